This is an optimization exercise on Yosys and OpenROAD, whose aim is small area and a short achievable clock period, not a production implementation. RTL that was checked went through simulation tests only; none was proved equivalent to the original. Runs are listed by start time; runs that overlapped did not see each other's results, and the first one shown may already differ from the original design. Not every run is shown, and edits may drop behaviour that the tests do not exercise. Function not checked in runs 5 and 6: the RTL went through the layout flow alone. The flow treats the clock pin as an ideal source, which a real chip does not have.

File: config.mk
export PLATFORM = sky130hd
export DESIGN_NAME = keyed_permutation
export DESIGN_NICKNAME = keyed_permutation
export VERILOG_FILES = /design/flow/design.v
export SDC_FILE = /design/flow/constraint.sdc
export NUM_CORES = 4
export LEC_CHECK = 0
export CAP_MARGIN = 20
export CORE_MARGIN = 2
export CORE_UTILIZATION = 40
export SLEW_MARGIN = 20
File: constraint.sdc
create_clock -name core_clock -period 300.0 [get_ports {i_clk}]
set_input_delay 60.0000 -clock core_clock [delete_from_list [all_inputs] [get_ports {i_clk}]]
set_output_delay 60.0000 -clock core_clock [all_outputs]
set_load 0.01 [all_outputs]
File: design.v
module keyed_permutation #(
    parameter UNIT_WIDTH = 1
    )(
    input wire i_clk,
    input wire [16*UNIT_WIDTH-1:0] i_dat,
    input wire [16*INDEX_WIDTH-1:0] i_key,
    input wire i_inverse,
    output reg [16*UNIT_WIDTH-1:0] o_dat
    );
localparam NUNITS = 16;
localparam INDEX_WIDTH = 4;
localparam KEY_WIDTH = 49;
function [INDEX_WIDTH-1:0] get_nth_zero_index;
    input [NUNITS-1:0] in;
    input [INDEX_WIDTH-1:0] index;
    integer i;
    reg [INDEX_WIDTH-1:0] zero_index;
    reg [INDEX_WIDTH-1:0] out;
    begin
        out = {INDEX_WIDTH{1'bx}};
        zero_index = 0;
        for(i=0;i<NUNITS;i=i+1) begin
           if(~in[i]) begin
            if(index==zero_index) begin
                out = i;
            end
            zero_index = zero_index + 1;
           end 
        end
        get_nth_zero_index = out;
    end
endfunction
function [NUNITS*INDEX_WIDTH-1:0] compute_map;
	input [KEY_WIDTH-1:0] key;
	reg [NUNITS*INDEX_WIDTH-1:0] map;
    reg [NUNITS-1:0] done;
    reg [INDEX_WIDTH-1:0] outPos;
    reg [NUNITS-1:0] outDone;
	reg [8:0] pos;
    reg [INDEX_WIDTH-1:0] index;
    begin
        outDone = {NUNITS{1'b0}};
        pos = 0;
        outPos = 0;
		index = {INDEX_WIDTH{1'b0}};
		index = key[pos+:4] % 16;
		pos = pos + 4;
		outPos = get_nth_zero_index(outDone,index);
		outDone[outPos]=1'b1;
		map[0*INDEX_WIDTH+:INDEX_WIDTH]=outPos; 
		index = {INDEX_WIDTH{1'b0}};
		index = key[pos+:4] % 15;
		pos = pos + 4;
		outPos = get_nth_zero_index(outDone,index);
		outDone[outPos]=1'b1;
		map[1*INDEX_WIDTH+:INDEX_WIDTH]=outPos; 
		index = {INDEX_WIDTH{1'b0}};
		index = key[pos+:4] % 14;
		pos = pos + 4;
		outPos = get_nth_zero_index(outDone,index);
		outDone[outPos]=1'b1;
		map[2*INDEX_WIDTH+:INDEX_WIDTH]=outPos; 
		index = {INDEX_WIDTH{1'b0}};
		index = key[pos+:4] % 13;
		pos = pos + 4;
		outPos = get_nth_zero_index(outDone,index);
		outDone[outPos]=1'b1;
		map[3*INDEX_WIDTH+:INDEX_WIDTH]=outPos; 
		index = {INDEX_WIDTH{1'b0}};
		index = key[pos+:4] % 12;
		pos = pos + 4;
		outPos = get_nth_zero_index(outDone,index);
		outDone[outPos]=1'b1;
		map[4*INDEX_WIDTH+:INDEX_WIDTH]=outPos; 
		index = {INDEX_WIDTH{1'b0}};
		index = key[pos+:4] % 11;
		pos = pos + 4;
		outPos = get_nth_zero_index(outDone,index);
		outDone[outPos]=1'b1;
		map[5*INDEX_WIDTH+:INDEX_WIDTH]=outPos; 
		index = {INDEX_WIDTH{1'b0}};
		index = key[pos+:4] % 10;
		pos = pos + 4;
		outPos = get_nth_zero_index(outDone,index);
		outDone[outPos]=1'b1;
		map[6*INDEX_WIDTH+:INDEX_WIDTH]=outPos; 
		index = {INDEX_WIDTH{1'b0}};
		index = key[pos+:4] % 9;
		pos = pos + 4;
		outPos = get_nth_zero_index(outDone,index);
		outDone[outPos]=1'b1;
		map[7*INDEX_WIDTH+:INDEX_WIDTH]=outPos; 
		index = {INDEX_WIDTH{1'b0}};
		index = key[pos+:3] % 8;
		pos = pos + 3;
		outPos = get_nth_zero_index(outDone,index);
		outDone[outPos]=1'b1;
		map[8*INDEX_WIDTH+:INDEX_WIDTH]=outPos; 
		index = {INDEX_WIDTH{1'b0}};
		index = key[pos+:3] % 7;
		pos = pos + 3;
		outPos = get_nth_zero_index(outDone,index);
		outDone[outPos]=1'b1;
		map[9*INDEX_WIDTH+:INDEX_WIDTH]=outPos; 
		index = {INDEX_WIDTH{1'b0}};
		index = key[pos+:3] % 6;
		pos = pos + 3;
		outPos = get_nth_zero_index(outDone,index);
		outDone[outPos]=1'b1;
		map[10*INDEX_WIDTH+:INDEX_WIDTH]=outPos; 
		index = {INDEX_WIDTH{1'b0}};
		index = key[pos+:3] % 5;
		pos = pos + 3;
		outPos = get_nth_zero_index(outDone,index);
		outDone[outPos]=1'b1;
		map[11*INDEX_WIDTH+:INDEX_WIDTH]=outPos; 
		index = {INDEX_WIDTH{1'b0}};
		index = key[pos+:2] % 4;
		pos = pos + 2;
		outPos = get_nth_zero_index(outDone,index);
		outDone[outPos]=1'b1;
		map[12*INDEX_WIDTH+:INDEX_WIDTH]=outPos; 
		index = {INDEX_WIDTH{1'b0}};
		index = key[pos+:2] % 3;
		pos = pos + 2;
		outPos = get_nth_zero_index(outDone,index);
		outDone[outPos]=1'b1;
		map[13*INDEX_WIDTH+:INDEX_WIDTH]=outPos; 
		index = {INDEX_WIDTH{1'b0}};
		index = key[pos+:1] % 2;
		pos = pos + 1;
		outPos = get_nth_zero_index(outDone,index);
		outDone[outPos]=1'b1;
		map[14*INDEX_WIDTH+:INDEX_WIDTH]=outPos; 
		index = {INDEX_WIDTH{1'b0}};
		outPos = get_nth_zero_index(outDone,index);
		outDone[outPos]=1'b1;
		map[15*INDEX_WIDTH+:INDEX_WIDTH]=outPos; 
        compute_map = map;
    end 
endfunction 
function [NUNITS*UNIT_WIDTH-1:0] permute;
    input [NUNITS*UNIT_WIDTH-1:0] in;
    input [NUNITS*INDEX_WIDTH-1:0] map;
    reg [NUNITS*UNIT_WIDTH-1:0] out;
    integer i;    
    reg [INDEX_WIDTH-1:0] index;    
    begin
        for(i=0;i<NUNITS;i=i+1) begin
            index = map[i*INDEX_WIDTH+:INDEX_WIDTH];
            out[i*UNIT_WIDTH+:UNIT_WIDTH] = in[index*UNIT_WIDTH+:UNIT_WIDTH];
        end
        permute = out;
    end
endfunction
function [NUNITS*UNIT_WIDTH-1:0] unpermute;
    input [NUNITS*UNIT_WIDTH-1:0] in;
    input [NUNITS*INDEX_WIDTH-1:0] map;
    reg [NUNITS*UNIT_WIDTH-1:0] out;
    integer i;    
    reg [INDEX_WIDTH-1:0] index;    
    begin
        for(i=0;i<NUNITS;i=i+1) begin
            index = map[i*INDEX_WIDTH+:INDEX_WIDTH];
            out[index*UNIT_WIDTH+:UNIT_WIDTH] = in[i*UNIT_WIDTH+:UNIT_WIDTH];
        end
        unpermute = out;
    end
endfunction
reg [NUNITS*INDEX_WIDTH-1:0] map;
always @(posedge i_clk) begin
    map <= compute_map(i_key);
    o_dat <= i_inverse ? unpermute(i_dat,map) : permute(i_dat,map);
end
endmodule
File: run.sh
#!/bin/bash
# synth_recipe.tcl (not shown) runs the flow's synth.tcl, then flattens the netlist and writes it again
# the make line also repeats each setting of config.mk as NAME=value (left out here)
make -C /OpenROAD-flow-scripts/flow DESIGN_CONFIG=/design/flow/config.mk WORK_HOME=/design/flow/orfs CLKGATE_MAP_FILE= SYNTH_SCRIPT=/design/flow/synth_recipe.tcl finish
==> summary.txt, run 1 <==
Setup crit end=map[61]; root buffer cell=clkbuf_16; clock-pin slew on the worst setup and hold paths=about 70 ps; hold crit path type=reg -> reg; Worst EP required=300300 ps; Routed WL=a little under 200 mm; placed inst area=0.0609 mm²; ys async rst share=0%; Critical Path Stages=1138; Post-Place Worst Slack=56310 ps; core area=0.146 mm²; post-CTS setup repair buffer count=0; synthesized area per cell=7.50 µm²; Initial Util=40.3%; H-tree depth=3; r2r startpoint=map[4]; worst path bufs/invs=142; fill count=15053; max_cap viols=0; Data arrival, critical path=246500 ps; worst hold start=map[7]; drc violations=0; Worst Skew=about 10 ps; status=timing/DRC/antenna clean; final setup vio count=0; Slew @ Worst Pin=1220 ps; post-DR vias/cell=6.40; Syn Nets=8239; nets@finish=8083; sequential area share after synthesis=under 10%; CP Launch Type=input pin; delay-heaviest family, CP=adder cells; die width=387 µm; vias in the first global route=around 56000; Worst Setup End Kind=register; Post-Synthesis Cells=7835; #FFs+latches synth=80; Worst Path Class, Setup=in -> reg; Min Clock Period, post-route=246200 ps; # IOs=98; maximum number of pins on one net before global-route repair=33; FMAX=a little over 0.004 GHz; Reg2Reg Depth=32; post-DR wirelength/cell=20.5 µm; most common cell after layout, fill and taps aside=nand2_1; share of cells above drive strength 1=under 10%; R2R setup slack=294830 ps; Final TNS setup=0 ps; IO buf count=82; slew margin rel.=about a fifth; HPWL after DPL=159 mm; row count=140; synthesized area=between 0.05 and 0.06 mm²; final worst slack=53800 ps; peak fanout along the critical path=22; Die ar.=0.150 mm²; Num Clock Sinks=80; Crit path top cell by count=ha_1; Global Route Usage Sum=between 20% and 30%; Vert. Die Dim=a little under 400 µm; fin area=0.0612 mm²; Layout area overhead=4.18%; cts repair resizes=0; top_reg_cell synth=dfxtp_1; leading cell types in the layout, fill and taps excluded=nand2_1, xnor2_1, nor2_1; Post-synth EDFFs=0; Min-Delay Endpoint=o_dat[1]; first-pass GRT wire length=310 mm; CTS Buf Count=9; # hold bufs at CTS=0; Slew Limit Fails=0; Yosys warnings=17; Tcrit/Tclk final=82.1%; Worst-Skew Late Latency=370 ps; Fin. Hold Viols=0; reg2reg end=o_dat[15]; Hold Crit Depth=3; initial antenna violation count=15; drt first pass iters=5; total grt overflow=0; gpl congestion=approximately 0.94; post-route ant nets=0; vias=a little over 60000; library cells used by synthesis=between 150 and 200; worst stage delay on the critical path=980 ps; RSZ-0062 raised after global routing=false; Bufs on Longest Clock Path=2; CTS tree=done; slowest CP cell=clkdlybuf4s50_1; DR iter-0 viols=5766; Crit. Startpoint=i_key[0]
==> per-stage QoR <==
| step | instances | hold slack (ps) | util [%] |
|---|---|---|---|
| floorplan | 7835 | 667 | - |
| global placement | 9584 | 725 | 41.8 |
| detailed placement | 9584 | 737 | 41.8 |
| CTS | 9600 | 762 | 42.0 |
| global route | 9602 | 799 | 42.0 |
| finish | 9604 | 759 | 42.0 |
==> flip-flops by register name, summed over array words and instances (netlist names) <==
register,flops
map,64
o_dat,16
==> logic make-up (layout without fill, tap and decap cells) <==
family                     after synthesis  count (layout)  synth area share [%]
xor gates and xnor gates              1113            1113                  21.8
muxes                                  246             246                  6.13
AOI/OAI and AO/OA                     2395            2395                  30.5
and+or+nand+nor                       2976            2976                  26.6
buffers and inverters                  703             552                  5.35
other                                    0               3                     0
DFF                                     80              80                  2.73
adders and majority gates              322             322                  6.87
==> cell usage after synthesis, drive strengths merged, types with 41 or more instances <==
master   count  area share [%]
a31oi      153             1.7
buf        144             1.6
o22ai       57            0.63
mux2        58             1.2
o21a        68            0.88
o211a       42            0.73
nor3       285             2.5
or2         71            0.76
or3         88            0.98
a21boi      41            0.58
o21ai      348             3.0
nor2       596             4.0
clkbuf     182             1.3
and3       107             1.2
nor2b       66            0.70
xnor2      725              12
nor4       108             1.3
o2111ai     45            0.71
a31o        52            0.78
and2       150             1.6
a22oi       53            0.72
nand2b      89            0.96
inv        364             2.3
o31ai       87             1.3
nand3      299             2.6
mux4        80             3.1
a2111oi     62             1.3
a21oi      513             4.5
mux2i      108             1.9
xor2       225             3.6
nand2      742             4.8
o211ai     110             1.4
and4        42            0.64
dfxtp       80             2.7
a211o       51            0.77
ha         321             6.8
a211oi     127             1.8
nand4      111             1.2
a21o        99             1.3
xnor3      138             5.3
==> layer usage <==
layer	vias up	global-route usage, %	part of all wire [%]
met4	22	5.11	1.9
met5	-	0	0.063
met3	250	2.75	7.0
li1	29447	-	-
met2	2254	40.4	45
met1	29485	34.6	46
==> cell type report <==
type / instances / area, µm² / share of cell area [%]
clock inverters: 7 / 104 / 0.170
clock buffers: 9 / 225 / 0.368
diodes: 3 / 7.51 / 0.0123
flip-flops and latches: 80 / 1600 / 2.62
multi-input cells: 7052 / 54000 / 88.3
repair buffers: 163 / 1420 / 2.32
inverters: 373 / 1410 / 2.30
well taps: 1917 / 2400 / 3.92
Power of run 1 is not shown: the default activity estimate is doubtful for this run.
==> run 2: changes to the inputs <==
==> design.v (replaced) <==
module keyed_permutation #(
    parameter UNIT_WIDTH = 1
    )(
    input wire i_clk,
    input wire [16*UNIT_WIDTH-1:0] i_dat,
    input wire [16*INDEX_WIDTH-1:0] i_key,
    input wire i_inverse,
    output reg [16*UNIT_WIDTH-1:0] o_dat
    );
localparam INDEX_WIDTH = 4;
reg [48:0] key_r;
always @(posedge i_clk) key_r <= i_key[48:0];
wire [3:0] x [0:14];
wire [15:0] t [0:14];
genvar g, h;
generate
    for (g = 0; g < 15; g = g + 1) begin : dig
        localparam integer W = (g < 8) ? 4 : (g < 12) ? 3 : (g < 14) ? 2 : 1;
        localparam integer P = (g < 8) ? 4*g : (g < 12) ? 32 + 3*(g-8) : (g < 14) ? 44 + 2*(g-12) : 48;
        wire [3:0] d = key_r[P +: W];
        reg [3:0] xr;
        reg [15:0] tr;
        integer v;
        always @* begin
            xr = 4'd0;
            tr = 16'd0;
            for (v = 0; v < (1 << W); v = v + 1)
                if (d == v) begin
                    xr = v % (16 - g);
                    tr = ~(16'hffff << (v % (16 - g)));
                end
        end
        assign x[g] = xr;
        assign t[g] = tr;
    end
endgenerate
reg [15:0] D;
reg c, a;
integer s, i, k, kr;
always @* begin
    D = i_dat;
    for (s = 0; s < 29; s = s + 1) begin
        for (i = 0; i < 15; i = i + 1) begin
            if (((14 - i) % 2) == (s % 2) && i >= 14 - s && i >= s - 14) begin
                k  = (s - 14 + i) / 2;
                kr = (14 - s + i) / 2;
                c = i_inverse ? t[kr][i-kr] : t[k][i-k];
                if (c) begin
                    a = D[i];
                    D[i] = D[i+1];
                    D[i+1] = a;
                end
            end
        end
    end
end
always @(posedge i_clk)
    o_dat <= D;
endmodule
--- a/config.mk
+++ b/config.mk
@@ -5,6 +5,7 @@
 export SDC_FILE = /design/flow/constraint.sdc
 export NUM_CORES = 4
 export LEC_CHECK = 0
+export ABC_AREA = 1
 export CAP_MARGIN = 20
 export CORE_MARGIN = 2
 export CORE_UTILIZATION = 40
==> run 2 against run 1 <==
Net effect: routed wire length down 89%; synthesized cell count down 84%; clock skew about the same; cell area down 87%; critical endpoint is now o_dat[13]; utilization up 6.8 points.
==> summary.txt, run 2 <==
top_reg_cell synth=dfxtp_1; core area=0.0167 mm² (-89%); hold crit path type=reg -> reg; R2R setup slack=295330 ps (+500 ps); drt first pass iters=5 (unchanged); row count=47 (-66%); Layout area overhead=18.7%; top cells by area, synth=nand3_1, dfxtp_1, nand2_1; vias in the first global route=7194 (-87%); Worst-Skew Late Latency=350 ps (-20 ps); peak fanout along the critical path=103 (+370%); Worst EP required=300240 ps (-60 ps); max reg flops=49 (-23%); drc violations=0 (unchanged); cts repair resizes=0 (unchanged); Yosys warnings=1 (-16); Die ar.=0.0182 mm² (-88%); CTS tree=done; synthesized area=0.00687 mm² (-88%); total grt overflow=0 (unchanged); clock-pin slew on the worst setup and hold paths=60 ps (about the same); # IOs=98 (unchanged); most flop-heavy register=key_r; nets@finish=1411 (-83%); Critical Path Stages=33 (-97%); post-route ant nets=0 (unchanged); Fin. Hold Viols=0 (unchanged); Crit. Startpoint=i_inverse; Slew @ Worst Pin=968 ps (-247 ps); gpl congestion=0.911 (-3.6%); most common cell after layout, fill and taps aside=nand3_1; Worst Setup End Kind=register; Data arrival, critical path=64810 ps (-181690 ps); Reg2Reg Depth=32 (unchanged); HPWL after DPL=18.0 mm (-89%); dominant cell type by area after synthesis=nand3_1; commonest cells in the netlist=nand3_1, nand2_1, inv_1; count leader, synth=nand3_1; Bufs on Longest Clock Path=2 (unchanged); DR iter-0 viols=596 (-90%); Initial Util=41.1% (+0.83 points); H-tree depth=3 (unchanged); Vert. Die Dim=135 µm (-65%); CP Launch Type=input pin; die width=135 µm (-65%); RSZ-0062 raised after global routing=false; biggest regs=key_r x49, o_dat x16; Worst Skew=10.8 ps (+0.324 ps); first-pass GRT wire length=34.4 mm (-89%); ys async rst share=0% (unchanged); fill count=1885 (-87%); Global Route Usage Sum=24.0% (-0.63 points); Setup crit end=o_dat[13]; slew margin rel.=35.4% (+17 points); library cells used by synthesis=33 (-83%); worst path bufs/invs=3 (-98%); post-DR wirelength/cell=13.9 µm (-32%); post-CTS setup repair buffer count=0 (unchanged); IO buf count=82 (unchanged); root buffer cell=clkbuf_16; fin cells=1553 (-84%); Min Clock Period, post-route=64570 ps (-181630 ps); Routed WL=21.6 mm (-89%); slowest CP cell=buf_4; CTS Buf Count=9 (unchanged); post-DR vias/cell=5.31 (-17%); initial antenna violation count=0 (-15); Worst Path Class, Setup=in -> reg; FMAX=0.0155 GHz (+280%); leading cell types in the layout, fill and taps excluded=nand3_1, nand2_1, inv_1; Num Clock Sinks=65 (-19%); synthesized area per cell=5.46 µm² (-27%); Antenna diodes=0 (-3); Min Hold Slack=596 ps (-163 ps); Tcrit/Tclk final=21.5% (-61 points); Post-synth EDFFs=0 (unchanged); Crit path top cell by count=nand3_1; Post-Synthesis Cells=1259 (-84%); Slew Limit Fails=0 (unchanged); worst stage delay on the critical path=690 ps (-290 ps); Syn Nets=1342 (-84%); share of cells above drive strength 1=4.95% (-4.9 points); sequential area share after synthesis=18.9% (+16 points); Placed Cells=1537 (-84%); #FFs+latches synth=65 (-19%); max_cap viols=0 (unchanged); final setup vio count=0 (unchanged); top cell type's share of synthesized area=31.4% (+22 points); maximum number of pins on one net before global-route repair=104 (+220%); status=timing/DRC/antenna clean; reg2reg end=o_dat[13]; Final TNS setup=0 ps (unchanged); # hold bufs at CTS=0 (unchanged); r2r startpoint=key_r[3]; vias=8246 (-87%); delay-heaviest family, CP=simple AND/OR/NAND/NOR gates
-- run 2: how the worst min path moves through the flow --
stage	slack, ps	end	from	cells past startpoint
global route	670	o_dat[0]	key_r[0]	3
floorplan	530	o_dat[0]	key_r[0]	3
detailed placement	600	o_dat[0]	key_r[0]	3
finish	600	o_dat[0]	key_r[0]	3
CTS	600	o_dat[0]	key_r[0]	3
global placement	580	o_dat[0]	key_r[0]	3
-- run 2: cell type report --
type                            instances  area, µm²  share of cell area, %
Tap cell                              220        275                   3.38
Timing Repair Buffer                   84        833                   10.2
Multi-Input combinational cell        949       4620                   56.6
Sequential cell                        65       1300                   16.0
Inverter                              219        823                   10.1
Clock buffer                            9        225                   2.76
Clock inverter                          7       78.8                  0.967
-- run 2: metrics by stage --
step	setup WS [ps]	util [%]	cell area (µm²)
after floorplan	236730	-	6870
after global placement	235130	47.0	7850
after detailed placement	235110	47.0	7850
after CTS	235450	48.8	8160
after global routing	234720	48.8	8160
final	235430	48.8	8160
-- run 2: cell families (layout without fill, tap and decap cells) --
kind of cell,Yosys count,in the layout,synth area share (%)
buffers and inverters,245,319,13.9
AOI/OAI and AO/OA,175,175,13.8
adders and majority gates,1,1,0.182
xor gates and xnor gates,1,1,0.127
and+or+nand+nor,772,772,53.1
DFF,65,65,18.9
-- run 2: metal layers --
layer	GRT usage, %	vias to the layer above	wire (µm)
met1	32.9	3674	10300
li1	-	4357	-
met2	39.5	192	9820
met5	0	-	0
met4	6.31	0	392
met3	3.49	23	1080
-- run 2: worst min-delay path, stage by stage (launching register included) --
cell	delay [ps]
dfxtp_1	370
nor2_1	90
nand2_1	50
nand2_1	40
Power of run 2 is not shown: the default activity estimate is doubtful for this run.
==> run 3: changes to the inputs <==
==> flow/run.sh (new file) <==
#!/bin/bash
# Layout flow: the standard ORFS flow, with two changes:
#  - synthesis maps with an area-oriented ABC script (flow/abc_map.script)
#  - ports are buffered with the smallest buffer (sky130_fd_sc_hd__buf_1)
# Each tool's output goes to a log file of its own in this folder.
set -euo pipefail
W=$PWD
F=$W/flow
# synthesis script: the standard flow's, with every abc call using our ABC script
{
  echo 'proc abc {args} {'
  echo '  set i [lsearch -exact $args -script]'
  echo "  if {\$i >= 0} { lset args [expr {\$i + 1}] $F/abc_map.script }"
  echo '  yosys abc {*}$args'
  echo '}'
  cat $W/synth_recipe.tcl
} > $W/flow_synth.tcl
# the make command of standard.sh, with our synthesis script
MK=$(grep -m1 '^make ' $W/standard.sh | sed "s|SYNTH_SCRIPT=[^ ]*|SYNTH_SCRIPT=$W/flow_synth.tcl|; s|\"\${@:-finish}\"||")
export BUFFER_PORTS_ARGS="-buffer_cell sky130_fd_sc_hd__buf_1"
eval "$MK finish" > $W/flow_make.log 2>&1
R=$(echo "$MK" | sed -E 's|.*WORK_HOME=([^ ]*).*|\1|')/results/$FLOW_PLATFORM/keyed_permutation/base
: # left out here: write the final layout as DEF
==> flow/abc_map.script (new file) <==
strash
dch
amap -m
topo
==> standard.sh (new file) <==
#!/bin/bash
# synth_recipe.tcl (not shown) runs the flow's synth.tcl, then flattens the netlist and writes it again
# the make line also repeats each setting of config.mk as NAME=value (left out here)
make -C /OpenROAD-flow-scripts/flow DESIGN_CONFIG=/design/flow/config.mk WORK_HOME=/design/flow/orfs CLKGATE_MAP_FILE= SYNTH_SCRIPT=/design/flow/synth_recipe.tcl "${@:-finish}"
removed: run.sh
==> run 3 against run 2 <==
Net effect: still clean on timing, DRC and antenna; final cell count decreased by 33%; non-clock buffer count increased by 1; clock skew decreased by 5.9 ps; synthesized cell count decreased by 39%; cell area decreased by 22%; fmax decreased by 4.0%; critical endpoint is now o_dat[15]; highest routed layer unchanged.
==> summary.txt, run 3 <==
status=timing/DRC/antenna clean; row count=42 (-11%); max_cap viols=0 (unchanged); Antenna diodes=0 (unchanged); Worst Setup End Kind=register; Post-Synth Simple-Gate Area=8.22% (-45 points); synthesized area=0.00548 mm² (-20%); Fin. Hold Viols=0 (unchanged); Final TNS setup=0 ps (unchanged); #FFs+latches synth=65 (unchanged); Data arrival, critical path=67560 ps (+2750 ps); register area=0.00130 mm² (unchanged); die width=121 µm (-10%); HPWL after DPL=12.4 mm (-31%); peak fanout along the critical path=66 (-36%); Yosys warnings=1 (unchanged); FMAX=0.0149 GHz (-4.0%); RSZ-0062 raised after global routing=false; count leader, synth=o22a_1; Worst EP required=300260 ps (+20 ps); Post-synth EDFFs=0 (unchanged); most flop-heavy register=key_r; fill count=1373 (-27%); slew margin rel.=53.2% (+18 points); slowest CP cell=clkbuf_4; Global Route Usage Sum=22.2% (-1.8 points); CTS Buf Count=9 (unchanged); drt first pass iters=5 (unchanged); post-DR vias/cell=5.82 (+9.7%); Synth Area in XOR/XNOR=0% (-0.13 points); Syn Nets=846 (-37%); clock-pin slew on the worst setup and hold paths=50 ps (about the same); gpl congestion=0.824 (-9.5%); # hold bufs at CTS=0 (unchanged); # IOs=98 (unchanged); share of cells above drive strength 1=2.20% (-2.7 points); ys async rst share=0% (unchanged); maximum number of pins on one net before global-route repair=67 (-36%); leading cell types in the layout, fill and taps excluded=o22a_1, clkinv_1, o22ai_1; Slew @ Worst Pin=702 ps (-266 ps); Vert. Die Dim=121 µm (-10%); H-tree depth=3 (unchanged); library cells used by synthesis=25 (-24%); vias in the first global route=5485 (-24%); Min Clock Period, post-route=67300 ps (+2720 ps); Worst Path Class, Setup=in -> reg; CTS tree=done; Layout area overhead=15.5%; worst stage delay on the critical path=560 ps (-130 ps); post-synthesis adder-cell area fraction=0.228% (+0.046 points); Synth Area in Compound Gates=56.2% (+42 points); max reg flops=49 (unchanged); Hold Crit Depth=3 (unchanged); post-route ant nets=0 (unchanged); largest family of logic cells by synthesized area=compound AO/OA/AOI/OAI gates; top_reg_cell synth=dfxtp_1; cts repair resizes=0 (unchanged); Routed WL=15.6 mm (-28%); dominant cell type by area after synthesis=o22a_1; top cells by area, synth=o22a_1, dfxtp_1, o22ai_1; Die ar.=0.0146 mm² (-20%); biggest regs=key_r x49, o_dat x16; IO buf count=82 (unchanged); post-CTS setup repair buffer count=0 (unchanged); top cell type's share of synthesized area=32.8% (+1.4 points); core area=0.0133 mm² (-20%); Reg2Reg Depth=36 (+13%); Multi-input gate area=0.00354 mm² (-23%); Tcrit/Tclk final=22.4% (+0.91 points); Bufs on Longest Clock Path=2 (unchanged); multiplexer share of the synthesized area=0% (unchanged); nets@finish=942 (-33%); Worst-Skew Late Latency=340 ps (about the same); synthesized area per cell=7.18 µm² (+32%); CP Launch Type=input pin; post-DR wirelength/cell=15.0 µm (+7.8%); Slew Limit Fails=0 (unchanged); Min Hold Slack=616 ps (+20.0 ps); fin cells=1039 (-33%); first-pass GRT wire length=25.5 mm (-26%); initial antenna violation count=0 (unchanged); hold crit path type=reg -> reg; R2R setup slack=292590 ps (-2740 ps); Initial Util=41.2% (+0.066 points); Placed Cells=1024 (-33%); DR iter-0 viols=377 (-37%); most common cell after layout, fill and taps aside=o22a_1; total grt overflow=0 (unchanged); Worst Skew=4.90 ps (-5.87 ps); final setup vio count=0 (unchanged); Crit path top cell by count=o22a_1; commonest cells in the netlist=o22a_1, clkinv_1, o22ai_1; Post-Synthesis Cells=763 (-39%); drc violations=0 (unchanged); Num Clock Sinks=65 (unchanged); sequential area share after synthesis=23.7% (+4.8 points); vias=6050 (-27%); root buffer cell=clkbuf_16
[run 3: cell families (layout without fill, tap and decap cells)]
group / Yosys count / count (layout)
buffers and inverters: 170 / 270
adder cells (fa/ha/maj): 1 / 1
AO/OA/AOI/OAI: 416 / 416
AND/OR/NAND/NOR: 111 / 111
flip-flops: 65 / 65
[run 3: worst max-delay path: cells and delay by family]
| kind | cells | cell delay [ps] |
|---|---|---|
| AND/OR/NAND/NOR | 3 | 290 |
| buffers and inverters | 3 | 1200 |
| AO/OA/AOI/OAI | 30 | 6010 |
[run 3: routing by layer]
metal,part of all wire (%),track usage (%),up-vias
met5,0,0,-
met4,2.5,7.56,0
met3,4.0,3.57,18
met2,47,37.6,127
met1,47,28.5,2714
li1,-,-,3191
[run 3: layout make-up]
type,instances,share of cell area (%)
tap,176,3.48
timing repair buffer,85,5.28
inverter,170,10.1
clock inverter,3,0.633
multi-input combinational,528,55.9
clock buffer,12,4.05
sequential,65,20.6
[run 3: final timing paths]
path,from,endpoint
worst max-delay path,i_inverse,o_dat[15]
worst min-delay path,key_r[0],o_dat[0]
worst max register to register,key_r[1],o_dat[15]
worst min register to register,key_r[0],o_dat[0]
[run 3: per-stage QoR]
| step | setup slack [ps] | area, µm² | util (%) |
|---|---|---|---|
| after global placement | 232460 | 6030 | 45.4 |
| after global routing | 232120 | 6330 | 47.6 |
| final | 232700 | 6330 | 47.6 |
| after floorplan | 232010 | 5480 | - |
| after CTS | 232770 | 6330 | 47.6 |
| after detailed placement | 232460 | 6030 | 45.4 |
Power of run 3 is not shown: the default activity estimate is doubtful for this run.
==> run 4: changes to the inputs <==
==> design.v (replaced) <==
module kp_digit #(
    parameter K = 0,
    parameter W = 4
    )(
    input wire [W-1:0] d,
    output reg [14-K:0] t
    );
integer v;
always @* begin
    t = 0;
    for (v = 0; v < (1 << W); v = v + 1)
        if (d == v)
            t = ~({(15-K){1'b1}} << (v % (16 - K)));
end
endmodule
module kp_swap (
    input wire a,
    input wire b,
    input wire c,
    input wire cn,
    output wire ya,
    output wire yb
    );
assign ya = ~((c | a) & (cn | b));
assign yb = ~((c | b) & (cn | a));
endmodule
module kp_ctl (
    input wire inv,
    input wire invn,
    input wire tf,
    input wire ti,
    output wire c,
    output wire cn
    );
assign cn = ~((inv | tf) & (invn | ti));
assign c = ~cn;
endmodule
module keyed_permutation #(
    parameter UNIT_WIDTH = 1
    )(
    input wire i_clk,
    input wire [16*UNIT_WIDTH-1:0] i_dat,
    input wire [16*INDEX_WIDTH-1:0] i_key,
    input wire i_inverse,
    output reg [16*UNIT_WIDTH-1:0] o_dat
    );
localparam INDEX_WIDTH = 4;
reg [48:0] key_r;
always @(posedge i_clk) key_r <= i_key[48:0];
wire [14:0] t0;
kp_digit #(.K(0), .W(4)) u_dig0 (.d(key_r[3:0]), .t(t0));
wire [13:0] t1;
kp_digit #(.K(1), .W(4)) u_dig1 (.d(key_r[7:4]), .t(t1));
wire [12:0] t2;
kp_digit #(.K(2), .W(4)) u_dig2 (.d(key_r[11:8]), .t(t2));
wire [11:0] t3;
kp_digit #(.K(3), .W(4)) u_dig3 (.d(key_r[15:12]), .t(t3));
wire [10:0] t4;
kp_digit #(.K(4), .W(4)) u_dig4 (.d(key_r[19:16]), .t(t4));
wire [9:0] t5;
kp_digit #(.K(5), .W(4)) u_dig5 (.d(key_r[23:20]), .t(t5));
wire [8:0] t6;
kp_digit #(.K(6), .W(4)) u_dig6 (.d(key_r[27:24]), .t(t6));
wire [7:0] t7;
kp_digit #(.K(7), .W(4)) u_dig7 (.d(key_r[31:28]), .t(t7));
wire [6:0] t8;
kp_digit #(.K(8), .W(3)) u_dig8 (.d(key_r[34:32]), .t(t8));
wire [5:0] t9;
kp_digit #(.K(9), .W(3)) u_dig9 (.d(key_r[37:35]), .t(t9));
wire [4:0] t10;
kp_digit #(.K(10), .W(3)) u_dig10 (.d(key_r[40:38]), .t(t10));
wire [3:0] t11;
kp_digit #(.K(11), .W(3)) u_dig11 (.d(key_r[43:41]), .t(t11));
wire [2:0] t12;
kp_digit #(.K(12), .W(2)) u_dig12 (.d(key_r[45:44]), .t(t12));
wire [1:0] t13;
kp_digit #(.K(13), .W(2)) u_dig13 (.d(key_r[47:46]), .t(t13));
wire [0:0] t14;
kp_digit #(.K(14), .W(1)) u_dig14 (.d(key_r[48:48]), .t(t14));
wire invn = ~i_inverse;
wire d0_14, d0_15;
wire c0_14, cn0_14;
kp_ctl u_c0_14 (.inv(i_inverse), .invn(invn), .tf(t0[14]), .ti(t14[0]), .c(c0_14), .cn(cn0_14));
kp_swap u_s0_14 (.a(i_dat[14]), .b((~(~i_dat[15]))), .c(c0_14), .cn(cn0_14), .ya(d0_14), .yb(d0_15));
wire d1_13, d1_14;
wire c1_13, cn1_13;
kp_ctl u_c1_13 (.inv(i_inverse), .invn(invn), .tf(t0[13]), .ti(t13[0]), .c(c1_13), .cn(cn1_13));
kp_swap u_s1_13 (.a((~i_dat[13])), .b(d0_14), .c(c1_13), .cn(cn1_13), .ya(d1_13), .yb(d1_14));
wire d2_12, d2_13;
wire c2_12, cn2_12;
kp_ctl u_c2_12 (.inv(i_inverse), .invn(invn), .tf(t0[12]), .ti(t12[0]), .c(c2_12), .cn(cn2_12));
kp_swap u_s2_12 (.a(i_dat[12]), .b(d1_13), .c(c2_12), .cn(cn2_12), .ya(d2_12), .yb(d2_13));
wire d2_14, d2_15;
wire c2_14, cn2_14;
kp_ctl u_c2_14 (.inv(i_inverse), .invn(invn), .tf(t1[13]), .ti(t13[1]), .c(c2_14), .cn(cn2_14));
kp_swap u_s2_14 (.a(d1_14), .b((~d0_15)), .c(c2_14), .cn(cn2_14), .ya(d2_14), .yb(d2_15));
wire d3_11, d3_12;
wire c3_11, cn3_11;
kp_ctl u_c3_11 (.inv(i_inverse), .invn(invn), .tf(t0[11]), .ti(t11[0]), .c(c3_11), .cn(cn3_11));
kp_swap u_s3_11 (.a((~i_dat[11])), .b(d2_12), .c(c3_11), .cn(cn3_11), .ya(d3_11), .yb(d3_12));
wire d3_13, d3_14;
wire c3_13, cn3_13;
kp_ctl u_c3_13 (.inv(i_inverse), .invn(invn), .tf(t1[12]), .ti(t12[1]), .c(c3_13), .cn(cn3_13));
kp_swap u_s3_13 (.a(d2_13), .b(d2_14), .c(c3_13), .cn(cn3_13), .ya(d3_13), .yb(d3_14));
wire d4_10, d4_11;
wire c4_10, cn4_10;
kp_ctl u_c4_10 (.inv(i_inverse), .invn(invn), .tf(t0[10]), .ti(t10[0]), .c(c4_10), .cn(cn4_10));
kp_swap u_s4_10 (.a(i_dat[10]), .b(d3_11), .c(c4_10), .cn(cn4_10), .ya(d4_10), .yb(d4_11));
wire d4_12, d4_13;
wire c4_12, cn4_12;
kp_ctl u_c4_12 (.inv(i_inverse), .invn(invn), .tf(t1[11]), .ti(t11[1]), .c(c4_12), .cn(cn4_12));
kp_swap u_s4_12 (.a(d3_12), .b(d3_13), .c(c4_12), .cn(cn4_12), .ya(d4_12), .yb(d4_13));
wire d4_14, d4_15;
wire c4_14, cn4_14;
kp_ctl u_c4_14 (.inv(i_inverse), .invn(invn), .tf(t2[12]), .ti(t12[2]), .c(c4_14), .cn(cn4_14));
kp_swap u_s4_14 (.a(d3_14), .b((~d2_15)), .c(c4_14), .cn(cn4_14), .ya(d4_14), .yb(d4_15));
wire d5_9, d5_10;
wire c5_9, cn5_9;
kp_ctl u_c5_9 (.inv(i_inverse), .invn(invn), .tf(t0[9]), .ti(t9[0]), .c(c5_9), .cn(cn5_9));
kp_swap u_s5_9 (.a((~i_dat[9])), .b(d4_10), .c(c5_9), .cn(cn5_9), .ya(d5_9), .yb(d5_10));
wire d5_11, d5_12;
wire c5_11, cn5_11;
kp_ctl u_c5_11 (.inv(i_inverse), .invn(invn), .tf(t1[10]), .ti(t10[1]), .c(c5_11), .cn(cn5_11));
kp_swap u_s5_11 (.a(d4_11), .b(d4_12), .c(c5_11), .cn(cn5_11), .ya(d5_11), .yb(d5_12));
wire d5_13, d5_14;
wire c5_13, cn5_13;
kp_ctl u_c5_13 (.inv(i_inverse), .invn(invn), .tf(t2[11]), .ti(t11[2]), .c(c5_13), .cn(cn5_13));
kp_swap u_s5_13 (.a(d4_13), .b(d4_14), .c(c5_13), .cn(cn5_13), .ya(d5_13), .yb(d5_14));
wire d6_8, d6_9;
wire c6_8, cn6_8;
kp_ctl u_c6_8 (.inv(i_inverse), .invn(invn), .tf(t0[8]), .ti(t8[0]), .c(c6_8), .cn(cn6_8));
kp_swap u_s6_8 (.a(i_dat[8]), .b(d5_9), .c(c6_8), .cn(cn6_8), .ya(d6_8), .yb(d6_9));
wire d6_10, d6_11;
wire c6_10, cn6_10;
kp_ctl u_c6_10 (.inv(i_inverse), .invn(invn), .tf(t1[9]), .ti(t9[1]), .c(c6_10), .cn(cn6_10));
kp_swap u_s6_10 (.a(d5_10), .b(d5_11), .c(c6_10), .cn(cn6_10), .ya(d6_10), .yb(d6_11));
wire d6_12, d6_13;
wire c6_12, cn6_12;
kp_ctl u_c6_12 (.inv(i_inverse), .invn(invn), .tf(t2[10]), .ti(t10[2]), .c(c6_12), .cn(cn6_12));
kp_swap u_s6_12 (.a(d5_12), .b(d5_13), .c(c6_12), .cn(cn6_12), .ya(d6_12), .yb(d6_13));
wire d6_14, d6_15;
wire c6_14, cn6_14;
kp_ctl u_c6_14 (.inv(i_inverse), .invn(invn), .tf(t3[11]), .ti(t11[3]), .c(c6_14), .cn(cn6_14));
kp_swap u_s6_14 (.a(d5_14), .b((~d4_15)), .c(c6_14), .cn(cn6_14), .ya(d6_14), .yb(d6_15));
wire d7_7, d7_8;
wire c7_7, cn7_7;
kp_ctl u_c7_7 (.inv(i_inverse), .invn(invn), .tf(t0[7]), .ti(t7[0]), .c(c7_7), .cn(cn7_7));
kp_swap u_s7_7 (.a((~i_dat[7])), .b(d6_8), .c(c7_7), .cn(cn7_7), .ya(d7_7), .yb(d7_8));
wire d7_9, d7_10;
wire c7_9, cn7_9;
kp_ctl u_c7_9 (.inv(i_inverse), .invn(invn), .tf(t1[8]), .ti(t8[1]), .c(c7_9), .cn(cn7_9));
kp_swap u_s7_9 (.a(d6_9), .b(d6_10), .c(c7_9), .cn(cn7_9), .ya(d7_9), .yb(d7_10));
wire d7_11, d7_12;
wire c7_11, cn7_11;
kp_ctl u_c7_11 (.inv(i_inverse), .invn(invn), .tf(t2[9]), .ti(t9[2]), .c(c7_11), .cn(cn7_11));
kp_swap u_s7_11 (.a(d6_11), .b(d6_12), .c(c7_11), .cn(cn7_11), .ya(d7_11), .yb(d7_12));
wire d7_13, d7_14;
wire c7_13, cn7_13;
kp_ctl u_c7_13 (.inv(i_inverse), .invn(invn), .tf(t3[10]), .ti(t10[3]), .c(c7_13), .cn(cn7_13));
kp_swap u_s7_13 (.a(d6_13), .b(d6_14), .c(c7_13), .cn(cn7_13), .ya(d7_13), .yb(d7_14));
wire d8_6, d8_7;
wire c8_6, cn8_6;
kp_ctl u_c8_6 (.inv(i_inverse), .invn(invn), .tf(t0[6]), .ti(t6[0]), .c(c8_6), .cn(cn8_6));
kp_swap u_s8_6 (.a(i_dat[6]), .b(d7_7), .c(c8_6), .cn(cn8_6), .ya(d8_6), .yb(d8_7));
wire d8_8, d8_9;
wire c8_8, cn8_8;
kp_ctl u_c8_8 (.inv(i_inverse), .invn(invn), .tf(t1[7]), .ti(t7[1]), .c(c8_8), .cn(cn8_8));
kp_swap u_s8_8 (.a(d7_8), .b(d7_9), .c(c8_8), .cn(cn8_8), .ya(d8_8), .yb(d8_9));
wire d8_10, d8_11;
wire c8_10, cn8_10;
kp_ctl u_c8_10 (.inv(i_inverse), .invn(invn), .tf(t2[8]), .ti(t8[2]), .c(c8_10), .cn(cn8_10));
kp_swap u_s8_10 (.a(d7_10), .b(d7_11), .c(c8_10), .cn(cn8_10), .ya(d8_10), .yb(d8_11));
wire d8_12, d8_13;
wire c8_12, cn8_12;
kp_ctl u_c8_12 (.inv(i_inverse), .invn(invn), .tf(t3[9]), .ti(t9[3]), .c(c8_12), .cn(cn8_12));
kp_swap u_s8_12 (.a(d7_12), .b(d7_13), .c(c8_12), .cn(cn8_12), .ya(d8_12), .yb(d8_13));
wire d8_14, d8_15;
wire c8_14, cn8_14;
kp_ctl u_c8_14 (.inv(i_inverse), .invn(invn), .tf(t4[10]), .ti(t10[4]), .c(c8_14), .cn(cn8_14));
kp_swap u_s8_14 (.a(d7_14), .b((~d6_15)), .c(c8_14), .cn(cn8_14), .ya(d8_14), .yb(d8_15));
wire d9_5, d9_6;
wire c9_5, cn9_5;
kp_ctl u_c9_5 (.inv(i_inverse), .invn(invn), .tf(t0[5]), .ti(t5[0]), .c(c9_5), .cn(cn9_5));
kp_swap u_s9_5 (.a((~i_dat[5])), .b(d8_6), .c(c9_5), .cn(cn9_5), .ya(d9_5), .yb(d9_6));
wire d9_7, d9_8;
wire c9_7, cn9_7;
kp_ctl u_c9_7 (.inv(i_inverse), .invn(invn), .tf(t1[6]), .ti(t6[1]), .c(c9_7), .cn(cn9_7));
kp_swap u_s9_7 (.a(d8_7), .b(d8_8), .c(c9_7), .cn(cn9_7), .ya(d9_7), .yb(d9_8));
wire d9_9, d9_10;
wire c9_9, cn9_9;
kp_ctl u_c9_9 (.inv(i_inverse), .invn(invn), .tf(t2[7]), .ti(t7[2]), .c(c9_9), .cn(cn9_9));
kp_swap u_s9_9 (.a(d8_9), .b(d8_10), .c(c9_9), .cn(cn9_9), .ya(d9_9), .yb(d9_10));
wire d9_11, d9_12;
wire c9_11, cn9_11;
kp_ctl u_c9_11 (.inv(i_inverse), .invn(invn), .tf(t3[8]), .ti(t8[3]), .c(c9_11), .cn(cn9_11));
kp_swap u_s9_11 (.a(d8_11), .b(d8_12), .c(c9_11), .cn(cn9_11), .ya(d9_11), .yb(d9_12));
wire d9_13, d9_14;
wire c9_13, cn9_13;
kp_ctl u_c9_13 (.inv(i_inverse), .invn(invn), .tf(t4[9]), .ti(t9[4]), .c(c9_13), .cn(cn9_13));
kp_swap u_s9_13 (.a(d8_13), .b(d8_14), .c(c9_13), .cn(cn9_13), .ya(d9_13), .yb(d9_14));
wire d10_4, d10_5;
wire c10_4, cn10_4;
kp_ctl u_c10_4 (.inv(i_inverse), .invn(invn), .tf(t0[4]), .ti(t4[0]), .c(c10_4), .cn(cn10_4));
kp_swap u_s10_4 (.a(i_dat[4]), .b(d9_5), .c(c10_4), .cn(cn10_4), .ya(d10_4), .yb(d10_5));
wire d10_6, d10_7;
wire c10_6, cn10_6;
kp_ctl u_c10_6 (.inv(i_inverse), .invn(invn), .tf(t1[5]), .ti(t5[1]), .c(c10_6), .cn(cn10_6));
kp_swap u_s10_6 (.a(d9_6), .b(d9_7), .c(c10_6), .cn(cn10_6), .ya(d10_6), .yb(d10_7));
wire d10_8, d10_9;
wire c10_8, cn10_8;
kp_ctl u_c10_8 (.inv(i_inverse), .invn(invn), .tf(t2[6]), .ti(t6[2]), .c(c10_8), .cn(cn10_8));
kp_swap u_s10_8 (.a(d9_8), .b(d9_9), .c(c10_8), .cn(cn10_8), .ya(d10_8), .yb(d10_9));
wire d10_10, d10_11;
wire c10_10, cn10_10;
kp_ctl u_c10_10 (.inv(i_inverse), .invn(invn), .tf(t3[7]), .ti(t7[3]), .c(c10_10), .cn(cn10_10));
kp_swap u_s10_10 (.a(d9_10), .b(d9_11), .c(c10_10), .cn(cn10_10), .ya(d10_10), .yb(d10_11));
wire d10_12, d10_13;
wire c10_12, cn10_12;
kp_ctl u_c10_12 (.inv(i_inverse), .invn(invn), .tf(t4[8]), .ti(t8[4]), .c(c10_12), .cn(cn10_12));
kp_swap u_s10_12 (.a(d9_12), .b(d9_13), .c(c10_12), .cn(cn10_12), .ya(d10_12), .yb(d10_13));
wire d10_14, d10_15;
wire c10_14, cn10_14;
kp_ctl u_c10_14 (.inv(i_inverse), .invn(invn), .tf(t5[9]), .ti(t9[5]), .c(c10_14), .cn(cn10_14));
kp_swap u_s10_14 (.a(d9_14), .b((~d8_15)), .c(c10_14), .cn(cn10_14), .ya(d10_14), .yb(d10_15));
wire d11_3, d11_4;
wire c11_3, cn11_3;
kp_ctl u_c11_3 (.inv(i_inverse), .invn(invn), .tf(t0[3]), .ti(t3[0]), .c(c11_3), .cn(cn11_3));
kp_swap u_s11_3 (.a((~i_dat[3])), .b(d10_4), .c(c11_3), .cn(cn11_3), .ya(d11_3), .yb(d11_4));
wire d11_5, d11_6;
wire c11_5, cn11_5;
kp_ctl u_c11_5 (.inv(i_inverse), .invn(invn), .tf(t1[4]), .ti(t4[1]), .c(c11_5), .cn(cn11_5));
kp_swap u_s11_5 (.a(d10_5), .b(d10_6), .c(c11_5), .cn(cn11_5), .ya(d11_5), .yb(d11_6));
wire d11_7, d11_8;
wire c11_7, cn11_7;
kp_ctl u_c11_7 (.inv(i_inverse), .invn(invn), .tf(t2[5]), .ti(t5[2]), .c(c11_7), .cn(cn11_7));
kp_swap u_s11_7 (.a(d10_7), .b(d10_8), .c(c11_7), .cn(cn11_7), .ya(d11_7), .yb(d11_8));
wire d11_9, d11_10;
wire c11_9, cn11_9;
kp_ctl u_c11_9 (.inv(i_inverse), .invn(invn), .tf(t3[6]), .ti(t6[3]), .c(c11_9), .cn(cn11_9));
kp_swap u_s11_9 (.a(d10_9), .b(d10_10), .c(c11_9), .cn(cn11_9), .ya(d11_9), .yb(d11_10));
wire d11_11, d11_12;
wire c11_11, cn11_11;
kp_ctl u_c11_11 (.inv(i_inverse), .invn(invn), .tf(t4[7]), .ti(t7[4]), .c(c11_11), .cn(cn11_11));
kp_swap u_s11_11 (.a(d10_11), .b(d10_12), .c(c11_11), .cn(cn11_11), .ya(d11_11), .yb(d11_12));
wire d11_13, d11_14;
wire c11_13, cn11_13;
kp_ctl u_c11_13 (.inv(i_inverse), .invn(invn), .tf(t5[8]), .ti(t8[5]), .c(c11_13), .cn(cn11_13));
kp_swap u_s11_13 (.a(d10_13), .b(d10_14), .c(c11_13), .cn(cn11_13), .ya(d11_13), .yb(d11_14));
wire d12_2, d12_3;
wire c12_2, cn12_2;
kp_ctl u_c12_2 (.inv(i_inverse), .invn(invn), .tf(t0[2]), .ti(t2[0]), .c(c12_2), .cn(cn12_2));
kp_swap u_s12_2 (.a(i_dat[2]), .b(d11_3), .c(c12_2), .cn(cn12_2), .ya(d12_2), .yb(d12_3));
wire d12_4, d12_5;
wire c12_4, cn12_4;
kp_ctl u_c12_4 (.inv(i_inverse), .invn(invn), .tf(t1[3]), .ti(t3[1]), .c(c12_4), .cn(cn12_4));
kp_swap u_s12_4 (.a(d11_4), .b(d11_5), .c(c12_4), .cn(cn12_4), .ya(d12_4), .yb(d12_5));
wire d12_6, d12_7;
wire c12_6, cn12_6;
kp_ctl u_c12_6 (.inv(i_inverse), .invn(invn), .tf(t2[4]), .ti(t4[2]), .c(c12_6), .cn(cn12_6));
kp_swap u_s12_6 (.a(d11_6), .b(d11_7), .c(c12_6), .cn(cn12_6), .ya(d12_6), .yb(d12_7));
wire d12_8, d12_9;
wire c12_8, cn12_8;
kp_ctl u_c12_8 (.inv(i_inverse), .invn(invn), .tf(t3[5]), .ti(t5[3]), .c(c12_8), .cn(cn12_8));
kp_swap u_s12_8 (.a(d11_8), .b(d11_9), .c(c12_8), .cn(cn12_8), .ya(d12_8), .yb(d12_9));
wire d12_10, d12_11;
wire c12_10, cn12_10;
kp_ctl u_c12_10 (.inv(i_inverse), .invn(invn), .tf(t4[6]), .ti(t6[4]), .c(c12_10), .cn(cn12_10));
kp_swap u_s12_10 (.a(d11_10), .b(d11_11), .c(c12_10), .cn(cn12_10), .ya(d12_10), .yb(d12_11));
wire d12_12, d12_13;
wire c12_12, cn12_12;
kp_ctl u_c12_12 (.inv(i_inverse), .invn(invn), .tf(t5[7]), .ti(t7[5]), .c(c12_12), .cn(cn12_12));
kp_swap u_s12_12 (.a(d11_12), .b(d11_13), .c(c12_12), .cn(cn12_12), .ya(d12_12), .yb(d12_13));
wire d12_14, d12_15;
wire c12_14, cn12_14;
kp_ctl u_c12_14 (.inv(i_inverse), .invn(invn), .tf(t6[8]), .ti(t8[6]), .c(c12_14), .cn(cn12_14));
kp_swap u_s12_14 (.a(d11_14), .b((~d10_15)), .c(c12_14), .cn(cn12_14), .ya(d12_14), .yb(d12_15));
wire d13_1, d13_2;
wire c13_1, cn13_1;
kp_ctl u_c13_1 (.inv(i_inverse), .invn(invn), .tf(t0[1]), .ti(t1[0]), .c(c13_1), .cn(cn13_1));
kp_swap u_s13_1 (.a((~i_dat[1])), .b(d12_2), .c(c13_1), .cn(cn13_1), .ya(d13_1), .yb(d13_2));
wire d13_3, d13_4;
wire c13_3, cn13_3;
kp_ctl u_c13_3 (.inv(i_inverse), .invn(invn), .tf(t1[2]), .ti(t2[1]), .c(c13_3), .cn(cn13_3));
kp_swap u_s13_3 (.a(d12_3), .b(d12_4), .c(c13_3), .cn(cn13_3), .ya(d13_3), .yb(d13_4));
wire d13_5, d13_6;
wire c13_5, cn13_5;
kp_ctl u_c13_5 (.inv(i_inverse), .invn(invn), .tf(t2[3]), .ti(t3[2]), .c(c13_5), .cn(cn13_5));
kp_swap u_s13_5 (.a(d12_5), .b(d12_6), .c(c13_5), .cn(cn13_5), .ya(d13_5), .yb(d13_6));
wire d13_7, d13_8;
wire c13_7, cn13_7;
kp_ctl u_c13_7 (.inv(i_inverse), .invn(invn), .tf(t3[4]), .ti(t4[3]), .c(c13_7), .cn(cn13_7));
kp_swap u_s13_7 (.a(d12_7), .b(d12_8), .c(c13_7), .cn(cn13_7), .ya(d13_7), .yb(d13_8));
wire d13_9, d13_10;
wire c13_9, cn13_9;
kp_ctl u_c13_9 (.inv(i_inverse), .invn(invn), .tf(t4[5]), .ti(t5[4]), .c(c13_9), .cn(cn13_9));
kp_swap u_s13_9 (.a(d12_9), .b(d12_10), .c(c13_9), .cn(cn13_9), .ya(d13_9), .yb(d13_10));
wire d13_11, d13_12;
wire c13_11, cn13_11;
kp_ctl u_c13_11 (.inv(i_inverse), .invn(invn), .tf(t5[6]), .ti(t6[5]), .c(c13_11), .cn(cn13_11));
kp_swap u_s13_11 (.a(d12_11), .b(d12_12), .c(c13_11), .cn(cn13_11), .ya(d13_11), .yb(d13_12));
wire d13_13, d13_14;
wire c13_13, cn13_13;
kp_ctl u_c13_13 (.inv(i_inverse), .invn(invn), .tf(t6[7]), .ti(t7[6]), .c(c13_13), .cn(cn13_13));
kp_swap u_s13_13 (.a(d12_13), .b(d12_14), .c(c13_13), .cn(cn13_13), .ya(d13_13), .yb(d13_14));
wire d14_0, d14_1;
kp_swap u_s14_0 (.a(i_dat[0]), .b(d13_1), .c(t0[0]), .cn((~t0[0])), .ya(d14_0), .yb(d14_1));
wire d14_2, d14_3;
kp_swap u_s14_2 (.a(d13_2), .b(d13_3), .c(t1[1]), .cn((~t1[1])), .ya(d14_2), .yb(d14_3));
wire d14_4, d14_5;
kp_swap u_s14_4 (.a(d13_4), .b(d13_5), .c(t2[2]), .cn((~t2[2])), .ya(d14_4), .yb(d14_5));
wire d14_6, d14_7;
kp_swap u_s14_6 (.a(d13_6), .b(d13_7), .c(t3[3]), .cn((~t3[3])), .ya(d14_6), .yb(d14_7));
wire d14_8, d14_9;
kp_swap u_s14_8 (.a(d13_8), .b(d13_9), .c(t4[4]), .cn((~t4[4])), .ya(d14_8), .yb(d14_9));
wire d14_10, d14_11;
kp_swap u_s14_10 (.a(d13_10), .b(d13_11), .c(t5[5]), .cn((~t5[5])), .ya(d14_10), .yb(d14_11));
wire d14_12, d14_13;
kp_swap u_s14_12 (.a(d13_12), .b(d13_13), .c(t6[6]), .cn((~t6[6])), .ya(d14_12), .yb(d14_13));
wire d14_14, d14_15;
kp_swap u_s14_14 (.a(d13_14), .b((~d12_15)), .c(t7[7]), .cn((~t7[7])), .ya(d14_14), .yb(d14_15));
wire d15_1, d15_2;
wire c15_1, cn15_1;
kp_ctl u_c15_1 (.inv(i_inverse), .invn(invn), .tf(t1[0]), .ti(t0[1]), .c(c15_1), .cn(cn15_1));
kp_swap u_s15_1 (.a(d14_1), .b(d14_2), .c(c15_1), .cn(cn15_1), .ya(d15_1), .yb(d15_2));
wire d15_3, d15_4;
wire c15_3, cn15_3;
kp_ctl u_c15_3 (.inv(i_inverse), .invn(invn), .tf(t2[1]), .ti(t1[2]), .c(c15_3), .cn(cn15_3));
kp_swap u_s15_3 (.a(d14_3), .b(d14_4), .c(c15_3), .cn(cn15_3), .ya(d15_3), .yb(d15_4));
wire d15_5, d15_6;
wire c15_5, cn15_5;
kp_ctl u_c15_5 (.inv(i_inverse), .invn(invn), .tf(t3[2]), .ti(t2[3]), .c(c15_5), .cn(cn15_5));
kp_swap u_s15_5 (.a(d14_5), .b(d14_6), .c(c15_5), .cn(cn15_5), .ya(d15_5), .yb(d15_6));
wire d15_7, d15_8;
wire c15_7, cn15_7;
kp_ctl u_c15_7 (.inv(i_inverse), .invn(invn), .tf(t4[3]), .ti(t3[4]), .c(c15_7), .cn(cn15_7));
kp_swap u_s15_7 (.a(d14_7), .b(d14_8), .c(c15_7), .cn(cn15_7), .ya(d15_7), .yb(d15_8));
wire d15_9, d15_10;
wire c15_9, cn15_9;
kp_ctl u_c15_9 (.inv(i_inverse), .invn(invn), .tf(t5[4]), .ti(t4[5]), .c(c15_9), .cn(cn15_9));
kp_swap u_s15_9 (.a(d14_9), .b(d14_10), .c(c15_9), .cn(cn15_9), .ya(d15_9), .yb(d15_10));
wire d15_11, d15_12;
wire c15_11, cn15_11;
kp_ctl u_c15_11 (.inv(i_inverse), .invn(invn), .tf(t6[5]), .ti(t5[6]), .c(c15_11), .cn(cn15_11));
kp_swap u_s15_11 (.a(d14_11), .b(d14_12), .c(c15_11), .cn(cn15_11), .ya(d15_11), .yb(d15_12));
wire d15_13, d15_14;
wire c15_13, cn15_13;
kp_ctl u_c15_13 (.inv(i_inverse), .invn(invn), .tf(t7[6]), .ti(t6[7]), .c(c15_13), .cn(cn15_13));
kp_swap u_s15_13 (.a(d14_13), .b(d14_14), .c(c15_13), .cn(cn15_13), .ya(d15_13), .yb(d15_14));
wire d16_2, d16_3;
wire c16_2, cn16_2;
kp_ctl u_c16_2 (.inv(i_inverse), .invn(invn), .tf(t2[0]), .ti(t0[2]), .c(c16_2), .cn(cn16_2));
kp_swap u_s16_2 (.a(d15_2), .b(d15_3), .c(c16_2), .cn(cn16_2), .ya(d16_2), .yb(d16_3));
wire d16_4, d16_5;
wire c16_4, cn16_4;
kp_ctl u_c16_4 (.inv(i_inverse), .invn(invn), .tf(t3[1]), .ti(t1[3]), .c(c16_4), .cn(cn16_4));
kp_swap u_s16_4 (.a(d15_4), .b(d15_5), .c(c16_4), .cn(cn16_4), .ya(d16_4), .yb(d16_5));
wire d16_6, d16_7;
wire c16_6, cn16_6;
kp_ctl u_c16_6 (.inv(i_inverse), .invn(invn), .tf(t4[2]), .ti(t2[4]), .c(c16_6), .cn(cn16_6));
kp_swap u_s16_6 (.a(d15_6), .b(d15_7), .c(c16_6), .cn(cn16_6), .ya(d16_6), .yb(d16_7));
wire d16_8, d16_9;
wire c16_8, cn16_8;
kp_ctl u_c16_8 (.inv(i_inverse), .invn(invn), .tf(t5[3]), .ti(t3[5]), .c(c16_8), .cn(cn16_8));
kp_swap u_s16_8 (.a(d15_8), .b(d15_9), .c(c16_8), .cn(cn16_8), .ya(d16_8), .yb(d16_9));
wire d16_10, d16_11;
wire c16_10, cn16_10;
kp_ctl u_c16_10 (.inv(i_inverse), .invn(invn), .tf(t6[4]), .ti(t4[6]), .c(c16_10), .cn(cn16_10));
kp_swap u_s16_10 (.a(d15_10), .b(d15_11), .c(c16_10), .cn(cn16_10), .ya(d16_10), .yb(d16_11));
wire d16_12, d16_13;
wire c16_12, cn16_12;
kp_ctl u_c16_12 (.inv(i_inverse), .invn(invn), .tf(t7[5]), .ti(t5[7]), .c(c16_12), .cn(cn16_12));
kp_swap u_s16_12 (.a(d15_12), .b(d15_13), .c(c16_12), .cn(cn16_12), .ya(d16_12), .yb(d16_13));
wire d16_14, d16_15;
wire c16_14, cn16_14;
kp_ctl u_c16_14 (.inv(i_inverse), .invn(invn), .tf(t8[6]), .ti(t6[8]), .c(c16_14), .cn(cn16_14));
kp_swap u_s16_14 (.a(d15_14), .b((~d14_15)), .c(c16_14), .cn(cn16_14), .ya(d16_14), .yb(d16_15));
wire d17_3, d17_4;
wire c17_3, cn17_3;
kp_ctl u_c17_3 (.inv(i_inverse), .invn(invn), .tf(t3[0]), .ti(t0[3]), .c(c17_3), .cn(cn17_3));
kp_swap u_s17_3 (.a(d16_3), .b(d16_4), .c(c17_3), .cn(cn17_3), .ya(d17_3), .yb(d17_4));
wire d17_5, d17_6;
wire c17_5, cn17_5;
kp_ctl u_c17_5 (.inv(i_inverse), .invn(invn), .tf(t4[1]), .ti(t1[4]), .c(c17_5), .cn(cn17_5));
kp_swap u_s17_5 (.a(d16_5), .b(d16_6), .c(c17_5), .cn(cn17_5), .ya(d17_5), .yb(d17_6));
wire d17_7, d17_8;
wire c17_7, cn17_7;
kp_ctl u_c17_7 (.inv(i_inverse), .invn(invn), .tf(t5[2]), .ti(t2[5]), .c(c17_7), .cn(cn17_7));
kp_swap u_s17_7 (.a(d16_7), .b(d16_8), .c(c17_7), .cn(cn17_7), .ya(d17_7), .yb(d17_8));
wire d17_9, d17_10;
wire c17_9, cn17_9;
kp_ctl u_c17_9 (.inv(i_inverse), .invn(invn), .tf(t6[3]), .ti(t3[6]), .c(c17_9), .cn(cn17_9));
kp_swap u_s17_9 (.a(d16_9), .b(d16_10), .c(c17_9), .cn(cn17_9), .ya(d17_9), .yb(d17_10));
wire d17_11, d17_12;
wire c17_11, cn17_11;
kp_ctl u_c17_11 (.inv(i_inverse), .invn(invn), .tf(t7[4]), .ti(t4[7]), .c(c17_11), .cn(cn17_11));
kp_swap u_s17_11 (.a(d16_11), .b(d16_12), .c(c17_11), .cn(cn17_11), .ya(d17_11), .yb(d17_12));
wire d17_13, d17_14;
wire c17_13, cn17_13;
kp_ctl u_c17_13 (.inv(i_inverse), .invn(invn), .tf(t8[5]), .ti(t5[8]), .c(c17_13), .cn(cn17_13));
kp_swap u_s17_13 (.a(d16_13), .b(d16_14), .c(c17_13), .cn(cn17_13), .ya(d17_13), .yb(d17_14));
wire d18_4, d18_5;
wire c18_4, cn18_4;
kp_ctl u_c18_4 (.inv(i_inverse), .invn(invn), .tf(t4[0]), .ti(t0[4]), .c(c18_4), .cn(cn18_4));
kp_swap u_s18_4 (.a(d17_4), .b(d17_5), .c(c18_4), .cn(cn18_4), .ya(d18_4), .yb(d18_5));
wire d18_6, d18_7;
wire c18_6, cn18_6;
kp_ctl u_c18_6 (.inv(i_inverse), .invn(invn), .tf(t5[1]), .ti(t1[5]), .c(c18_6), .cn(cn18_6));
kp_swap u_s18_6 (.a(d17_6), .b(d17_7), .c(c18_6), .cn(cn18_6), .ya(d18_6), .yb(d18_7));
wire d18_8, d18_9;
wire c18_8, cn18_8;
kp_ctl u_c18_8 (.inv(i_inverse), .invn(invn), .tf(t6[2]), .ti(t2[6]), .c(c18_8), .cn(cn18_8));
kp_swap u_s18_8 (.a(d17_8), .b(d17_9), .c(c18_8), .cn(cn18_8), .ya(d18_8), .yb(d18_9));
wire d18_10, d18_11;
wire c18_10, cn18_10;
kp_ctl u_c18_10 (.inv(i_inverse), .invn(invn), .tf(t7[3]), .ti(t3[7]), .c(c18_10), .cn(cn18_10));
kp_swap u_s18_10 (.a(d17_10), .b(d17_11), .c(c18_10), .cn(cn18_10), .ya(d18_10), .yb(d18_11));
wire d18_12, d18_13;
wire c18_12, cn18_12;
kp_ctl u_c18_12 (.inv(i_inverse), .invn(invn), .tf(t8[4]), .ti(t4[8]), .c(c18_12), .cn(cn18_12));
kp_swap u_s18_12 (.a(d17_12), .b(d17_13), .c(c18_12), .cn(cn18_12), .ya(d18_12), .yb(d18_13));
wire d18_14, d18_15;
wire c18_14, cn18_14;
kp_ctl u_c18_14 (.inv(i_inverse), .invn(invn), .tf(t9[5]), .ti(t5[9]), .c(c18_14), .cn(cn18_14));
kp_swap u_s18_14 (.a(d17_14), .b((~d16_15)), .c(c18_14), .cn(cn18_14), .ya(d18_14), .yb(d18_15));
wire d19_5, d19_6;
wire c19_5, cn19_5;
kp_ctl u_c19_5 (.inv(i_inverse), .invn(invn), .tf(t5[0]), .ti(t0[5]), .c(c19_5), .cn(cn19_5));
kp_swap u_s19_5 (.a(d18_5), .b(d18_6), .c(c19_5), .cn(cn19_5), .ya(d19_5), .yb(d19_6));
wire d19_7, d19_8;
wire c19_7, cn19_7;
kp_ctl u_c19_7 (.inv(i_inverse), .invn(invn), .tf(t6[1]), .ti(t1[6]), .c(c19_7), .cn(cn19_7));
kp_swap u_s19_7 (.a(d18_7), .b(d18_8), .c(c19_7), .cn(cn19_7), .ya(d19_7), .yb(d19_8));
wire d19_9, d19_10;
wire c19_9, cn19_9;
kp_ctl u_c19_9 (.inv(i_inverse), .invn(invn), .tf(t7[2]), .ti(t2[7]), .c(c19_9), .cn(cn19_9));
kp_swap u_s19_9 (.a(d18_9), .b(d18_10), .c(c19_9), .cn(cn19_9), .ya(d19_9), .yb(d19_10));
wire d19_11, d19_12;
wire c19_11, cn19_11;
kp_ctl u_c19_11 (.inv(i_inverse), .invn(invn), .tf(t8[3]), .ti(t3[8]), .c(c19_11), .cn(cn19_11));
kp_swap u_s19_11 (.a(d18_11), .b(d18_12), .c(c19_11), .cn(cn19_11), .ya(d19_11), .yb(d19_12));
wire d19_13, d19_14;
wire c19_13, cn19_13;
kp_ctl u_c19_13 (.inv(i_inverse), .invn(invn), .tf(t9[4]), .ti(t4[9]), .c(c19_13), .cn(cn19_13));
kp_swap u_s19_13 (.a(d18_13), .b(d18_14), .c(c19_13), .cn(cn19_13), .ya(d19_13), .yb(d19_14));
wire d20_6, d20_7;
wire c20_6, cn20_6;
kp_ctl u_c20_6 (.inv(i_inverse), .invn(invn), .tf(t6[0]), .ti(t0[6]), .c(c20_6), .cn(cn20_6));
kp_swap u_s20_6 (.a(d19_6), .b(d19_7), .c(c20_6), .cn(cn20_6), .ya(d20_6), .yb(d20_7));
wire d20_8, d20_9;
wire c20_8, cn20_8;
kp_ctl u_c20_8 (.inv(i_inverse), .invn(invn), .tf(t7[1]), .ti(t1[7]), .c(c20_8), .cn(cn20_8));
kp_swap u_s20_8 (.a(d19_8), .b(d19_9), .c(c20_8), .cn(cn20_8), .ya(d20_8), .yb(d20_9));
wire d20_10, d20_11;
wire c20_10, cn20_10;
kp_ctl u_c20_10 (.inv(i_inverse), .invn(invn), .tf(t8[2]), .ti(t2[8]), .c(c20_10), .cn(cn20_10));
kp_swap u_s20_10 (.a(d19_10), .b(d19_11), .c(c20_10), .cn(cn20_10), .ya(d20_10), .yb(d20_11));
wire d20_12, d20_13;
wire c20_12, cn20_12;
kp_ctl u_c20_12 (.inv(i_inverse), .invn(invn), .tf(t9[3]), .ti(t3[9]), .c(c20_12), .cn(cn20_12));
kp_swap u_s20_12 (.a(d19_12), .b(d19_13), .c(c20_12), .cn(cn20_12), .ya(d20_12), .yb(d20_13));
wire d20_14, d20_15;
wire c20_14, cn20_14;
kp_ctl u_c20_14 (.inv(i_inverse), .invn(invn), .tf(t10[4]), .ti(t4[10]), .c(c20_14), .cn(cn20_14));
kp_swap u_s20_14 (.a(d19_14), .b((~d18_15)), .c(c20_14), .cn(cn20_14), .ya(d20_14), .yb(d20_15));
wire d21_7, d21_8;
wire c21_7, cn21_7;
kp_ctl u_c21_7 (.inv(i_inverse), .invn(invn), .tf(t7[0]), .ti(t0[7]), .c(c21_7), .cn(cn21_7));
kp_swap u_s21_7 (.a(d20_7), .b(d20_8), .c(c21_7), .cn(cn21_7), .ya(d21_7), .yb(d21_8));
wire d21_9, d21_10;
wire c21_9, cn21_9;
kp_ctl u_c21_9 (.inv(i_inverse), .invn(invn), .tf(t8[1]), .ti(t1[8]), .c(c21_9), .cn(cn21_9));
kp_swap u_s21_9 (.a(d20_9), .b(d20_10), .c(c21_9), .cn(cn21_9), .ya(d21_9), .yb(d21_10));
wire d21_11, d21_12;
wire c21_11, cn21_11;
kp_ctl u_c21_11 (.inv(i_inverse), .invn(invn), .tf(t9[2]), .ti(t2[9]), .c(c21_11), .cn(cn21_11));
kp_swap u_s21_11 (.a(d20_11), .b(d20_12), .c(c21_11), .cn(cn21_11), .ya(d21_11), .yb(d21_12));
wire d21_13, d21_14;
wire c21_13, cn21_13;
kp_ctl u_c21_13 (.inv(i_inverse), .invn(invn), .tf(t10[3]), .ti(t3[10]), .c(c21_13), .cn(cn21_13));
kp_swap u_s21_13 (.a(d20_13), .b(d20_14), .c(c21_13), .cn(cn21_13), .ya(d21_13), .yb(d21_14));
wire d22_8, d22_9;
wire c22_8, cn22_8;
kp_ctl u_c22_8 (.inv(i_inverse), .invn(invn), .tf(t8[0]), .ti(t0[8]), .c(c22_8), .cn(cn22_8));
kp_swap u_s22_8 (.a(d21_8), .b(d21_9), .c(c22_8), .cn(cn22_8), .ya(d22_8), .yb(d22_9));
wire d22_10, d22_11;
wire c22_10, cn22_10;
kp_ctl u_c22_10 (.inv(i_inverse), .invn(invn), .tf(t9[1]), .ti(t1[9]), .c(c22_10), .cn(cn22_10));
kp_swap u_s22_10 (.a(d21_10), .b(d21_11), .c(c22_10), .cn(cn22_10), .ya(d22_10), .yb(d22_11));
wire d22_12, d22_13;
wire c22_12, cn22_12;
kp_ctl u_c22_12 (.inv(i_inverse), .invn(invn), .tf(t10[2]), .ti(t2[10]), .c(c22_12), .cn(cn22_12));
kp_swap u_s22_12 (.a(d21_12), .b(d21_13), .c(c22_12), .cn(cn22_12), .ya(d22_12), .yb(d22_13));
wire d22_14, d22_15;
wire c22_14, cn22_14;
kp_ctl u_c22_14 (.inv(i_inverse), .invn(invn), .tf(t11[3]), .ti(t3[11]), .c(c22_14), .cn(cn22_14));
kp_swap u_s22_14 (.a(d21_14), .b((~d20_15)), .c(c22_14), .cn(cn22_14), .ya(d22_14), .yb(d22_15));
wire d23_9, d23_10;
wire c23_9, cn23_9;
kp_ctl u_c23_9 (.inv(i_inverse), .invn(invn), .tf(t9[0]), .ti(t0[9]), .c(c23_9), .cn(cn23_9));
kp_swap u_s23_9 (.a(d22_9), .b(d22_10), .c(c23_9), .cn(cn23_9), .ya(d23_9), .yb(d23_10));
wire d23_11, d23_12;
wire c23_11, cn23_11;
kp_ctl u_c23_11 (.inv(i_inverse), .invn(invn), .tf(t10[1]), .ti(t1[10]), .c(c23_11), .cn(cn23_11));
kp_swap u_s23_11 (.a(d22_11), .b(d22_12), .c(c23_11), .cn(cn23_11), .ya(d23_11), .yb(d23_12));
wire d23_13, d23_14;
wire c23_13, cn23_13;
kp_ctl u_c23_13 (.inv(i_inverse), .invn(invn), .tf(t11[2]), .ti(t2[11]), .c(c23_13), .cn(cn23_13));
kp_swap u_s23_13 (.a(d22_13), .b(d22_14), .c(c23_13), .cn(cn23_13), .ya(d23_13), .yb(d23_14));
wire d24_10, d24_11;
wire c24_10, cn24_10;
kp_ctl u_c24_10 (.inv(i_inverse), .invn(invn), .tf(t10[0]), .ti(t0[10]), .c(c24_10), .cn(cn24_10));
kp_swap u_s24_10 (.a(d23_10), .b(d23_11), .c(c24_10), .cn(cn24_10), .ya(d24_10), .yb(d24_11));
wire d24_12, d24_13;
wire c24_12, cn24_12;
kp_ctl u_c24_12 (.inv(i_inverse), .invn(invn), .tf(t11[1]), .ti(t1[11]), .c(c24_12), .cn(cn24_12));
kp_swap u_s24_12 (.a(d23_12), .b(d23_13), .c(c24_12), .cn(cn24_12), .ya(d24_12), .yb(d24_13));
wire d24_14, d24_15;
wire c24_14, cn24_14;
kp_ctl u_c24_14 (.inv(i_inverse), .invn(invn), .tf(t12[2]), .ti(t2[12]), .c(c24_14), .cn(cn24_14));
kp_swap u_s24_14 (.a(d23_14), .b((~d22_15)), .c(c24_14), .cn(cn24_14), .ya(d24_14), .yb(d24_15));
wire d25_11, d25_12;
wire c25_11, cn25_11;
kp_ctl u_c25_11 (.inv(i_inverse), .invn(invn), .tf(t11[0]), .ti(t0[11]), .c(c25_11), .cn(cn25_11));
kp_swap u_s25_11 (.a(d24_11), .b(d24_12), .c(c25_11), .cn(cn25_11), .ya(d25_11), .yb(d25_12));
wire d25_13, d25_14;
wire c25_13, cn25_13;
kp_ctl u_c25_13 (.inv(i_inverse), .invn(invn), .tf(t12[1]), .ti(t1[12]), .c(c25_13), .cn(cn25_13));
kp_swap u_s25_13 (.a(d24_13), .b(d24_14), .c(c25_13), .cn(cn25_13), .ya(d25_13), .yb(d25_14));
wire d26_12, d26_13;
wire c26_12, cn26_12;
kp_ctl u_c26_12 (.inv(i_inverse), .invn(invn), .tf(t12[0]), .ti(t0[12]), .c(c26_12), .cn(cn26_12));
kp_swap u_s26_12 (.a(d25_12), .b(d25_13), .c(c26_12), .cn(cn26_12), .ya(d26_12), .yb(d26_13));
wire d26_14, d26_15;
wire c26_14, cn26_14;
kp_ctl u_c26_14 (.inv(i_inverse), .invn(invn), .tf(t13[1]), .ti(t1[13]), .c(c26_14), .cn(cn26_14));
kp_swap u_s26_14 (.a(d25_14), .b((~d24_15)), .c(c26_14), .cn(cn26_14), .ya(d26_14), .yb(d26_15));
wire d27_13, d27_14;
wire c27_13, cn27_13;
kp_ctl u_c27_13 (.inv(i_inverse), .invn(invn), .tf(t13[0]), .ti(t0[13]), .c(c27_13), .cn(cn27_13));
kp_swap u_s27_13 (.a(d26_13), .b(d26_14), .c(c27_13), .cn(cn27_13), .ya(d27_13), .yb(d27_14));
wire d28_14, d28_15;
wire c28_14, cn28_14;
kp_ctl u_c28_14 (.inv(i_inverse), .invn(invn), .tf(t14[0]), .ti(t0[14]), .c(c28_14), .cn(cn28_14));
kp_swap u_s28_14 (.a(d27_14), .b((~d26_15)), .c(c28_14), .cn(cn28_14), .ya(d28_14), .yb(d28_15));
wire [15:0] res = {~d28_15, ~d28_14, d27_13, ~d26_12, d25_11, ~d24_10, d23_9, ~d22_8, d21_7, ~d20_6, d19_5, ~d18_4, d17_3, ~d16_2, d15_1, ~d14_0};
always @(posedge i_clk)
    o_dat <= res;
endmodule
--- a/flow/run.sh
+++ b/flow/run.sh
@@ -1,7 +1,8 @@
 #!/bin/bash
-# Layout flow: the standard ORFS flow, with two changes:
+# Layout flow: the standard ORFS flow, with these changes:
 #  - synthesis maps with an area-oriented ABC script (flow/abc_map.script)
 #  - ports are buffered with the smallest buffer (sky130_fd_sc_hd__buf_1)
+#  - the clock tree is built from clkbuf_8 cells, without dummy loads
 # Each tool's output goes to a log file of its own in this folder.
 set -euo pipefail
 W=$PWD
@@ -18,6 +19,7 @@
 # the make command of standard.sh, with our synthesis script
 MK=$(grep -m1 '^make ' $W/standard.sh | sed "s|SYNTH_SCRIPT=[^ ]*|SYNTH_SCRIPT=$W/flow_synth.tcl|; s|\"\${@:-finish}\"||")
 export BUFFER_PORTS_ARGS="-buffer_cell sky130_fd_sc_hd__buf_1"
+export CTS_ARGS="-sink_clustering_enable -repair_clock_nets -dont_use_dummy_load -buf_list sky130_fd_sc_hd__clkbuf_8 -sink_clustering_size 12 -sink_clustering_max_diameter 50"
 eval "$MK finish" > $W/flow_make.log 2>&1
 R=$(echo "$MK" | sed -E 's|.*WORK_HOME=([^ ]*).*|\1|')/results/$FLOW_PLATFORM/keyed_permutation/base
 : # left out here: write the final layout as DEF
--- a/config.mk
+++ b/config.mk
@@ -8,5 +8,7 @@
 export ABC_AREA = 1
 export CAP_MARGIN = 20
 export CORE_MARGIN = 2
-export CORE_UTILIZATION = 40
+export CORE_UTILIZATION = 65
 export SLEW_MARGIN = 20
+export SYNTH_HIERARCHICAL = 1
+export SYNTH_MINIMUM_KEEP_SIZE = 0
==> run 4 against run 3 <==
Net effect: still clean on timing, DRC and antenna; setup slack got worse by 200 ps; first-iteration DRC count increased by 49%; cell area decreased by 11%; routed wire length decreased by 0.24%; sequential share of layout area increased by 2.5 points; non-clock buffer count decreased by 1; die area decreased by 42%; final cell count decreased by 6.4%; largest cell class unchanged.
==> summary.txt, run 4 <==
commonest cells in the netlist=o22ai_1, clkinv_1, dfxtp_1; Post-synth EDFFs=0 (unchanged); status=timing/DRC/antenna clean; Worst Skew=29.6 ps (+24.7 ps); IO buf count=82 (unchanged); Slew Limit Fails=0 (unchanged); top cell type's share of synthesized area=43.3% (+11 points); post-DR wirelength/cell=16.0 µm (+6.6%); gpl congestion=0.979 (+19%); maximum number of pins on one net before global-route repair=77 (+15%); count leader, synth=o22ai_1; FMAX=0.0148 GHz (-0.30%); Worst Setup End Kind=register; max_cap viols=0 (unchanged); most common cell after layout, fill and taps aside=o22ai_1; Vert. Die Dim=92.5 µm (-24%); drc violations=0 (unchanged); Routed WL=15.6 mm (-0.24%); cts repair resizes=0 (unchanged); RSZ-0062 raised after global routing=false; Layout area overhead=11.0%; drt first pass iters=6 (+1); peak fanout along the critical path=72 (+9.1%); Syn Nets=864 (+2.1%); row count=32 (-24%); Data arrival, critical path=67720 ps (+160 ps); root buffer cell=clkbuf_8; total grt overflow=0 (unchanged); H-tree depth=3 (unchanged); Tcrit/Tclk final=22.5% (+0.067 points); Min Clock Period, post-route=67500 ps (+200 ps); first-pass GRT wire length=24.3 mm (-4.9%); Finished Core Util=73.8% (+26 points); Global Route Usage Sum=35.9% (+14 points); post-CTS setup repair buffer count=0 (unchanged); Worst Path Class, Setup=in -> reg; worst stage delay on the critical path=690 ps (+130 ps); Crit path top cell by count=o22ai_1; CP Launch Type=input pin; HPWL after DPL=12.2 mm (-2.0%); library cells used by synthesis=31 (+24%); DR iter-0 viols=563 (+49%); post-route ant nets=0 (unchanged); biggest regs=key_r x49, o_dat x16; # IOs=98 (unchanged); Synth Area in Compound Gates=51.1% (-5.1 points); Min Hold Slack=674 ps (+58.1 ps); largest family of logic cells by synthesized area=compound AO/OA/AOI/OAI gates; Worst EP required=300230 ps (-30 ps); vias in the first global route=5437 (-0.88%); Initial Util=66.5% (+25 points); sequential area share after synthesis=25.6% (+1.8 points); fill count=654 (-52%); most flop-heavy register=key_r; Yosys warnings=22 (+21); final setup vio count=0 (unchanged); Slew @ Worst Pin=730 ps (+27.2 ps); post-synthesis adder-cell area fraction=0.246% (+0.018 points); Synth Area in XOR/XNOR=0% (unchanged); initial antenna violation count=0 (unchanged); top cells by area, synth=o22ai_1, dfxtp_1, clkinv_1; CTS tree=done; slew margin rel.=51.4% (-1.8 points); dominant cell type by area after synthesis=o22ai_1; register area=0.00130 mm² (unchanged); Worst-Skew Late Latency=360 ps (+20 ps); share of cells above drive strength 1=1.49% (-0.71 points); #FFs+latches synth=65 (unchanged); Multi-input gate area=0.00304 mm² (-14%); Final TNS setup=0 ps (unchanged); synthesized area=0.00509 mm² (-7.2%); nets@finish=955 (+1.4%); post-DR vias/cell=6.73 (+16%); Bufs on Longest Clock Path=2 (unchanged); leading cell types in the layout, fill and taps excluded=o22ai_1, clkinv_1, buf_1; R2R setup slack=292400 ps (-190 ps); ys async rst share=0% (unchanged); Antenna diodes=0 (unchanged); Post-Synth Simple-Gate Area=8.41% (+0.19 points); hold crit path type=reg -> reg; slowest CP cell=buf_4; CTS Buf Count=9 (unchanged); clock-pin slew on the worst setup and hold paths=60 ps (about the same); Post-Synthesis Cells=781 (+2.4%); die width=92.5 µm (-24%); # hold bufs at CTS=0 (unchanged); Num Clock Sinks=65 (unchanged); Fin. Hold Viols=0 (unchanged); multiplexer share of the synthesized area=0% (unchanged); synthesized area per cell=6.51 µm² (-9.3%); vias=6538 (+8.1%); Die ar.=0.00855 mm² (-42%); top_reg_cell synth=dfxtp_1; max reg flops=49 (unchanged); core area=0.00765 mm² (-42%)
## run 4: cell families (layout without fill, tap and decap cells)
group	Yosys count	count (layout)
compound gates	415	415
fa+ha+maj	1	1
buf+inv	198	287
flops	65	65
simple gates	102	102
## run 4: layout make-up
class                      instances  area share [%]
inverter                         194            12.9
multi-input combinational        518            53.8
tap                              102            2.26
clock buffer                       9            2.19
timing repair buffer              84            5.78
sequential                        65            23.0
## run 4: through the flow
| step | cell area [µm²] | cells | setup WS [ps] |
|---|---|---|---|
| after global routing | 5650 | 972 | 232010 |
| after global placement | 5520 | 963 | 232720 |
| final | 5650 | 972 | 232500 |
| after floorplan | 5090 | 781 | 232700 |
| after detailed placement | 5520 | 963 | 232530 |
| after CTS | 5650 | 972 | 232840 |
## run 4: per-module statistics from Yosys (local to each module, per instance), a selection
module             flops+latches  cells
keyed_permutation             65    104
kp_ctl                         0      2
kp_swap                        0      2
## run 4: worst paths after layout
path	depth (start not counted)	start	end
max	34	i_inverse	o_dat[15]
min	4	key_r[48]	o_dat[14]
max reg2reg	35	key_r[3]	o_dat[15]
min reg2reg	4	key_r[48]	o_dat[14]
## run 4: critical path: cells and delay by family
family | cells | cell delay (ps)
AOI/OAI and AO/OA | 29 | 5960
buffers and inverters | 5 | 1710
## run 4: per-layer routing
layer  GRT usage, %  vias up  wire length [µm]
met5              0        -                 0
met4           16.8        0               632
met3           6.02       60              1550
met2           60.7      374              7200
met1           44.4     2901              6180
li1               -     3203                 -
Power of run 4 is not shown: the default activity estimate is doubtful for this run.
==> run 5: changes to the inputs <==
==> design.v (replaced) <==
module kp_swap (
    input wire a,
    input wire b,
    input wire c,
    input wire cn,
    output wire ya,
    output wire yb
    );
assign ya = ~((c | a) & (cn | b));
assign yb = ~((c | b) & (cn | a));
endmodule
module keyed_permutation #(
    parameter UNIT_WIDTH = 1
    )(
    input wire i_clk,
    input wire [16*UNIT_WIDTH-1:0] i_dat,
    input wire [16*INDEX_WIDTH-1:0] i_key,
    input wire i_inverse,
    output reg [16*UNIT_WIDTH-1:0] o_dat
    );
localparam INDEX_WIDTH = 4;
reg [48:0] key_r;
always @(posedge i_clk) key_r <= i_key[48:0];
reg [14:0] t0;
integer v0;
always @* begin
    t0 = 0;
    for (v0 = 0; v0 < 16; v0 = v0 + 1)
        if (key_r[3:0] == v0)
            t0 = ~({15{1'b1}} << (v0 % 16));
end
reg [13:0] t1;
integer v1;
always @* begin
    t1 = 0;
    for (v1 = 0; v1 < 16; v1 = v1 + 1)
        if (key_r[7:4] == v1)
            t1 = ~({14{1'b1}} << (v1 % 15));
end
reg [12:0] t2;
integer v2;
always @* begin
    t2 = 0;
    for (v2 = 0; v2 < 16; v2 = v2 + 1)
        if (key_r[11:8] == v2)
            t2 = ~({13{1'b1}} << (v2 % 14));
end
reg [11:0] t3;
integer v3;
always @* begin
    t3 = 0;
    for (v3 = 0; v3 < 16; v3 = v3 + 1)
        if (key_r[15:12] == v3)
            t3 = ~({12{1'b1}} << (v3 % 13));
end
reg [10:0] t4;
integer v4;
always @* begin
    t4 = 0;
    for (v4 = 0; v4 < 16; v4 = v4 + 1)
        if (key_r[19:16] == v4)
            t4 = ~({11{1'b1}} << (v4 % 12));
end
reg [9:0] t5;
integer v5;
always @* begin
    t5 = 0;
    for (v5 = 0; v5 < 16; v5 = v5 + 1)
        if (key_r[23:20] == v5)
            t5 = ~({10{1'b1}} << (v5 % 11));
end
reg [8:0] t6;
integer v6;
always @* begin
    t6 = 0;
    for (v6 = 0; v6 < 16; v6 = v6 + 1)
        if (key_r[27:24] == v6)
            t6 = ~({9{1'b1}} << (v6 % 10));
end
reg [7:0] t7;
integer v7;
always @* begin
    t7 = 0;
    for (v7 = 0; v7 < 16; v7 = v7 + 1)
        if (key_r[31:28] == v7)
            t7 = ~({8{1'b1}} << (v7 % 9));
end
reg [6:0] t8;
integer v8;
always @* begin
    t8 = 0;
    for (v8 = 0; v8 < 8; v8 = v8 + 1)
        if (key_r[34:32] == v8)
            t8 = ~({7{1'b1}} << (v8 % 8));
end
reg [5:0] t9;
integer v9;
always @* begin
    t9 = 0;
    for (v9 = 0; v9 < 8; v9 = v9 + 1)
        if (key_r[37:35] == v9)
            t9 = ~({6{1'b1}} << (v9 % 7));
end
reg [4:0] t10;
integer v10;
always @* begin
    t10 = 0;
    for (v10 = 0; v10 < 8; v10 = v10 + 1)
        if (key_r[40:38] == v10)
            t10 = ~({5{1'b1}} << (v10 % 6));
end
reg [3:0] t11;
integer v11;
always @* begin
    t11 = 0;
    for (v11 = 0; v11 < 8; v11 = v11 + 1)
        if (key_r[43:41] == v11)
            t11 = ~({4{1'b1}} << (v11 % 5));
end
reg [2:0] t12;
integer v12;
always @* begin
    t12 = 0;
    for (v12 = 0; v12 < 4; v12 = v12 + 1)
        if (key_r[45:44] == v12)
            t12 = ~({3{1'b1}} << (v12 % 4));
end
reg [1:0] t13;
integer v13;
always @* begin
    t13 = 0;
    for (v13 = 0; v13 < 4; v13 = v13 + 1)
        if (key_r[47:46] == v13)
            t13 = ~({2{1'b1}} << (v13 % 3));
end
reg [0:0] t14;
integer v14;
always @* begin
    t14 = 0;
    for (v14 = 0; v14 < 2; v14 = v14 + 1)
        if (key_r[48:48] == v14)
            t14 = ~({1{1'b1}} << (v14 % 2));
end
wire invn = ~i_inverse;
wire d0_14, d0_15;
wire c0_14, cn0_14;
assign cn0_14 = ~((i_inverse | t0[14]) & (invn | t14[0]));
assign c0_14 = ~cn0_14;
kp_swap u_s0_14 (.a(i_dat[14]), .b(i_dat[15]), .c(c0_14), .cn(cn0_14), .ya(d0_14), .yb(d0_15));
wire d1_13, d1_14;
wire c1_13, cn1_13;
assign cn1_13 = ~((i_inverse | t0[13]) & (invn | t13[0]));
assign c1_13 = ~cn1_13;
kp_swap u_s1_13 (.a(i_dat[13]), .b((~d0_14)), .c(c1_13), .cn(cn1_13), .ya(d1_13), .yb(d1_14));
wire d2_12, d2_13;
wire c2_12, cn2_12;
assign cn2_12 = ~((i_inverse | t0[12]) & (invn | t12[0]));
assign c2_12 = ~cn2_12;
kp_swap u_s2_12 (.a((~i_dat[12])), .b(d1_13), .c(c2_12), .cn(cn2_12), .ya(d2_12), .yb(d2_13));
wire d2_14, d2_15;
wire c2_14, cn2_14;
assign cn2_14 = ~((i_inverse | t1[13]) & (invn | t13[1]));
assign c2_14 = ~cn2_14;
kp_swap u_s2_14 (.a(d1_14), .b(d0_15), .c(c2_14), .cn(cn2_14), .ya(d2_14), .yb(d2_15));
wire d3_11, d3_12;
wire c3_11, cn3_11;
assign cn3_11 = ~((i_inverse | t0[11]) & (invn | t11[0]));
assign c3_11 = ~cn3_11;
kp_swap u_s3_11 (.a(i_dat[11]), .b(d2_12), .c(c3_11), .cn(cn3_11), .ya(d3_11), .yb(d3_12));
wire d3_13, d3_14;
wire c3_13, cn3_13;
assign cn3_13 = ~((i_inverse | t1[12]) & (invn | t12[1]));
assign c3_13 = ~cn3_13;
kp_swap u_s3_13 (.a(d2_13), .b(d2_14), .c(c3_13), .cn(cn3_13), .ya(d3_13), .yb(d3_14));
wire d4_10, d4_11;
wire c4_10, cn4_10;
assign cn4_10 = ~((i_inverse | t0[10]) & (invn | t10[0]));
assign c4_10 = ~cn4_10;
kp_swap u_s4_10 (.a((~i_dat[10])), .b(d3_11), .c(c4_10), .cn(cn4_10), .ya(d4_10), .yb(d4_11));
wire d4_12, d4_13;
wire c4_12, cn4_12;
assign cn4_12 = ~((i_inverse | t1[11]) & (invn | t11[1]));
assign c4_12 = ~cn4_12;
kp_swap u_s4_12 (.a(d3_12), .b(d3_13), .c(c4_12), .cn(cn4_12), .ya(d4_12), .yb(d4_13));
wire d4_14, d4_15;
wire c4_14, cn4_14;
assign cn4_14 = ~((i_inverse | t2[12]) & (invn | t12[2]));
assign c4_14 = ~cn4_14;
kp_swap u_s4_14 (.a(d3_14), .b((~d2_15)), .c(c4_14), .cn(cn4_14), .ya(d4_14), .yb(d4_15));
wire d5_9, d5_10;
wire c5_9, cn5_9;
assign cn5_9 = ~((i_inverse | t0[9]) & (invn | t9[0]));
assign c5_9 = ~cn5_9;
kp_swap u_s5_9 (.a(i_dat[9]), .b(d4_10), .c(c5_9), .cn(cn5_9), .ya(d5_9), .yb(d5_10));
wire d5_11, d5_12;
wire c5_11, cn5_11;
assign cn5_11 = ~((i_inverse | t1[10]) & (invn | t10[1]));
assign c5_11 = ~cn5_11;
kp_swap u_s5_11 (.a(d4_11), .b(d4_12), .c(c5_11), .cn(cn5_11), .ya(d5_11), .yb(d5_12));
wire d5_13, d5_14;
wire c5_13, cn5_13;
assign cn5_13 = ~((i_inverse | t2[11]) & (invn | t11[2]));
assign c5_13 = ~cn5_13;
kp_swap u_s5_13 (.a(d4_13), .b(d4_14), .c(c5_13), .cn(cn5_13), .ya(d5_13), .yb(d5_14));
wire d6_8, d6_9;
wire c6_8, cn6_8;
assign cn6_8 = ~((i_inverse | t0[8]) & (invn | t8[0]));
assign c6_8 = ~cn6_8;
kp_swap u_s6_8 (.a((~i_dat[8])), .b(d5_9), .c(c6_8), .cn(cn6_8), .ya(d6_8), .yb(d6_9));
wire d6_10, d6_11;
wire c6_10, cn6_10;
assign cn6_10 = ~((i_inverse | t1[9]) & (invn | t9[1]));
assign c6_10 = ~cn6_10;
kp_swap u_s6_10 (.a(d5_10), .b(d5_11), .c(c6_10), .cn(cn6_10), .ya(d6_10), .yb(d6_11));
wire d6_12, d6_13;
wire c6_12, cn6_12;
assign cn6_12 = ~((i_inverse | t2[10]) & (invn | t10[2]));
assign c6_12 = ~cn6_12;
kp_swap u_s6_12 (.a(d5_12), .b(d5_13), .c(c6_12), .cn(cn6_12), .ya(d6_12), .yb(d6_13));
wire d6_14, d6_15;
wire c6_14, cn6_14;
assign cn6_14 = ~((i_inverse | t3[11]) & (invn | t11[3]));
assign c6_14 = ~cn6_14;
kp_swap u_s6_14 (.a(d5_14), .b((~d4_15)), .c(c6_14), .cn(cn6_14), .ya(d6_14), .yb(d6_15));
wire d7_7, d7_8;
wire c7_7, cn7_7;
assign cn7_7 = ~((i_inverse | t0[7]) & (invn | t7[0]));
assign c7_7 = ~cn7_7;
kp_swap u_s7_7 (.a(i_dat[7]), .b(d6_8), .c(c7_7), .cn(cn7_7), .ya(d7_7), .yb(d7_8));
wire d7_9, d7_10;
wire c7_9, cn7_9;
assign cn7_9 = ~((i_inverse | t1[8]) & (invn | t8[1]));
assign c7_9 = ~cn7_9;
kp_swap u_s7_9 (.a(d6_9), .b(d6_10), .c(c7_9), .cn(cn7_9), .ya(d7_9), .yb(d7_10));
wire d7_11, d7_12;
wire c7_11, cn7_11;
assign cn7_11 = ~((i_inverse | t2[9]) & (invn | t9[2]));
assign c7_11 = ~cn7_11;
kp_swap u_s7_11 (.a(d6_11), .b(d6_12), .c(c7_11), .cn(cn7_11), .ya(d7_11), .yb(d7_12));
wire d7_13, d7_14;
wire c7_13, cn7_13;
assign cn7_13 = ~((i_inverse | t3[10]) & (invn | t10[3]));
assign c7_13 = ~cn7_13;
kp_swap u_s7_13 (.a(d6_13), .b(d6_14), .c(c7_13), .cn(cn7_13), .ya(d7_13), .yb(d7_14));
wire d8_6, d8_7;
wire c8_6, cn8_6;
assign cn8_6 = ~((i_inverse | t0[6]) & (invn | t6[0]));
assign c8_6 = ~cn8_6;
kp_swap u_s8_6 (.a((~i_dat[6])), .b(d7_7), .c(c8_6), .cn(cn8_6), .ya(d8_6), .yb(d8_7));
wire d8_8, d8_9;
wire c8_8, cn8_8;
assign cn8_8 = ~((i_inverse | t1[7]) & (invn | t7[1]));
assign c8_8 = ~cn8_8;
kp_swap u_s8_8 (.a(d7_8), .b(d7_9), .c(c8_8), .cn(cn8_8), .ya(d8_8), .yb(d8_9));
wire d8_10, d8_11;
wire c8_10, cn8_10;
assign cn8_10 = ~((i_inverse | t2[8]) & (invn | t8[2]));
assign c8_10 = ~cn8_10;
kp_swap u_s8_10 (.a(d7_10), .b(d7_11), .c(c8_10), .cn(cn8_10), .ya(d8_10), .yb(d8_11));
wire d8_12, d8_13;
wire c8_12, cn8_12;
assign cn8_12 = ~((i_inverse | t3[9]) & (invn | t9[3]));
assign c8_12 = ~cn8_12;
kp_swap u_s8_12 (.a(d7_12), .b(d7_13), .c(c8_12), .cn(cn8_12), .ya(d8_12), .yb(d8_13));
wire d8_14, d8_15;
wire c8_14, cn8_14;
assign cn8_14 = ~((i_inverse | t4[10]) & (invn | t10[4]));
assign c8_14 = ~cn8_14;
kp_swap u_s8_14 (.a(d7_14), .b((~d6_15)), .c(c8_14), .cn(cn8_14), .ya(d8_14), .yb(d8_15));
wire d9_5, d9_6;
wire c9_5, cn9_5;
assign cn9_5 = ~((i_inverse | t0[5]) & (invn | t5[0]));
assign c9_5 = ~cn9_5;
kp_swap u_s9_5 (.a(i_dat[5]), .b(d8_6), .c(c9_5), .cn(cn9_5), .ya(d9_5), .yb(d9_6));
wire d9_7, d9_8;
wire c9_7, cn9_7;
assign cn9_7 = ~((i_inverse | t1[6]) & (invn | t6[1]));
assign c9_7 = ~cn9_7;
kp_swap u_s9_7 (.a(d8_7), .b(d8_8), .c(c9_7), .cn(cn9_7), .ya(d9_7), .yb(d9_8));
wire d9_9, d9_10;
wire c9_9, cn9_9;
assign cn9_9 = ~((i_inverse | t2[7]) & (invn | t7[2]));
assign c9_9 = ~cn9_9;
kp_swap u_s9_9 (.a(d8_9), .b(d8_10), .c(c9_9), .cn(cn9_9), .ya(d9_9), .yb(d9_10));
wire d9_11, d9_12;
wire c9_11, cn9_11;
assign cn9_11 = ~((i_inverse | t3[8]) & (invn | t8[3]));
assign c9_11 = ~cn9_11;
kp_swap u_s9_11 (.a(d8_11), .b(d8_12), .c(c9_11), .cn(cn9_11), .ya(d9_11), .yb(d9_12));
wire d9_13, d9_14;
wire c9_13, cn9_13;
assign cn9_13 = ~((i_inverse | t4[9]) & (invn | t9[4]));
assign c9_13 = ~cn9_13;
kp_swap u_s9_13 (.a(d8_13), .b(d8_14), .c(c9_13), .cn(cn9_13), .ya(d9_13), .yb(d9_14));
wire d10_4, d10_5;
wire c10_4, cn10_4;
assign cn10_4 = ~((i_inverse | t0[4]) & (invn | t4[0]));
assign c10_4 = ~cn10_4;
kp_swap u_s10_4 (.a((~i_dat[4])), .b(d9_5), .c(c10_4), .cn(cn10_4), .ya(d10_4), .yb(d10_5));
wire d10_6, d10_7;
wire c10_6, cn10_6;
assign cn10_6 = ~((i_inverse | t1[5]) & (invn | t5[1]));
assign c10_6 = ~cn10_6;
kp_swap u_s10_6 (.a(d9_6), .b(d9_7), .c(c10_6), .cn(cn10_6), .ya(d10_6), .yb(d10_7));
wire d10_8, d10_9;
wire c10_8, cn10_8;
assign cn10_8 = ~((i_inverse | t2[6]) & (invn | t6[2]));
assign c10_8 = ~cn10_8;
kp_swap u_s10_8 (.a(d9_8), .b(d9_9), .c(c10_8), .cn(cn10_8), .ya(d10_8), .yb(d10_9));
wire d10_10, d10_11;
wire c10_10, cn10_10;
assign cn10_10 = ~((i_inverse | t3[7]) & (invn | t7[3]));
assign c10_10 = ~cn10_10;
kp_swap u_s10_10 (.a(d9_10), .b(d9_11), .c(c10_10), .cn(cn10_10), .ya(d10_10), .yb(d10_11));
wire d10_12, d10_13;
wire c10_12, cn10_12;
assign cn10_12 = ~((i_inverse | t4[8]) & (invn | t8[4]));
assign c10_12 = ~cn10_12;
kp_swap u_s10_12 (.a(d9_12), .b(d9_13), .c(c10_12), .cn(cn10_12), .ya(d10_12), .yb(d10_13));
wire d10_14, d10_15;
wire c10_14, cn10_14;
assign cn10_14 = ~((i_inverse | t5[9]) & (invn | t9[5]));
assign c10_14 = ~cn10_14;
kp_swap u_s10_14 (.a(d9_14), .b((~d8_15)), .c(c10_14), .cn(cn10_14), .ya(d10_14), .yb(d10_15));
wire d11_3, d11_4;
wire c11_3, cn11_3;
assign cn11_3 = ~((i_inverse | t0[3]) & (invn | t3[0]));
assign c11_3 = ~cn11_3;
kp_swap u_s11_3 (.a(i_dat[3]), .b(d10_4), .c(c11_3), .cn(cn11_3), .ya(d11_3), .yb(d11_4));
wire d11_5, d11_6;
wire c11_5, cn11_5;
assign cn11_5 = ~((i_inverse | t1[4]) & (invn | t4[1]));
assign c11_5 = ~cn11_5;
kp_swap u_s11_5 (.a(d10_5), .b(d10_6), .c(c11_5), .cn(cn11_5), .ya(d11_5), .yb(d11_6));
wire d11_7, d11_8;
wire c11_7, cn11_7;
assign cn11_7 = ~((i_inverse | t2[5]) & (invn | t5[2]));
assign c11_7 = ~cn11_7;
kp_swap u_s11_7 (.a(d10_7), .b(d10_8), .c(c11_7), .cn(cn11_7), .ya(d11_7), .yb(d11_8));
wire d11_9, d11_10;
wire c11_9, cn11_9;
assign cn11_9 = ~((i_inverse | t3[6]) & (invn | t6[3]));
assign c11_9 = ~cn11_9;
kp_swap u_s11_9 (.a(d10_9), .b(d10_10), .c(c11_9), .cn(cn11_9), .ya(d11_9), .yb(d11_10));
wire d11_11, d11_12;
wire c11_11, cn11_11;
assign cn11_11 = ~((i_inverse | t4[7]) & (invn | t7[4]));
assign c11_11 = ~cn11_11;
kp_swap u_s11_11 (.a(d10_11), .b(d10_12), .c(c11_11), .cn(cn11_11), .ya(d11_11), .yb(d11_12));
wire d11_13, d11_14;
wire c11_13, cn11_13;
assign cn11_13 = ~((i_inverse | t5[8]) & (invn | t8[5]));
assign c11_13 = ~cn11_13;
kp_swap u_s11_13 (.a(d10_13), .b(d10_14), .c(c11_13), .cn(cn11_13), .ya(d11_13), .yb(d11_14));
wire d12_2, d12_3;
wire c12_2, cn12_2;
assign cn12_2 = ~((i_inverse | t0[2]) & (invn | t2[0]));
assign c12_2 = ~cn12_2;
kp_swap u_s12_2 (.a((~i_dat[2])), .b(d11_3), .c(c12_2), .cn(cn12_2), .ya(d12_2), .yb(d12_3));
wire d12_4, d12_5;
wire c12_4, cn12_4;
assign cn12_4 = ~((i_inverse | t1[3]) & (invn | t3[1]));
assign c12_4 = ~cn12_4;
kp_swap u_s12_4 (.a(d11_4), .b(d11_5), .c(c12_4), .cn(cn12_4), .ya(d12_4), .yb(d12_5));
wire d12_6, d12_7;
wire c12_6, cn12_6;
assign cn12_6 = ~((i_inverse | t2[4]) & (invn | t4[2]));
assign c12_6 = ~cn12_6;
kp_swap u_s12_6 (.a(d11_6), .b(d11_7), .c(c12_6), .cn(cn12_6), .ya(d12_6), .yb(d12_7));
wire d12_8, d12_9;
wire c12_8, cn12_8;
assign cn12_8 = ~((i_inverse | t3[5]) & (invn | t5[3]));
assign c12_8 = ~cn12_8;
kp_swap u_s12_8 (.a(d11_8), .b(d11_9), .c(c12_8), .cn(cn12_8), .ya(d12_8), .yb(d12_9));
wire d12_10, d12_11;
wire c12_10, cn12_10;
assign cn12_10 = ~((i_inverse | t4[6]) & (invn | t6[4]));
assign c12_10 = ~cn12_10;
kp_swap u_s12_10 (.a(d11_10), .b(d11_11), .c(c12_10), .cn(cn12_10), .ya(d12_10), .yb(d12_11));
wire d12_12, d12_13;
wire c12_12, cn12_12;
assign cn12_12 = ~((i_inverse | t5[7]) & (invn | t7[5]));
assign c12_12 = ~cn12_12;
kp_swap u_s12_12 (.a(d11_12), .b(d11_13), .c(c12_12), .cn(cn12_12), .ya(d12_12), .yb(d12_13));
wire d12_14, d12_15;
wire c12_14, cn12_14;
assign cn12_14 = ~((i_inverse | t6[8]) & (invn | t8[6]));
assign c12_14 = ~cn12_14;
kp_swap u_s12_14 (.a(d11_14), .b((~d10_15)), .c(c12_14), .cn(cn12_14), .ya(d12_14), .yb(d12_15));
wire d13_1, d13_2;
wire c13_1, cn13_1;
assign cn13_1 = ~((i_inverse | t0[1]) & (invn | t1[0]));
assign c13_1 = ~cn13_1;
kp_swap u_s13_1 (.a(i_dat[1]), .b(d12_2), .c(c13_1), .cn(cn13_1), .ya(d13_1), .yb(d13_2));
wire d13_3, d13_4;
wire c13_3, cn13_3;
assign cn13_3 = ~((i_inverse | t1[2]) & (invn | t2[1]));
assign c13_3 = ~cn13_3;
kp_swap u_s13_3 (.a(d12_3), .b(d12_4), .c(c13_3), .cn(cn13_3), .ya(d13_3), .yb(d13_4));
wire d13_5, d13_6;
wire c13_5, cn13_5;
assign cn13_5 = ~((i_inverse | t2[3]) & (invn | t3[2]));
assign c13_5 = ~cn13_5;
kp_swap u_s13_5 (.a(d12_5), .b(d12_6), .c(c13_5), .cn(cn13_5), .ya(d13_5), .yb(d13_6));
wire d13_7, d13_8;
wire c13_7, cn13_7;
assign cn13_7 = ~((i_inverse | t3[4]) & (invn | t4[3]));
assign c13_7 = ~cn13_7;
kp_swap u_s13_7 (.a(d12_7), .b(d12_8), .c(c13_7), .cn(cn13_7), .ya(d13_7), .yb(d13_8));
wire d13_9, d13_10;
wire c13_9, cn13_9;
assign cn13_9 = ~((i_inverse | t4[5]) & (invn | t5[4]));
assign c13_9 = ~cn13_9;
kp_swap u_s13_9 (.a(d12_9), .b(d12_10), .c(c13_9), .cn(cn13_9), .ya(d13_9), .yb(d13_10));
wire d13_11, d13_12;
wire c13_11, cn13_11;
assign cn13_11 = ~((i_inverse | t5[6]) & (invn | t6[5]));
assign c13_11 = ~cn13_11;
kp_swap u_s13_11 (.a(d12_11), .b(d12_12), .c(c13_11), .cn(cn13_11), .ya(d13_11), .yb(d13_12));
wire d13_13, d13_14;
wire c13_13, cn13_13;
assign cn13_13 = ~((i_inverse | t6[7]) & (invn | t7[6]));
assign c13_13 = ~cn13_13;
kp_swap u_s13_13 (.a(d12_13), .b(d12_14), .c(c13_13), .cn(cn13_13), .ya(d13_13), .yb(d13_14));
wire d14_0, d14_1;
kp_swap u_s14_0 (.a((~i_dat[0])), .b(d13_1), .c(t0[0]), .cn((~t0[0])), .ya(d14_0), .yb(d14_1));
wire d14_2, d14_3;
kp_swap u_s14_2 (.a(d13_2), .b(d13_3), .c(t1[1]), .cn((~t1[1])), .ya(d14_2), .yb(d14_3));
wire d14_4, d14_5;
kp_swap u_s14_4 (.a(d13_4), .b(d13_5), .c(t2[2]), .cn((~t2[2])), .ya(d14_4), .yb(d14_5));
wire d14_6, d14_7;
kp_swap u_s14_6 (.a(d13_6), .b(d13_7), .c(t3[3]), .cn((~t3[3])), .ya(d14_6), .yb(d14_7));
wire d14_8, d14_9;
kp_swap u_s14_8 (.a(d13_8), .b(d13_9), .c(t4[4]), .cn((~t4[4])), .ya(d14_8), .yb(d14_9));
wire d14_10, d14_11;
kp_swap u_s14_10 (.a(d13_10), .b(d13_11), .c(t5[5]), .cn((~t5[5])), .ya(d14_10), .yb(d14_11));
wire d14_12, d14_13;
kp_swap u_s14_12 (.a(d13_12), .b(d13_13), .c(t6[6]), .cn((~t6[6])), .ya(d14_12), .yb(d14_13));
wire d14_14, d14_15;
kp_swap u_s14_14 (.a(d13_14), .b((~d12_15)), .c(t7[7]), .cn((~t7[7])), .ya(d14_14), .yb(d14_15));
wire d15_1, d15_2;
wire c15_1, cn15_1;
assign cn15_1 = ~((i_inverse | t1[0]) & (invn | t0[1]));
assign c15_1 = ~cn15_1;
kp_swap u_s15_1 (.a(d14_1), .b(d14_2), .c(c15_1), .cn(cn15_1), .ya(d15_1), .yb(d15_2));
wire d15_3, d15_4;
wire c15_3, cn15_3;
assign cn15_3 = ~((i_inverse | t2[1]) & (invn | t1[2]));
assign c15_3 = ~cn15_3;
kp_swap u_s15_3 (.a(d14_3), .b(d14_4), .c(c15_3), .cn(cn15_3), .ya(d15_3), .yb(d15_4));
wire d15_5, d15_6;
wire c15_5, cn15_5;
assign cn15_5 = ~((i_inverse | t3[2]) & (invn | t2[3]));
assign c15_5 = ~cn15_5;
kp_swap u_s15_5 (.a(d14_5), .b(d14_6), .c(c15_5), .cn(cn15_5), .ya(d15_5), .yb(d15_6));
wire d15_7, d15_8;
wire c15_7, cn15_7;
assign cn15_7 = ~((i_inverse | t4[3]) & (invn | t3[4]));
assign c15_7 = ~cn15_7;
kp_swap u_s15_7 (.a(d14_7), .b(d14_8), .c(c15_7), .cn(cn15_7), .ya(d15_7), .yb(d15_8));
wire d15_9, d15_10;
wire c15_9, cn15_9;
assign cn15_9 = ~((i_inverse | t5[4]) & (invn | t4[5]));
assign c15_9 = ~cn15_9;
kp_swap u_s15_9 (.a(d14_9), .b(d14_10), .c(c15_9), .cn(cn15_9), .ya(d15_9), .yb(d15_10));
wire d15_11, d15_12;
wire c15_11, cn15_11;
assign cn15_11 = ~((i_inverse | t6[5]) & (invn | t5[6]));
assign c15_11 = ~cn15_11;
kp_swap u_s15_11 (.a(d14_11), .b(d14_12), .c(c15_11), .cn(cn15_11), .ya(d15_11), .yb(d15_12));
wire d15_13, d15_14;
wire c15_13, cn15_13;
assign cn15_13 = ~((i_inverse | t7[6]) & (invn | t6[7]));
assign c15_13 = ~cn15_13;
kp_swap u_s15_13 (.a(d14_13), .b(d14_14), .c(c15_13), .cn(cn15_13), .ya(d15_13), .yb(d15_14));
wire d16_2, d16_3;
wire c16_2, cn16_2;
assign cn16_2 = ~((i_inverse | t2[0]) & (invn | t0[2]));
assign c16_2 = ~cn16_2;
kp_swap u_s16_2 (.a(d15_2), .b(d15_3), .c(c16_2), .cn(cn16_2), .ya(d16_2), .yb(d16_3));
wire d16_4, d16_5;
wire c16_4, cn16_4;
assign cn16_4 = ~((i_inverse | t3[1]) & (invn | t1[3]));
assign c16_4 = ~cn16_4;
kp_swap u_s16_4 (.a(d15_4), .b(d15_5), .c(c16_4), .cn(cn16_4), .ya(d16_4), .yb(d16_5));
wire d16_6, d16_7;
wire c16_6, cn16_6;
assign cn16_6 = ~((i_inverse | t4[2]) & (invn | t2[4]));
assign c16_6 = ~cn16_6;
kp_swap u_s16_6 (.a(d15_6), .b(d15_7), .c(c16_6), .cn(cn16_6), .ya(d16_6), .yb(d16_7));
wire d16_8, d16_9;
wire c16_8, cn16_8;
assign cn16_8 = ~((i_inverse | t5[3]) & (invn | t3[5]));
assign c16_8 = ~cn16_8;
kp_swap u_s16_8 (.a(d15_8), .b(d15_9), .c(c16_8), .cn(cn16_8), .ya(d16_8), .yb(d16_9));
wire d16_10, d16_11;
wire c16_10, cn16_10;
assign cn16_10 = ~((i_inverse | t6[4]) & (invn | t4[6]));
assign c16_10 = ~cn16_10;
kp_swap u_s16_10 (.a(d15_10), .b(d15_11), .c(c16_10), .cn(cn16_10), .ya(d16_10), .yb(d16_11));
wire d16_12, d16_13;
wire c16_12, cn16_12;
assign cn16_12 = ~((i_inverse | t7[5]) & (invn | t5[7]));
assign c16_12 = ~cn16_12;
kp_swap u_s16_12 (.a(d15_12), .b(d15_13), .c(c16_12), .cn(cn16_12), .ya(d16_12), .yb(d16_13));
wire d16_14, d16_15;
wire c16_14, cn16_14;
assign cn16_14 = ~((i_inverse | t8[6]) & (invn | t6[8]));
assign c16_14 = ~cn16_14;
kp_swap u_s16_14 (.a(d15_14), .b((~d14_15)), .c(c16_14), .cn(cn16_14), .ya(d16_14), .yb(d16_15));
wire d17_3, d17_4;
wire c17_3, cn17_3;
assign cn17_3 = ~((i_inverse | t3[0]) & (invn | t0[3]));
assign c17_3 = ~cn17_3;
kp_swap u_s17_3 (.a(d16_3), .b(d16_4), .c(c17_3), .cn(cn17_3), .ya(d17_3), .yb(d17_4));
wire d17_5, d17_6;
wire c17_5, cn17_5;
assign cn17_5 = ~((i_inverse | t4[1]) & (invn | t1[4]));
assign c17_5 = ~cn17_5;
kp_swap u_s17_5 (.a(d16_5), .b(d16_6), .c(c17_5), .cn(cn17_5), .ya(d17_5), .yb(d17_6));
wire d17_7, d17_8;
wire c17_7, cn17_7;
assign cn17_7 = ~((i_inverse | t5[2]) & (invn | t2[5]));
assign c17_7 = ~cn17_7;
kp_swap u_s17_7 (.a(d16_7), .b(d16_8), .c(c17_7), .cn(cn17_7), .ya(d17_7), .yb(d17_8));
wire d17_9, d17_10;
wire c17_9, cn17_9;
assign cn17_9 = ~((i_inverse | t6[3]) & (invn | t3[6]));
assign c17_9 = ~cn17_9;
kp_swap u_s17_9 (.a(d16_9), .b(d16_10), .c(c17_9), .cn(cn17_9), .ya(d17_9), .yb(d17_10));
wire d17_11, d17_12;
wire c17_11, cn17_11;
assign cn17_11 = ~((i_inverse | t7[4]) & (invn | t4[7]));
assign c17_11 = ~cn17_11;
kp_swap u_s17_11 (.a(d16_11), .b(d16_12), .c(c17_11), .cn(cn17_11), .ya(d17_11), .yb(d17_12));
wire d17_13, d17_14;
wire c17_13, cn17_13;
assign cn17_13 = ~((i_inverse | t8[5]) & (invn | t5[8]));
assign c17_13 = ~cn17_13;
kp_swap u_s17_13 (.a(d16_13), .b(d16_14), .c(c17_13), .cn(cn17_13), .ya(d17_13), .yb(d17_14));
wire d18_4, d18_5;
wire c18_4, cn18_4;
assign cn18_4 = ~((i_inverse | t4[0]) & (invn | t0[4]));
assign c18_4 = ~cn18_4;
kp_swap u_s18_4 (.a(d17_4), .b(d17_5), .c(c18_4), .cn(cn18_4), .ya(d18_4), .yb(d18_5));
wire d18_6, d18_7;
wire c18_6, cn18_6;
assign cn18_6 = ~((i_inverse | t5[1]) & (invn | t1[5]));
assign c18_6 = ~cn18_6;
kp_swap u_s18_6 (.a(d17_6), .b(d17_7), .c(c18_6), .cn(cn18_6), .ya(d18_6), .yb(d18_7));
wire d18_8, d18_9;
wire c18_8, cn18_8;
assign cn18_8 = ~((i_inverse | t6[2]) & (invn | t2[6]));
assign c18_8 = ~cn18_8;
kp_swap u_s18_8 (.a(d17_8), .b(d17_9), .c(c18_8), .cn(cn18_8), .ya(d18_8), .yb(d18_9));
wire d18_10, d18_11;
wire c18_10, cn18_10;
assign cn18_10 = ~((i_inverse | t7[3]) & (invn | t3[7]));
assign c18_10 = ~cn18_10;
kp_swap u_s18_10 (.a(d17_10), .b(d17_11), .c(c18_10), .cn(cn18_10), .ya(d18_10), .yb(d18_11));
wire d18_12, d18_13;
wire c18_12, cn18_12;
assign cn18_12 = ~((i_inverse | t8[4]) & (invn | t4[8]));
assign c18_12 = ~cn18_12;
kp_swap u_s18_12 (.a(d17_12), .b(d17_13), .c(c18_12), .cn(cn18_12), .ya(d18_12), .yb(d18_13));
wire d18_14, d18_15;
wire c18_14, cn18_14;
assign cn18_14 = ~((i_inverse | t9[5]) & (invn | t5[9]));
assign c18_14 = ~cn18_14;
kp_swap u_s18_14 (.a(d17_14), .b((~d16_15)), .c(c18_14), .cn(cn18_14), .ya(d18_14), .yb(d18_15));
wire d19_5, d19_6;
wire c19_5, cn19_5;
assign cn19_5 = ~((i_inverse | t5[0]) & (invn | t0[5]));
assign c19_5 = ~cn19_5;
kp_swap u_s19_5 (.a(d18_5), .b(d18_6), .c(c19_5), .cn(cn19_5), .ya(d19_5), .yb(d19_6));
wire d19_7, d19_8;
wire c19_7, cn19_7;
assign cn19_7 = ~((i_inverse | t6[1]) & (invn | t1[6]));
assign c19_7 = ~cn19_7;
kp_swap u_s19_7 (.a(d18_7), .b(d18_8), .c(c19_7), .cn(cn19_7), .ya(d19_7), .yb(d19_8));
wire d19_9, d19_10;
wire c19_9, cn19_9;
assign cn19_9 = ~((i_inverse | t7[2]) & (invn | t2[7]));
assign c19_9 = ~cn19_9;
kp_swap u_s19_9 (.a(d18_9), .b(d18_10), .c(c19_9), .cn(cn19_9), .ya(d19_9), .yb(d19_10));
wire d19_11, d19_12;
wire c19_11, cn19_11;
assign cn19_11 = ~((i_inverse | t8[3]) & (invn | t3[8]));
assign c19_11 = ~cn19_11;
kp_swap u_s19_11 (.a(d18_11), .b(d18_12), .c(c19_11), .cn(cn19_11), .ya(d19_11), .yb(d19_12));
wire d19_13, d19_14;
wire c19_13, cn19_13;
assign cn19_13 = ~((i_inverse | t9[4]) & (invn | t4[9]));
assign c19_13 = ~cn19_13;
kp_swap u_s19_13 (.a(d18_13), .b(d18_14), .c(c19_13), .cn(cn19_13), .ya(d19_13), .yb(d19_14));
wire d20_6, d20_7;
wire c20_6, cn20_6;
assign cn20_6 = ~((i_inverse | t6[0]) & (invn | t0[6]));
assign c20_6 = ~cn20_6;
kp_swap u_s20_6 (.a(d19_6), .b(d19_7), .c(c20_6), .cn(cn20_6), .ya(d20_6), .yb(d20_7));
wire d20_8, d20_9;
wire c20_8, cn20_8;
assign cn20_8 = ~((i_inverse | t7[1]) & (invn | t1[7]));
assign c20_8 = ~cn20_8;
kp_swap u_s20_8 (.a(d19_8), .b(d19_9), .c(c20_8), .cn(cn20_8), .ya(d20_8), .yb(d20_9));
wire d20_10, d20_11;
wire c20_10, cn20_10;
assign cn20_10 = ~((i_inverse | t8[2]) & (invn | t2[8]));
assign c20_10 = ~cn20_10;
kp_swap u_s20_10 (.a(d19_10), .b(d19_11), .c(c20_10), .cn(cn20_10), .ya(d20_10), .yb(d20_11));
wire d20_12, d20_13;
wire c20_12, cn20_12;
assign cn20_12 = ~((i_inverse | t9[3]) & (invn | t3[9]));
assign c20_12 = ~cn20_12;
kp_swap u_s20_12 (.a(d19_12), .b(d19_13), .c(c20_12), .cn(cn20_12), .ya(d20_12), .yb(d20_13));
wire d20_14, d20_15;
wire c20_14, cn20_14;
assign cn20_14 = ~((i_inverse | t10[4]) & (invn | t4[10]));
assign c20_14 = ~cn20_14;
kp_swap u_s20_14 (.a(d19_14), .b((~d18_15)), .c(c20_14), .cn(cn20_14), .ya(d20_14), .yb(d20_15));
wire d21_7, d21_8;
wire c21_7, cn21_7;
assign cn21_7 = ~((i_inverse | t7[0]) & (invn | t0[7]));
assign c21_7 = ~cn21_7;
kp_swap u_s21_7 (.a(d20_7), .b(d20_8), .c(c21_7), .cn(cn21_7), .ya(d21_7), .yb(d21_8));
wire d21_9, d21_10;
wire c21_9, cn21_9;
assign cn21_9 = ~((i_inverse | t8[1]) & (invn | t1[8]));
assign c21_9 = ~cn21_9;
kp_swap u_s21_9 (.a(d20_9), .b(d20_10), .c(c21_9), .cn(cn21_9), .ya(d21_9), .yb(d21_10));
wire d21_11, d21_12;
wire c21_11, cn21_11;
assign cn21_11 = ~((i_inverse | t9[2]) & (invn | t2[9]));
assign c21_11 = ~cn21_11;
kp_swap u_s21_11 (.a(d20_11), .b(d20_12), .c(c21_11), .cn(cn21_11), .ya(d21_11), .yb(d21_12));
wire d21_13, d21_14;
wire c21_13, cn21_13;
assign cn21_13 = ~((i_inverse | t10[3]) & (invn | t3[10]));
assign c21_13 = ~cn21_13;
kp_swap u_s21_13 (.a(d20_13), .b(d20_14), .c(c21_13), .cn(cn21_13), .ya(d21_13), .yb(d21_14));
wire d22_8, d22_9;
wire c22_8, cn22_8;
assign cn22_8 = ~((i_inverse | t8[0]) & (invn | t0[8]));
assign c22_8 = ~cn22_8;
kp_swap u_s22_8 (.a(d21_8), .b(d21_9), .c(c22_8), .cn(cn22_8), .ya(d22_8), .yb(d22_9));
wire d22_10, d22_11;
wire c22_10, cn22_10;
assign cn22_10 = ~((i_inverse | t9[1]) & (invn | t1[9]));
assign c22_10 = ~cn22_10;
kp_swap u_s22_10 (.a(d21_10), .b(d21_11), .c(c22_10), .cn(cn22_10), .ya(d22_10), .yb(d22_11));
wire d22_12, d22_13;
wire c22_12, cn22_12;
assign cn22_12 = ~((i_inverse | t10[2]) & (invn | t2[10]));
assign c22_12 = ~cn22_12;
kp_swap u_s22_12 (.a(d21_12), .b(d21_13), .c(c22_12), .cn(cn22_12), .ya(d22_12), .yb(d22_13));
wire d22_14, d22_15;
wire c22_14, cn22_14;
assign cn22_14 = ~((i_inverse | t11[3]) & (invn | t3[11]));
assign c22_14 = ~cn22_14;
kp_swap u_s22_14 (.a(d21_14), .b((~d20_15)), .c(c22_14), .cn(cn22_14), .ya(d22_14), .yb(d22_15));
wire d23_9, d23_10;
wire c23_9, cn23_9;
assign cn23_9 = ~((i_inverse | t9[0]) & (invn | t0[9]));
assign c23_9 = ~cn23_9;
kp_swap u_s23_9 (.a(d22_9), .b(d22_10), .c(c23_9), .cn(cn23_9), .ya(d23_9), .yb(d23_10));
wire d23_11, d23_12;
wire c23_11, cn23_11;
assign cn23_11 = ~((i_inverse | t10[1]) & (invn | t1[10]));
assign c23_11 = ~cn23_11;
kp_swap u_s23_11 (.a(d22_11), .b(d22_12), .c(c23_11), .cn(cn23_11), .ya(d23_11), .yb(d23_12));
wire d23_13, d23_14;
wire c23_13, cn23_13;
assign cn23_13 = ~((i_inverse | t11[2]) & (invn | t2[11]));
assign c23_13 = ~cn23_13;
kp_swap u_s23_13 (.a(d22_13), .b(d22_14), .c(c23_13), .cn(cn23_13), .ya(d23_13), .yb(d23_14));
wire d24_10, d24_11;
wire c24_10, cn24_10;
assign cn24_10 = ~((i_inverse | t10[0]) & (invn | t0[10]));
assign c24_10 = ~cn24_10;
kp_swap u_s24_10 (.a(d23_10), .b(d23_11), .c(c24_10), .cn(cn24_10), .ya(d24_10), .yb(d24_11));
wire d24_12, d24_13;
wire c24_12, cn24_12;
assign cn24_12 = ~((i_inverse | t11[1]) & (invn | t1[11]));
assign c24_12 = ~cn24_12;
kp_swap u_s24_12 (.a(d23_12), .b(d23_13), .c(c24_12), .cn(cn24_12), .ya(d24_12), .yb(d24_13));
wire d24_14, d24_15;
wire c24_14, cn24_14;
assign cn24_14 = ~((i_inverse | t12[2]) & (invn | t2[12]));
assign c24_14 = ~cn24_14;
kp_swap u_s24_14 (.a(d23_14), .b((~d22_15)), .c(c24_14), .cn(cn24_14), .ya(d24_14), .yb(d24_15));
wire d25_11, d25_12;
wire c25_11, cn25_11;
assign cn25_11 = ~((i_inverse | t11[0]) & (invn | t0[11]));
assign c25_11 = ~cn25_11;
kp_swap u_s25_11 (.a(d24_11), .b(d24_12), .c(c25_11), .cn(cn25_11), .ya(d25_11), .yb(d25_12));
wire d25_13, d25_14;
wire c25_13, cn25_13;
assign cn25_13 = ~((i_inverse | t12[1]) & (invn | t1[12]));
assign c25_13 = ~cn25_13;
kp_swap u_s25_13 (.a(d24_13), .b(d24_14), .c(c25_13), .cn(cn25_13), .ya(d25_13), .yb(d25_14));
wire d26_12, d26_13;
wire c26_12, cn26_12;
assign cn26_12 = ~((i_inverse | t12[0]) & (invn | t0[12]));
assign c26_12 = ~cn26_12;
kp_swap u_s26_12 (.a(d25_12), .b(d25_13), .c(c26_12), .cn(cn26_12), .ya(d26_12), .yb(d26_13));
wire d26_14, d26_15;
wire c26_14, cn26_14;
assign cn26_14 = ~((i_inverse | t13[1]) & (invn | t1[13]));
assign c26_14 = ~cn26_14;
kp_swap u_s26_14 (.a(d25_14), .b((~d24_15)), .c(c26_14), .cn(cn26_14), .ya(d26_14), .yb(d26_15));
wire d27_13, d27_14;
wire c27_13, cn27_13;
assign cn27_13 = ~((i_inverse | t13[0]) & (invn | t0[13]));
assign c27_13 = ~cn27_13;
kp_swap u_s27_13 (.a(d26_13), .b(d26_14), .c(c27_13), .cn(cn27_13), .ya(d27_13), .yb(d27_14));
wire d28_14, d28_15;
wire c28_14, cn28_14;
assign cn28_14 = ~((i_inverse | t14[0]) & (invn | t0[14]));
assign c28_14 = ~cn28_14;
kp_swap u_s28_14 (.a(d27_14), .b((~d26_15)), .c(c28_14), .cn(cn28_14), .ya(d28_14), .yb(d28_15));
wire [15:0] res = {d28_15, d28_14, ~d27_13, d26_12, ~d25_11, d24_10, ~d23_9, d22_8, ~d21_7, d20_6, ~d19_5, d18_4, ~d17_3, d16_2, ~d15_1, d14_0};
always @(posedge i_clk)
    o_dat <= res;
endmodule
--- a/flow/run.sh
+++ b/flow/run.sh
@@ -19,7 +19,7 @@
 # the make command of standard.sh, with our synthesis script
 MK=$(grep -m1 '^make ' $W/standard.sh | sed "s|SYNTH_SCRIPT=[^ ]*|SYNTH_SCRIPT=$W/flow_synth.tcl|; s|\"\${@:-finish}\"||")
 export BUFFER_PORTS_ARGS="-buffer_cell sky130_fd_sc_hd__buf_1"
-export CTS_ARGS="-sink_clustering_enable -repair_clock_nets -dont_use_dummy_load -buf_list sky130_fd_sc_hd__clkbuf_8 -sink_clustering_size 12 -sink_clustering_max_diameter 50"
+export CTS_ARGS="-sink_clustering_enable -repair_clock_nets -dont_use_dummy_load -buf_list sky130_fd_sc_hd__clkbuf_8 -sink_clustering_size 20 -sink_clustering_max_diameter 80"
 eval "$MK finish" > $W/flow_make.log 2>&1
 R=$(echo "$MK" | sed -E 's|.*WORK_HOME=([^ ]*).*|\1|')/results/$FLOW_PLATFORM/keyed_permutation/base
 : # left out here: write the final layout as DEF
==> flow/abc_map.script (replaced) <==
strash
&get -n
&deepsyn -T 5
&put
dch
amap -m
topo
--- a/config.mk
+++ b/config.mk
@@ -8,7 +8,7 @@
 export ABC_AREA = 1
 export CAP_MARGIN = 20
 export CORE_MARGIN = 2
-export CORE_UTILIZATION = 65
+export CORE_UTILIZATION = 75
 export SLEW_MARGIN = 20
 export SYNTH_HIERARCHICAL = 1
 export SYNTH_MINIMUM_KEEP_SIZE = 0
==> run 5 against run 4 <==
Net effect: still clean; synthesized cell count rose by 0.77%; clock skew fell by 20 ps; final cell count fell by 1.5%; via count rose by 3.3%; routed wire length rose by 6.6%; critical endpoint unchanged; largest cell class unchanged; highest routed layer unchanged.
==> summary.txt, run 5 <==
delay-heaviest family, CP=compound AO/OA/AOI/OAI gates; share of cells above drive strength 1=1.36% (-0.13 points); final setup vio count=0 (unchanged); most common cell after layout, fill and taps aside=o22ai_1; gpl congestion=1.06 (+8.3%); die width=85.6 µm (-7.4%); sequential area share after synthesis=26.0% (+0.46 points); # hold bufs at CTS=0 (unchanged); Min Hold Slack=710 ps (+35.7 ps); drt first pass iters=9 (+3); DR iter-0 viols=1075 (+91%); biggest regs=key_r x49, o_dat x16; maximum number of pins on one net before global-route repair=78 (+1.3%); peak fanout along the critical path=68 (-5.6%); Worst-Skew Late Latency=360 ps (about the same); Crit. Startpoint=i_inverse; RSZ-0062 raised after global routing=false; Routed WL=16.6 mm (+6.6%); total grt overflow=0 (unchanged); Post-Synthesis Cells=787 (+0.77%); status=timing/DRC/antenna clean; slew margin rel.=47.6% (-3.7 points); cts repair resizes=0 (unchanged); # IOs=98 (unchanged); FMAX=0.0148 GHz (-0.36%); Hold Crit Depth=2 (-2); CTS tree=done; drc violations=0 (unchanged); Fin. Hold Viols=0 (unchanged); Placed Cells=948 (-1.6%); root buffer cell=clkbuf_8; Global Route Usage Sum=44.7% (+8.9 points); post-route ant nets=0 (unchanged); slowest CP cell=buf_4; dominant cell type by area after synthesis=o22ai_1; Slew Limit Fails=0 (unchanged); R2R setup slack=292030 ps (-370 ps); r2r startpoint=key_r[2]; post-DR vias/cell=7.06 (+4.9%); CTS Buf Count=9 (unchanged); top cells by area, synth=o22ai_1, dfxtp_1, clkinv_1; Initial Util=78.2% (+12 points); row count=29 (-9.4%); IO buf count=82 (unchanged); Min-Delay Endpoint=o_dat[0]; max_cap viols=0 (unchanged); library cells used by synthesis=20 (-35%); core area=0.00639 mm² (-16%); nets@finish=965 (+1.0%); Post-synth EDFFs=0 (unchanged); Worst Setup End Kind=register; synthesized area=0.00500 mm² (-1.8%); clock-pin slew on the worst setup and hold paths=60 ps (about the same); initial antenna violation count=0 (unchanged); most flop-heavy register=key_r; top_reg_cell synth=dfxtp_1; Min Clock Period, post-route=67740 ps (+241 ps); leading cell types in the layout, fill and taps excluded=o22ai_1, clkinv_1, buf_1; #FFs+latches synth=65 (unchanged); Tcrit/Tclk final=22.6% (+0.080 points); fill count=389 (-41%); HPWL after DPL=12.3 mm (+1.1%); worst hold start=key_r[0]; worst path bufs/invs=5 (unchanged); H-tree depth=3 (unchanged); hold crit path type=reg -> reg; vias=6755 (+3.3%); Final TNS setup=0 ps (unchanged); Worst EP required=300220 ps (about the same); worst stage delay on the critical path=570 ps (-120 ps); vias in the first global route=5992 (+10%); Layout area overhead=10.9% (about the same); Data arrival, critical path=67960 ps (+240 ps); reg2reg end=o_dat[15]; Antenna diodes=0 (unchanged); synthesized area per cell=6.35 µm² (-2.5%); Bufs on Longest Clock Path=2 (unchanged); commonest cells in the netlist=o22ai_1, clkinv_1, dfxtp_1; Reg2Reg Depth=34 (-2.9%); Num Clock Sinks=65 (unchanged); Worst Path Class, Setup=in -> reg; Yosys warnings=7 (-68%); max reg flops=49 (unchanged); ys async rst share=0% (unchanged); Die ar.=0.00733 mm² (-14%); Slew @ Worst Pin=785 ps (+55.8 ps); fin cells=957 (-1.5%); Worst Skew=9.21 ps (-20.4 ps); top cell type's share of synthesized area=38.2% (-5.1 points); Crit path top cell by count=o22ai_1; post-CTS setup repair buffer count=0 (unchanged); Syn Nets=870 (+0.69%); post-DR wirelength/cell=17.3 µm (+8.3%); first-pass GRT wire length=26.2 mm (+7.8%); count leader, synth=o22ai_1; CP Launch Type=input pin; Vert. Die Dim=85.6 µm (-7.4%)
==> run 5: cell types whose count changed after synthesis, moves of 4 or more <==
cell,previous run,this run
nor2_1,49,63
clkinv_1,194,209
nand2_1,29,37
o21ai_0,23,52
o31ai_1,6,2
a31oi_1,2,8
o32ai_1,1,10
a21oi_1,12,8
o22ai_1,352,305
==> run 5: worst max-delay path by stage <==
stage	to	slack (ps)	depth (start not counted)
after floorplan	o_dat[15]	233500	33
after global placement	o_dat[15]	232940	36
after detailed placement	o_dat[15]	232560	36
after CTS	o_dat[15]	232820	36
after global routing	o_dat[15]	231810	36
final	o_dat[15]	232260	36
==> run 5: Yosys stat by module (local to each module, per instance) <==
module / flip-flops and latches / cells inside / cell area (µm²)
keyed_permutation: 65 / 547 / 3490
kp_swap: 0 / 2 / 12.5
==> run 5: kinds of logic after synthesis <==
| logic type | Yosys count | share of synthesized area, % |
|---|---|---|
| compound gates | 389 | 47.9 |
| fa+ha+maj | 1 | 0.250 |
| buf+inv | 209 | 15.7 |
| flops | 65 | 26.0 |
| simple gates | 123 | 10.1 |
==> run 5: per-stage QoR <==
| stage | instance area (µm²) | setup slack, ps | util [%] |
|---|---|---|---|
| final | 5540 | 232260 | 86.8 |
| after global routing | 5540 | 231810 | 86.8 |
| after CTS | 5540 | 232820 | 86.8 |
| after detailed placement | 5420 | 232560 | 84.8 |
| after global placement | 5420 | 232940 | 84.8 |
| after floorplan | 5000 | 233500 | - |
==> run 5: worst register-to-register path: cells and delay by family (launching register included) <==
kind | cells | cell delay (ps)
AO/OA/AOI/OAI | 29 | 6350
buffers and inverters | 4 | 760
flip-flops | 1 | 460
AND/OR/NAND/NOR | 1 | 310
==> run 5: final cells by class <==
| cell class | count | area [µm²] | area share, % |
|---|---|---|---|
| Clock buffer | 9 | 124 | 2.24 |
| Sequential cell | 65 | 1300 | 23.5 |
| Inverter | 209 | 785 | 14.2 |
| Timing Repair Buffer | 84 | 324 | 5.85 |
| Multi-Input combinational cell | 513 | 2910 | 52.5 |
| Tap cell | 77 | 96.3 | 1.74 |
==> run 5: layer usage <==
layer  up-vias  GRT usage, %  part of all wire, %  wire, µm
met1      2818          53.2                   36      5920
met5         -             0                    0         0
li1       3149             -                    -         -
met4         0          25.8                  7.1      1180
met3       168          12.1                   14      2360
met2       620          72.7                   43      7130
Power of run 5 is not shown: the default activity estimate is doubtful for this run.
==> run 6: changes to the inputs <==
--- a/flow/run.sh
+++ b/flow/run.sh
@@ -19,7 +19,7 @@
 # the make command of standard.sh, with our synthesis script
 MK=$(grep -m1 '^make ' $W/standard.sh | sed "s|SYNTH_SCRIPT=[^ ]*|SYNTH_SCRIPT=$W/flow_synth.tcl|; s|\"\${@:-finish}\"||")
 export BUFFER_PORTS_ARGS="-buffer_cell sky130_fd_sc_hd__buf_1"
-export CTS_ARGS="-sink_clustering_enable -repair_clock_nets -dont_use_dummy_load -buf_list sky130_fd_sc_hd__clkbuf_8 -sink_clustering_size 20 -sink_clustering_max_diameter 80"
+export CTS_ARGS="-sink_clustering_enable -repair_clock_nets -dont_use_dummy_load -buf_list sky130_fd_sc_hd__clkbuf_8 -sink_clustering_size 12 -sink_clustering_max_diameter 50"
 eval "$MK finish" > $W/flow_make.log 2>&1
 R=$(echo "$MK" | sed -E 's|.*WORK_HOME=([^ ]*).*|\1|')/results/$FLOW_PLATFORM/keyed_permutation/base
 : # left out here: write the final layout as DEF
--- a/config.mk
+++ b/config.mk
@@ -8,7 +8,7 @@
 export ABC_AREA = 1
 export CAP_MARGIN = 20
 export CORE_MARGIN = 2
-export CORE_UTILIZATION = 75
+export CORE_UTILIZATION = 65
 export SLEW_MARGIN = 20
 export SYNTH_HIERARCHICAL = 1
 export SYNTH_MINIMUM_KEEP_SIZE = 0
==> run 6 against run 5 <==
Net effect: die area rose by 15%; critical path depth is the same; non-clock buffer count unchanged; synthesized area unchanged; count of clock-buffer cells in the layout unchanged; cell area is 0.50% higher; setup slack got worse by 430 ps; fmax is 0.64% lower; routed wire length up 0.83%; via count fell by 2.1%; global-route usage fell by 4.7 points.
==> summary.txt, run 6 <==
leading cell types in the layout, fill and taps excluded=o22ai_1, clkinv_1, buf_1; vias in the first global route=5990 (-0.033%); Worst Skew=19.7 ps (+10.5 ps); Worst EP required=300210 ps (about the same); Data arrival, critical path=68380 ps (+420 ps); ys async rst share=0% (unchanged); gpl congestion=1.02 (-3.7%); Tcrit/Tclk final=22.7% (+0.14 points); Slew @ Worst Pin=676 ps (-109 ps); most common cell after layout, fill and taps aside=o22ai_1; Die ar.=0.00840 mm² (+15%); top cells by area, synth=o22ai_1, dfxtp_1, clkinv_1; count leader, synth=o22ai_1; Reg2Reg Depth=34 (unchanged); Min-Delay Endpoint=o_dat[14]; Syn Nets=870 (unchanged); top cell type's share of synthesized area=38.2% (unchanged); RSZ-0062 raised after global routing=false; slew margin rel.=54.9% (+7.3 points); first-pass GRT wire length=27.1 mm (+3.4%); Routed WL=16.7 mm (+0.83%); Final TNS setup=0 ps (unchanged); synthesized area=0.00500 mm² (unchanged); Min Clock Period, post-route=68170 ps (+434 ps); total grt overflow=0 (unchanged); library cells used by synthesis=20 (unchanged); HPWL after DPL=13.1 mm (+6.4%); Vert. Die Dim=91.7 µm (+7.1%); nets@finish=965 (unchanged); core area=0.00733 mm² (+15%); post-route ant nets=0 (unchanged); Bufs on Longest Clock Path=2 (unchanged); final setup vio count=0 (unchanged); drc violations=0 (unchanged); # hold bufs at CTS=0 (unchanged); initial antenna violation count=0 (unchanged); Min Hold Slack=670 ps (-40.2 ps); cts repair resizes=0 (unchanged); H-tree depth=3 (unchanged); most flop-heavy register=key_r; post-DR vias/cell=6.75 (-4.3%); hold crit path type=reg -> reg; Worst-Skew Late Latency=350 ps (about the same); Crit path top cell by count=o22ai_1; Yosys warnings=7 (unchanged); worst stage delay on the critical path=570 ps (about the same); Worst Path Class, Setup=in -> reg; DR iter-0 viols=789 (-27%); reg2reg end=o_dat[15]; Slew Limit Fails=0 (unchanged); die width=91.7 µm (+7.1%); #FFs+latches synth=65 (unchanged); top_reg_cell synth=dfxtp_1; Post-synth EDFFs=0 (unchanged); Global Route Usage Sum=40.1% (-4.7 points); Worst Setup End Kind=register; Initial Util=68.2% (-10 points); CP Launch Type=input pin; post-CTS setup repair buffer count=0 (unchanged); synthesized area per cell=6.35 µm² (unchanged); CTS Buf Count=9 (unchanged); clock-pin slew on the worst setup and hold paths=60 ps (about the same); share of cells above drive strength 1=1.36% (unchanged); biggest regs=key_r x49, o_dat x16; IO buf count=82 (unchanged); commonest cells in the netlist=o22ai_1, clkinv_1, dfxtp_1; max_cap viols=0 (unchanged); Fin. Hold Viols=0 (unchanged); Hold Crit Depth=3 (+1); row count=31 (+6.9%); Antenna diodes=0 (unchanged); Post-Synthesis Cells=787 (unchanged); root buffer cell=clkbuf_8; FMAX=0.0147 GHz (-0.64%); sequential area share after synthesis=26.0% (unchanged); worst hold start=key_r[48]; max reg flops=49 (unchanged); dominant cell type by area after synthesis=o22ai_1; R2R setup slack=292070 ps (+40 ps); vias=6610 (-2.1%); peak fanout along the critical path=58 (-15%); r2r startpoint=key_r[2]; drt first pass iters=16 (+7); post-DR wirelength/cell=17.1 µm (-1.4%); Layout area overhead=11.4%; status=timing/DRC/antenna clean; maximum number of pins on one net before global-route repair=59 (-24%); Num Clock Sinks=65 (unchanged); # IOs=98 (unchanged); CTS tree=done; slowest CP cell=buf_4
-- run 6: cell counts after synthesis --
No cell type changed its count.
-- run 6: critical path: cells and delay by family --
| kind | cells | cell delay, ps |
|---|---|---|
| AOI/OAI and AO/OA | 30 | 6350 |
| and+or+nand+nor | 1 | 320 |
| buffers and inverters | 5 | 1670 |
-- run 6: cells by family after synthesis --
logic type	share of synthesized area, %
compound gates	47.9
buf+inv	15.7
fa+ha+maj	0.250
flops	26.0
simple gates	10.1
-- run 6: final cells by class --
cell class	count	area [µm²]
inverters	209	785
multi-input cells	513	2910
well taps	99	124
fillers	589	1760
flip-flops and latches	65	1300
clock buffers	9	124
repair buffers	84	324
-- run 6: per-module statistics from Yosys (local to each module, per instance) --
module             times used  cell area [µm²]
kp_swap                   120             12.5
keyed_permutation           1             3490
-- run 6: routing by layer --
| layer | up-vias | GRT usage, % | wire length, µm |
|---|---|---|---|
| met1 | 2799 | 51.1 | 6460 |
| met2 | 550 | 67.6 | 7410 |
| met4 | 0 | 16.8 | 843 |
| li1 | 3154 | - | - |
| met3 | 107 | 5.75 | 2010 |
| met5 | - | 0 | 0 |
-- run 6: worst max path at each step --
stage          startpoint        end  slack [ps]  cells past startpoint
3_3_place_gp    i_inverse  o_dat[15]      232370                     36
4_1_cts         i_inverse  o_dat[15]      232320                     36
3_5_place_dp    i_inverse  o_dat[15]      232010                     36
2_1_floorplan   i_inverse  o_dat[15]      233500                     33
6_report        i_inverse  o_dat[15]      231830                     36
5_1_grt         i_inverse  o_dat[15]      231360                     36
-- run 6: metrics by stage --
stage / worst slack, ps / utilization [%] / std cells / area (µm²)
final: 231830 / 76.0 / 979 / 5570
after global placement: 232370 / 74.3 / 970 / 5440
after detailed placement: 232010 / 74.3 / 970 / 5440
after global routing: 231360 / 76.0 / 979 / 5570
after floorplan: 233500 / - / 787 / 5000
after CTS: 232320 / 76.0 / 979 / 5570
Power of run 6 is not shown: the default activity estimate is doubtful for this run.
==> run 7: changes to the inputs <==
==> design.v (replaced) <==
module kp_swap (
    input wire a,
    input wire b,
    input wire c,
    input wire cn,
    output wire ya,
    output wire yb
    );
assign ya = ~((c | a) & (cn | b));
assign yb = ~((c | b) & (cn | a));
endmodule
module kp_ctl (
    input wire inv,
    input wire invn,
    input wire tf,
    input wire ti,
    output wire c,
    output wire cn
    );
assign cn = ~((inv | tf) & (invn | ti));
assign c = ~cn;
endmodule
module keyed_permutation #(
    parameter UNIT_WIDTH = 1
    )(
    input wire i_clk,
    input wire [16*UNIT_WIDTH-1:0] i_dat,
    input wire [16*INDEX_WIDTH-1:0] i_key,
    input wire i_inverse,
    output reg [16*UNIT_WIDTH-1:0] o_dat
    );
localparam INDEX_WIDTH = 4;
reg [48:0] key_r;
always @(posedge i_clk) key_r <= i_key[48:0];
reg [14:0] t0;
integer v0;
always @* begin
    t0 = 0;
    for (v0 = 0; v0 < 16; v0 = v0 + 1)
        if (key_r[3:0] == v0)
            t0 = ~({15{1'b1}} << (v0 % 16));
end
reg [13:0] t1;
integer v1;
always @* begin
    t1 = 0;
    for (v1 = 0; v1 < 16; v1 = v1 + 1)
        if (key_r[7:4] == v1)
            t1 = ~({14{1'b1}} << (v1 % 15));
end
reg [12:0] t2;
integer v2;
always @* begin
    t2 = 0;
    for (v2 = 0; v2 < 16; v2 = v2 + 1)
        if (key_r[11:8] == v2)
            t2 = ~({13{1'b1}} << (v2 % 14));
end
reg [11:0] t3;
integer v3;
always @* begin
    t3 = 0;
    for (v3 = 0; v3 < 16; v3 = v3 + 1)
        if (key_r[15:12] == v3)
            t3 = ~({12{1'b1}} << (v3 % 13));
end
reg [10:0] t4;
integer v4;
always @* begin
    t4 = 0;
    for (v4 = 0; v4 < 16; v4 = v4 + 1)
        if (key_r[19:16] == v4)
            t4 = ~({11{1'b1}} << (v4 % 12));
end
reg [9:0] t5;
integer v5;
always @* begin
    t5 = 0;
    for (v5 = 0; v5 < 16; v5 = v5 + 1)
        if (key_r[23:20] == v5)
            t5 = ~({10{1'b1}} << (v5 % 11));
end
reg [8:0] t6;
integer v6;
always @* begin
    t6 = 0;
    for (v6 = 0; v6 < 16; v6 = v6 + 1)
        if (key_r[27:24] == v6)
            t6 = ~({9{1'b1}} << (v6 % 10));
end
reg [7:0] t7;
integer v7;
always @* begin
    t7 = 0;
    for (v7 = 0; v7 < 16; v7 = v7 + 1)
        if (key_r[31:28] == v7)
            t7 = ~({8{1'b1}} << (v7 % 9));
end
reg [6:0] t8;
integer v8;
always @* begin
    t8 = 0;
    for (v8 = 0; v8 < 8; v8 = v8 + 1)
        if (key_r[34:32] == v8)
            t8 = ~({7{1'b1}} << (v8 % 8));
end
reg [5:0] t9;
integer v9;
always @* begin
    t9 = 0;
    for (v9 = 0; v9 < 8; v9 = v9 + 1)
        if (key_r[37:35] == v9)
            t9 = ~({6{1'b1}} << (v9 % 7));
end
reg [4:0] t10;
integer v10;
always @* begin
    t10 = 0;
    for (v10 = 0; v10 < 8; v10 = v10 + 1)
        if (key_r[40:38] == v10)
            t10 = ~({5{1'b1}} << (v10 % 6));
end
reg [3:0] t11;
integer v11;
always @* begin
    t11 = 0;
    for (v11 = 0; v11 < 8; v11 = v11 + 1)
        if (key_r[43:41] == v11)
            t11 = ~({4{1'b1}} << (v11 % 5));
end
reg [2:0] t12;
integer v12;
always @* begin
    t12 = 0;
    for (v12 = 0; v12 < 4; v12 = v12 + 1)
        if (key_r[45:44] == v12)
            t12 = ~({3{1'b1}} << (v12 % 4));
end
reg [1:0] t13;
integer v13;
always @* begin
    t13 = 0;
    for (v13 = 0; v13 < 4; v13 = v13 + 1)
        if (key_r[47:46] == v13)
            t13 = ~({2{1'b1}} << (v13 % 3));
end
reg [0:0] t14;
integer v14;
always @* begin
    t14 = 0;
    for (v14 = 0; v14 < 2; v14 = v14 + 1)
        if (key_r[48:48] == v14)
            t14 = ~({1{1'b1}} << (v14 % 2));
end
wire invn = ~i_inverse;
wire d0_14, d0_15;
wire c0_14, cn0_14;
kp_ctl u_c0_14 (.inv(i_inverse), .invn(invn), .tf(t0[14]), .ti(t14[0]), .c(c0_14), .cn(cn0_14));
kp_swap u_s0_14 (.a(i_dat[14]), .b(i_dat[15]), .c(c0_14), .cn(cn0_14), .ya(d0_14), .yb(d0_15));
wire d1_13, d1_14;
wire c1_13, cn1_13;
kp_ctl u_c1_13 (.inv(i_inverse), .invn(invn), .tf(t0[13]), .ti(t13[0]), .c(c1_13), .cn(cn1_13));
kp_swap u_s1_13 (.a(i_dat[13]), .b((~d0_14)), .c(c1_13), .cn(cn1_13), .ya(d1_13), .yb(d1_14));
wire d2_12, d2_13;
wire c2_12, cn2_12;
kp_ctl u_c2_12 (.inv(i_inverse), .invn(invn), .tf(t0[12]), .ti(t12[0]), .c(c2_12), .cn(cn2_12));
kp_swap u_s2_12 (.a((~i_dat[12])), .b(d1_13), .c(c2_12), .cn(cn2_12), .ya(d2_12), .yb(d2_13));
wire d2_14, d2_15;
wire c2_14, cn2_14;
kp_ctl u_c2_14 (.inv(i_inverse), .invn(invn), .tf(t1[13]), .ti(t13[1]), .c(c2_14), .cn(cn2_14));
kp_swap u_s2_14 (.a(d1_14), .b(d0_15), .c(c2_14), .cn(cn2_14), .ya(d2_14), .yb(d2_15));
wire d3_11, d3_12;
wire c3_11, cn3_11;
kp_ctl u_c3_11 (.inv(i_inverse), .invn(invn), .tf(t0[11]), .ti(t11[0]), .c(c3_11), .cn(cn3_11));
kp_swap u_s3_11 (.a(i_dat[11]), .b(d2_12), .c(c3_11), .cn(cn3_11), .ya(d3_11), .yb(d3_12));
wire d3_13, d3_14;
wire c3_13, cn3_13;
kp_ctl u_c3_13 (.inv(i_inverse), .invn(invn), .tf(t1[12]), .ti(t12[1]), .c(c3_13), .cn(cn3_13));
kp_swap u_s3_13 (.a(d2_13), .b(d2_14), .c(c3_13), .cn(cn3_13), .ya(d3_13), .yb(d3_14));
wire d4_10, d4_11;
wire c4_10, cn4_10;
kp_ctl u_c4_10 (.inv(i_inverse), .invn(invn), .tf(t0[10]), .ti(t10[0]), .c(c4_10), .cn(cn4_10));
kp_swap u_s4_10 (.a((~i_dat[10])), .b(d3_11), .c(c4_10), .cn(cn4_10), .ya(d4_10), .yb(d4_11));
wire d4_12, d4_13;
wire c4_12, cn4_12;
kp_ctl u_c4_12 (.inv(i_inverse), .invn(invn), .tf(t1[11]), .ti(t11[1]), .c(c4_12), .cn(cn4_12));
kp_swap u_s4_12 (.a(d3_12), .b(d3_13), .c(c4_12), .cn(cn4_12), .ya(d4_12), .yb(d4_13));
wire d4_14, d4_15;
wire c4_14, cn4_14;
kp_ctl u_c4_14 (.inv(i_inverse), .invn(invn), .tf(t2[12]), .ti(t12[2]), .c(c4_14), .cn(cn4_14));
kp_swap u_s4_14 (.a(d3_14), .b((~d2_15)), .c(c4_14), .cn(cn4_14), .ya(d4_14), .yb(d4_15));
wire d5_9, d5_10;
wire c5_9, cn5_9;
kp_ctl u_c5_9 (.inv(i_inverse), .invn(invn), .tf(t0[9]), .ti(t9[0]), .c(c5_9), .cn(cn5_9));
kp_swap u_s5_9 (.a(i_dat[9]), .b(d4_10), .c(c5_9), .cn(cn5_9), .ya(d5_9), .yb(d5_10));
wire d5_11, d5_12;
wire c5_11, cn5_11;
kp_ctl u_c5_11 (.inv(i_inverse), .invn(invn), .tf(t1[10]), .ti(t10[1]), .c(c5_11), .cn(cn5_11));
kp_swap u_s5_11 (.a(d4_11), .b(d4_12), .c(c5_11), .cn(cn5_11), .ya(d5_11), .yb(d5_12));
wire d5_13, d5_14;
wire c5_13, cn5_13;
kp_ctl u_c5_13 (.inv(i_inverse), .invn(invn), .tf(t2[11]), .ti(t11[2]), .c(c5_13), .cn(cn5_13));
kp_swap u_s5_13 (.a(d4_13), .b(d4_14), .c(c5_13), .cn(cn5_13), .ya(d5_13), .yb(d5_14));
wire d6_8, d6_9;
wire c6_8, cn6_8;
kp_ctl u_c6_8 (.inv(i_inverse), .invn(invn), .tf(t0[8]), .ti(t8[0]), .c(c6_8), .cn(cn6_8));
kp_swap u_s6_8 (.a((~i_dat[8])), .b(d5_9), .c(c6_8), .cn(cn6_8), .ya(d6_8), .yb(d6_9));
wire d6_10, d6_11;
wire c6_10, cn6_10;
kp_ctl u_c6_10 (.inv(i_inverse), .invn(invn), .tf(t1[9]), .ti(t9[1]), .c(c6_10), .cn(cn6_10));
kp_swap u_s6_10 (.a(d5_10), .b(d5_11), .c(c6_10), .cn(cn6_10), .ya(d6_10), .yb(d6_11));
wire d6_12, d6_13;
wire c6_12, cn6_12;
kp_ctl u_c6_12 (.inv(i_inverse), .invn(invn), .tf(t2[10]), .ti(t10[2]), .c(c6_12), .cn(cn6_12));
kp_swap u_s6_12 (.a(d5_12), .b(d5_13), .c(c6_12), .cn(cn6_12), .ya(d6_12), .yb(d6_13));
wire d6_14, d6_15;
wire c6_14, cn6_14;
kp_ctl u_c6_14 (.inv(i_inverse), .invn(invn), .tf(t3[11]), .ti(t11[3]), .c(c6_14), .cn(cn6_14));
kp_swap u_s6_14 (.a(d5_14), .b((~d4_15)), .c(c6_14), .cn(cn6_14), .ya(d6_14), .yb(d6_15));
wire d7_7, d7_8;
wire c7_7, cn7_7;
kp_ctl u_c7_7 (.inv(i_inverse), .invn(invn), .tf(t0[7]), .ti(t7[0]), .c(c7_7), .cn(cn7_7));
kp_swap u_s7_7 (.a(i_dat[7]), .b(d6_8), .c(c7_7), .cn(cn7_7), .ya(d7_7), .yb(d7_8));
wire d7_9, d7_10;
wire c7_9, cn7_9;
kp_ctl u_c7_9 (.inv(i_inverse), .invn(invn), .tf(t1[8]), .ti(t8[1]), .c(c7_9), .cn(cn7_9));
kp_swap u_s7_9 (.a(d6_9), .b(d6_10), .c(c7_9), .cn(cn7_9), .ya(d7_9), .yb(d7_10));
wire d7_11, d7_12;
wire c7_11, cn7_11;
kp_ctl u_c7_11 (.inv(i_inverse), .invn(invn), .tf(t2[9]), .ti(t9[2]), .c(c7_11), .cn(cn7_11));
kp_swap u_s7_11 (.a(d6_11), .b(d6_12), .c(c7_11), .cn(cn7_11), .ya(d7_11), .yb(d7_12));
wire d7_13, d7_14;
wire c7_13, cn7_13;
kp_ctl u_c7_13 (.inv(i_inverse), .invn(invn), .tf(t3[10]), .ti(t10[3]), .c(c7_13), .cn(cn7_13));
kp_swap u_s7_13 (.a(d6_13), .b(d6_14), .c(c7_13), .cn(cn7_13), .ya(d7_13), .yb(d7_14));
wire d8_6, d8_7;
wire c8_6, cn8_6;
kp_ctl u_c8_6 (.inv(i_inverse), .invn(invn), .tf(t0[6]), .ti(t6[0]), .c(c8_6), .cn(cn8_6));
kp_swap u_s8_6 (.a((~i_dat[6])), .b(d7_7), .c(c8_6), .cn(cn8_6), .ya(d8_6), .yb(d8_7));
wire d8_8, d8_9;
wire c8_8, cn8_8;
kp_ctl u_c8_8 (.inv(i_inverse), .invn(invn), .tf(t1[7]), .ti(t7[1]), .c(c8_8), .cn(cn8_8));
kp_swap u_s8_8 (.a(d7_8), .b(d7_9), .c(c8_8), .cn(cn8_8), .ya(d8_8), .yb(d8_9));
wire d8_10, d8_11;
wire c8_10, cn8_10;
kp_ctl u_c8_10 (.inv(i_inverse), .invn(invn), .tf(t2[8]), .ti(t8[2]), .c(c8_10), .cn(cn8_10));
kp_swap u_s8_10 (.a(d7_10), .b(d7_11), .c(c8_10), .cn(cn8_10), .ya(d8_10), .yb(d8_11));
wire d8_12, d8_13;
wire c8_12, cn8_12;
kp_ctl u_c8_12 (.inv(i_inverse), .invn(invn), .tf(t3[9]), .ti(t9[3]), .c(c8_12), .cn(cn8_12));
kp_swap u_s8_12 (.a(d7_12), .b(d7_13), .c(c8_12), .cn(cn8_12), .ya(d8_12), .yb(d8_13));
wire d8_14, d8_15;
wire c8_14, cn8_14;
kp_ctl u_c8_14 (.inv(i_inverse), .invn(invn), .tf(t4[10]), .ti(t10[4]), .c(c8_14), .cn(cn8_14));
kp_swap u_s8_14 (.a(d7_14), .b((~d6_15)), .c(c8_14), .cn(cn8_14), .ya(d8_14), .yb(d8_15));
wire d9_5, d9_6;
wire c9_5, cn9_5;
kp_ctl u_c9_5 (.inv(i_inverse), .invn(invn), .tf(t0[5]), .ti(t5[0]), .c(c9_5), .cn(cn9_5));
kp_swap u_s9_5 (.a(i_dat[5]), .b(d8_6), .c(c9_5), .cn(cn9_5), .ya(d9_5), .yb(d9_6));
wire d9_7, d9_8;
wire c9_7, cn9_7;
kp_ctl u_c9_7 (.inv(i_inverse), .invn(invn), .tf(t1[6]), .ti(t6[1]), .c(c9_7), .cn(cn9_7));
kp_swap u_s9_7 (.a(d8_7), .b(d8_8), .c(c9_7), .cn(cn9_7), .ya(d9_7), .yb(d9_8));
wire d9_9, d9_10;
wire c9_9, cn9_9;
kp_ctl u_c9_9 (.inv(i_inverse), .invn(invn), .tf(t2[7]), .ti(t7[2]), .c(c9_9), .cn(cn9_9));
kp_swap u_s9_9 (.a(d8_9), .b(d8_10), .c(c9_9), .cn(cn9_9), .ya(d9_9), .yb(d9_10));
wire d9_11, d9_12;
wire c9_11, cn9_11;
kp_ctl u_c9_11 (.inv(i_inverse), .invn(invn), .tf(t3[8]), .ti(t8[3]), .c(c9_11), .cn(cn9_11));
kp_swap u_s9_11 (.a(d8_11), .b(d8_12), .c(c9_11), .cn(cn9_11), .ya(d9_11), .yb(d9_12));
wire d9_13, d9_14;
wire c9_13, cn9_13;
kp_ctl u_c9_13 (.inv(i_inverse), .invn(invn), .tf(t4[9]), .ti(t9[4]), .c(c9_13), .cn(cn9_13));
kp_swap u_s9_13 (.a(d8_13), .b(d8_14), .c(c9_13), .cn(cn9_13), .ya(d9_13), .yb(d9_14));
wire d10_4, d10_5;
wire c10_4, cn10_4;
kp_ctl u_c10_4 (.inv(i_inverse), .invn(invn), .tf(t0[4]), .ti(t4[0]), .c(c10_4), .cn(cn10_4));
kp_swap u_s10_4 (.a((~i_dat[4])), .b(d9_5), .c(c10_4), .cn(cn10_4), .ya(d10_4), .yb(d10_5));
wire d10_6, d10_7;
wire c10_6, cn10_6;
kp_ctl u_c10_6 (.inv(i_inverse), .invn(invn), .tf(t1[5]), .ti(t5[1]), .c(c10_6), .cn(cn10_6));
kp_swap u_s10_6 (.a(d9_6), .b(d9_7), .c(c10_6), .cn(cn10_6), .ya(d10_6), .yb(d10_7));
wire d10_8, d10_9;
wire c10_8, cn10_8;
kp_ctl u_c10_8 (.inv(i_inverse), .invn(invn), .tf(t2[6]), .ti(t6[2]), .c(c10_8), .cn(cn10_8));
kp_swap u_s10_8 (.a(d9_8), .b(d9_9), .c(c10_8), .cn(cn10_8), .ya(d10_8), .yb(d10_9));
wire d10_10, d10_11;
wire c10_10, cn10_10;
kp_ctl u_c10_10 (.inv(i_inverse), .invn(invn), .tf(t3[7]), .ti(t7[3]), .c(c10_10), .cn(cn10_10));
kp_swap u_s10_10 (.a(d9_10), .b(d9_11), .c(c10_10), .cn(cn10_10), .ya(d10_10), .yb(d10_11));
wire d10_12, d10_13;
wire c10_12, cn10_12;
kp_ctl u_c10_12 (.inv(i_inverse), .invn(invn), .tf(t4[8]), .ti(t8[4]), .c(c10_12), .cn(cn10_12));
kp_swap u_s10_12 (.a(d9_12), .b(d9_13), .c(c10_12), .cn(cn10_12), .ya(d10_12), .yb(d10_13));
wire d10_14, d10_15;
wire c10_14, cn10_14;
kp_ctl u_c10_14 (.inv(i_inverse), .invn(invn), .tf(t5[9]), .ti(t9[5]), .c(c10_14), .cn(cn10_14));
kp_swap u_s10_14 (.a(d9_14), .b((~d8_15)), .c(c10_14), .cn(cn10_14), .ya(d10_14), .yb(d10_15));
wire d11_3, d11_4;
wire c11_3, cn11_3;
kp_ctl u_c11_3 (.inv(i_inverse), .invn(invn), .tf(t0[3]), .ti(t3[0]), .c(c11_3), .cn(cn11_3));
kp_swap u_s11_3 (.a(i_dat[3]), .b(d10_4), .c(c11_3), .cn(cn11_3), .ya(d11_3), .yb(d11_4));
wire d11_5, d11_6;
wire c11_5, cn11_5;
kp_ctl u_c11_5 (.inv(i_inverse), .invn(invn), .tf(t1[4]), .ti(t4[1]), .c(c11_5), .cn(cn11_5));
kp_swap u_s11_5 (.a(d10_5), .b(d10_6), .c(c11_5), .cn(cn11_5), .ya(d11_5), .yb(d11_6));
wire d11_7, d11_8;
wire c11_7, cn11_7;
kp_ctl u_c11_7 (.inv(i_inverse), .invn(invn), .tf(t2[5]), .ti(t5[2]), .c(c11_7), .cn(cn11_7));
kp_swap u_s11_7 (.a(d10_7), .b(d10_8), .c(c11_7), .cn(cn11_7), .ya(d11_7), .yb(d11_8));
wire d11_9, d11_10;
wire c11_9, cn11_9;
kp_ctl u_c11_9 (.inv(i_inverse), .invn(invn), .tf(t3[6]), .ti(t6[3]), .c(c11_9), .cn(cn11_9));
kp_swap u_s11_9 (.a(d10_9), .b(d10_10), .c(c11_9), .cn(cn11_9), .ya(d11_9), .yb(d11_10));
wire d11_11, d11_12;
wire c11_11, cn11_11;
kp_ctl u_c11_11 (.inv(i_inverse), .invn(invn), .tf(t4[7]), .ti(t7[4]), .c(c11_11), .cn(cn11_11));
kp_swap u_s11_11 (.a(d10_11), .b(d10_12), .c(c11_11), .cn(cn11_11), .ya(d11_11), .yb(d11_12));
wire d11_13, d11_14;
wire c11_13, cn11_13;
kp_ctl u_c11_13 (.inv(i_inverse), .invn(invn), .tf(t5[8]), .ti(t8[5]), .c(c11_13), .cn(cn11_13));
kp_swap u_s11_13 (.a(d10_13), .b(d10_14), .c(c11_13), .cn(cn11_13), .ya(d11_13), .yb(d11_14));
wire d12_2, d12_3;
wire c12_2, cn12_2;
kp_ctl u_c12_2 (.inv(i_inverse), .invn(invn), .tf(t0[2]), .ti(t2[0]), .c(c12_2), .cn(cn12_2));
kp_swap u_s12_2 (.a((~i_dat[2])), .b(d11_3), .c(c12_2), .cn(cn12_2), .ya(d12_2), .yb(d12_3));
wire d12_4, d12_5;
wire c12_4, cn12_4;
kp_ctl u_c12_4 (.inv(i_inverse), .invn(invn), .tf(t1[3]), .ti(t3[1]), .c(c12_4), .cn(cn12_4));
kp_swap u_s12_4 (.a(d11_4), .b(d11_5), .c(c12_4), .cn(cn12_4), .ya(d12_4), .yb(d12_5));
wire d12_6, d12_7;
wire c12_6, cn12_6;
kp_ctl u_c12_6 (.inv(i_inverse), .invn(invn), .tf(t2[4]), .ti(t4[2]), .c(c12_6), .cn(cn12_6));
kp_swap u_s12_6 (.a(d11_6), .b(d11_7), .c(c12_6), .cn(cn12_6), .ya(d12_6), .yb(d12_7));
wire d12_8, d12_9;
wire c12_8, cn12_8;
kp_ctl u_c12_8 (.inv(i_inverse), .invn(invn), .tf(t3[5]), .ti(t5[3]), .c(c12_8), .cn(cn12_8));
kp_swap u_s12_8 (.a(d11_8), .b(d11_9), .c(c12_8), .cn(cn12_8), .ya(d12_8), .yb(d12_9));
wire d12_10, d12_11;
wire c12_10, cn12_10;
kp_ctl u_c12_10 (.inv(i_inverse), .invn(invn), .tf(t4[6]), .ti(t6[4]), .c(c12_10), .cn(cn12_10));
kp_swap u_s12_10 (.a(d11_10), .b(d11_11), .c(c12_10), .cn(cn12_10), .ya(d12_10), .yb(d12_11));
wire d12_12, d12_13;
wire c12_12, cn12_12;
kp_ctl u_c12_12 (.inv(i_inverse), .invn(invn), .tf(t5[7]), .ti(t7[5]), .c(c12_12), .cn(cn12_12));
kp_swap u_s12_12 (.a(d11_12), .b(d11_13), .c(c12_12), .cn(cn12_12), .ya(d12_12), .yb(d12_13));
wire d12_14, d12_15;
wire c12_14, cn12_14;
kp_ctl u_c12_14 (.inv(i_inverse), .invn(invn), .tf(t6[8]), .ti(t8[6]), .c(c12_14), .cn(cn12_14));
kp_swap u_s12_14 (.a(d11_14), .b((~d10_15)), .c(c12_14), .cn(cn12_14), .ya(d12_14), .yb(d12_15));
wire d13_1, d13_2;
wire c13_1, cn13_1;
kp_ctl u_c13_1 (.inv(i_inverse), .invn(invn), .tf(t0[1]), .ti(t1[0]), .c(c13_1), .cn(cn13_1));
kp_swap u_s13_1 (.a(i_dat[1]), .b(d12_2), .c(c13_1), .cn(cn13_1), .ya(d13_1), .yb(d13_2));
wire d13_3, d13_4;
wire c13_3, cn13_3;
kp_ctl u_c13_3 (.inv(i_inverse), .invn(invn), .tf(t1[2]), .ti(t2[1]), .c(c13_3), .cn(cn13_3));
kp_swap u_s13_3 (.a(d12_3), .b(d12_4), .c(c13_3), .cn(cn13_3), .ya(d13_3), .yb(d13_4));
wire d13_5, d13_6;
wire c13_5, cn13_5;
kp_ctl u_c13_5 (.inv(i_inverse), .invn(invn), .tf(t2[3]), .ti(t3[2]), .c(c13_5), .cn(cn13_5));
kp_swap u_s13_5 (.a(d12_5), .b(d12_6), .c(c13_5), .cn(cn13_5), .ya(d13_5), .yb(d13_6));
wire d13_7, d13_8;
wire c13_7, cn13_7;
kp_ctl u_c13_7 (.inv(i_inverse), .invn(invn), .tf(t3[4]), .ti(t4[3]), .c(c13_7), .cn(cn13_7));
kp_swap u_s13_7 (.a(d12_7), .b(d12_8), .c(c13_7), .cn(cn13_7), .ya(d13_7), .yb(d13_8));
wire d13_9, d13_10;
wire c13_9, cn13_9;
kp_ctl u_c13_9 (.inv(i_inverse), .invn(invn), .tf(t4[5]), .ti(t5[4]), .c(c13_9), .cn(cn13_9));
kp_swap u_s13_9 (.a(d12_9), .b(d12_10), .c(c13_9), .cn(cn13_9), .ya(d13_9), .yb(d13_10));
wire d13_11, d13_12;
wire c13_11, cn13_11;
kp_ctl u_c13_11 (.inv(i_inverse), .invn(invn), .tf(t5[6]), .ti(t6[5]), .c(c13_11), .cn(cn13_11));
kp_swap u_s13_11 (.a(d12_11), .b(d12_12), .c(c13_11), .cn(cn13_11), .ya(d13_11), .yb(d13_12));
wire d13_13, d13_14;
wire c13_13, cn13_13;
kp_ctl u_c13_13 (.inv(i_inverse), .invn(invn), .tf(t6[7]), .ti(t7[6]), .c(c13_13), .cn(cn13_13));
kp_swap u_s13_13 (.a(d12_13), .b(d12_14), .c(c13_13), .cn(cn13_13), .ya(d13_13), .yb(d13_14));
wire d14_0, d14_1;
kp_swap u_s14_0 (.a((~i_dat[0])), .b(d13_1), .c(t0[0]), .cn((~t0[0])), .ya(d14_0), .yb(d14_1));
wire d14_2, d14_3;
kp_swap u_s14_2 (.a(d13_2), .b(d13_3), .c(t1[1]), .cn((~t1[1])), .ya(d14_2), .yb(d14_3));
wire d14_4, d14_5;
kp_swap u_s14_4 (.a(d13_4), .b(d13_5), .c(t2[2]), .cn((~t2[2])), .ya(d14_4), .yb(d14_5));
wire d14_6, d14_7;
kp_swap u_s14_6 (.a(d13_6), .b(d13_7), .c(t3[3]), .cn((~t3[3])), .ya(d14_6), .yb(d14_7));
wire d14_8, d14_9;
kp_swap u_s14_8 (.a(d13_8), .b(d13_9), .c(t4[4]), .cn((~t4[4])), .ya(d14_8), .yb(d14_9));
wire d14_10, d14_11;
kp_swap u_s14_10 (.a(d13_10), .b(d13_11), .c(t5[5]), .cn((~t5[5])), .ya(d14_10), .yb(d14_11));
wire d14_12, d14_13;
kp_swap u_s14_12 (.a(d13_12), .b(d13_13), .c(t6[6]), .cn((~t6[6])), .ya(d14_12), .yb(d14_13));
wire d14_14, d14_15;
kp_swap u_s14_14 (.a(d13_14), .b((~d12_15)), .c(t7[7]), .cn((~t7[7])), .ya(d14_14), .yb(d14_15));
wire d15_1, d15_2;
wire c15_1, cn15_1;
kp_ctl u_c15_1 (.inv(i_inverse), .invn(invn), .tf(t1[0]), .ti(t0[1]), .c(c15_1), .cn(cn15_1));
kp_swap u_s15_1 (.a(d14_1), .b(d14_2), .c(c15_1), .cn(cn15_1), .ya(d15_1), .yb(d15_2));
wire d15_3, d15_4;
wire c15_3, cn15_3;
kp_ctl u_c15_3 (.inv(i_inverse), .invn(invn), .tf(t2[1]), .ti(t1[2]), .c(c15_3), .cn(cn15_3));
kp_swap u_s15_3 (.a(d14_3), .b(d14_4), .c(c15_3), .cn(cn15_3), .ya(d15_3), .yb(d15_4));
wire d15_5, d15_6;
wire c15_5, cn15_5;
kp_ctl u_c15_5 (.inv(i_inverse), .invn(invn), .tf(t3[2]), .ti(t2[3]), .c(c15_5), .cn(cn15_5));
kp_swap u_s15_5 (.a(d14_5), .b(d14_6), .c(c15_5), .cn(cn15_5), .ya(d15_5), .yb(d15_6));
wire d15_7, d15_8;
wire c15_7, cn15_7;
kp_ctl u_c15_7 (.inv(i_inverse), .invn(invn), .tf(t4[3]), .ti(t3[4]), .c(c15_7), .cn(cn15_7));
kp_swap u_s15_7 (.a(d14_7), .b(d14_8), .c(c15_7), .cn(cn15_7), .ya(d15_7), .yb(d15_8));
wire d15_9, d15_10;
wire c15_9, cn15_9;
kp_ctl u_c15_9 (.inv(i_inverse), .invn(invn), .tf(t5[4]), .ti(t4[5]), .c(c15_9), .cn(cn15_9));
kp_swap u_s15_9 (.a(d14_9), .b(d14_10), .c(c15_9), .cn(cn15_9), .ya(d15_9), .yb(d15_10));
wire d15_11, d15_12;
wire c15_11, cn15_11;
kp_ctl u_c15_11 (.inv(i_inverse), .invn(invn), .tf(t6[5]), .ti(t5[6]), .c(c15_11), .cn(cn15_11));
kp_swap u_s15_11 (.a(d14_11), .b(d14_12), .c(c15_11), .cn(cn15_11), .ya(d15_11), .yb(d15_12));
wire d15_13, d15_14;
wire c15_13, cn15_13;
kp_ctl u_c15_13 (.inv(i_inverse), .invn(invn), .tf(t7[6]), .ti(t6[7]), .c(c15_13), .cn(cn15_13));
kp_swap u_s15_13 (.a(d14_13), .b(d14_14), .c(c15_13), .cn(cn15_13), .ya(d15_13), .yb(d15_14));
wire d16_2, d16_3;
wire c16_2, cn16_2;
kp_ctl u_c16_2 (.inv(i_inverse), .invn(invn), .tf(t2[0]), .ti(t0[2]), .c(c16_2), .cn(cn16_2));
kp_swap u_s16_2 (.a(d15_2), .b(d15_3), .c(c16_2), .cn(cn16_2), .ya(d16_2), .yb(d16_3));
wire d16_4, d16_5;
wire c16_4, cn16_4;
kp_ctl u_c16_4 (.inv(i_inverse), .invn(invn), .tf(t3[1]), .ti(t1[3]), .c(c16_4), .cn(cn16_4));
kp_swap u_s16_4 (.a(d15_4), .b(d15_5), .c(c16_4), .cn(cn16_4), .ya(d16_4), .yb(d16_5));
wire d16_6, d16_7;
wire c16_6, cn16_6;
kp_ctl u_c16_6 (.inv(i_inverse), .invn(invn), .tf(t4[2]), .ti(t2[4]), .c(c16_6), .cn(cn16_6));
kp_swap u_s16_6 (.a(d15_6), .b(d15_7), .c(c16_6), .cn(cn16_6), .ya(d16_6), .yb(d16_7));
wire d16_8, d16_9;
wire c16_8, cn16_8;
kp_ctl u_c16_8 (.inv(i_inverse), .invn(invn), .tf(t5[3]), .ti(t3[5]), .c(c16_8), .cn(cn16_8));
kp_swap u_s16_8 (.a(d15_8), .b(d15_9), .c(c16_8), .cn(cn16_8), .ya(d16_8), .yb(d16_9));
wire d16_10, d16_11;
wire c16_10, cn16_10;
kp_ctl u_c16_10 (.inv(i_inverse), .invn(invn), .tf(t6[4]), .ti(t4[6]), .c(c16_10), .cn(cn16_10));
kp_swap u_s16_10 (.a(d15_10), .b(d15_11), .c(c16_10), .cn(cn16_10), .ya(d16_10), .yb(d16_11));
wire d16_12, d16_13;
wire c16_12, cn16_12;
kp_ctl u_c16_12 (.inv(i_inverse), .invn(invn), .tf(t7[5]), .ti(t5[7]), .c(c16_12), .cn(cn16_12));
kp_swap u_s16_12 (.a(d15_12), .b(d15_13), .c(c16_12), .cn(cn16_12), .ya(d16_12), .yb(d16_13));
wire d16_14, d16_15;
wire c16_14, cn16_14;
kp_ctl u_c16_14 (.inv(i_inverse), .invn(invn), .tf(t8[6]), .ti(t6[8]), .c(c16_14), .cn(cn16_14));
kp_swap u_s16_14 (.a(d15_14), .b((~d14_15)), .c(c16_14), .cn(cn16_14), .ya(d16_14), .yb(d16_15));
wire d17_3, d17_4;
wire c17_3, cn17_3;
kp_ctl u_c17_3 (.inv(i_inverse), .invn(invn), .tf(t3[0]), .ti(t0[3]), .c(c17_3), .cn(cn17_3));
kp_swap u_s17_3 (.a(d16_3), .b(d16_4), .c(c17_3), .cn(cn17_3), .ya(d17_3), .yb(d17_4));
wire d17_5, d17_6;
wire c17_5, cn17_5;
kp_ctl u_c17_5 (.inv(i_inverse), .invn(invn), .tf(t4[1]), .ti(t1[4]), .c(c17_5), .cn(cn17_5));
kp_swap u_s17_5 (.a(d16_5), .b(d16_6), .c(c17_5), .cn(cn17_5), .ya(d17_5), .yb(d17_6));
wire d17_7, d17_8;
wire c17_7, cn17_7;
kp_ctl u_c17_7 (.inv(i_inverse), .invn(invn), .tf(t5[2]), .ti(t2[5]), .c(c17_7), .cn(cn17_7));
kp_swap u_s17_7 (.a(d16_7), .b(d16_8), .c(c17_7), .cn(cn17_7), .ya(d17_7), .yb(d17_8));
wire d17_9, d17_10;
wire c17_9, cn17_9;
kp_ctl u_c17_9 (.inv(i_inverse), .invn(invn), .tf(t6[3]), .ti(t3[6]), .c(c17_9), .cn(cn17_9));
kp_swap u_s17_9 (.a(d16_9), .b(d16_10), .c(c17_9), .cn(cn17_9), .ya(d17_9), .yb(d17_10));
wire d17_11, d17_12;
wire c17_11, cn17_11;
kp_ctl u_c17_11 (.inv(i_inverse), .invn(invn), .tf(t7[4]), .ti(t4[7]), .c(c17_11), .cn(cn17_11));
kp_swap u_s17_11 (.a(d16_11), .b(d16_12), .c(c17_11), .cn(cn17_11), .ya(d17_11), .yb(d17_12));
wire d17_13, d17_14;
wire c17_13, cn17_13;
kp_ctl u_c17_13 (.inv(i_inverse), .invn(invn), .tf(t8[5]), .ti(t5[8]), .c(c17_13), .cn(cn17_13));
kp_swap u_s17_13 (.a(d16_13), .b(d16_14), .c(c17_13), .cn(cn17_13), .ya(d17_13), .yb(d17_14));
wire d18_4, d18_5;
wire c18_4, cn18_4;
kp_ctl u_c18_4 (.inv(i_inverse), .invn(invn), .tf(t4[0]), .ti(t0[4]), .c(c18_4), .cn(cn18_4));
kp_swap u_s18_4 (.a(d17_4), .b(d17_5), .c(c18_4), .cn(cn18_4), .ya(d18_4), .yb(d18_5));
wire d18_6, d18_7;
wire c18_6, cn18_6;
kp_ctl u_c18_6 (.inv(i_inverse), .invn(invn), .tf(t5[1]), .ti(t1[5]), .c(c18_6), .cn(cn18_6));
kp_swap u_s18_6 (.a(d17_6), .b(d17_7), .c(c18_6), .cn(cn18_6), .ya(d18_6), .yb(d18_7));
wire d18_8, d18_9;
wire c18_8, cn18_8;
kp_ctl u_c18_8 (.inv(i_inverse), .invn(invn), .tf(t6[2]), .ti(t2[6]), .c(c18_8), .cn(cn18_8));
kp_swap u_s18_8 (.a(d17_8), .b(d17_9), .c(c18_8), .cn(cn18_8), .ya(d18_8), .yb(d18_9));
wire d18_10, d18_11;
wire c18_10, cn18_10;
kp_ctl u_c18_10 (.inv(i_inverse), .invn(invn), .tf(t7[3]), .ti(t3[7]), .c(c18_10), .cn(cn18_10));
kp_swap u_s18_10 (.a(d17_10), .b(d17_11), .c(c18_10), .cn(cn18_10), .ya(d18_10), .yb(d18_11));
wire d18_12, d18_13;
wire c18_12, cn18_12;
kp_ctl u_c18_12 (.inv(i_inverse), .invn(invn), .tf(t8[4]), .ti(t4[8]), .c(c18_12), .cn(cn18_12));
kp_swap u_s18_12 (.a(d17_12), .b(d17_13), .c(c18_12), .cn(cn18_12), .ya(d18_12), .yb(d18_13));
wire d18_14, d18_15;
wire c18_14, cn18_14;
kp_ctl u_c18_14 (.inv(i_inverse), .invn(invn), .tf(t9[5]), .ti(t5[9]), .c(c18_14), .cn(cn18_14));
kp_swap u_s18_14 (.a(d17_14), .b((~d16_15)), .c(c18_14), .cn(cn18_14), .ya(d18_14), .yb(d18_15));
wire d19_5, d19_6;
wire c19_5, cn19_5;
kp_ctl u_c19_5 (.inv(i_inverse), .invn(invn), .tf(t5[0]), .ti(t0[5]), .c(c19_5), .cn(cn19_5));
kp_swap u_s19_5 (.a(d18_5), .b(d18_6), .c(c19_5), .cn(cn19_5), .ya(d19_5), .yb(d19_6));
wire d19_7, d19_8;
wire c19_7, cn19_7;
kp_ctl u_c19_7 (.inv(i_inverse), .invn(invn), .tf(t6[1]), .ti(t1[6]), .c(c19_7), .cn(cn19_7));
kp_swap u_s19_7 (.a(d18_7), .b(d18_8), .c(c19_7), .cn(cn19_7), .ya(d19_7), .yb(d19_8));
wire d19_9, d19_10;
wire c19_9, cn19_9;
kp_ctl u_c19_9 (.inv(i_inverse), .invn(invn), .tf(t7[2]), .ti(t2[7]), .c(c19_9), .cn(cn19_9));
kp_swap u_s19_9 (.a(d18_9), .b(d18_10), .c(c19_9), .cn(cn19_9), .ya(d19_9), .yb(d19_10));
wire d19_11, d19_12;
wire c19_11, cn19_11;
kp_ctl u_c19_11 (.inv(i_inverse), .invn(invn), .tf(t8[3]), .ti(t3[8]), .c(c19_11), .cn(cn19_11));
kp_swap u_s19_11 (.a(d18_11), .b(d18_12), .c(c19_11), .cn(cn19_11), .ya(d19_11), .yb(d19_12));
wire d19_13, d19_14;
wire c19_13, cn19_13;
kp_ctl u_c19_13 (.inv(i_inverse), .invn(invn), .tf(t9[4]), .ti(t4[9]), .c(c19_13), .cn(cn19_13));
kp_swap u_s19_13 (.a(d18_13), .b(d18_14), .c(c19_13), .cn(cn19_13), .ya(d19_13), .yb(d19_14));
wire d20_6, d20_7;
wire c20_6, cn20_6;
kp_ctl u_c20_6 (.inv(i_inverse), .invn(invn), .tf(t6[0]), .ti(t0[6]), .c(c20_6), .cn(cn20_6));
kp_swap u_s20_6 (.a(d19_6), .b(d19_7), .c(c20_6), .cn(cn20_6), .ya(d20_6), .yb(d20_7));
wire d20_8, d20_9;
wire c20_8, cn20_8;
kp_ctl u_c20_8 (.inv(i_inverse), .invn(invn), .tf(t7[1]), .ti(t1[7]), .c(c20_8), .cn(cn20_8));
kp_swap u_s20_8 (.a(d19_8), .b(d19_9), .c(c20_8), .cn(cn20_8), .ya(d20_8), .yb(d20_9));
wire d20_10, d20_11;
wire c20_10, cn20_10;
kp_ctl u_c20_10 (.inv(i_inverse), .invn(invn), .tf(t8[2]), .ti(t2[8]), .c(c20_10), .cn(cn20_10));
kp_swap u_s20_10 (.a(d19_10), .b(d19_11), .c(c20_10), .cn(cn20_10), .ya(d20_10), .yb(d20_11));
wire d20_12, d20_13;
wire c20_12, cn20_12;
kp_ctl u_c20_12 (.inv(i_inverse), .invn(invn), .tf(t9[3]), .ti(t3[9]), .c(c20_12), .cn(cn20_12));
kp_swap u_s20_12 (.a(d19_12), .b(d19_13), .c(c20_12), .cn(cn20_12), .ya(d20_12), .yb(d20_13));
wire d20_14, d20_15;
wire c20_14, cn20_14;
kp_ctl u_c20_14 (.inv(i_inverse), .invn(invn), .tf(t10[4]), .ti(t4[10]), .c(c20_14), .cn(cn20_14));
kp_swap u_s20_14 (.a(d19_14), .b((~d18_15)), .c(c20_14), .cn(cn20_14), .ya(d20_14), .yb(d20_15));
wire d21_7, d21_8;
wire c21_7, cn21_7;
kp_ctl u_c21_7 (.inv(i_inverse), .invn(invn), .tf(t7[0]), .ti(t0[7]), .c(c21_7), .cn(cn21_7));
kp_swap u_s21_7 (.a(d20_7), .b(d20_8), .c(c21_7), .cn(cn21_7), .ya(d21_7), .yb(d21_8));
wire d21_9, d21_10;
wire c21_9, cn21_9;
kp_ctl u_c21_9 (.inv(i_inverse), .invn(invn), .tf(t8[1]), .ti(t1[8]), .c(c21_9), .cn(cn21_9));
kp_swap u_s21_9 (.a(d20_9), .b(d20_10), .c(c21_9), .cn(cn21_9), .ya(d21_9), .yb(d21_10));
wire d21_11, d21_12;
wire c21_11, cn21_11;
kp_ctl u_c21_11 (.inv(i_inverse), .invn(invn), .tf(t9[2]), .ti(t2[9]), .c(c21_11), .cn(cn21_11));
kp_swap u_s21_11 (.a(d20_11), .b(d20_12), .c(c21_11), .cn(cn21_11), .ya(d21_11), .yb(d21_12));
wire d21_13, d21_14;
wire c21_13, cn21_13;
kp_ctl u_c21_13 (.inv(i_inverse), .invn(invn), .tf(t10[3]), .ti(t3[10]), .c(c21_13), .cn(cn21_13));
kp_swap u_s21_13 (.a(d20_13), .b(d20_14), .c(c21_13), .cn(cn21_13), .ya(d21_13), .yb(d21_14));
wire d22_8, d22_9;
wire c22_8, cn22_8;
kp_ctl u_c22_8 (.inv(i_inverse), .invn(invn), .tf(t8[0]), .ti(t0[8]), .c(c22_8), .cn(cn22_8));
kp_swap u_s22_8 (.a(d21_8), .b(d21_9), .c(c22_8), .cn(cn22_8), .ya(d22_8), .yb(d22_9));
wire d22_10, d22_11;
wire c22_10, cn22_10;
kp_ctl u_c22_10 (.inv(i_inverse), .invn(invn), .tf(t9[1]), .ti(t1[9]), .c(c22_10), .cn(cn22_10));
kp_swap u_s22_10 (.a(d21_10), .b(d21_11), .c(c22_10), .cn(cn22_10), .ya(d22_10), .yb(d22_11));
wire d22_12, d22_13;
wire c22_12, cn22_12;
kp_ctl u_c22_12 (.inv(i_inverse), .invn(invn), .tf(t10[2]), .ti(t2[10]), .c(c22_12), .cn(cn22_12));
kp_swap u_s22_12 (.a(d21_12), .b(d21_13), .c(c22_12), .cn(cn22_12), .ya(d22_12), .yb(d22_13));
wire d22_14, d22_15;
wire c22_14, cn22_14;
kp_ctl u_c22_14 (.inv(i_inverse), .invn(invn), .tf(t11[3]), .ti(t3[11]), .c(c22_14), .cn(cn22_14));
kp_swap u_s22_14 (.a(d21_14), .b((~d20_15)), .c(c22_14), .cn(cn22_14), .ya(d22_14), .yb(d22_15));
wire d23_9, d23_10;
wire c23_9, cn23_9;
kp_ctl u_c23_9 (.inv(i_inverse), .invn(invn), .tf(t9[0]), .ti(t0[9]), .c(c23_9), .cn(cn23_9));
kp_swap u_s23_9 (.a(d22_9), .b(d22_10), .c(c23_9), .cn(cn23_9), .ya(d23_9), .yb(d23_10));
wire d23_11, d23_12;
wire c23_11, cn23_11;
kp_ctl u_c23_11 (.inv(i_inverse), .invn(invn), .tf(t10[1]), .ti(t1[10]), .c(c23_11), .cn(cn23_11));
kp_swap u_s23_11 (.a(d22_11), .b(d22_12), .c(c23_11), .cn(cn23_11), .ya(d23_11), .yb(d23_12));
wire d23_13, d23_14;
wire c23_13, cn23_13;
kp_ctl u_c23_13 (.inv(i_inverse), .invn(invn), .tf(t11[2]), .ti(t2[11]), .c(c23_13), .cn(cn23_13));
kp_swap u_s23_13 (.a(d22_13), .b(d22_14), .c(c23_13), .cn(cn23_13), .ya(d23_13), .yb(d23_14));
wire d24_10, d24_11;
wire c24_10, cn24_10;
kp_ctl u_c24_10 (.inv(i_inverse), .invn(invn), .tf(t10[0]), .ti(t0[10]), .c(c24_10), .cn(cn24_10));
kp_swap u_s24_10 (.a(d23_10), .b(d23_11), .c(c24_10), .cn(cn24_10), .ya(d24_10), .yb(d24_11));
wire d24_12, d24_13;
wire c24_12, cn24_12;
kp_ctl u_c24_12 (.inv(i_inverse), .invn(invn), .tf(t11[1]), .ti(t1[11]), .c(c24_12), .cn(cn24_12));
kp_swap u_s24_12 (.a(d23_12), .b(d23_13), .c(c24_12), .cn(cn24_12), .ya(d24_12), .yb(d24_13));
wire d24_14, d24_15;
wire c24_14, cn24_14;
kp_ctl u_c24_14 (.inv(i_inverse), .invn(invn), .tf(t12[2]), .ti(t2[12]), .c(c24_14), .cn(cn24_14));
kp_swap u_s24_14 (.a(d23_14), .b((~d22_15)), .c(c24_14), .cn(cn24_14), .ya(d24_14), .yb(d24_15));
wire d25_11, d25_12;
wire c25_11, cn25_11;
kp_ctl u_c25_11 (.inv(i_inverse), .invn(invn), .tf(t11[0]), .ti(t0[11]), .c(c25_11), .cn(cn25_11));
kp_swap u_s25_11 (.a(d24_11), .b(d24_12), .c(c25_11), .cn(cn25_11), .ya(d25_11), .yb(d25_12));
wire d25_13, d25_14;
wire c25_13, cn25_13;
kp_ctl u_c25_13 (.inv(i_inverse), .invn(invn), .tf(t12[1]), .ti(t1[12]), .c(c25_13), .cn(cn25_13));
kp_swap u_s25_13 (.a(d24_13), .b(d24_14), .c(c25_13), .cn(cn25_13), .ya(d25_13), .yb(d25_14));
wire d26_12, d26_13;
wire c26_12, cn26_12;
kp_ctl u_c26_12 (.inv(i_inverse), .invn(invn), .tf(t12[0]), .ti(t0[12]), .c(c26_12), .cn(cn26_12));
kp_swap u_s26_12 (.a(d25_12), .b(d25_13), .c(c26_12), .cn(cn26_12), .ya(d26_12), .yb(d26_13));
wire d26_14, d26_15;
wire c26_14, cn26_14;
kp_ctl u_c26_14 (.inv(i_inverse), .invn(invn), .tf(t13[1]), .ti(t1[13]), .c(c26_14), .cn(cn26_14));
kp_swap u_s26_14 (.a(d25_14), .b((~d24_15)), .c(c26_14), .cn(cn26_14), .ya(d26_14), .yb(d26_15));
wire d27_13, d27_14;
wire c27_13, cn27_13;
kp_ctl u_c27_13 (.inv(i_inverse), .invn(invn), .tf(t13[0]), .ti(t0[13]), .c(c27_13), .cn(cn27_13));
kp_swap u_s27_13 (.a(d26_13), .b(d26_14), .c(c27_13), .cn(cn27_13), .ya(d27_13), .yb(d27_14));
wire d28_14, d28_15;
wire c28_14, cn28_14;
kp_ctl u_c28_14 (.inv(i_inverse), .invn(invn), .tf(t14[0]), .ti(t0[14]), .c(c28_14), .cn(cn28_14));
kp_swap u_s28_14 (.a(d27_14), .b((~d26_15)), .c(c28_14), .cn(cn28_14), .ya(d28_14), .yb(d28_15));
wire [15:0] res = {d28_15, d28_14, ~d27_13, d26_12, ~d25_11, d24_10, ~d23_9, d22_8, ~d21_7, d20_6, ~d19_5, d18_4, ~d17_3, d16_2, ~d15_1, d14_0};
always @(posedge i_clk)
    o_dat <= res;
endmodule
==> run 7 against run 6 <==
Net effect: critical path depth down 2; clock skew rose by 2.2 ps; register-to-register slack better by 310 ps; hold slack lost 27 ps; via count down 3.4%; final cell count decreased by 1.9%; largest cell class unchanged; synthesized area down 0.30%; still clean on timing, DRC and antenna; sequential cell count unchanged; die area fell by 0.28%; count of clock-buffer cells in the layout stayed put; routed wire length fell by 9.8%; setup slack gained 1100 ps.
==> summary.txt, run 7 <==
vias in the first global route=5521 (-7.8%); commonest cells in the netlist=o22ai_1, clkinv_1, dfxtp_1; top_reg_cell synth=dfxtp_1; Data arrival, critical path=67300 ps (-1080 ps); #FFs+latches synth=65 (unchanged); Post-Synthesis Cells=771 (-2.0%); post-route ant nets=0 (unchanged); Worst EP required=300240 ps (+30 ps); max_cap viols=0 (unchanged); CTS tree=done; synthesized area=0.00498 mm² (-0.30%); maximum number of pins on one net before global-route repair=75 (+27%); sequential area share after synthesis=26.1% (+0.079 points); drc violations=0 (unchanged); most common cell after layout, fill and taps aside=o22ai_1; dominant cell type by area after synthesis=o22ai_1; ys async rst share=0% (unchanged); Vert. Die Dim=91.5 µm (-0.14%); max reg flops=49 (unchanged); drt first pass iters=7 (-9); gpl congestion=0.945 (-7.3%); leading cell types in the layout, fill and taps excluded=o22ai_1, clkinv_1, buf_1; DR iter-0 viols=594 (-25%); Global Route Usage Sum=35.0% (-5.1 points); Final TNS setup=0 ps (unchanged); peak fanout along the critical path=47 (-19%); synthesized area per cell=6.46 µm² (+1.8%); core area=0.00733 mm² (unchanged); HPWL after DPL=11.7 mm (-11%); RSZ-0062 raised after global routing=false; Antenna diodes=0 (unchanged); final setup vio count=0 (unchanged); Syn Nets=854 (-1.8%); Post-synth EDFFs=0 (unchanged); CP Launch Type=input pin; H-tree depth=3 (unchanged); Bufs on Longest Clock Path=2 (unchanged); cts repair resizes=0 (unchanged); Yosys warnings=7 (unchanged); initial antenna violation count=0 (unchanged); biggest regs=key_r x49, o_dat x16; status=timing/DRC/antenna clean; hold crit path type=reg -> reg; post-DR wirelength/cell=15.7 µm (-8.0%); vias=6386 (-3.4%); # hold bufs at CTS=0 (unchanged); library cells used by synthesis=19 (-5.0%); CTS Buf Count=9 (unchanged); Initial Util=67.9% (-0.20 points); row count=31 (unchanged); first-pass GRT wire length=23.8 mm (-12%); Num Clock Sinks=65 (unchanged); slew margin rel.=35.8% (-19 points); die width=91.5 µm (-0.14%); Min Hold Slack=643 ps (-27.2 ps); most flop-heavy register=key_r; top cells by area, synth=o22ai_1, dfxtp_1, clkinv_1; top cell type's share of synthesized area=44.3% (+6.1 points); Slew Limit Fails=0 (unchanged); Die ar.=0.00838 mm² (-0.28%); Worst-Skew Late Latency=350 ps (about the same); # IOs=98 (unchanged); FMAX=0.0149 GHz (+1.7%); nets@finish=946 (-2.0%); Layout area overhead=11.3%; root buffer cell=clkbuf_8; Worst Path Class, Setup=in -> reg; Worst Setup End Kind=register; Routed WL=15.1 mm (-9.8%); total grt overflow=0 (unchanged); IO buf count=82 (unchanged); Crit path top cell by count=o22ai_1; Hold Crit Depth=3 (unchanged); Fin. Hold Viols=0 (unchanged); Slew @ Worst Pin=952 ps (+276 ps); Min Clock Period, post-route=67060 ps (-1110 ps); share of cells above drive strength 1=1.51% (+0.15 points); slowest CP cell=clkbuf_4; worst stage delay on the critical path=440 ps (-130 ps); post-CTS setup repair buffer count=0 (unchanged); clock-pin slew on the worst setup and hold paths=80 ps (+20 ps); post-DR vias/cell=6.65 (-1.5%); Tcrit/Tclk final=22.4% (-0.37 points); count leader, synth=o22ai_1; Reg2Reg Depth=35 (+2.9%); Worst Skew=21.9 ps (+2.16 ps)
## run 7: changes by cell type in the layout (fill, tap and decap cells not counted), sizes merged, moves of 5 or more
| cell | change |
|---|---|
| nand2 | -13 |
| o21ai | -21 |
| o32ai | -10 |
| clkinv | -15 |
| a31oi | -8 |
| nor2 | -14 |
| a21oi | +8 |
| nand3 | -6 |
| nor3 | +5 |
| o22ai | +48 |
## run 7: worst max-delay path, delay by kind of cell
kind                   cells  cell delay, ps
AO/OA/AOI/OAI             30            6200
buffers and inverters      4            1050
## run 7: metal layers
metal	vias up	track usage, %	part of all wire (%)
li1	3152	-	-
met1	2764	42.3	39
met2	397	58.3	46
met3	73	7.14	11
met4	0	17.8	4.9
met5	-	0	0
## run 7: logic make-up (layout without fill, tap and decap cells)
logic type / after synthesis / after routing / share of synthesized area, %
flip-flops: 65 / 65 / 26.1
buffers and inverters: 198 / 288 / 14.9
AND/OR/NAND/NOR: 101 / 101 / 8.74
AO/OA/AOI/OAI: 406 / 406 / 50.0
adder cells (fa/ha/maj): 1 / 1 / 0.251
## run 7: final cells by class
type	count	area (µm²)
fill	606	1790
clock buffer	9	124
sequential	65	1300
tap	99	124
timing repair buffer	84	327
inverter	195	732
multi-input combinational	508	2940
## run 7: path summary, 6_finish.rpt
| check | endpoint | start | slack (ps) |
|---|---|---|---|
| setup / recovery | o_dat[15] | i_inverse | 232940 |
| hold / removal | o_dat[15] | key_r[48] | 640 |
| setup reg to reg | o_dat[15] | key_r[3] | 292380 |
| hold reg to reg | o_dat[15] | key_r[48] | 640 |
## run 7: metrics by stage
stage	std cells	instance area [µm²]	utilization, %	worst slack (ps)
floorplan	771	4980	-	232640
detailed placement	951	5420	73.9	232960
global route	960	5540	75.6	232360
CTS	960	5540	75.6	233260
global placement	951	5420	73.9	233120
finish	960	5540	75.6	232940
## run 7: Yosys stat by module, one instance, submodules excluded
module | flip-flops and latches | cells inside | cell area, µm²
keyed_permutation | 65 | 307 | 2360
kp_swap | 0 | 2 | 12.5
kp_ctl | 0 | 2 | 10.0
Power of run 7 is not shown: the default activity estimate is doubtful for this run.
==> run 8: changes to the inputs <==
--- a/flow/run.sh
+++ b/flow/run.sh
@@ -2,7 +2,7 @@
 # Layout flow: the standard ORFS flow, with these changes:
 #  - synthesis maps with an area-oriented ABC script (flow/abc_map.script)
 #  - ports are buffered with the smallest buffer (sky130_fd_sc_hd__buf_1)
-#  - the clock tree is built from clkbuf_8 cells, without dummy loads
+#  - the clock tree is built from clkbuf_4 cells under a clkbuf_8 root, without dummy loads
 # Each tool's output goes to a log file of its own in this folder.
 set -euo pipefail
 W=$PWD
@@ -19,7 +19,7 @@
 # the make command of standard.sh, with our synthesis script
 MK=$(grep -m1 '^make ' $W/standard.sh | sed "s|SYNTH_SCRIPT=[^ ]*|SYNTH_SCRIPT=$W/flow_synth.tcl|; s|\"\${@:-finish}\"||")
 export BUFFER_PORTS_ARGS="-buffer_cell sky130_fd_sc_hd__buf_1"
-export CTS_ARGS="-sink_clustering_enable -repair_clock_nets -dont_use_dummy_load -buf_list sky130_fd_sc_hd__clkbuf_8 -sink_clustering_size 12 -sink_clustering_max_diameter 50"
+export CTS_ARGS="-sink_clustering_enable -repair_clock_nets -dont_use_dummy_load -buf_list sky130_fd_sc_hd__clkbuf_4 -root_buf sky130_fd_sc_hd__clkbuf_8 -sink_clustering_size 10 -sink_clustering_max_diameter 40"
 eval "$MK finish" > $W/flow_make.log 2>&1
 R=$(echo "$MK" | sed -E 's|.*WORK_HOME=([^ ]*).*|\1|')/results/$FLOW_PLATFORM/keyed_permutation/base
 : # left out here: write the final layout as DEF
==> run 8 against run 7 <==
Net effect: clock skew unchanged; non-clock buffer count unchanged; count of clock-buffer cells in the layout unchanged; critical path type unchanged; critical endpoint unchanged.
==> summary.txt, run 8 <==
Worst Skew=21.9 ps (unchanged); Worst EP required=300240 ps (about the same); total grt overflow=0 (unchanged); slew margin rel.=35.8% (unchanged); top_reg_cell synth=dfxtp_1; Die ar.=0.00838 mm² (unchanged); Antenna diodes=0 (unchanged); post-DR wirelength/cell=15.7 µm (unchanged); Fin. Hold Viols=0 (unchanged); slowest CP cell=clkbuf_4; post-CTS setup repair buffer count=0 (unchanged); worst hold start=key_r[48]; Num Clock Sinks=65 (unchanged); Crit. Startpoint=i_inverse; Routed WL=15.1 mm (unchanged); hold crit path type=reg -> reg; gpl congestion=0.945 (unchanged); Post-synth EDFFs=0 (unchanged); Bufs on Longest Clock Path=2 (unchanged); maximum number of pins on one net before global-route repair=75 (unchanged); #FFs+latches synth=65 (unchanged); biggest regs=key_r x49, o_dat x16; most flop-heavy register=key_r; Min Clock Period, post-route=67060 ps (unchanged); Slew Limit Fails=0 (unchanged); vias in the first global route=5521 (unchanged); fill count=606 (unchanged); status=timing/DRC/antenna clean; Vert. Die Dim=91.5 µm (unchanged); Yosys warnings=7 (unchanged); Slew @ Worst Pin=952 ps (unchanged); Worst Path Class, Setup=in -> reg; CTS Buf Count=9 (unchanged); max_cap viols=0 (unchanged); row count=31 (unchanged); Data arrival, critical path=67300 ps (about the same); top cells by area, synth=o22ai_1, dfxtp_1, clkinv_1; Syn Nets=854 (unchanged); worst stage delay on the critical path=440 ps (about the same); # hold bufs at CTS=0 (unchanged); DR iter-0 viols=594 (unchanged); post-DR vias/cell=6.65 (unchanged); Layout area overhead=11.3% (unchanged); clock-pin slew on the worst setup and hold paths=80 ps (about the same); Initial Util=67.9% (unchanged); # IOs=98 (unchanged); vias=6386 (unchanged); most common cell after layout, fill and taps aside=o22ai_1; drt first pass iters=7 (unchanged); Final TNS setup=0 ps (unchanged); core area=0.00733 mm² (unchanged); synthesized area per cell=6.46 µm² (unchanged); IO buf count=82 (unchanged); register area=0.00130 mm² (unchanged); commonest cells in the netlist=o22ai_1, clkinv_1, dfxtp_1; cts repair resizes=0 (unchanged); H-tree depth=3 (unchanged); Global Route Usage Sum=35.0% (unchanged); Multi-input gate area=0.00294 mm² (unchanged); synthesized area=0.00498 mm² (unchanged); root buffer cell=clkbuf_8; Tcrit/Tclk final=22.4% (unchanged); share of cells above drive strength 1=1.51% (unchanged); sequential area share after synthesis=26.1% (unchanged); CTS tree=done; RSZ-0062 raised after global routing=false; FMAX=0.0149 GHz (unchanged); r2r startpoint=key_r[3]; top cell type's share of synthesized area=44.3% (unchanged); post-route ant nets=0 (unchanged); Worst-Skew Late Latency=350 ps (about the same); HPWL after DPL=11.7 mm (unchanged); count leader, synth=o22ai_1; Worst Setup End Kind=register; nets@finish=946 (unchanged); ys async rst share=0% (unchanged); initial antenna violation count=0 (unchanged); peak fanout along the critical path=47 (unchanged); dominant cell type by area after synthesis=o22ai_1; first-pass GRT wire length=23.8 mm (unchanged); Crit path top cell by count=o22ai_1; final setup vio count=0 (unchanged); leading cell types in the layout, fill and taps excluded=o22ai_1, clkinv_1, buf_1; max reg flops=49 (unchanged); drc violations=0 (unchanged); CP Launch Type=input pin; Post-Synthesis Cells=771 (unchanged); library cells used by synthesis=19 (unchanged); die width=91.5 µm (unchanged)
run 8: modules after synthesis, one instance, submodules excluded:
module             flip-flops and latches  cells inside  area [µm²]
keyed_permutation                      65           307        2360
kp_swap                                 0             2        12.5
kp_ctl                                  0             2        10.0
run 8: cells by family (layout without fill, tap and decap cells):
family          count (synthesis)  count (layout)  share of synthesized area [%]
compound gates                406             406                           50.0
buf+inv                       198             288                           14.9
fa+ha+maj                       1               1                          0.251
simple gates                  101             101                           8.74
flops                          65              65                           26.1
run 8: metal layers:
metal	global-route usage, %	share of wire, %	vias up
met5	0	0	-
li1	-	-	3152
met2	58.3	46	397
met4	17.8	4.9	0
met1	42.3	39	2764
met3	7.14	11	73
run 8: cell type report:
class                   instances  area share, %
well taps                      99           2.23
multi-input cells             508           53.0
repair buffers                 84           5.89
inverters                     195           13.2
clock buffers                   9           2.23
flip-flops and latches         65           23.5
run 8: critical path: cells and delay by family:
family,cells,cell delay (ps)
buffers and inverters,4,1050
AOI/OAI and AO/OA,30,6200
run 8: worst paths after layout:
kind / slack, ps / cells past startpoint / end
worst max-delay path: 232940 / 34 / o_dat[15]
worst min-delay path: 640 / 3 / o_dat[15]
worst max register to register: 292380 / 35 / o_dat[15]
worst min register to register: 640 / 3 / o_dat[15]
run 8: metrics by stage:
stage                     setup slack [ps]  instances  cell area, µm²  utilization, %  hold WS, ps
final                               232940        960            5540            75.6          643
after global routing                232360        960            5540            75.6          699
after CTS                           233260        960            5540            75.6          639
after detailed placement            232960        951            5420            73.9          624
after global placement              233120        951            5420            73.9          618
after floorplan                     232640        771            4980               -          572
Power of run 8 is not shown: the default activity estimate is doubtful for this run.
==> run 9: changes to the inputs <==
==> flow/run.sh (replaced) <==
#!/bin/bash
# Layout flow: the standard ORFS flow, with these changes:
#  - synthesis maps with an area-oriented ABC script (flow/abc_map.script)
#  - ports are buffered with the smallest buffer (sky130_fd_sc_hd__buf_1)
#  - the clock tree is built from clkbuf_8 cells, without dummy loads
#  - after clock tree synthesis, input pins are swapped for speed (flow/post_cts.tcl)
# Each tool's output goes to a log file of its own in this folder.
set -euo pipefail
W=$PWD
F=$W/flow
# synthesis script: the standard flow's, with every abc call using our ABC script
{
  echo 'proc abc {args} {'
  echo '  set i [lsearch -exact $args -script]'
  echo "  if {\$i >= 0} { lset args [expr {\$i + 1}] $F/abc_map.script }"
  echo '  yosys abc {*}$args'
  echo '}'
  cat $W/synth_recipe.tcl
} > $W/flow_synth.tcl
# the make command of standard.sh, with our synthesis script
MK=$(grep -m1 '^make ' $W/standard.sh | sed "s|SYNTH_SCRIPT=[^ ]*|SYNTH_SCRIPT=$W/flow_synth.tcl|; s|\"\${@:-finish}\"||")
export BUFFER_PORTS_ARGS="-buffer_cell sky130_fd_sc_hd__buf_1"
export POST_CTS_TCL="$F/post_cts.tcl"
export CTS_ARGS="-sink_clustering_enable -repair_clock_nets -dont_use_dummy_load -buf_list sky130_fd_sc_hd__clkbuf_8 -sink_clustering_size 12 -sink_clustering_max_diameter 50"
eval "$MK finish" > $W/flow_make.log 2>&1
R=$(echo "$MK" | sed -E 's|.*WORK_HOME=([^ ]*).*|\1|')/results/$FLOW_PLATFORM/keyed_permutation/base
: # left out here: write the final layout as DEF
==> flow/post_cts.tcl (new file) <==
# Sourced by ORFS's cts.tcl after clock tree synthesis (POST_CTS_TCL).
# Swap the commutative input pins of cells so that late signals use the
# faster pins. The margin only makes every path a candidate for the swaps;
# no cell is added, removed or resized.
estimate_parasitics -placement
repair_timing -setup -setup_margin 240 -sequence swap,buffer \
  -skip_gate_cloning -skip_size_down -skip_buffer_removal \
  -skip_last_gasp -skip_vt_swap -skip_crit_vt_swap -verbose
report_design_area
report_worst_slack -max
==> run 9 against run 8 <==
Net effect: the run now fails in global routing; synthesized area did not move; synthesized cell count did not move.
==> summary.txt, run 9 <==
Placed Cells=951 (unchanged); library cells used by synthesis=19 (unchanged); Stop Error=[ERROR DRT-0073] No access point for rebuffer139/A (sky130_fd_sc_hd__buf_4).; synthesized area per cell=6.46 µm² (unchanged); Initial Util=67.9% (unchanged); Halt Stage=global routing; synthesized area=0.00498 mm² (unchanged); Syn Nets=854 (unchanged); top cell type's share of synthesized area=44.3% (unchanged); gpl congestion=0.945 (unchanged); row count=31 (unchanged); Yosys warnings=7 (unchanged); Post-synth EDFFs=0 (unchanged); sequential area share after synthesis=26.1% (unchanged); count leader, synth=o22ai_1; top cells by area, synth=o22ai_1, dfxtp_1, clkinv_1; status=aborted with a tool error; Num Clock Sinks=65 (unchanged); dominant cell type by area after synthesis=o22ai_1; # IOs=98 (unchanged); #FFs+latches synth=65 (unchanged); Vert. Die Dim=91.5 µm (unchanged); HPWL after DPL=11.7 mm (unchanged); IO buf count=82 (unchanged); top_reg_cell synth=dfxtp_1; commonest cells in the netlist=o22ai_1, clkinv_1, dfxtp_1; ys async rst share=0% (unchanged); Post-Synthesis Cells=771 (unchanged); die width=91.5 µm (unchanged)
[run 9: cell counts after synthesis]
No cell type changed its count.
[run 9: cells by family after synthesis]
logic type | synth area share, %
flip-flops | 26.1
AND/OR/NAND/NOR | 8.74
buffers and inverters | 14.9
AO/OA/AOI/OAI | 50.0
adder cells (fa/ha/maj) | 0.251
[run 9: Yosys stat by module (local to each module, per instance)]
| module | cells | flip-flops and latches | cell area, µm² | times used |
|---|---|---|---|---|
| kp_swap | 2 | 0 | 12.5 | 120 |
| kp_ctl | 2 | 0 | 10.0 | 112 |
| keyed_permutation | 307 | 65 | 2360 | 1 |
[run 9: how the worst max path moves through the flow]
| stage | cells past startpoint | to | startpoint | slack, ps |
|---|---|---|---|---|
| floorplan | 33 | o_dat[15] | i_inverse | 232640 |
| global placement | 34 | o_dat[15] | i_inverse | 233120 |
| detailed placement | 34 | o_dat[15] | i_inverse | 232960 |
[run 9: through the flow]
stage	hold WS [ps]	setup WS, ps	util [%]	instance area (µm²)
floorplan	572	232640	-	4980
global placement	618	233120	73.9	5420
detailed placement	624	232960	73.9	5420
==> run 10: changes to the inputs <==
==> flow/post_cts.tcl (replaced) <==
# Sourced by ORFS's cts.tcl after clock tree synthesis (POST_CTS_TCL).
# Swap the commutative input pins of cells so that late signals use the
# faster pins. The margin only makes every path a candidate for the swaps;
# no cell is added, removed or resized.
estimate_parasitics -placement
repair_timing -setup -setup_margin 240 -sequence swap \
  -skip_gate_cloning -skip_size_down -skip_buffering -skip_buffer_removal \
  -skip_last_gasp -skip_vt_swap -skip_crit_vt_swap -verbose
report_design_area
report_worst_slack -max
==> run 10 against run 9 <==
Net effect: now clean on timing, DRC and antenna; synthesized area stayed put; synthesized cell count stayed put.
==> summary.txt, run 10 <==
status=timing/DRC/antenna clean; maximum number of pins on one net before global-route repair=75; vias=6396; placed inst area=0.00542 mm² (unchanged); max reg flops=a little under 50; gpl congestion=0.945 (unchanged); sequential area share after synthesis=26.1% (unchanged); nets@finish=between 900 and 1000; fin area=0.00554 mm²; commonest cells in the netlist=o22ai_1, clkinv_1, dfxtp_1; final worst slack=233310 ps; Global Route Usage Sum=34.9%; RSZ-0062 raised after global routing=false; top_reg_cell synth=dfxtp_1; worst stage delay on the critical path=440 ps; Fin. Hold Viols=0; Data arrival, critical path=approximately 67000 ps; Syn Nets=854 (unchanged); biggest regs=key_r x49, o_dat x16; synthesized area per cell=6.46 µm² (unchanged); Initial Util=67.9% (unchanged); Worst-Skew Late Latency=around 350 ps; peak fanout along the critical path=47; first-pass GRT wire length=23.7 mm; Crit path top cell by count=o22ai_1; # IOs=98 (unchanged); Vert. Die Dim=91.5 µm (unchanged); Die ar.=0.00838 mm²; post-DR wirelength/cell=around 16 µm; clock-pin slew on the worst setup and hold paths=80 ps; HPWL after DPL=11.7 mm (unchanged); row count=31 (unchanged); CTS tree=done; max_cap viols=0; die width=91.5 µm (unchanged); slowest CP cell=clkbuf_4; vias in the first global route=5514; Worst Path Class, Setup=in -> reg; IO buf count=82 (unchanged); Worst Setup End Kind=register; DR iter-0 viols=582; synthesized area=0.00498 mm² (unchanged); top cell type's share of synthesized area=44.3% (unchanged); Yosys warnings=7 (unchanged); Tcrit/Tclk final=22.2%; Finished Core Util=75.6%; hold crit path type=reg -> reg; Worst Skew=20.1 ps; initial antenna violation count=0; core area=0.00733 mm²; library cells used by synthesis=19 (unchanged); Routed WL=15.1 mm; count leader, synth=o22ai_1; Post-synth EDFFs=0 (unchanged); FMAX=0.0150 GHz; total grt overflow=0; most common cell after layout, fill and taps aside=o22ai_1; Antenna diodes=0; final setup vio count=0; leading cell types in the layout, fill and taps excluded=o22ai_1, clkinv_1, buf_1; Post-Synthesis Cells=771 (unchanged); Layout area overhead=11.3%; post-DR vias/cell=between 6 and 7; Worst EP required=300230 ps; drt first pass iters=8; Slew Limit Fails=0; #FFs+latches synth=65 (unchanged); dominant cell type by area after synthesis=o22ai_1; fill count=606; slew margin rel.=35.7%; Num Clock Sinks=65 (unchanged); CP Launch Type=input pin; Slew @ Worst Pin=between 900 and 1000 ps; share of cells above drive strength 1=1.51%; top cells by area, synth=o22ai_1, dfxtp_1, clkinv_1; ys async rst share=0% (unchanged); most flop-heavy register=key_r; Post-Place Worst Slack=232960 ps (unchanged); Min Clock Period, post-route=around 67000 ps; Final TNS setup=0 ps; drc violations=0; post-route ant nets=0
[run 10: routing by layer]
metal | GRT usage (%) | vias up | part of all wire [%]
met4 | 17.8 | 0 | 4.6
li1 | - | 3153 | -
met1 | 42.1 | 2788 | 39
met3 | 7.14 | 72 | 10
met5 | 0 | - | 0
met2 | 58.3 | 383 | 46
[run 10: logic make-up (layout without fill, tap and decap cells)]
logic type / Yosys count / after routing / synth area share, %
adder cells (fa/ha/maj): 1 / 1 / 0.251
AND/OR/NAND/NOR: 101 / 101 / 8.74
AO/OA/AOI/OAI: 406 / 406 / 50.0
flip-flops: 65 / 65 / 26.1
buffers and inverters: 198 / 288 / 14.9
[run 10: stage by stage]
| step | std cells | hold WS [ps] |
|---|---|---|
| 2_1_floorplan | 771 | 572 |
| 3_3_place_gp | 951 | 618 |
| 3_5_place_dp | 951 | 624 |
| 5_1_grt | 960 | 698 |
| 6_report | 960 | 635 |
[run 10: modules after synthesis, one instance, submodules excluded]
module	cells inside	times used	flops+latches	area [µm²]
keyed_permutation	307	1	65	2360
kp_swap	2	120	0	12.5
kp_ctl	2	112	0	10.0
[run 10: worst max-delay path: cells and delay by family]
| family | cells | cell delay (ps) |
|---|---|---|
| compound gates | 30 | 5850 |
| buf+inv | 4 | 1060 |
[run 10: cell type report]
cell class	count	area [µm²]	area share (%)
Clock buffer	9	124	2.23
Timing Repair Buffer	84	327	5.89
Inverter	195	732	13.2
Tap cell	99	124	2.23
Multi-Input combinational cell	508	2940	53.0
Sequential cell	65	1300	23.5
[run 10: path summary, 6_finish.rpt]
check             from        end  slack, ps  cells past startpoint
max          i_inverse  o_dat[15]     233310                     34
min reg2reg  key_r[48]  o_dat[15]        640                      3
min          key_r[48]  o_dat[15]        640                      3
max reg2reg   key_r[3]  o_dat[15]     292780                     35
Power of run 10 is not shown: the default activity estimate is doubtful for this run.

port drivers added, routing unchanged:
How much do the figures lean on ideal ports? The routed layouts below were timed once more, with nothing changed but the port constraints.
Step 1 sets driving cells, clkbuf_16 on the clock port and buf_2 on the other inputs (assumed; they add their load-dependent delay and slew).
Step 2 also shifts input and output timing later by t, the mid clock arrival at the registers, as if the neighbouring blocks saw the same clock.
a / b / c = no drivers / after step 1 / after step 2; a / b = the first two.
| run | shift t [ns] | slack for setup (ns) | hold slack, ns | worst setup path after step 2 | cell pins on the clock port's net |
|---|---|---|---|---|---|
| run 1 | 0.429 | 53.798 / 53.834 / 53.405 | 0.759 / 0.759 / 0.759 | input to register | 1 |
| run 2 | 0.393 | 235.427 / 235.451 / 235.059 | 0.596 / 0.596 / 0.596 | input to register | 1 |
| run 3 | 0.374 | 232.704 / 232.711 / 232.337 | 0.616 / 0.616 / 0.616 | input to register | 1 |
| run 4 | 0.377 | 232.504 / 232.520 / 232.143 | 0.674 / 0.674 / 0.674 | input to register | 1 |
| run 5 | 0.390 | 232.263 / 232.274 / 231.885 | 0.710 / 0.710 / 0.710 | input to register | 1 |
| run 6 | 0.373 | 231.829 / 231.843 / 231.470 | 0.670 / 0.670 / 0.670 | input to register | 1 |
| run 7 | 0.375 | 232.936 / 232.942 / 232.567 | 0.643 / 0.643 / 0.643 | input to register | 1 |
| run 8 | 0.375 | 232.936 / 232.942 / 232.567 | 0.643 / 0.643 / 0.643 | input to register | 1 |
| run 10 | 0.372 | 233.306 / 233.310 / 232.938 | 0.635 / 0.635 / 0.635 | input to register | 1 |
After both steps every run listed still meets setup and hold. For run 1, which loses most, drivers alone change the setup slack by +0.036 ns; drivers and shift together by -0.393 ns.
